This is an optimization exercise on Yosys and OpenROAD, whose aim is small area, a short achievable clock period and few clock cycles, not a production implementation. RTL that was checked went through simulation tests only; none was proved equivalent to the original. Runs are listed by start time; runs that overlapped did not see each other's results, and the first one shown may already differ from the original design. The series may have gaps, and a smaller design here may also do less where the tests do not look. The RTL of runs 5 and 10 was laid out without a check of its function. Power is estimated from default activity; no workload was simulated.

## flow/run.sh

```bash
#!/bin/bash
# synth_recipe.tcl (not shown) runs the flow's synth.tcl, then flattens the netlist and writes it again
# the make line also repeats each setting of config.mk as NAME=value (left out here)
make -C /OpenROAD-flow-scripts/flow DESIGN_CONFIG=/design/flow/config.mk WORK_HOME=/design/flow/orfs CLKGATE_MAP_FILE= SYNTH_SCRIPT=/design/flow/synth_recipe.tcl finish
```

## flow/config.mk

```make
export PLATFORM = sky130hd
export DESIGN_NAME = processor_16b
export DESIGN_NICKNAME = processor_16b
export VERILOG_FILES = /design/flow/design.v
export SDC_FILE = /design/flow/constraint.sdc
export NUM_CORES = 4
export LEC_CHECK = 0
export CAP_MARGIN = 20
export CORE_MARGIN = 2
export CORE_UTILIZATION = 40
export SLEW_MARGIN = 20
```

## flow/constraint.sdc

```tcl
create_clock -name core_clock -period 50.0 [get_ports {clk}]
set_input_delay 10.0000 -clock core_clock [delete_from_list [all_inputs] [get_ports {clk}]]
set_output_delay 10.0000 -clock core_clock [all_outputs]
set_load 0.01 [all_outputs]
```

## flow/design.v

```verilog
`timescale 1ns / 1ps
module decoder_3x8(
input [2:0] in,
input en,
output reg [7:0] out
    );
    always@(en or in)
    begin
        out = 8'b0;
    if (en) begin
        case(in)
            3'b000: out = 8'b00000001;
            3'b001: out = 8'b00000010;
            3'b010: out = 8'b00000100;
            3'b011: out = 8'b00001000;
            3'b100: out = 8'b00010000;
            3'b101: out = 8'b00100000;
            3'b110: out = 8'b01000000;
            3'b111: out = 8'b10000000;
            default: out = 8'b00000000;
        endcase
        end
     end
endmodule
`timescale 1ns / 1ps
module reg_16b(
input clk, rst, load,
input [15:0] in,
output reg [15:0] dataout
    );
always@ (posedge clk)
begin
    if (rst)
        dataout <= 16'b0;
    else
        if(load)
            dataout <= in;
        else
            dataout <= dataout;
end
endmodule
`timescale 1ns / 1ps
module register(
input clk, rst, en, 
input [2:0] write_add, fir_add, sec_add,
input [15:0] write,
output [15:0] fir, sec
    );
wire [7:0] load;
wire [15:0] q [0:7];
decoder_3x8 write_dec(.in(write_add),.en(en),.out(load));
genvar k;
generate for (k = 0; k < 8; k = k + 1) begin : regs
    reg_16b r(.clk(clk), .rst(rst), .load(load[k]), .in(write), .dataout(q[k]));
end endgenerate
assign fir = q[fir_add];
assign sec = q[sec_add];
endmodule
`timescale 1ns / 1ps
module alu(
input [15:0] R, S,
input [3:0] opcode,
output reg [15:0] out,
output reg N, Z, C
    );
    wire [31:0] prod = R * S;
    always@(*) begin
    C = 1'b0;
    case(opcode)
        4'b0000: {C,out} = {1'b0, R} + {1'b0, S};  
        4'b0001: {C,out} = {1'b0, R} - {1'b0, S};  
        4'b0010: {C,out} = {prod[16], prod[15:0]};  
        4'b0011: out = (S == 16'b0) ? 16'hFFFF : R / S;  
        4'b0100: out = R + 16'd1;  
        4'b0101: out = R - 16'd1;  
        4'b0110: out = R & S;  
        4'b0111: out = R | S;  
        4'b1000: out = R ^ S;  
        4'b1001: out = ~R;  
        4'b1010: out = S;  
        4'b1011: out = S;  
        4'b1111: out = S;
        default: out = S;
    endcase
    N = out[15];
		if  (out == 16'b0)
		      Z = 1'b1;
		else
		      Z = 1'b0;
    end
endmodule
`timescale 1ns / 1ps
module idp(
input clk, rst, sel, en,
input [2:0] write_add, fir_add, sec_add,
input [3:0] opcode,
input [15:0] secin,
output [15:0] fir,
output [15:0] aluout,
output N, Z, C
    );
    wire [15:0] sec;
    wire [15:0] secmux;
    register regii(clk, rst, en, write_add, fir_add, sec_add, aluout, fir, sec);
    alu a1(fir, secmux, opcode, aluout, N, Z, C);
    assign secmux = sel ? secin : sec ;
endmodule
`timescale 1ns / 1ps
module instreg(
input clk, rst, load,
input [15:0] in,
output reg [15:0] dataout
    );
always@ (posedge clk)
begin
    if (rst)
        dataout <= 16'b0;
    else
        if(load)
            dataout <= in;
        else
            dataout <= dataout;
end
endmodule
`timescale 1ns / 1ps
module program_counter(
input clk, rst, load, inc,
input [15:0] in,
output reg [15:0] dataout
    );
    always@ (posedge clk)
    begin
        if(rst)
            dataout <= 16'b0;
        else
            if(load)
                dataout <= in;
            else if (inc)
                dataout <= dataout+1;
            else
                dataout <= dataout;
    end
endmodule
`timescale 1ns / 1ps
module executee(
input clk, rst, en, sel, pc_sel, pc_load, pc_inc, ir_load, add_sel, link,
input [15:0] din,
input [2:0] write_add, fir_add, sec_add,
input [3:0] opcode,
output C, N, Z,
output [15:0] dataout, irout, address
    );
wire [15:0] pc_out;
wire [15:0] pc_mux;
wire [15:0] sign_extn; 
wire [15:0] jadd; 
wire [15:0] fir;
wire [15:0] aluout;
instreg i0(clk, rst, ir_load, din, irout);
idp i1(clk, rst, sel, en, write_add, fir_add, sec_add, opcode, din, fir, aluout, N, Z, C);
program_counter p0(clk, rst, pc_load, pc_inc, pc_mux, pc_out);
assign address = (add_sel) ? fir : pc_out;
assign dataout = (link) ? pc_out : aluout;
assign sign_extn = {{8{irout[7]}}, irout[7:0]};
assign jadd = pc_out + sign_extn;
assign pc_mux = (pc_sel) ? aluout : jadd;
endmodule
`timescale 1ns / 1ps
module control_unit(
input clk, rst, N, Z, C,
input [15:0] IR,
output reg [2:0] write_add, fir_add, sec_add,
output reg add_sel, mux_sel, pc_id, pc_inc, pc_sel, ir_id, mem_wr, reg_wr, link,
output reg [3:0] opcode,
output reg [7:0] status
    );
reg [4:0] state;
reg [4:0] ns;
reg ps_N, ps_Z, ps_C; 				
reg ns_N, ns_Z, ns_C;
parameter RESET = 0, FETCH = 1, DECODE = 2, ADD=3, SUB = 4, MUL = 5, MOV = 6, DIV = 7, INC = 8, DEC = 9, AND = 10, OR = 11, XOR = 12, NOT = 13,  LD = 14, ST = 15, JMP = 16, BEQ = 17, BNE = 18, CALL = 19, RET = 20, ILLEGAL = 31;
always@ (posedge clk)
begin
    if(rst)
    state <= RESET;
    else
    state <= ns;
end
always@ (posedge clk)
begin
    if(rst)
    {ps_N, ps_Z, ps_C} <= 3'b0;
    else
    {ps_N, ps_Z, ps_C} <= {ns_N, ns_Z, ns_C};
end
always@ (*)
begin
    link = 1'b0;
    case(state)
        RESET: begin
            write_add = 3'b0; fir_add = 3'b0; sec_add = 3'b0;
            add_sel = 1'b0; mux_sel = 1'b0; pc_id = 1'b0; pc_inc = 1'b0; pc_sel = 1'b0; ir_id = 1'b0; mem_wr = 1'b0; reg_wr = 1'b0;
            opcode = 4'b1111;
            {ns_N, ns_Z, ns_C} = 3'b0;
            status = 8'hFF;
            ns = FETCH; 
        end   
        FETCH: begin
            write_add = 3'b0; fir_add = 3'b0; sec_add = 3'b0;
            add_sel = 1'b0; mux_sel = 1'b0; pc_id = 1'b0; pc_inc = 1'b1; pc_sel = 1'b0; ir_id = 1'b1; mem_wr = 1'b0; reg_wr = 1'b0;
            opcode = 4'b1111;
            {ns_N, ns_Z, ns_C} = {ps_N, ps_Z, ps_C};
            status = 8'h80;
            ns = DECODE; 
        end 
        DECODE: begin
            write_add = 3'b0; fir_add = 3'b0; sec_add = 3'b0;
            add_sel = 1'b0; mux_sel = 1'b0; pc_id = 1'b0; pc_inc = 1'b0; pc_sel = 1'b0; ir_id = 1'b0; mem_wr = 1'b0; reg_wr = 1'b0;
            opcode = 4'b1111;
            {ns_N, ns_Z, ns_C} = {ps_N, ps_Z, ps_C};
            status = 8'hC0;
            case( IR[15:7])
                   8'h80: ns = ADD;
                   8'h81: ns = SUB;
                   8'h82: ns = MUL;
                   8'h83: ns = MOV;
                   8'h84: ns = DIV;
                   8'h85: ns = INC;
                   8'h86: ns = DEC;
                   8'h87: ns = AND;
                   8'h88: ns = OR;
                   8'h89: ns = XOR;
                   8'h8A: ns = NOT;
                   8'h8B: ns = LD;
                   8'h8C: ns = ST;
                   8'h8D: ns = JMP;
                   8'h8E: ns = BEQ;
                   8'h8F: ns = BNE;
                   8'h90: ns = CALL;
                   8'h91: ns = RET;
                   default: ns = ILLEGAL;
            endcase
        end 
        ADD: begin
            write_add = IR[8:6]; fir_add = IR[5:3]; sec_add = IR[2:0];
            add_sel = 1'b0; mux_sel = 1'b0; pc_id = 1'b0; pc_inc = 1'b0; pc_sel = 1'b0; ir_id = 1'b0; mem_wr = 1'b0; reg_wr = 1'b1;
            opcode = 4'b0000;
            {ns_N, ns_Z, ns_C} = {N, Z, C}; 
            status =  {ps_N, ps_Z, ps_C, 5'b00000}; 
            ns = FETCH;
        end
        SUB: begin
            write_add = IR[8:6]; fir_add = IR[5:3]; sec_add = IR[2:0];
            add_sel = 1'b0; mux_sel = 1'b0; pc_id = 1'b0; pc_inc = 1'b0; pc_sel = 1'b0; ir_id = 1'b0; mem_wr = 1'b0; reg_wr = 1'b1;
            opcode = 4'b0001;
            {ns_N, ns_Z, ns_C} = {N, Z, C}; 
            status = 8'hC0;
            ns = FETCH;
        end
        MUL: begin
            write_add = IR[8:6]; fir_add = IR[5:3]; sec_add = IR[2:0];
            add_sel = 1'b0; mux_sel = 1'b0; pc_id = 1'b0; pc_inc = 1'b0; pc_sel = 1'b0; ir_id = 1'b0; mem_wr = 1'b0; reg_wr = 1'b1;
            opcode = 4'b0010;
            {ns_N, ns_Z, ns_C} = {N, Z, C}; 
            status = {ps_N, ps_Z, ps_C, 5'b00010};
            ns = FETCH;
        end
        MOV: begin
            write_add = IR[8:6]; fir_add = IR[5:3]; sec_add = IR[2:0];
            add_sel = 1'b0; mux_sel = 1'b0; pc_id = 1'b0; pc_inc = 1'b0; pc_sel = 1'b0; ir_id = 1'b0; mem_wr = 1'b0; reg_wr = 1'b1;
            opcode = 4'b1111;
            {ns_N, ns_Z, ns_C} = {ps_N, ps_Z, ps_C};
            status = {ps_N, ps_Z, ps_C, 5'b00011}; 
            ns = FETCH;
        end
        DIV: begin
            write_add = IR[8:6]; fir_add = IR[5:3]; sec_add = IR[2:0];
            add_sel = 1'b0; mux_sel = 1'b0; pc_id = 1'b0; pc_inc = 1'b0; pc_sel = 1'b0; ir_id = 1'b0; mem_wr = 1'b0; reg_wr = 1'b1;
            opcode = 4'b0011;
            {ns_N, ns_Z, ns_C} = {N, Z, C}; 
            status = {ps_N, ps_Z, ps_C, 5'b00100}; 
            ns = FETCH;
        end
        INC: begin
            write_add = IR[8:6]; fir_add = IR[5:3]; sec_add = IR[2:0];
            add_sel = 1'b0; mux_sel = 1'b0; pc_id = 1'b0; pc_inc = 1'b0; pc_sel = 1'b0; ir_id = 1'b0; mem_wr = 1'b0; reg_wr = 1'b1;
            opcode = 4'b0100;
            {ns_N, ns_Z, ns_C} = {ps_N, ps_Z, ps_C}; 
            status = {ps_N, ps_Z, ps_C, 5'b00110};
            ns = FETCH;
        end
        DEC: begin
            write_add = IR[8:6]; fir_add = IR[5:3]; sec_add = IR[2:0];
            add_sel = 1'b0; mux_sel = 1'b0; pc_id = 1'b0; pc_inc = 1'b0; pc_sel = 1'b0; ir_id = 1'b0; mem_wr = 1'b0; reg_wr = 1'b1;
            opcode = 4'b0101;
            {ns_N, ns_Z, ns_C} = {ps_N, ps_Z, ps_C}; 
            status = {ps_N, ps_Z, ps_C, 5'b01000};
            ns = FETCH;
        end
        AND: begin
            write_add = IR[8:6]; fir_add = IR[5:3]; sec_add = IR[2:0];
            add_sel = 1'b0; mux_sel = 1'b0; pc_id = 1'b0; pc_inc = 1'b0; pc_sel = 1'b0; ir_id = 1'b0; mem_wr = 1'b0; reg_wr = 1'b1;
            opcode = 4'b0110;
            {ns_N, ns_Z, ns_C} = {ps_N, ps_Z, ps_C}; 
            status = {ps_N, ps_Z, ps_C, 5'b01001};
            ns = FETCH;
        end
        OR: begin
            write_add = IR[8:6]; fir_add = IR[5:3]; sec_add = IR[2:0];
            add_sel = 1'b0; mux_sel = 1'b0; pc_id = 1'b0; pc_inc = 1'b0; pc_sel = 1'b0; ir_id = 1'b0; mem_wr = 1'b0; reg_wr = 1'b1;
            opcode = 4'b0111;
            {ns_N, ns_Z, ns_C} = {ps_N, ps_Z, ps_C};
            status = {ps_N, ps_Z, ps_C, 5'b01010};
            ns = FETCH;
        end
        XOR: begin
            write_add = IR[8:6]; fir_add = IR[5:3]; sec_add = IR[2:0];
            add_sel = 1'b0; mux_sel = 1'b0; pc_id = 1'b0; pc_inc = 1'b0; pc_sel = 1'b0; ir_id = 1'b0; mem_wr = 1'b0; reg_wr = 1'b1;
            opcode = 4'b1000;
            {ns_N, ns_Z, ns_C} = {ps_N, ps_Z, ps_C}; 
            status = {ps_N, ps_Z, ps_C, 5'b01011};
            ns = FETCH;
        end
        NOT: begin
            write_add = IR[8:6]; fir_add = IR[5:3]; sec_add = IR[2:0];
            add_sel = 1'b0; mux_sel = 1'b0; pc_id = 1'b0; pc_inc = 1'b0; pc_sel = 1'b0; ir_id = 1'b0; mem_wr = 1'b0; reg_wr = 1'b1;
            opcode = 4'b1001;
            {ns_N, ns_Z, ns_C} = {ps_N, ps_Z, ps_C};
            status = {ps_N, ps_Z, ps_C, 5'b01100};
            ns = FETCH;
        end
        LD: begin
            write_add = IR[8:6]; fir_add = IR[2:0]; sec_add = 4'b0;
            add_sel = 1'b1; mux_sel = 1'b1; pc_id = 1'b0; pc_inc = 1'b0; pc_sel = 1'b0; ir_id = 1'b0; mem_wr = 1'b0; reg_wr = 1'b1;
            opcode = 4'b1010;
            {ns_N, ns_Z, ns_C} = {ps_N, ps_Z, ps_C}; 
            status = {ps_N, ps_Z, ps_C, 5'b01101};
            ns = FETCH;
        end
        ST: begin
            write_add = 3'b000; fir_add = IR[5:3]; sec_add = IR[2:0];
            add_sel = 1'b1; mux_sel = 1'b0; pc_id = 1'b0; pc_inc = 1'b0; pc_sel = 1'b0; ir_id = 1'b0; mem_wr = 1'b1; reg_wr = 1'b0;
            opcode = 4'b1011;
            {ns_N, ns_Z, ns_C} = {ps_N, ps_Z, ps_C}; 
            status = {ps_N, ps_Z, ps_C, 5'b01110}; 
            ns = FETCH;
        end
        JMP: begin
            write_add = 3'b000; fir_add = 3'b000; sec_add = IR[2:0];
            add_sel = 1'b0; mux_sel = 1'b0; pc_id = 1'b1; pc_inc = 1'b0; pc_sel = 1'b1; ir_id = 1'b0; mem_wr = 1'b0; reg_wr = 1'b0;
            opcode = 4'b1111;
            {ns_N, ns_Z, ns_C} = {ps_N, ps_Z, ps_C}; 
            status = {ps_N, ps_Z, ps_C, 5'b01111};
            ns = FETCH; 
        end
        BEQ: begin
            write_add = 3'b000; fir_add = 3'b000; sec_add = IR[2:0];
            add_sel = 1'b0; mux_sel = 1'b0; pc_id = ps_Z; pc_inc = 1'b0; pc_sel = 1'b1; ir_id = 1'b0; mem_wr = 1'b0; reg_wr = 1'b0;
            opcode = 4'b1111;
            {ns_N, ns_Z, ns_C} = {ps_N, ps_Z, ps_C}; 
            status = {ps_N, ps_Z, ps_C, 5'b10000} ;
            ns = FETCH; 
        end
        BNE: begin
            write_add = 3'b000; fir_add = 3'b000; sec_add = IR[2:0];
            add_sel = 1'b0; mux_sel = 1'b0; pc_id = ~ps_Z; pc_inc = 1'b0; pc_sel = 1'b1; ir_id = 1'b0; mem_wr = 1'b0; reg_wr = 1'b0;
            opcode = 4'b1111;
            {ns_N, ns_Z, ns_C} = {ps_N, ps_Z, ps_C}; 
            status = {ps_N, ps_Z, ps_C, 5'b10001} ;
            ns = FETCH; 
        end
        CALL: begin
            write_add = 3'b000; fir_add = IR[5:3]; sec_add = IR[2:0];
            add_sel = 1'b1; mux_sel = 1'b0; pc_id = 1'b1; pc_inc = 1'b0; pc_sel = 1'b1; ir_id = 1'b0; mem_wr = 1'b1; reg_wr = 1'b0;
            link = 1'b1;
            opcode = 4'b1111;
            {ns_N, ns_Z, ns_C} = {ps_N, ps_Z, ps_C}; 
            status = {ps_N, ps_Z, ps_C, 5'b10010} ;
            ns = FETCH; 
        end
        RET: begin
            write_add = 3'b000; fir_add = IR[5:3]; sec_add = IR[2:0];
            add_sel = 1'b1; mux_sel = 1'b1; pc_id = 1'b1; pc_inc = 1'b0; pc_sel = 1'b1; ir_id = 1'b0; mem_wr = 1'b0; reg_wr = 1'b0;
            opcode = 4'b1111;
            {ns_N, ns_Z, ns_C} = {ps_N, ps_Z, ps_C}; 
            status = {ps_N, ps_Z, ps_C, 5'b10011} ;
            ns = FETCH; 
        end
        default: begin
            write_add = 3'b000; fir_add = 3'b000; sec_add = IR[2:0];
            add_sel = 1'b0; mux_sel = 1'b0; pc_id = 1'b0; pc_inc = 1'b0; pc_sel = 1'b0; ir_id = 1'b0; mem_wr = 1'b0; reg_wr = 1'b0;
            opcode = 4'b1111;
            {ns_N, ns_Z, ns_C} = 3'b000; 
            status = 8'hF0;
            ns = ILLEGAL; 
        end
    endcase
end
endmodule
`timescale 1ns / 1ps
module processor_16b(
input clk, rst, 
input [15:0] din,
output [15:0] dataout, address,
output [7:0] status,
output mem_wr
    );
    wire [15:0] irout;
    wire [2:0] write_add, fir_add, sec_add;
    wire [3:0] opcode;
    wire N, Z, C;
    wire add_sel, sel, pc_load, pc_inc, pc_sel, ir_load, reg_wr, link;
    control_unit u0(clk, rst, N, Z, C, irout ,write_add, fir_add, sec_add, add_sel, sel, pc_load, pc_inc, pc_sel, ir_load, mem_wr, reg_wr, link, opcode,status);
    executee eu0 (clk, rst, reg_wr, sel, pc_sel, pc_load, pc_inc, ir_load, add_sel, link, din,write_add, fir_add, sec_add,opcode,C, N, Z,dataout, irout, address);
endmodule
```

==> results of run 1 <==
[layer usage]
metal  GRT usage, %  part of all wire [%]  vias to the layer above
li1               -                     -                    11900
met1           40.5                    41                    12200
met2           49.4                    44                     1314
met3           5.07                   8.6                      309
met4           18.0                   6.3                        0
met5              0                     0                        -
[tightest hold or removal path, cell delays in order (launching register included)]
cell and delay [ns]:
dfxtp_1 0.31, nand2_1 0.05, a21oi_1 0.05
[state kept, by name, indices dropped and copies added (netlist names)]
signal and cells:
u0.ps_C 1, eu0.p0.dataout 16, eu0.i1.regii.regs.r.dataout 128, u0.state 5
eu0.i0.dataout 16, u0.ps_Z 1, u0.ps_N 1
[final cells by class]
cell class	count	area [um^2]	area share, %
Sequential cell	168	3360	12.2
Multi-Input combinational cell	2711	19700	71.5
Timing Repair Buffer	244	1980	7.21
Inverter	228	863	3.14
Tap cell	782	978	3.56
Clock inverter	15	211	0.769
Antenna cell	1	2.50	0.00910
Clock buffer	17	425	1.55
[worst min path at each step]
| stage | endpoint | slack (ns) | start | depth (start not counted) |
|---|---|---|---|---|
| floorplan | eu0.i0.dataout[12]$_SDFFE_PP0P_ | 0.43 | eu0.i0.dataout[12]$_SDFFE_PP0P_ | 2 |
| global placement | eu0.i0.dataout[13]$_SDFFE_PP0P_ | 0.44 | eu0.i0.dataout[13]$_SDFFE_PP0P_ | 2 |
| detailed placement | eu0.i0.dataout[13]$_SDFFE_PP0P_ | 0.45 | eu0.i0.dataout[13]$_SDFFE_PP0P_ | 2 |
| CTS | eu0.i0.dataout[13]$_SDFFE_PP0P_ | 0.46 | eu0.i0.dataout[13]$_SDFFE_PP0P_ | 2 |
| global route | eu0.i0.dataout[13]$_SDFFE_PP0P_ | 0.47 | eu0.i0.dataout[13]$_SDFFE_PP0P_ | 2 |
| finish | eu0.i0.dataout[15]$_SDFFE_PP0P_ | 0.46 | eu0.i0.dataout[15]$_SDFFE_PP0P_ | 2 |
[through the flow]
stage	worst slack, ns	TNS (ns)	instances	util [%]
floorplan	0.628	0	3301	-
global placement	-0.282	-0.282	4114	43.8
detailed placement	-0.752	-0.752	4114	43.8
CTS	0.0223	0	4148	44.9
global route	-0.263	-0.263	4165	45.6
finish	1.59	0	4166	45.6
[layout by cell type (no fill, tap or decap), types with 14 or more instances in the layout]
cell,instances
nand2_1,488
nor2_1,315
a21oi_1,255
ha_1,247
inv_1,215
buf_4,183
dfxtp_1,167
o21ai_0,118
fa_1,97
nor3_1,95
mux2_2,68
nand3_1,66
xnor2_1,64
clkdlybuf4s50_1,56
mux2i_1,53
o21a_1,51
xor2_1,47
a31oi_1,36
a21o_1,36
a211oi_1,35
and3_1,33
nor2b_1,32
o211ai_1,32
or3_1,26
nand2b_1,24
or2_2,24
a221oi_1,22
o31ai_1,21
nand3b_1,20
nand4_1,17
o22ai_1,17
clkbuf_16,17
a22oi_1,16
and2_1,15
nor4_1,15
o21bai_1,15
o21ai_1,14
[synthesized netlist by cell type (33+ instances only)]
cell        n  area [um^2]
a211oi_1   37          278
mux2_2     68          766
inv_1     215          807
nor2b_1    33          206
nand3_1    68          340
buf_2      37          185
mux2i_1    55          551
dfxtp_1   168         3360
nor2_1    320         1200
o21a_1     52          390
ha_1      249         3120
fa_1       97         1940
a31oi_1    38          238
clkbuf_1  129          484
nor3_1     98          490
xor2_1     47          412
nand2_1   491         1840
xnor2_1    64          561
a21oi_1   265         1330
o21ai_0   132          661
a21o_1     36          270
and3_1     35          219
[what timing repair did]
item	in CTS	in global routing
endpoints found under the setup margin	1	2
gates cloned	0	0
pin swaps	2	19
buffers inserted	2	17
gates resized for setup	9	69
[logic make-up after synthesis]
family | Yosys count | synth area share, %
AND/OR/NAND/NOR | 1235 | 23.3
AO/OA/AOI/OAI | 881 | 24.6
buffers and inverters | 422 | 7.15
adder cells (fa/ha/maj) | 348 | 20.8
flip-flops | 168 | 13.8
multiplexers | 132 | 6.10
XOR/XNOR | 115 | 4.35
==> summary.md, run 1 <==
| Metric | Value |
|---|---|
| Largest delay contributor family on the critical path | compound AO/OA/AOI/OAI gates |
| Outcome | finished clean |
| Achievable frequency | roughly 21 MHz |
| Setup crit start kind | input port |
| Setup violators final | 0 |
| Post-Syn Area | about 24000 um^2 |
| Worst relative slew slack | 22.6% |
| Slew @ Worst Pin | between 1 and 1.5 ns |
| Worst R2R Path Depth | 145 |
| Post-Syn Instances | 3301 |
| Average wire per standard cell | 24.2 um |
| Initial antenna violation count | 1 |
| YS warnings | 7 |
| Critical path depth | 143 |
| R2r startpoint | u0.state[1]$_SDFF_PP0_ |
| IO Count | 59 |
| Sink Count | 168 |
| H-tree depth | 4 |
| Critical Path Source | din[14] |
| DP HPWL | 73700 um |
| GR Util All Layers | 31.3% |
| Hold buffers post-CTS | 0 |
| Chip width | 251 um |
| Reg-to-reg endpoint | u0.ps_Z$_SDFFE_PP0N_ |
| Via density | approximately 6 |
| Antenna-violating nets left | 0 |
| Clock Root Buffer | clkbuf_16 |
| Critical path class | input port to primary output |
| Hold Crit Class | flop to flop |
| DRT Wirelength | between 100000 and 150000 um |
| Final Cycle Share | 96.8% |
| Length of the first detailed-routing pass in iterations | 8 |
| Crit path DAT | 38.41 ns |
| Nets@finish | 3734 |
| Hold WS | 0.457 ns |
| Synthesized flop and latch total | approximately 170 |
| Post-route cell area | 27500 um^2 |
| Core ar. | just over 60000 um^2 |
| Cell variety after synth | 122 |
| Clock Pin Slew Worst Setup and Hold Paths | approximately 0.08 ns |
| Iter 0 DRT Violations | 2434 |
| Worst EP required | 40.00 ns |
| Critical path endpoint | dataout[0] |
| Drt drc | 0 |
| Gr ovfl total | 0 |
| Max Root-Sink Buffers | 2 |
| CTS tree | built |
| Share of cells above drive strength 1 | 13.0% |
| Num CTS Buffers | 17 |
| IO Port Bufs | 58 |
| Max Slew Vio Count | 0 |
| Crit-path max FO | 18 |
| Final Hold Vio Count | 0 |
| Dominant synthesized flop cell | dfxtp_1 |
| Fillers | about 6100 |
| Crit path buf inv count | 15 |
| Post-route clock skew | around 0.014 ns |
| R2r setup slk | around 18 ns |
| CP peak stage delay | 0.48 ns |
| Placer's final routability congestion estimate | just under 1 |
| Via count | 25700 |
| Layout overhead on the synthesized area | 12.7% |
| Fin crit period | roughly 48 ns |
| Crit path capture type | primary output |
| Initial Util | 40.4% |
| Clock latency at the later pin of the worst-skew pair | 0.46 ns |
| Largest net degree at the start of global routing | 82 |
| Dpl cell area | 26400 um^2 |
| Die area | between 60000 and 70000 um^2 |
| Rows | 90 |
| First-pass GRT wire length | between 150000 and 200000 um |
| Max Cap Violations | 0 |
| Post-synth EDFFs | 0 |
| Sequential element share of the synthesized area | 13.8% |
| Die Y | 251 um |
| Mean post-synth cell area | 7.40 um^2 |
| Critical-path top delay cell | a2111oi_1 |
| FFs w/ async S/R, synth | 0% |
| Vias in the first global route | 24300 |
Testbench counts, summed over its fixed seeds: cycles 59,404.
Power of run 1 is left out: the tool's default activity adds up to more than one toggle a clock period on the data nets, which glitch-free logic cannot reach.
==> run 2, diff against run 1 <==
==> flow/design.v (replaced) <==
`timescale 1ns / 1ps
module processor_16b(
input clk, rst,
input [15:0] din,
output [15:0] dataout, address,
output [7:0] status,
output mem_wr
    );
    reg        exe;             
    reg        dv;              
    reg [15:0] pc;              
    reg [15:0] ir;
    reg        fN, fZ, fC;
    reg [15:0] rem, quo;        
    reg [3:0]  cnt;             
    wire [2:0] wa = ir[8:6];
    wire [2:0] fa = ir[5:3];
    wire [2:0] sa = ir[2:0];
    wire [4:0] k  = ir[11:7];
    wire legal = (ir[15:12] == 4'b0100) && (k <= 5'd17);
    wire op_add = legal && k == 5'd0;
    wire op_sub = legal && k == 5'd1;
    wire op_mul = legal && k == 5'd2;
    wire op_mov = legal && k == 5'd3;
    wire op_div = legal && k == 5'd4;
    wire op_inc = legal && k == 5'd5;
    wire op_dec = legal && k == 5'd6;
    wire op_and = legal && k == 5'd7;
    wire op_or  = legal && k == 5'd8;
    wire op_xor = legal && k == 5'd9;
    wire op_not = legal && k == 5'd10;
    wire op_ld  = legal && k == 5'd11;
    wire op_st  = legal && k == 5'd12;
    wire op_jmp = legal && k == 5'd13;
    wire op_beq = legal && k == 5'd14;
    wire op_bne = legal && k == 5'd15;
    wire op_cal = legal && k == 5'd16;
    wire op_ret = legal && k == 5'd17;
    wire [15:0] rf [0:7];
    wire [15:0] a = rf[fa];
    wire [15:0] b = rf[sa];
    wire [16:0] sum  = {1'b0, a} + {1'b0, b};
    wire [16:0] diff = {1'b0, a} - {1'b0, b};
    wire [16:0] prod = {1'b0, a} * {1'b0, b};
    function [4:0] blen;
        input [15:0] x;
        integer i;
        begin
            blen = 5'd0;
            for (i = 0; i < 16; i = i + 1)
                if (x[i]) blen = i + 1;
        end
    endfunction
    wire [4:0] la = blen(a);
    wire [4:0] lb = blen(b);
    wire [3:0] d0 = la[3:0] - lb[3:0];
    wire b_zero = (b == 16'd0);
    wire div_trivial = b_zero || diff[16];            
    wire [15:0] bs    = b << cnt;
    wire [16:0] rdiff = {1'b0, rem} - {1'b0, bs};
    wire        qbit  = ~rdiff[16];
    wire [15:0] qnext = {quo[14:0], qbit};
    reg [15:0] res;
    reg        setf;            
    reg        cres;
    always @(*) begin
        res = b; cres = 1'b0; setf = 1'b0;
        if (dv) begin
            res = qnext; setf = 1'b1;
        end else begin
            case (1'b1)
                op_add: begin res = sum[15:0];  cres = sum[16];  setf = 1'b1; end
                op_sub: begin res = diff[15:0]; cres = diff[16]; setf = 1'b1; end
                op_mul: begin res = prod[15:0]; cres = prod[16]; setf = 1'b1; end
                op_div: begin res = b_zero ? 16'hFFFF : 16'h0000; setf = 1'b1; end
                op_inc: res = a + 16'd1;
                op_dec: res = a - 16'd1;
                op_and: res = a & b;
                op_or:  res = a | b;
                op_xor: res = a ^ b;
                op_not: res = ~a;
                default: res = b;
            endcase
        end
    end
    wire halted  = exe && !legal;
    wire taken   = op_jmp || (op_beq && fZ) || (op_bne && !fZ);
    wire div_go  = op_div && !div_trivial;             
    wire div_end = dv && (cnt == 4'd0);
    wire seq = exe && !dv && (op_add || op_sub || op_mul || op_mov || (op_div && div_trivial) ||
               op_inc || op_dec || op_and || op_or || op_xor || op_not ||
               op_jmp || op_beq || op_bne);
    wire fetch = !exe || seq || div_end;
    wire wr_reg = exe && ((seq && !(op_jmp || op_beq || op_bne)) || div_end || op_ld) && !(dv && !div_end);
    wire use_a = exe && !dv && (op_st || op_cal || op_ret);
    wire use_b = exe && !dv && (op_ld || taken);
    assign address = use_a ? a : use_b ? b : pc;
    assign dataout = op_cal ? pc : b;
    assign mem_wr  = exe && !dv && (op_st || op_cal);
    assign status  = halted ? 8'hF0 : 8'h00;
    wire [15:0] wdata = (op_ld && !dv) ? din : res;
    genvar g;
    generate for (g = 0; g < 8; g = g + 1) begin : regs
        reg [15:0] r;
        always @(posedge clk) begin
            if (rst)
                r <= 16'd0;
            else if (wr_reg && wa == g)
                r <= wdata;
        end
        assign rf[g] = r;
    end endgenerate
    always @(posedge clk) begin
        if (rst) begin
            exe <= 1'b0;
            dv  <= 1'b0;
            pc  <= 16'd0;
            ir  <= 16'd0;
            {fN, fZ, fC} <= 3'b000;
            rem <= 16'd0;
            quo <= 16'd0;
            cnt <= 4'd0;
        end else begin
            if (exe && wr_reg && setf)
                {fN, fZ, fC} <= {res[15], res == 16'd0, cres};
            if (fetch) begin
                ir  <= din;
                pc  <= address + 16'd1;
                exe <= 1'b1;
            end else if (exe && !dv) begin
                if (op_ld || op_st || op_cal || op_ret)
                    exe <= 1'b0;
                if (op_cal)
                    pc <= b;
                if (op_ret)
                    pc <= din;
            end
            if (div_go && exe && !dv) begin
                dv  <= 1'b1;
                rem <= a;
                quo <= 16'd0;
                cnt <= d0;
            end else if (dv) begin
                if (qbit)
                    rem <= rdiff[15:0];
                quo <= qnext;
                cnt <= cnt - 4'd1;
                if (div_end)
                    dv <= 1'b0;
            end
        end
    end
endmodule
==> summary.md, run 2 <==
| Metric | Value |
|---|---|
| Sequential element share of the synthesized area | 19.4% (+5.6 points) |
| Leak | 8.87 nW |
| Setup bufs post-CTS | 0 (-2) |
| Crit-path max FO | 40 (+22) |
| Initial Util | 40.6% (+0.19 points) |
| Synthesized flop and latch total | 198 (+18%) |
| Cell variety after synth | 109 (-11%) |
| Max Cap Violations | 0 (unchanged) |
| Fin crit period | 14.70 ns (-33.71 ns) |
| Core ar. | 50400 um^2 (-17%) |
| Sink Count | 198 (+18%) |
| Drt drc | 0 (unchanged) |
| Max FFs per register | 128 (unchanged) |
| Worst EP required | 40.00 ns (about the same) |
| Setup violators final | 0 (unchanged) |
| Final Cycle Share | 29.4% (-67 points) |
| Power Total | 0.000695 W |
| Yosys top cell by area | dfxtp_1 |
| Most frequent cell after synthesis | nor2_1 |
| Final Worst Setup Slack | 35.30 ns (+33.71 ns) |
| Final Hold Vio Count | 0 (unchanged) |
| Layout overhead on the synthesized area | 8.17% |
| Reg with most FFs | regs.r |
| Via density | 6.35 (+2.9%) |
| DRT Wirelength | 96700 um (-4.1%) |
| R2r startpoint | ir[2]$_SDFFE_PP0N_ |
| Largest net degree at the start of global routing | 76 (-7.3%) |
| Clock Pin Slew Worst Setup and Hold Paths | 0.08 ns (about the same) |
| Clock Root Buffer | clkbuf_16 |
| Hold Path Origin | rem[0]$_SDFFE_PP0P_ |
| Num CTS Buffers | 17 (unchanged) |
| Gr ovfl total | 0 (unchanged) |
| Hold Crit Class | flop to flop |
| Cell area power density | 31.4 nW/um^2 |
| YS warnings | 1 (-6) |
| Post-synth EDFFs | 0 (unchanged) |
| Initial antenna violation count | 0 (-1) |
| CTS tree | built |
| Crit path DAT | 4.70 ns (-33.71 ns) |
| Setup TNS | 0 ns (unchanged) |
| Rows | 82 (-8.9%) |
| Commonest cells post-synth | nor2_1, nand2_1, dfxtp_1 |
| Post-route clock skew | 0.0288 ns (+0.0146 ns) |
| Commonest non-fill, non-tap cell in the layout | nor2_1 |
| GR Util All Layers | 36.0% (+4.7 points) |
| Sequential Area | 3970 um^2 (+18%) |
| Critical path class | flop to primary output |
| DP HPWL | 71500 um (-2.9%) |
| Antenna cells | 0 (-1) |
| Via count | 21100 (-18%) |
| Achievable frequency | 68.0 MHz (+230%) |
| Crit path capture type | primary output |
| H-tree depth | 4 (unchanged) |
| RSZ-0062 raised after global routing | false |
| Top cells by area, synth | dfxtp_1, fa_1, ha_1 |
| First-pass GRT wire length | 140000 um (-7.7%) |
| Worst vdd ir | 25.5 uV |
| Share of cells above drive strength 1 | 8.19% (-4.8 points) |
| Post-Syn Instances | 2683 (-19%) |
| Worst relative slew slack | 28.8% (+6.2 points) |
| Synth top area share | 19.4% (+5.6 points) |
| Vias in the first global route | 20500 (-16%) |
| Post-Syn Area | 20500 um^2 (-16%) |
| Clock latency at the later pin of the worst-skew pair | 0.51 ns (+0.05 ns) |
| Nets@finish | 2859 (-23%) |
| Cts repair resizes | 0 (-9) |
| Placer's final routability congestion estimate | 1.07 (+9.9%) |
| Multi-input gate area | 14900 um^2 (-24%) |
| Commonest cells after routing, fill and taps aside | nor2_1, nand2_1, dfxtp_1 |
| Max Root-Sink Buffers | 2 (unchanged) |
| Iter 0 DRT Violations | 2492 (+2.4%) |
| Antenna-violating nets left | 0 (unchanged) |
| Chip width | 230 um (-8.3%) |
| Die area | 53000 um^2 (-16%) |
| Slew @ Worst Pin | 1.06 ns (-0.0937 ns) |
| FFs w/ async S/R, synth | 0% (unchanged) |
| Length of the first detailed-routing pass in iterations | 5 (-3) |
| Setup crit start kind | flop |
| Hold buffers post-CTS | 0 (unchanged) |
| Critical Path Source | ir[2]$_SDFFE_PP0N_ |
| Dominant synthesized flop cell | dfxtp_1 |
| Die Y | 230 um (-8.3%) |
| IO Port Bufs | 54 (-6.9%) |
| Pre-CTS setup slack | 35.95 ns (+36.70 ns) |
| Outcome | finished clean |
| Max Slew Vio Count | 0 (unchanged) |
| Mean post-synth cell area | 7.63 um^2 (+3.2%) |
| IO Count | 59 (unchanged) |
| Average wire per standard cell | 29.1 um (+20%) |
| Fillers | 5155 (-16%) |
[run 2: cell types whose count changed after synthesis, sizes merged, moves of 30 or more]
cell / change
mux2i: +95
ha: -127
o21a: -40
mux2: -47
nor3: -58
a21oi: -78
inv: -36
dfxtp: +30
nand2: -191
[run 2: report_power, final]
part           internal, W  switching (W)
Sequential        0.000160     0.00000299
Clock            0.0000679      0.0000767
Combinational     0.000130       0.000257
Total             0.000358       0.000337
[run 2: logic make-up (layout without fill, tap and decap cells)]
| kind of cell | Yosys count | after routing | synth area share (%) |
|---|---|---|---|
| XOR/XNOR | 95 | 95 | 4.33 |
| flip-flops | 198 | 198 | 19.4 |
| other | 1 | 4 | 0.0183 |
| AO/OA/AOI/OAI | 695 | 695 | 22.9 |
| multiplexers | 179 | 179 | 9.24 |
| AND/OR/NAND/NOR | 918 | 918 | 20.3 |
| adder cells (fa/ha/maj) | 206 | 206 | 15.7 |
| buffers and inverters | 391 | 353 | 8.11 |
[run 2: worst paths after layout]
| path | endpoint | slack (ns) | cells past startpoint |
|---|---|---|---|
| min reg2reg | rem[0]$_SDFFE_PP0P_ | 0.46 | 2 |
| max reg2reg | regs[1].r[15]$_SDFFE_PP0P_ | 40.46 | 28 |
| max | address[0] | 35.30 | 10 |
| min | rem[0]$_SDFFE_PP0P_ | 0.46 | 2 |
[run 2: through the flow]
stage / hold WS [ns] / utilization (%) / cell area (um^2) / instances
after floorplan: 0.437 / - / 20500 / 2686
after global placement: 0.451 / 42.7 / 21500 / 3288
after detailed placement: 0.459 / 42.8 / 21500 / 3288
after CTS: 0.467 / 44.0 / 22100 / 3320
after global routing: 0.500 / 44.0 / 22100 / 3320
final: 0.463 / 44.0 / 22100 / 3320
[run 2: critical path, cell delays in order (launching register included)]
cell and delay, ns:
dfxtp_2 0.32, buf_4 0.42, clkinv_1 0.46, nand2_1 0.47
nor2_1 0.11, or2_1 0.25, buf_4 0.22, inv_1 0.59
mux2i_1 0.16, a21oi_1 0.51, clkdlybuf4s50_1 0.65
[run 2: metal layers]
| layer | wire (um) | vias to the layer above | part of all wire [%] | track usage [%] |
|---|---|---|---|---|
| met5 | 0 | - | 0 | 0 |
| met4 | 7510 | 0 | 7.8 | 24.9 |
| met3 | 8120 | 339 | 8.4 | 6.77 |
| met2 | 41500 | 1199 | 43 | 55.1 |
| met1 | 39600 | 10300 | 41 | 45.7 |
| li1 | - | 9304 | - | - |
[run 2: cell type report]
type / instances / area share (%)
clock inverter: 15 / 0.802
sequential: 198 / 17.9
clock buffer: 17 / 1.92
tap: 672 / 3.80
timing repair buffer: 126 / 4.87
multi-input combinational: 2097 / 67.4
inverter: 195 / 3.32
Testbench counts for the RTL of run 2, summed over its fixed seeds: cycles 28,483.
==> run 3, diff against run 2 <==
--- a/flow/design.v
+++ b/flow/design.v
@@ -39,8 +39,10 @@
     wire [15:0] rf [0:7];
     wire [15:0] a = rf[fa];
     wire [15:0] b = rf[sa];
-    wire [16:0] sum  = {1'b0, a} + {1'b0, b};
-    wire [16:0] diff = {1'b0, a} - {1'b0, b};
+    wire        subm = op_sub || op_div;
+    wire [15:0] yb   = op_inc ? 16'h0000 : op_dec ? 16'hFFFF : subm ? ~b : b;
+    wire [16:0] sum  = {1'b0, a} + {1'b0, yb} + {16'd0, subm || op_inc};
+    wire        cry  = sum[16] ^ subm;                
     wire [16:0] prod = {1'b0, a} * {1'b0, b};
     function [4:0] blen;
         input [15:0] x;
@@ -55,7 +57,8 @@
     wire [4:0] lb = blen(b);
     wire [3:0] d0 = la[3:0] - lb[3:0];
     wire b_zero = (b == 16'd0);
-    wire div_trivial = b_zero || diff[16];            
+    wire div_one = (la == lb);                        
+    wire div_trivial = b_zero || cry || div_one;       
     wire [15:0] bs    = b << cnt;
     wire [16:0] rdiff = {1'b0, rem} - {1'b0, bs};
     wire        qbit  = ~rdiff[16];
@@ -69,12 +72,12 @@
             res = qnext; setf = 1'b1;
         end else begin
             case (1'b1)
-                op_add: begin res = sum[15:0];  cres = sum[16];  setf = 1'b1; end
-                op_sub: begin res = diff[15:0]; cres = diff[16]; setf = 1'b1; end
+                op_add: begin res = sum[15:0];  cres = cry;  setf = 1'b1; end
+                op_sub: begin res = sum[15:0];  cres = cry;  setf = 1'b1; end
                 op_mul: begin res = prod[15:0]; cres = prod[16]; setf = 1'b1; end
-                op_div: begin res = b_zero ? 16'hFFFF : 16'h0000; setf = 1'b1; end
-                op_inc: res = a + 16'd1;
-                op_dec: res = a - 16'd1;
+                op_div: begin res = b_zero ? 16'hFFFF : cry ? 16'h0000 : 16'h0001; setf = 1'b1; end
+                op_inc: res = sum[15:0];
+                op_dec: res = sum[15:0];
                 op_and: res = a & b;
                 op_or:  res = a | b;
                 op_xor: res = a ^ b;
@@ -98,33 +101,42 @@
     assign dataout = op_cal ? pc : b;
     assign mem_wr  = exe && !dv && (op_st || op_cal);
     assign status  = halted ? 8'hF0 : 8'h00;
-    wire [15:0] wdata = (op_ld && !dv) ? din : res;
+    wire [15:0] wdata = rst ? 16'd0 : (op_ld && !dv) ? din : res;
     genvar g;
     generate for (g = 0; g < 8; g = g + 1) begin : regs
         reg [15:0] r;
-        always @(posedge clk) begin
-            if (rst)
-                r <= 16'd0;
-            else if (wr_reg && wa == g)
-                r <= wdata;
-        end
+        wire en = rst || (wr_reg && wa == g);
+        always @(posedge clk)
+            if (en) r <= wdata;
         assign rf[g] = r;
     end endgenerate
+    always @(posedge clk)
+        if (!rst && fetch)
+            ir <= din;
+    always @(posedge clk) begin
+        if (!rst) begin
+            if (div_go && exe && !dv) begin
+                rem <= a;
+                quo <= 16'd0;
+                cnt <= d0;
+            end else if (dv) begin
+                if (qbit)
+                    rem <= rdiff[15:0];
+                quo <= qnext;
+                cnt <= cnt - 4'd1;
+            end
+        end
+    end
     always @(posedge clk) begin
         if (rst) begin
             exe <= 1'b0;
             dv  <= 1'b0;
             pc  <= 16'd0;
-            ir  <= 16'd0;
             {fN, fZ, fC} <= 3'b000;
-            rem <= 16'd0;
-            quo <= 16'd0;
-            cnt <= 4'd0;
         end else begin
             if (exe && wr_reg && setf)
                 {fN, fZ, fC} <= {res[15], res == 16'd0, cres};
             if (fetch) begin
-                ir  <= din;
                 pc  <= address + 16'd1;
                 exe <= 1'b1;
             end else if (exe && !dv) begin
@@ -135,19 +147,10 @@
                 if (op_ret)
                     pc <= din;
             end
-            if (div_go && exe && !dv) begin
-                dv  <= 1'b1;
-                rem <= a;
-                quo <= 16'd0;
-                cnt <= d0;
-            end else if (dv) begin
-                if (qbit)
-                    rem <= rdiff[15:0];
-                quo <= qnext;
-                cnt <= cnt - 4'd1;
-                if (div_end)
-                    dv <= 1'b0;
-            end
+            if (div_go && exe && !dv)
+                dv <= 1'b1;
+            else if (div_end)
+                dv <= 1'b0;
         end
     end
 endmodule
==> summary.md, run 3 <==
| Metric | Value |
|---|---|
| Largest family of logic cells by synthesized area | compound AO/OA/AOI/OAI gates |
| Initial Util | 40.7% (+0.068 points) |
| Clock latency at the later pin of the worst-skew pair | 0.48 ns (-0.03 ns) |
| DP HPWL | 54300 um (-24%) |
| Die Y | 222 um (-3.5%) |
| Setup crit start kind | flop |
| Achievable frequency | 68.5 MHz (+0.68%) |
| Final Worst Setup Slack | 35.40 ns (+0.0999 ns) |
| Sink Count | 198 (unchanged) |
| Nets@finish | 2340 (-18%) |
| Antenna-violating nets left | 0 (unchanged) |
| Logic pwr share | 60.6% (+4.9 points) |
| Drt drc | 0 (unchanged) |
| Max Slew Vio Count | 0 (unchanged) |
| P_int | 0.000461 W (+29%) |
| Iter 0 DRT Violations | 2148 (-14%) |
| Most frequent cell after synthesis | nor2_1 |
| Setup TNS | 0 ns (unchanged) |
| Core ar. | 46800 um^2 (-7.2%) |
| Post-synth EDFFs | 179 (+179) |
| Setup bufs post-CTS | 0 (unchanged) |
| Gr ovfl total | 0 (unchanged) |
| Length of the first detailed-routing pass in iterations | 7 (+2) |
| Crit path DAT | 4.60 ns (-0.10 ns) |
| Post-Synth Simple-Gate Area | 16.6% (-3.8 points) |
| Worst EP required | 40.00 ns (about the same) |
| Post-Syn Instances | 2130 (-21%) |
| Xor/xnor share of the synthesized area | 4.64% (+0.31 points) |
| CTS tree | built |
| Post-Syn Area | 19000 um^2 (-7.0%) |
| Hold Crit Class | flop to flop |
| Layout overhead on the synthesized area | 8.78% |
| Placer's final routability congestion estimate | 1.01 (-5.4%) |
| Commonest cells after routing, fill and taps aside | nor2_1, nand2_1, inv_1 |
| Leak | 8.45 nW (-4.8%) |
| First-pass GRT wire length | 108000 um (-23%) |
| Slew @ Worst Pin | 1.15 ns (+0.0887 ns) |
| Initial antenna violation count | 2 (+2) |
| Cts repair resizes | 0 (unchanged) |
| YS warnings | 1 (unchanged) |
| Post-route clock skew | 0.0184 ns (-0.0104 ns) |
| Sequential element share of the synthesized area | 30.2% (+11 points) |
| Yosys top cell by area | edfxtp_1 |
| Clock Power Share | 16.3% (-4.5 points) |
| Net switching power figure | 0.000405 W (+20%) |
| Dominant synthesized flop cell | edfxtp_1 |
| Crit-path max FO | 44 (+10%) |
| Crit path buf inv count | 3 (-2) |
| DRT Wirelength | 73800 um (-24%) |
| Worst relative slew slack | 22.1% (-6.7 points) |
| Hold WS | 0.525 ns (+0.0614 ns) |
| Num CTS Buffers | 17 (unchanged) |
| Dpl cell area | 20100 um^2 (-6.6%) |
| Switching share of power | 46.8% (-1.7 points) |
| Mux contribution to synthesized area | 6.71% (-2.5 points) |
| IO Count | 59 (unchanged) |
| Clock Root Buffer | clkbuf_16 |
| Via count | 17200 (-19%) |
| Vias in the first global route | 16300 (-21%) |
| Reg with most FFs | regs.r |
| H-tree depth | 4 (unchanged) |
| Max FFs per register | 128 (unchanged) |
| Max Root-Sink Buffers | 2 (unchanged) |
| Die area | 49300 um^2 (-6.9%) |
| Sequential Power Share | 23.1% (-0.4 points) |
| Worst Hold Depth | 2 (unchanged) |
| Largest net degree at the start of global routing | 51 (-33%) |
| Crit path capture type | primary output |
| Pre-CTS setup slack | 36.02 ns (+0.0707 ns) |
| Outcome | finished clean |
| Final Hold Vio Count | 0 (unchanged) |
| Final Cycle Share | 29.2% (-0.20 points) |
| Synthesized flop and latch total | 198 (unchanged) |
| RSZ-0062 raised after global routing | false |
| Worst vdd ir | 47.1 uV (+84%) |
| Commonest non-fill, non-tap cell in the layout | nor2_1 |
| Via density | 6.26 (-1.5%) |
| Rows | 79 (-3.7%) |
| Adder-cell share of the synthesized area | 16.5% (+0.86 points) |
| Commonest cells post-synth | nor2_1, nand2_1, inv_1 |
| Critical-path top delay cell | a21boi_1 |
| Critical path, cell by cell | buf_4 -> or3_1 -> or2_2 -> a21boi_1 -> inv_1 -> mux2i_1 -> clkdlybuf4s50_1 |
| CP peak stage delay | 0.80 ns (+0.15 ns) |
| Cell area power density | 41.8 nW/um^2 (+33%) |
| Cell variety after synth | 104 (-4.6%) |
| Post-route cell area | 20700 um^2 (-6.5%) |
| Fin crit period | 14.60 ns (-0.0999 ns) |
| Average wire per standard cell | 26.9 um (-7.6%) |
| Chip width | 222 um (-3.5%) |
| Mean post-synth cell area | 8.93 um^2 (+17%) |
| Setup violators final | 0 (unchanged) |
| Max Cap Violations | 0 (unchanged) |
| Critical path depth | 7 (-3) |
| Top cells by area, synth | edfxtp_1, fa_1, ha_1 |
| Largest delay contributor family on the critical path | buffers and inverters |
| Worst R2R Path Depth | 27 (-3.6%) |
| FFs w/ async S/R, synth | 0% (unchanged) |
| Hold buffers post-CTS | 0 (unchanged) |
| IO Port Bufs | 54 (unchanged) |
| GR Util All Layers | 29.6% (-6.4 points) |
| Clock Pin Slew Worst Setup and Hold Paths | 0.08 ns (about the same) |
| Critical path class | flop to primary output |
| Post-synthesis compound-gate area fraction | 17.6% (-5.3 points) |
| Share of cells above drive strength 1 | 7.54% (-0.65 points) |
| Synth top area share | 28.2% (+8.9 points) |
==> run 3: cell count changes after synthesis, sizes merged, moves of 26 or more <==
cell,change
mux2i,-51
dfxtp,-179
edfxtp,+179
a21oi,-73
clkbuf,-35
o21ai,-45
nor2,-103
nand3,-26
nand2,-95
==> run 3: final timing paths <==
kind                            from                  to  slack [ns]
setup / recovery     ir[3]$_DFFE_PP_          address[2]       35.40
hold reg to reg   pc[2]$_SDFFE_PP0P_  pc[2]$_SDFFE_PP0P_        0.52
hold / removal    pc[2]$_SDFFE_PP0P_  pc[2]$_SDFFE_PP0P_        0.52
setup reg to reg     ir[3]$_DFFE_PP_     fZ$_SDFFE_PP0P_       40.26
==> run 3: metrics by stage <==
| step | util [%] | power [W] | cells |
|---|---|---|---|
| after floorplan | - | 0.000548 | 2133 |
| after global placement | 43.0 | 0.000713 | 2709 |
| after detailed placement | 43.0 | 0.000720 | 2709 |
| after CTS | 44.3 | 0.000863 | 2741 |
| after global routing | 44.3 | 0.000927 | 2741 |
| final | 44.3 | 0.000866 | 2742 |
==> run 3: cell type report <==
type / count / area [um^2]
Antenna cell: 1 / 2.50
Multi-Input combinational cell: 1593 / 11900
Sequential cell: 198 / 5760
Tap cell: 607 / 759
Clock buffer: 17 / 425
Timing Repair Buffer: 108 / 941
Clock inverter: 15 / 150
Fill cell: 4500 / 26100
Inverter: 203 / 762
==> run 3: kinds of logic after synthesis <==
| group | after synthesis |
|---|---|
| AND/OR/NAND/NOR | 687 |
| AO/OA/AOI/OAI | 492 |
| buffers and inverters | 342 |
| adder cells (fa/ha/maj) | 201 |
| flip-flops | 198 |
| multiplexers | 116 |
| XOR/XNOR | 93 |
| other | 1 |
==> run 3: worst min-delay path, stage by stage (launching register included) <==
cell	delay (ns)
dfxtp_1	0.32
nand3_1	0.07
a31oi_1	0.08
==> run 3: metal layers <==
layer  vias to the layer above  track usage, %  share of wire (%)
li1                       7493               -                  -
met1                      8352            41.0                 42
met2                      1104            43.6                 42
met3                       215            6.04                 11
met4                         2            15.1                5.5
met5                         -               0              0.011
==> run 3: power groups by stage <==
stage / registers, W / logic, W / clock network (W)
2_1_floorplan: 0.000200 / 0.000348 / 0
6_report: 0.000200 / 0.000525 / 0.000141
3_5_place_dp: 0.000203 / 0.000516 / 0
5_1_grt: 0.000201 / 0.000577 / 0.000149
3_3_place_gp: 0.000203 / 0.000509 / 0
4_1_cts: 0.000200 / 0.000520 / 0.000143
Testbench counts for the RTL of run 3, summed over its fixed seeds: cycles 28,282.
==> run 4, diff against run 3 <==
--- a/flow/design.v
+++ b/flow/design.v
@@ -8,20 +8,30 @@
     );
     reg        exe;             
     reg        dv;              
+    reg        rst_q;           
     reg [15:0] pc;              
     reg [15:0] ir;
     reg        fN, fZ, fC;
     reg [15:0] rem, quo;        
     reg [3:0]  cnt;             
+    reg        d_ua;            
+    reg        d_ld;            
+    reg        d_jmp, d_beq, d_bne;
+    reg        d_wr;            
+    reg        d_cal;           
+    reg        d_ill;           
+    function legal_f;
+        input [15:0] w;
+        legal_f = (w[15:12] == 4'b0100) && (w[11:7] <= 5'd17);
+    endfunction
     wire [2:0] wa = ir[8:6];
     wire [2:0] fa = ir[5:3];
     wire [2:0] sa = ir[2:0];
     wire [4:0] k  = ir[11:7];
-    wire legal = (ir[15:12] == 4'b0100) && (k <= 5'd17);
+    wire legal = legal_f(ir);
     wire op_add = legal && k == 5'd0;
     wire op_sub = legal && k == 5'd1;
     wire op_mul = legal && k == 5'd2;
-    wire op_mov = legal && k == 5'd3;
     wire op_div = legal && k == 5'd4;
     wire op_inc = legal && k == 5'd5;
     wire op_dec = legal && k == 5'd6;
@@ -31,11 +41,9 @@
     wire op_not = legal && k == 5'd10;
     wire op_ld  = legal && k == 5'd11;
     wire op_st  = legal && k == 5'd12;
-    wire op_jmp = legal && k == 5'd13;
-    wire op_beq = legal && k == 5'd14;
-    wire op_bne = legal && k == 5'd15;
     wire op_cal = legal && k == 5'd16;
     wire op_ret = legal && k == 5'd17;
+    wire op_br  = legal && (k == 5'd13 || k == 5'd14 || k == 5'd15);
     wire [15:0] rf [0:7];
     wire [15:0] a = rf[fa];
     wire [15:0] b = rf[sa];
@@ -86,62 +94,78 @@
             endcase
         end
     end
-    wire halted  = exe && !legal;
-    wire taken   = op_jmp || (op_beq && fZ) || (op_bne && !fZ);
+    wire taken   = d_jmp || (d_beq && fZ) || (d_bne && !fZ);
     wire div_go  = op_div && !div_trivial;             
     wire div_end = dv && (cnt == 4'd0);
-    wire seq = exe && !dv && (op_add || op_sub || op_mul || op_mov || (op_div && div_trivial) ||
-               op_inc || op_dec || op_and || op_or || op_xor || op_not ||
-               op_jmp || op_beq || op_bne);
+    wire seq = exe && !dv && legal && !(op_ld || op_st || op_cal || op_ret || div_go);
     wire fetch = !exe || seq || div_end;
-    wire wr_reg = exe && ((seq && !(op_jmp || op_beq || op_bne)) || div_end || op_ld) && !(dv && !div_end);
-    wire use_a = exe && !dv && (op_st || op_cal || op_ret);
-    wire use_b = exe && !dv && (op_ld || taken);
-    assign address = use_a ? a : use_b ? b : pc;
-    assign dataout = op_cal ? pc : b;
-    assign mem_wr  = exe && !dv && (op_st || op_cal);
-    assign status  = halted ? 8'hF0 : 8'h00;
-    wire [15:0] wdata = rst ? 16'd0 : (op_ld && !dv) ? din : res;
+    wire to_fetch = exe && (op_ld || op_st || op_cal || op_ret);
+    wire wr_reg = exe && !dv && legal && !(op_st || op_cal || op_ret || op_br || div_go) || div_end;
+    wire use_r = d_ua || d_ld || taken;
+    assign address = use_r ? (d_ua ? a : b) : pc;
+    assign dataout = d_cal ? pc : b;
+    assign mem_wr  = d_wr;
+    assign status  = d_ill ? 8'hF0 : 8'h00;
+    wire [15:0] wdata = rst_q ? 16'd0 : d_ld ? din : res;
     genvar g;
     generate for (g = 0; g < 8; g = g + 1) begin : regs
         reg [15:0] r;
-        wire en = rst || (wr_reg && wa == g);
+        wire en = rst_q || (wr_reg && wa == g);
         always @(posedge clk)
             if (en) r <= wdata;
         assign rf[g] = r;
     end endgenerate
     always @(posedge clk)
-        if (!rst && fetch)
+        rst_q <= rst;
+    always @(posedge clk)
+        if (fetch)
             ir <= din;
+    wire [4:0] nk = din[11:7];
+    wire       nl = legal_f(din);
     always @(posedge clk) begin
-        if (!rst) begin
-            if (div_go && exe && !dv) begin
-                rem <= a;
-                quo <= 16'd0;
-                cnt <= d0;
-            end else if (dv) begin
-                if (qbit)
-                    rem <= rdiff[15:0];
-                quo <= qnext;
-                cnt <= cnt - 4'd1;
-            end
+        if (rst || (!fetch && to_fetch)) begin
+            d_ua <= 1'b0; d_ld <= 1'b0; d_jmp <= 1'b0; d_beq <= 1'b0; d_bne <= 1'b0;
+            d_wr <= 1'b0; d_cal <= 1'b0; d_ill <= 1'b0;
+        end else if (fetch) begin
+            d_ua  <= nl && (nk == 5'd12 || nk == 5'd16 || nk == 5'd17);
+            d_ld  <= nl && nk == 5'd11;
+            d_jmp <= nl && nk == 5'd13;
+            d_beq <= nl && nk == 5'd14;
+            d_bne <= nl && nk == 5'd15;
+            d_wr  <= nl && (nk == 5'd12 || nk == 5'd16);
+            d_cal <= nl && nk == 5'd16;
+            d_ill <= !nl;
         end
+    end
+    always @(posedge clk) begin
+        if (div_go && exe && !dv) begin
+            rem <= a;
+            quo <= 16'd0;
+            cnt <= d0;
+        end else if (dv) begin
+            if (qbit)
+                rem <= rdiff[15:0];
+            quo <= qnext;
+            cnt <= cnt - 4'd1;
+        end
+    end
+    always @(posedge clk) begin
+        if (rst_q)
+            {fN, fZ, fC} <= 3'b000;
+        else if (wr_reg && setf)
+            {fN, fZ, fC} <= {res[15], res == 16'd0, cres};
     end
     always @(posedge clk) begin
         if (rst) begin
             exe <= 1'b0;
             dv  <= 1'b0;
             pc  <= 16'd0;
-            {fN, fZ, fC} <= 3'b000;
         end else begin
-            if (exe && wr_reg && setf)
-                {fN, fZ, fC} <= {res[15], res == 16'd0, cres};
             if (fetch) begin
                 pc  <= address + 16'd1;
                 exe <= 1'b1;
-            end else if (exe && !dv) begin
-                if (op_ld || op_st || op_cal || op_ret)
-                    exe <= 1'b0;
+            end else if (to_fetch) begin
+                exe <= 1'b0;
                 if (op_cal)
                     pc <= b;
                 if (op_ret)
==> summary.md, run 4 <==
| Metric | Value |
|---|---|
| IO Port Bufs | 54 (unchanged) |
| Post-Syn Area | 19800 um^2 (+3.9%) |
| Worst relative slew slack | 22.1% (about the same) |
| Reg with most FFs | regs.r |
| Placed cells | 2847 (+5.1%) |
| Commonest cells post-synth | nand2_1, nor2_1, inv_1 |
| Max FFs per register | 128 (unchanged) |
| Critical path class | flop to primary output |
| Setup TNS | 0 ns (unchanged) |
| Clock latency at the later pin of the worst-skew pair | 0.54 ns (+0.06 ns) |
| Worst hold endpoint | quo[8]$_SDFFE_PP0P_ |
| Chip width | 226 um (+1.9%) |
| Die area | 51200 um^2 (+3.8%) |
| Reg-to-reg endpoint | regs[3].r[15]$_DFFE_PP_ |
| CTS tree | built |
| Most frequent cell after synthesis | nand2_1 |
| Leak | 8.71 nW (+3.1%) |
| Worst vdd ir | 85.4 uV (+81%) |
| Die Y | 226 um (+1.9%) |
| DRT Wirelength | 75600 um (+2.4%) |
| Average wire per standard cell | 26.1 um (-2.9%) |
| Crit-path max FO | 48 (+9.1%) |
| Initial Util | 40.5% (-0.22 points) |
| Nets@finish | 2429 (+3.8%) |
| Switching share of power | 46.6% (-0.14 points) |
| Achievable frequency | 68.1 MHz (-0.61%) |
| Iter 0 DRT Violations | 2085 (-2.9%) |
| Logic pwr share | 64.0% (+3.4 points) |
| Worst R2R Path Depth | 26 (-3.7%) |
| Commonest non-fill, non-tap cell in the layout | nand2_1 |
| Crit path DAT | 4.69 ns (+0.09 ns) |
| P_int | 0.000599 W (+30%) |
| Dpl cell area | 20800 um^2 (+3.6%) |
| FFs w/ async S/R, synth | 0% (unchanged) |
| Antenna cells | 0 (-1) |
| Top cells by area, synth | edfxtp_1, fa_1, ha_1 |
| Hold Path Origin | quo[8]$_SDFFE_PP0P_ |
| Setup bufs post-CTS | 0 (unchanged) |
| Multi-input gate area | 12600 um^2 (+5.5%) |
| Hold WS | 0.447 ns (-0.0775 ns) |
| Max Root-Sink Buffers | 3 (+1) |
| Via density | 6.14 (-2.0%) |
| Outcome | finished clean |
| Cts repair resizes | 0 (unchanged) |
| Post-route cell area | 21700 um^2 (+4.9%) |
| Sequential element share of the synthesized area | 29.3% (-0.98 points) |
| Vias in the first global route | 17200 (+5.8%) |
| IO Count | 59 (unchanged) |
| Post-route clock skew | 0.0115 ns (-0.00685 ns) |
| Yosys top cell by area | edfxtp_1 |
| Fillers | 4815 (+7.0%) |
| RSZ-0062 raised after global routing | false |
| Synth top area share | 24.9% (-3.3 points) |
| Post-synth EDFFs | 164 (-8.4%) |
| Setup crit start kind | flop |
| Fin crit period | 14.69 ns (+0.0892 ns) |
| GR Util All Layers | 29.4% (-0.20 points) |
| Hold Crit Class | flop to flop |
| Cell area power density | 51.7 nW/um^2 (+24%) |
| Mean post-synth cell area | 8.94 um^2 (about the same) |
| Slew @ Worst Pin | 1.14 ns (-0.0143 ns) |
| Initial antenna violation count | 1 (-1) |
| Placer's final routability congestion estimate | 1.09 (+8.0%) |
| Max Slew Vio Count | 0 (unchanged) |
| R2r startpoint | ir[1]$_DFFE_PN_ |
| Non-Filler Instances | 2891 (+5.4%) |
| Post-layout util | 44.4% (+0.16 points) |
| Rows | 81 (+2.5%) |
| Layout overhead on the synthesized area | 9.78% |
| Commonest cells after routing, fill and taps aside | nand2_1, nor2_1, inv_1 |
| Length of the first detailed-routing pass in iterations | 6 (-1) |
| Worst Hold Depth | 2 (unchanged) |
| Sequential Power Share | 18.7% (-4.4 points) |
| Setup violators final | 0 (unchanged) |
| Max Cap Violations | 0 (unchanged) |
| Sequential Area | 5790 um^2 (+0.52%) |
| Gr ovfl total | 0 (unchanged) |
| DP HPWL | 54200 um (about the same) |
| Synthesized flop and latch total | 207 (+4.5%) |
| Drt drc | 0 (unchanged) |
| Hold buffers post-CTS | 0 (unchanged) |
| Share of cells above drive strength 1 | 9.70% (+2.2 points) |
| Via count | 17700 (+3.3%) |
| First-pass GRT wire length | 111000 um (+3.1%) |
| Final Hold Vio Count | 0 (unchanged) |
| Dominant synthesized flop cell | edfxtp_1 |
| Post-Syn Instances | 2211 (+3.8%) |
| Crit path capture type | primary output |
| Net switching power figure | 0.000523 W (+29%) |
| Antenna-violating nets left | 0 (unchanged) |
| Cell variety after synth | 125 (+20%) |
| Core ar. | 48800 um^2 (+4.5%) |
| Final Cycle Share | 29.4% (+0.18 points) |
| Num CTS Buffers | 24 (+7) |
| Sink Count | 207 (+4.5%) |
| Clock Root Buffer | clkbuf_16 |
| Clock Power Share | 17.3% (+1.0 points) |
| Worst EP required | 40.00 ns (about the same) |
| YS warnings | 1 (unchanged) |
| R2r setup slk | 40.42 ns (+0.16 ns) |
| Clock Pin Slew Worst Setup and Hold Paths | 0.06 ns (-0.02 ns) |
| Largest net degree at the start of global routing | 52 (+2.0%) |
| H-tree depth | 1 (-3) |
run 4: cell types whose count changed after synthesis, sizes merged, moves of 15 or more:
| cell | delta |
|---|---|
| nor2 | -18 |
| a211oi | +40 |
| edfxtp | -15 |
| nand2 | +46 |
| a21oi | +18 |
| dfxtp | +24 |
| mux2i | -31 |
run 4: area by class of cell:
type	instances	share of cell area [%]
Sequential cell	207	26.7
Inverter	197	3.44
Clock inverter	18	1.08
Multi-Input combinational cell	1674	57.8
Tap cell	664	3.83
Clock buffer	26	2.90
Timing Repair Buffer	105	4.25
run 4: power groups by stage:
stage	Combinational, W	Sequential (W)	Clock [W]
final	0.000718	0.000209	0.000195
after global placement	0.000691	0.000212	0
after CTS	0.000713	0.000209	0.000197
after detailed placement	0.000705	0.000212	0
after global routing	0.000794	0.000210	0.000202
after floorplan	0.000493	0.000209	0
run 4: worst max-delay path, cell delays in order, from the launching register on:
cell and delay (ns):
edfxtp_1 0.32, buf_4 0.50, or3_1 0.62, nor2_1 0.11
nor2_2 0.65, clkinv_1 0.71, a211oi_1 0.41, a21oi_1 0.14
inv_1 0.11, clkdlybuf4s50_1 0.54
run 4: kinds of logic after synthesis:
logic type | Yosys count | synth area share [%]
simple gates | 712 | 17.0
compound gates | 577 | 20.6
buf+inv | 333 | 7.59
flops | 207 | 29.3
fa+ha+maj | 202 | 16.0
mux | 97 | 5.63
xor+xnor | 82 | 3.95
other cells | 1 | 0.0190
run 4: stage by stage:
step / total power, W / setup WS, ns
2_1_floorplan: 0.000702 / 37.83
3_3_place_gp: 0.000903 / 36.04
3_5_place_dp: 0.000917 / 35.95
4_1_cts: 0.00112 / 35.33
5_1_grt: 0.00121 / 35.10
6_report: 0.00112 / 35.31
run 4: worst max-delay path by stage:
stage | from | to | slack [ns] | cells after the start
after floorplan | ir[1]$_DFFE_PN_ | address[12] | 37.83 | 9
after global placement | ir[0]$_DFFE_PN_ | address[10] | 36.04 | 9
after detailed placement | ir[0]$_DFFE_PN_ | address[10] | 35.95 | 9
after CTS | ir[0]$_DFFE_PN_ | address[10] | 35.33 | 9
after global routing | ir[0]$_DFFE_PN_ | address[10] | 35.10 | 9
final | ir[1]$_DFFE_PN_ | address[10] | 35.31 | 9
run 4: per-layer routing:
layer / routed length, um / up-vias / track usage [%]
met1: 31900 / 8741 / 40.2
met3: 7060 / 172 / 5.44
li1: - / 7880 / -
met4: 2890 / 0 / 9.66
met2: 33700 / 945 / 46.9
met5: 0 / - / 0
Testbench counts for the RTL of run 4, summed over its fixed seeds: cycles 28,282.
==> run 5, diff against run 4 <==
--- a/flow/design.v
+++ b/flow/design.v
@@ -8,11 +8,13 @@
     );
     reg        exe;             
     reg        dv;              
+    reg        mv;              
     reg        rst_q;           
     reg [15:0] pc;              
     reg [15:0] ir;
     reg        fN, fZ, fC;
-    reg [15:0] rem, quo;        
+    reg [16:0] acc;             
+    reg [15:0] quo;             
     reg [3:0]  cnt;             
     reg        d_ua;            
     reg        d_ld;            
@@ -51,7 +53,6 @@
     wire [15:0] yb   = op_inc ? 16'h0000 : op_dec ? 16'hFFFF : subm ? ~b : b;
     wire [16:0] sum  = {1'b0, a} + {1'b0, yb} + {16'd0, subm || op_inc};
     wire        cry  = sum[16] ^ subm;                
-    wire [16:0] prod = {1'b0, a} * {1'b0, b};
     function [4:0] blen;
         input [15:0] x;
         integer i;
@@ -67,8 +68,42 @@
     wire b_zero = (b == 16'd0);
     wire div_one = (la == lb);                        
     wire div_trivial = b_zero || cry || div_one;       
+    wire [15:0] rem   = acc[15:0];
     wire [15:0] bs    = b << cnt;
     wire [16:0] rdiff = {1'b0, rem} - {1'b0, bs};
+    function [2:0] topdig;                            
+        input [15:0] x;
+        begin
+            if (x[15])              topdig = 3'd5;
+            else if (|x[14:12])     topdig = 3'd4;
+            else if (|x[11:9])      topdig = 3'd3;
+            else if (|x[8:6])       topdig = 3'd2;
+            else if (|x[5:3])       topdig = 3'd1;
+            else                    topdig = 3'd0;
+        end
+    endfunction
+    wire [2:0]  ja  = topdig(a);
+    wire [2:0]  jb  = topdig(b);
+    wire        swp = (ja < jb);
+    wire [15:0] mx  = swp ? a : b;
+    wire [15:0] mm  = swp ? b : a;
+    wire [2:0]  mj0 = swp ? ja : jb;                  
+    wire [2:0]  mj  = mv ? cnt[2:0] : mj0;
+    reg  [2:0]  dg;
+    always @(*) begin
+        case (mj)
+            3'd0: dg = mx[2:0];
+            3'd1: dg = mx[5:3];
+            3'd2: dg = mx[8:6];
+            3'd3: dg = mx[11:9];
+            3'd4: dg = mx[14:12];
+            default: dg = {2'b00, mx[15]};
+        endcase
+    end
+    wire [16:0] mbase = mv ? {acc[13:0], 3'b000} : 17'd0;
+    wire [16:0] mres  = mbase + ({17{dg[0]}} & {1'b0, mm}) + ({17{dg[1]}} & {mm, 1'b0})
+                      + ({17{dg[2]}} & {mm[14:0], 2'b00});
+    wire        mlast = (mj == 3'd0);
     wire        qbit  = ~rdiff[16];
     wire [15:0] qnext = {quo[14:0], qbit};
     reg [15:0] res;
@@ -78,11 +113,13 @@
         res = b; cres = 1'b0; setf = 1'b0;
         if (dv) begin
             res = qnext; setf = 1'b1;
+        end else if (mv) begin
+            res = mres[15:0]; cres = mres[16]; setf = 1'b1;
         end else begin
             case (1'b1)
                 op_add: begin res = sum[15:0];  cres = cry;  setf = 1'b1; end
                 op_sub: begin res = sum[15:0];  cres = cry;  setf = 1'b1; end
-                op_mul: begin res = prod[15:0]; cres = prod[16]; setf = 1'b1; end
+                op_mul: begin res = mres[15:0]; cres = mres[16]; setf = 1'b1; end
                 op_div: begin res = b_zero ? 16'hFFFF : cry ? 16'h0000 : 16'h0001; setf = 1'b1; end
                 op_inc: res = sum[15:0];
                 op_dec: res = sum[15:0];
@@ -97,10 +134,13 @@
     wire taken   = d_jmp || (d_beq && fZ) || (d_bne && !fZ);
     wire div_go  = op_div && !div_trivial;             
     wire div_end = dv && (cnt == 4'd0);
-    wire seq = exe && !dv && legal && !(op_ld || op_st || op_cal || op_ret || div_go);
-    wire fetch = !exe || seq || div_end;
+    wire mul_go  = op_mul && !mlast;                   
+    wire mul_end = mv && mlast;
+    wire seq = exe && !dv && !mv && legal && !(op_ld || op_st || op_cal || op_ret || div_go || mul_go);
+    wire fetch = !exe || seq || div_end || mul_end;
     wire to_fetch = exe && (op_ld || op_st || op_cal || op_ret);
-    wire wr_reg = exe && !dv && legal && !(op_st || op_cal || op_ret || op_br || div_go) || div_end;
+    wire wr_reg = exe && !dv && !mv && legal && !(op_st || op_cal || op_ret || op_br || div_go || mul_go) ||
+                  div_end || mul_end;
     wire use_r = d_ua || d_ld || taken;
     assign address = use_r ? (d_ua ? a : b) : pc;
     assign dataout = d_cal ? pc : b;
@@ -138,14 +178,20 @@
         end
     end
     always @(posedge clk) begin
-        if (div_go && exe && !dv) begin
-            rem <= a;
+        if (div_go && exe && !dv && !mv) begin
+            acc <= {1'b0, a};
             quo <= 16'd0;
             cnt <= d0;
+        end else if (mul_go && exe && !dv && !mv) begin
+            acc <= mres;
+            cnt <= {1'b0, mj0 - 3'd1};
         end else if (dv) begin
             if (qbit)
-                rem <= rdiff[15:0];
+                acc[15:0] <= rdiff[15:0];
             quo <= qnext;
+            cnt <= cnt - 4'd1;
+        end else if (mv) begin
+            acc <= mres;
             cnt <= cnt - 4'd1;
         end
     end
@@ -159,6 +205,7 @@
         if (rst) begin
             exe <= 1'b0;
             dv  <= 1'b0;
+            mv  <= 1'b0;
             pc  <= 16'd0;
         end else begin
             if (fetch) begin
@@ -171,10 +218,14 @@
                 if (op_ret)
                     pc <= din;
             end
-            if (div_go && exe && !dv)
+            if (div_go && exe && !dv && !mv)
                 dv <= 1'b1;
             else if (div_end)
                 dv <= 1'b0;
+            if (mul_go && exe && !dv && !mv)
+                mv <= 1'b1;
+            else if (mul_end)
+                mv <= 1'b0;
         end
     end
 endmodule
==> flow/flow/run.sh (new file) <==
#!/bin/bash
# The standard layout, unchanged except that repair_timing is asked to
# leave a setup margin, so that the paths that set the achieved period (bus
# outputs, din inputs, ALU) are sized and buffered for a short period rather
# than only for the 50 ns clock. The SDC, clock period and every other step
# are the standard ones.
set -euo pipefail
bash standard.sh SETUP_SLACK_MARGIN=37 finish > standard.log 2>&1
==> flow/standard.sh (new file) <==
#!/bin/bash
# synth_recipe.tcl (not shown) runs the flow's synth.tcl, then flattens the netlist and writes it again
# the make line also repeats each setting of config.mk as NAME=value (left out here)
make -C /OpenROAD-flow-scripts/flow DESIGN_CONFIG=/design/flow/config.mk WORK_HOME=/design/flow/orfs CLKGATE_MAP_FILE= SYNTH_SCRIPT=/design/flow/synth_recipe.tcl "${@:-finish}"
removed: flow/run.sh
==> summary.md, run 5 <==
| Metric | Value |
|---|---|
| RSZ-0062 raised after global routing | true |
| Reg with most FFs | regs.r |
| Rows | 77 (-4.9%) |
| Post-Syn Instances | 2085 (-5.7%) |
| Post-layout util | 47.1% (+2.6 points) |
| Critical path class | flop to primary output |
| H-tree depth | 1 (unchanged) |
| Max Cap Violations | 0 (unchanged) |
| Worst relative slew slack | 28.8% (+6.7 points) |
| Chip width | 216 um (-4.8%) |
| Via density | 6.29 (+2.5%) |
| Share of cells above drive strength 1 | 14.5% (+4.8 points) |
| Initial Util | 40.5% (about the same) |
| FFs w/ async S/R, synth | 0% (unchanged) |
| Dominant synthesized flop cell | edfxtp_1 |
| Synth top area share | 27.5% (+2.6 points) |
| Hold Crit Class | flop to flop |
| Slew @ Worst Pin | 1.07 ns (-0.0727 ns) |
| Leak | 8.27 nW (-5.0%) |
| Nets@finish | 2280 (-6.1%) |
| First-pass GRT wire length | 106000 um (-5.2%) |
| Max Root-Sink Buffers | 3 (unchanged) |
| Most frequent cell after synthesis | nor2_1 |
| Vias in the first global route | 16200 (-5.7%) |
| IO Port Bufs | 54 (unchanged) |
| Core ar. | 44200 um^2 (-9.5%) |
| Post-route clock skew | 0.0351 ns (+0.0236 ns) |
| Num CTS Buffers | 24 (unchanged) |
| Drt drc | 0 (unchanged) |
| Clock latency at the later pin of the worst-skew pair | 0.59 ns (+0.05 ns) |
| Worst vdd ir | 29.6 uV (-65%) |
| Post-Syn Area | 17900 um^2 (-9.5%) |
| DRT Wirelength | 73100 um (-3.3%) |
| Synthesized flop and latch total | 208 (+0.48%) |
| Hold WS | 0.461 ns (+0.0136 ns) |
| Setup violators final | 0 (unchanged) |
| Iter 0 DRT Violations | 2517 (+21%) |
| Outcome | finished clean |
| Initial antenna violation count | 2 (+1) |
| Fin crit period | 13.05 ns (-1.64 ns) |
| Pre-CTS setup slack | 36.23 ns (+0.288 ns) |
| Commonest cells post-synth | nor2_1, a21oi_1, nand2_1 |
| Sequential element share of the synthesized area | 32.4% (+3.2 points) |
| Mean post-synth cell area | 8.59 um^2 (-4.0%) |
| Final Worst Setup Slack | 36.95 ns (+1.64 ns) |
| Clock Root Buffer | clkbuf_16 |
| Critical path, cell by cell | bufbuf_16 -> nand2b_1 -> o22ai_1 -> o32ai_4 -> mux2_2 -> a21oi_4 -> clkbuf_2 |
| GR Util All Layers | 30.2% (+0.78 points) |
| Antenna cells | 0 (unchanged) |
| Cell area power density | 39.1 nW/um^2 (-24%) |
| Commonest cells after routing, fill and taps aside | nor2_1, a21oi_1, nand2_1 |
| Worst EP required | 40.00 ns (about the same) |
| Crit path DAT | 3.05 ns (-1.64 ns) |
| Die Y | 216 um (-4.8%) |
| Via count | 17300 (-2.3%) |
| Setup crit start kind | flop |
| CTS tree | built |
| Length of the first detailed-routing pass in iterations | 6 (unchanged) |
| Crit-path max FO | 12 (-75%) |
| Crit path capture type | primary output |
| Antenna-violating nets left | 0 (unchanged) |
| Layout overhead on the synthesized area | 16.3% |
| Yosys top cell by area | edfxtp_1 |
| YS warnings | 1 (unchanged) |
| Largest net degree at the start of global routing | 56 (+7.7%) |
| DP HPWL | 51000 um (-6.0%) |
| Top cells by area, synth | edfxtp_1, ha_1, a21oi_1 |
| Sink Count | 208 (+0.48%) |
| Clock Pin Slew Worst Setup and Hold Paths | 0.06 ns (about the same) |
| Gr ovfl total | 0 (unchanged) |
| CP peak stage delay | 0.51 ns (-0.20 ns) |
| Final Cycle Share | 26.1% (-3.3 points) |
| Max Slew Vio Count | 0 (unchanged) |
| Max FFs per register | 128 (unchanged) |
| Average wire per standard cell | 26.5 um (+1.5%) |
| Commonest non-fill, non-tap cell in the layout | nor2_1 |
| Critical-path top delay cell | o22ai_1 |
| Placer's final routability congestion estimate | 1.01 (-7.9%) |
| Post-synth EDFFs | 164 (unchanged) |
| Final Hold Vio Count | 0 (unchanged) |
| IO Count | 59 (unchanged) |
| Achievable frequency | 76.6 MHz (+13%) |
| Setup TNS | 0 ns (unchanged) |
| Cell variety after synth | 109 (-13%) |
| Die area | 46500 um^2 (-9.3%) |
-- run 5: cell types whose count changed after synthesis, sizes merged, moves of 11 or more --
cell | previous run | this run
ha | 118 | 86
xnor2 | 56 | 44
or3 | 18 | 5
a221oi | 25 | 13
fa | 84 | 30
clkbuf | 70 | 87
mux2i | 68 | 90
buf | 66 | 55
nand2 | 254 | 185
nor2 | 231 | 257
a21oi | 134 | 209
inv | 186 | 116
-- run 5: worst max-delay path, delay by kind of cell, from the launching register on --
kind                   cells  cell delay, ns
AOI/OAI and AO/OA          3            0.97
buffers and inverters      2            0.52
DFF                        1            0.50
muxes                      1            0.34
and+or+nand+nor            1            0.14
-- run 5: where the power goes --
part | switching, W | leakage, nW | internal (W)
combinational | 0.000274 | 5.89 | 0.000146
clock | 0.0000790 | 0.375 | 0.0000971
sequential | 0.00000926 | 2.01 | 0.000209
total | 0.000362 | 8.27 | 0.000452
-- run 5: worst paths after layout --
path                       startpoint                      end  cells after the start  slack (ns)
setup / recovery      ir[3]$_DFFE_PN_               address[3]                      7       36.95
hold / removal    quo[8]$_SDFFE_PP0P_      quo[8]$_SDFFE_PP0P_                      2        0.46
setup reg to reg      ir[3]$_DFFE_PN_  regs[5].r[15]$_DFFE_PP_                     39       39.45
hold reg to reg   quo[8]$_SDFFE_PP0P_      quo[8]$_SDFFE_PP0P_                      2        0.46
-- run 5: through the flow --
step                      area [um^2]  power [W]  instances
after floorplan                 17900   0.000477       2088
after global placement          18800   0.000605       2630
after detailed placement        18800   0.000605       2630
after CTS                       20500   0.000797       2727
after global routing            20800   0.000853       2755
final                           20800   0.000814       2755
-- run 5: kinds of logic after synthesis --
kind of cell,after synthesis,share of synthesized area (%)
AOI/OAI and AO/OA,625,23.1
xor gates and xnor gates,74,3.66
adders and majority gates,116,9.37
buffers and inverters,265,6.58
DFF,208,32.4
muxes,108,6.70
other,1,0.0209
and+or+nand+nor,688,18.2
-- run 5: what timing repair did --
item,4_1_cts,5_1_grt
gates cloned,6,2
hold buffers,0,0
pin swaps,16,11
hold endpoints to repair,0,0
resized for setup,128,48
buffers inserted,48,26
setup endpoints to repair,32,22
-- run 5: final cells by class --
type	count	area, um^2
repair buffers	173	1680
well taps	592	741
clock inverters	12	113
multi-input cells	1616	11300
inverters	123	490
clock buffers	31	647
flip-flops and latches	208	5810
fillers	4250	23400
-- run 5: layer usage --
layer | GRT usage, % | vias to the layer above | share of wire (%)
li1 | - | 7643 | -
met1 | 42.1 | 8435 | 42
met2 | 46.1 | 1078 | 43
met3 | 6.33 | 170 | 11
met4 | 10.9 | 2 | 4.0
met5 | 0 | - | 0.018
==> run 6, diff against run 5 <==
--- a/flow/design.v
+++ b/flow/design.v
@@ -46,9 +46,18 @@
     wire op_cal = legal && k == 5'd16;
     wire op_ret = legal && k == 5'd17;
     wire op_br  = legal && (k == 5'd13 || k == 5'd14 || k == 5'd15);
+    reg  [7:0]  fa_oh, sa_oh;
     wire [15:0] rf [0:7];
-    wire [15:0] a = rf[fa];
-    wire [15:0] b = rf[sa];
+    reg  [15:0] a, b;
+    integer ri;
+    always @(*) begin
+        a = 16'd0;
+        b = 16'd0;
+        for (ri = 0; ri < 8; ri = ri + 1) begin
+            a = a | ({16{fa_oh[ri]}} & rf[ri]);
+            b = b | ({16{sa_oh[ri]}} & rf[ri]);
+        end
+    end
     wire        subm = op_sub || op_div;
     wire [15:0] yb   = op_inc ? 16'h0000 : op_dec ? 16'hFFFF : subm ? ~b : b;
     wire [16:0] sum  = {1'b0, a} + {1'b0, yb} + {16'd0, subm || op_inc};
@@ -141,8 +150,8 @@
     wire to_fetch = exe && (op_ld || op_st || op_cal || op_ret);
     wire wr_reg = exe && !dv && !mv && legal && !(op_st || op_cal || op_ret || op_br || div_go || mul_go) ||
                   div_end || mul_end;
-    wire use_r = d_ua || d_ld || taken;
-    assign address = use_r ? (d_ua ? a : b) : pc;
+    wire use_b = d_ld || taken;
+    assign address = ({16{d_ua}} & a) | ({16{use_b}} & b) | ({16{!(d_ua || use_b)}} & pc);
     assign dataout = d_cal ? pc : b;
     assign mem_wr  = d_wr;
     assign status  = d_ill ? 8'hF0 : 8'h00;
@@ -158,8 +167,11 @@
     always @(posedge clk)
         rst_q <= rst;
     always @(posedge clk)
-        if (fetch)
-            ir <= din;
+        if (fetch) begin
+            ir    <= din;
+            fa_oh <= 8'd1 << din[5:3];
+            sa_oh <= 8'd1 << din[2:0];
+        end
     wire [4:0] nk = din[11:7];
     wire       nl = legal_f(din);
     always @(posedge clk) begin
--- a/flow/flow/run.sh
+++ b/flow/flow/run.sh
@@ -5,4 +5,4 @@
 # than only for the 50 ns clock. The SDC, clock period and every other step
 # are the standard ones.
 set -euo pipefail
-bash standard.sh SETUP_SLACK_MARGIN=37 finish > standard.log 2>&1
+bash standard.sh SETUP_SLACK_MARGIN=38 finish > standard.log 2>&1
==> summary.md, run 6 <==
| Metric | Value |
|---|---|
| Hold Crit Class | flop to flop |
| Slew @ Worst Pin | 1.09 ns (+0.0274 ns) |
| Post-synth EDFFs | 174 (+6.1%) |
| Largest net degree at the start of global routing | 61 (+8.9%) |
| Final Cycle Share | 24.9% (-1.2 points) |
| Rows | 77 (unchanged) |
| Die area | 46100 um^2 (-0.74%) |
| H-tree depth | 1 (unchanged) |
| GR Util All Layers | 31.6% (+1.5 points) |
| Achievable frequency | 80.4 MHz (+4.9%) |
| Average wire per standard cell | 28.0 um (+5.4%) |
| Clock latency at the later pin of the worst-skew pair | 0.60 ns (about the same) |
| Via count | 17700 (+2.4%) |
| Die Y | 215 um (-0.37%) |
| Vias in the first global route | 16600 (+2.4%) |
| R2r startpoint | sa_oh[1]$_SDFFCE_PP0N_ |
| Worst relative slew slack | 27.1% (-1.7 points) |
| CTS tree | built |
| Initial Util | 40.4% (-0.13 points) |
| Antenna cells | 0 (unchanged) |
| R2r setup slk | 39.15 ns (-0.30 ns) |
| Top Registers | regs.r: 128 flops, acc: 16 flops, pc: 16 flops |
| Hold buffers post-CTS | 0 (unchanged) |
| YS warnings | 1 (unchanged) |
| Synth top area share | 29.4% (+1.9 points) |
| Layout overhead on the synthesized area | 22.4% |
| Max Root-Sink Buffers | 3 (unchanged) |
| Share of cells above drive strength 1 | 23.0% (+8.4 points) |
| Critical Path Source | fa_oh[1]$_SDFFCE_PP0N_ |
| CP dominant cell by count | buf_4 |
| Critical path class | flop to primary output |
| Cell area power density | 56.1 nW/um^2 (+43%) |
| Worst R2R Path Depth | 39 (unchanged) |
| Post-Syn Area | 17800 um^2 (-0.75%) |
| Post-route clock skew | 0.0344 ns (-0.000713 ns) |
| Post-Syn Instances | 1962 (-5.9%) |
| Outcome | finished clean |
| Final Hold Vio Count | 0 (unchanged) |
| IO Count | 59 (unchanged) |
| Critical path, cell by cell | buf_12 -> buf_4 -> a22oi_1 -> nand4_1 -> buf_4 -> a22oi_2 -> o21ai_2 -> buf_2 |
| Leak | 8.53 nW (+3.0%) |
| Initial antenna violation count | 1 (-1) |
| Mean post-synth cell area | 9.05 um^2 (+5.5%) |
| Synthesized flop and latch total | 218 (+4.8%) |
| Top cells by area, synth | edfxtp_1, ha_1, a22oi_1 |
| Core ar. | 44000 um^2 (-0.44%) |
| Nets@finish | 2250 (-1.3%) |
| Antenna-violating nets left | 0 (unchanged) |
| Post-layout util | 49.4% (+2.3 points) |
| Gr ovfl total | 0 (unchanged) |
| Sequential element share of the synthesized area | 34.4% (+1.9 points) |
| Clock Pin Slew Worst Setup and Hold Paths | 0.06 ns (about the same) |
| Chip width | 215 um (-0.37%) |
| Critical path endpoint | address[4] |
| CP peak stage delay | 0.47 ns (-0.04 ns) |
| DRT Wirelength | 76200 um (+4.3%) |
| RSZ-0062 raised after global routing | true |
| Fin crit period | 12.44 ns (-0.609 ns) |
| Setup violators final | 0 (unchanged) |
| Iter 0 DRT Violations | 2678 (+6.4%) |
| Length of the first detailed-routing pass in iterations | 6 (unchanged) |
| Via density | 6.51 (+3.5%) |
| Cell variety after synth | 98 (-10%) |
| Yosys top cell by area | edfxtp_1 |
| DP HPWL | 48900 um (-4.0%) |
| Critical path depth | 8 (+1) |
| Max Cap Violations | 0 (unchanged) |
| Max Slew Vio Count | 0 (unchanged) |
| Setup crit start kind | flop |
| Crit path DAT | 2.44 ns (-0.61 ns) |
| Placer's final routability congestion estimate | 1.06 (+5.3%) |
| IO Port Bufs | 54 (unchanged) |
| Crit path buf inv count | 4 (+2) |
| Commonest cells after routing, fill and taps aside | nor2_1, edfxtp_1, nand2_1 |
| Reg-to-reg endpoint | fZ$_SDFFE_PP0P_ |
| Sink Count | 218 (+4.8%) |
| Most frequent cell after synthesis | nor2_1 |
| Num CTS Buffers | 25 (+4.2%) |
| First-pass GRT wire length | 109000 um (+3.4%) |
| Worst EP required | 40.00 ns (about the same) |
| Clock Root Buffer | clkbuf_16 |
| Max FFs per register | 128 (unchanged) |
| Worst vdd ir | 107 uV (+260%) |
| Dominant synthesized flop cell | edfxtp_1 |
| Largest delay contributor family on the critical path | buffers and inverters |
| Critical-path top delay cell | edfxtp_1 |
| FFs w/ async S/R, synth | 0% (unchanged) |
| Commonest non-fill, non-tap cell in the layout | nor2_1 |
| Setup TNS | 0 ns (unchanged) |
| Crit path capture type | primary output |
| Crit-path max FO | 13 (+1) |
| Commonest cells post-synth | nor2_1, edfxtp_1, nand2_1 |
| Reg with most FFs | regs.r |
| Drt drc | 0 (unchanged) |
-- run 6: cell count changes after synthesis, sizes merged, moves of 13 or more --
cell,before,now
nand3b,17,1
a21oi,209,160
a22oi,6,142
inv,116,102
o21ai,126,112
mux2i,90,54
o211ai,26,39
nand4,4,31
nand2b,41,11
a211oi,57,24
o22ai,27,9
nor2,257,187
or3,5,28
-- run 6: worst min-delay path by stage --
stage / from / end / cells past startpoint
floorplan: d_bne$_SDFFE_PP0N_ / d_bne$_SDFFE_PP0N_ / 2
CTS: d_wr$_SDFFE_PP0N_ / d_wr$_SDFFE_PP0N_ / 2
global route: quo[5]$_SDFFE_PP0P_ / quo[5]$_SDFFE_PP0P_ / 2
global placement: d_wr$_SDFFE_PP0N_ / d_wr$_SDFFE_PP0N_ / 2
finish: d_wr$_SDFFE_PP0N_ / d_wr$_SDFFE_PP0N_ / 2
detailed placement: d_wr$_SDFFE_PP0N_ / d_wr$_SDFFE_PP0N_ / 2
-- run 6: worst min-delay path, delay by kind of cell, from the launching register on --
family	cells	cell delay, ns
flip-flops	1	0.31
AO/OA/AOI/OAI	1	0.05
AND/OR/NAND/NOR	1	0.06
-- run 6: metrics by stage --
step | setup slack, ns | hold slack [ns] | std cells | instance area (um^2) | power (W)
floorplan | 38.19 | 0.431 | 1965 | 17800 | 0.000725
global placement | 37.13 | 0.444 | 2501 | 18500 | 0.000950
detailed placement | 37.07 | 0.453 | 2501 | 18500 | 0.000959
CTS | 37.64 | 0.466 | 2703 | 21400 | 0.00120
global route | 37.52 | 0.488 | 2726 | 21700 | 0.00129
finish | 37.56 | 0.464 | 2726 | 21700 | 0.00122
-- run 6: final cells by class --
| type | instances | area [um^2] |
|---|---|---|
| sequential | 218 | 6120 |
| tap | 592 | 741 |
| clock inverter | 13 | 168 |
| fill | 4076 | 22300 |
| timing repair buffer | 271 | 2550 |
| multi-input combinational | 1490 | 11000 |
| inverter | 110 | 480 |
| clock buffer | 32 | 694 |
-- run 6: what timing repair did --
action / in CTS / in global routing
pin swaps: 51 / 27
resized for setup: 349 / 41
setup buffers: 156 / 22
setup endpoints to repair: 32 / 32
gates cloned: 1 / 0
-- run 6: kinds of logic after synthesis --
| logic type | count (synthesis) | synth area share [%] |
|---|---|---|
| compound gates | 630 | 24.1 |
| simple gates | 591 | 16.8 |
| buf+inv | 258 | 7.14 |
| flops | 218 | 34.4 |
| fa+ha+maj | 117 | 9.49 |
| mux | 75 | 4.50 |
| xor+xnor | 72 | 3.55 |
| other cells | 1 | 0.0211 |
-- run 6: power breakdown --
part	switching [W]	internal, W
registers	0.0000133	0.000238
logic	0.000490	0.000283
clock network	0.0000820	0.000115
-- run 6: per-layer routing --
metal	vias up	wire [um]	share of wire, %	track usage, %
li1	7579	-	-	-
met1	8535	29500	39	41.2
met2	1305	31600	42	47.2
met3	327	9220	12	8.46
met4	2	5800	7.6	18.4
met5	-	11	0.014	0
Testbench counts for the RTL of run 6, summed over its fixed seeds: cycles 29,935.
==> run 7, diff against run 6 <==
--- a/flow/flow/run.sh
+++ b/flow/flow/run.sh
@@ -5,4 +5,4 @@
 # than only for the 50 ns clock. The SDC, clock period and every other step
 # are the standard ones.
 set -euo pipefail
-bash standard.sh SETUP_SLACK_MARGIN=38 finish > standard.log 2>&1
+bash standard.sh SETUP_SLACK_MARGIN=39 finish > standard.log 2>&1
==> summary.md, run 7 <==
| Metric | Value |
|---|---|
| Layout overhead on the synthesized area | 23.4% |
| Iter 0 DRT Violations | 2464 (-8.0%) |
| Sequential Power Share | 20.8% (+0.2 points) |
| Power Total | 0.00122 W (about the same) |
| RSZ-0062 raised after global routing | true |
| Gr ovfl total | 0 (unchanged) |
| Logic pwr share | 63.9% (+0.6 points) |
| R2r startpoint | sa_oh[5]$_SDFFCE_PN0N_ |
| Worst relative slew slack | 19.0% (-8.1 points) |
| DP HPWL | 50000 um (+2.1%) |
| CP dominant cell by count | buf_6 |
| Hold WS | 0.470 ns (+0.00511 ns) |
| IO Count | 59 (unchanged) |
| Outcome | finished clean |
| Max Slew Vio Count | 0 (unchanged) |
| Placer's final routability congestion estimate | 1.01 (-4.5%) |
| Post-layout util | 49.8% (+0.41 points) |
| P_int | 0.000629 W (-1.1%) |
| Crit path capture type | primary output |
| Die area | 46100 um^2 (unchanged) |
| Non-Filler Instances | 2749 (+0.84%) |
| Share of cells above drive strength 1 | 25.2% (+2.2 points) |
| Worst Hold Depth | 2 (unchanged) |
| Reg-to-reg endpoint | fZ$_SDFFE_PP0P_ |
| H-tree depth | 1 (unchanged) |
| Post-Syn Area | 17800 um^2 (unchanged) |
| Hold buffers post-CTS | 0 (unchanged) |
| Antenna cells | 0 (unchanged) |
| Via count | 17600 (-0.91%) |
| Clock Root Buffer | clkbuf_16 |
| Initial antenna violation count | 1 (unchanged) |
| Sink Count | 218 (unchanged) |
| Clock Pin Slew Worst Setup and Hold Paths | 0.07 ns (about the same) |
| Vias in the first global route | 16600 (-0.078%) |
| Post-synth EDFFs | 174 (unchanged) |
| Reg with most FFs | regs.r |
| Slew @ Worst Pin | 1.20 ns (+0.109 ns) |
| R2r setup slk | 39.33 ns (+0.18 ns) |
| Largest net degree at the start of global routing | 61 (unchanged) |
| Leak | 8.68 nW (+1.8%) |
| Critical path class | flop to primary output |
| DRT Wirelength | 76000 um (-0.24%) |
| Sequential element share of the synthesized area | 34.4% (unchanged) |
| Num CTS Buffers | 25 (unchanged) |
| Max Cap Violations | 0 (unchanged) |
| Crit path DAT | 2.43 ns (about the same) |
| Final Hold Vio Count | 0 (unchanged) |
| Synth top area share | 29.4% (unchanged) |
| Antenna-violating nets left | 0 (unchanged) |
| Cell area power density | 55.6 nW/um^2 (-0.85%) |
| IO Port Bufs | 54 (unchanged) |
| Mean post-synth cell area | 9.05 um^2 (unchanged) |
| Nets@finish | 2272 (+0.98%) |
| Final Cycle Share | 24.9% (about the same) |
| Clock Power Share | 15.4% (-0.7 points) |
| Worst vdd ir | 101 uV (-5.0%) |
| Via density | 6.40 (-1.7%) |
| Clock latency at the later pin of the worst-skew pair | 0.59 ns (about the same) |
| Placed cells | 2507 (+0.24%) |
| Setup violators final | 0 (unchanged) |
| Fin crit period | 12.43 ns (-0.0106 ns) |
| Max FFs per register | 128 (unchanged) |
| Commonest non-fill, non-tap cell in the layout | nor2_1 |
| Hold Crit Class | flop to flop |
| Cell variety after synth | 98 (unchanged) |
| Core ar. | 44000 um^2 (unchanged) |
| Worst R2R Path Depth | 39 (unchanged) |
| Synthesized flop and latch total | 218 (unchanged) |
| FFs w/ async S/R, synth | 0% (unchanged) |
| Rows | 77 (unchanged) |
| CTS tree | built |
| Setup crit start kind | flop |
| Initial Util | 40.4% (unchanged) |
| Achievable frequency | 80.5 MHz (about the same) |
| Top Registers | regs.r: 128 flops, acc: 16 flops, pc: 16 flops |
| Yosys top cell by area | edfxtp_1 |
| Net switching power figure | 0.000591 W (+1.1%) |
| CP peak stage delay | 0.54 ns (+0.07 ns) |
| Post-route clock skew | 0.0267 ns (-0.00773 ns) |
| Worst EP required | 40.00 ns (about the same) |
| First-pass GRT wire length | 110000 um (+0.78%) |
| Drt drc | 0 (unchanged) |
| Dominant synthesized flop cell | edfxtp_1 |
| Max Root-Sink Buffers | 3 (unchanged) |
| Hold Path Origin | quo[5]$_SDFFE_PP0P_ |
| Average wire per standard cell | 27.7 um (-1.1%) |
| Most frequent cell after synthesis | nor2_1 |
| Chip width | 215 um (unchanged) |
| Commonest cells post-synth | nor2_1, edfxtp_1, nand2_1 |
| Switching share of power | 48.5% (+0.55 points) |
| Die Y | 215 um (unchanged) |
| Critical-path top delay cell | edfxtp_1 |
| YS warnings | 1 (unchanged) |
| GR Util All Layers | 31.9% (+0.29 points) |
| Setup TNS | 0 ns (unchanged) |
| Critical path, cell by cell | buf_6 -> buf_6 -> a22oi_2 -> nand4_4 -> buf_6 -> mux2_4 -> buf_6 |
| Commonest cells after routing, fill and taps aside | nor2_1, edfxtp_1, nand2_1 |
| Post-Syn Instances | 1962 (unchanged) |
| Worst hold endpoint | quo[5]$_SDFFE_PP0P_ |
| Top cells by area, synth | edfxtp_1, ha_1, a22oi_1 |
| Length of the first detailed-routing pass in iterations | 6 (unchanged) |
| Crit-path max FO | 5 (-8) |
[run 7: cell counts after synthesis]
Identical to the previous run, type by type.
[run 7: per-layer routing]
| layer | track usage, % | up-vias | wire, um |
|---|---|---|---|
| met4 | 18.9 | 0 | 5850 |
| li1 | - | 7645 | - |
| met1 | 42.2 | 8354 | 29300 |
| met5 | 0 | - | 0 |
| met3 | 8.29 | 340 | 9570 |
| met2 | 47.1 | 1247 | 31300 |
[run 7: through the flow]
step | cell area [um^2] | setup WS [ns]
after floorplan | 18300 | 38.36
after global placement | 18900 | 37.39
after detailed placement | 18900 | 37.25
after CTS | 21600 | 37.60
after global routing | 21900 | 37.56
final | 21900 | 37.57
[run 7: cells by family (layout without fill, tap and decap cells)]
kind of cell | after synthesis | count (layout) | share of synthesized area, %
AOI/OAI and AO/OA | 630 | 630 | 24.1
and+or+nand+nor | 591 | 592 | 16.8
buffers and inverters | 258 | 449 | 7.14
DFF | 218 | 218 | 34.4
adders and majority gates | 117 | 117 | 9.49
muxes | 75 | 75 | 4.50
xor gates and xnor gates | 72 | 72 | 3.55
other | 1 | 4 | 0.0211
[run 7: critical path, delay by kind of cell (launching register included)]
family                 cells  cell delay (ns)
and+or+nand+nor            1             0.23
AOI/OAI and AO/OA          1             0.20
buffers and inverters      4             0.60
muxes                      1             0.27
DFF                        1             0.54
[run 7: worst max-delay path by stage]
stage / startpoint / endpoint / depth (start not counted)
after floorplan: sa_oh[0]$_SDFFCE_PP0N_ / address[15] / 8
after global placement: fa_oh[0]$_SDFFCE_PP0N_ / address[6] / 5
after detailed placement: fa_oh[3]$_SDFFCE_PP0N_ / address[15] / 6
after CTS: sa_oh[5]$_SDFFCE_PN0N_ / dataout[11] / 7
after global routing: sa_oh[5]$_SDFFCE_PN0N_ / address[11] / 8
final: sa_oh[5]$_SDFFCE_PN0N_ / dataout[11] / 7
[run 7: area by class of cell]
class,count,area [um^2]
Inverter,110,489
Clock inverter,18,160
Clock buffer,28,658
Sequential cell,218,6110
Multi-Input combinational cell,1490,11100
Timing Repair Buffer,293,2660
Tap cell,592,741
Fill cell,4037,22100
[run 7: power groups by stage]
| stage | clock network, W | logic (W) | registers (W) |
|---|---|---|---|
| 2_1_floorplan | 0 | 0.000486 | 0.000248 |
| 3_5_place_dp | 0 | 0.000709 | 0.000259 |
| 4_1_cts | 0.000190 | 0.000752 | 0.000251 |
| 5_1_grt | 0.000196 | 0.000840 | 0.000254 |
| 3_3_place_gp | 0 | 0.000701 | 0.000259 |
| 6_report | 0.000188 | 0.000779 | 0.000253 |
[run 7: timing repair]
item,4_1_cts,5_1_grt
resized for setup,317,54
setup buffers,179,14
endpoints found under the setup margin,101,75
cloned,1,1
pin swaps,56,32
==> run 8, diff against run 7 <==
--- a/flow/design.v
+++ b/flow/design.v
@@ -9,16 +9,15 @@
     reg        exe;             
     reg        dv;              
     reg        mv;              
-    reg        rst_q;           
     reg [15:0] pc;              
     reg [15:0] ir;
+    reg [15:0] opa, opb;        
     reg        fN, fZ, fC;
     reg [16:0] acc;             
     reg [15:0] quo;             
     reg [3:0]  cnt;             
     reg        d_ua;            
-    reg        d_ld;            
-    reg        d_jmp, d_beq, d_bne;
+    reg        d_ub;            
     reg        d_wr;            
     reg        d_cal;           
     reg        d_ill;           
@@ -27,8 +26,6 @@
         legal_f = (w[15:12] == 4'b0100) && (w[11:7] <= 5'd17);
     endfunction
     wire [2:0] wa = ir[8:6];
-    wire [2:0] fa = ir[5:3];
-    wire [2:0] sa = ir[2:0];
     wire [4:0] k  = ir[11:7];
     wire legal = legal_f(ir);
     wire op_add = legal && k == 5'd0;
@@ -46,18 +43,8 @@
     wire op_cal = legal && k == 5'd16;
     wire op_ret = legal && k == 5'd17;
     wire op_br  = legal && (k == 5'd13 || k == 5'd14 || k == 5'd15);
-    reg  [7:0]  fa_oh, sa_oh;
-    wire [15:0] rf [0:7];
-    reg  [15:0] a, b;
-    integer ri;
-    always @(*) begin
-        a = 16'd0;
-        b = 16'd0;
-        for (ri = 0; ri < 8; ri = ri + 1) begin
-            a = a | ({16{fa_oh[ri]}} & rf[ri]);
-            b = b | ({16{sa_oh[ri]}} & rf[ri]);
-        end
-    end
+    wire [15:0] a = opa;
+    wire [15:0] b = opb;
     wire        subm = op_sub || op_div;
     wire [15:0] yb   = op_inc ? 16'h0000 : op_dec ? 16'hFFFF : subm ? ~b : b;
     wire [16:0] sum  = {1'b0, a} + {1'b0, yb} + {16'd0, subm || op_inc};
@@ -80,6 +67,8 @@
     wire [15:0] rem   = acc[15:0];
     wire [15:0] bs    = b << cnt;
     wire [16:0] rdiff = {1'b0, rem} - {1'b0, bs};
+    wire        qbit  = ~rdiff[16];
+    wire [15:0] qnext = {quo[14:0], qbit};
     function [2:0] topdig;                            
         input [15:0] x;
         begin
@@ -113,8 +102,6 @@
     wire [16:0] mres  = mbase + ({17{dg[0]}} & {1'b0, mm}) + ({17{dg[1]}} & {mm, 1'b0})
                       + ({17{dg[2]}} & {mm[14:0], 2'b00});
     wire        mlast = (mj == 3'd0);
-    wire        qbit  = ~rdiff[16];
-    wire [15:0] qnext = {quo[14:0], qbit};
     reg [15:0] res;
     reg        setf;            
     reg        cres;
@@ -140,7 +127,6 @@
             endcase
         end
     end
-    wire taken   = d_jmp || (d_beq && fZ) || (d_bne && !fZ);
     wire div_go  = op_div && !div_trivial;             
     wire div_end = dv && (cnt == 4'd0);
     wire mul_go  = op_mul && !mlast;                   
@@ -150,40 +136,40 @@
     wire to_fetch = exe && (op_ld || op_st || op_cal || op_ret);
     wire wr_reg = exe && !dv && !mv && legal && !(op_st || op_cal || op_ret || op_br || div_go || mul_go) ||
                   div_end || mul_end;
-    wire use_b = d_ld || taken;
-    assign address = ({16{d_ua}} & a) | ({16{use_b}} & b) | ({16{!(d_ua || use_b)}} & pc);
+    wire wr_fwd = wr_reg && !op_ld;
+    assign address = d_ua ? a : d_ub ? b : pc;
     assign dataout = d_cal ? pc : b;
     assign mem_wr  = d_wr;
     assign status  = d_ill ? 8'hF0 : 8'h00;
-    wire [15:0] wdata = rst_q ? 16'd0 : d_ld ? din : res;
+    wire [15:0] wdata = rst ? 16'd0 : op_ld ? din : res;
+    wire [15:0] rf [0:7];
     genvar g;
     generate for (g = 0; g < 8; g = g + 1) begin : regs
         reg [15:0] r;
-        wire en = rst_q || (wr_reg && wa == g);
+        wire en = rst || (wr_reg && wa == g);
         always @(posedge clk)
             if (en) r <= wdata;
         assign rf[g] = r;
     end endgenerate
-    always @(posedge clk)
-        rst_q <= rst;
+    wire [2:0]  nfa = din[5:3];
+    wire [2:0]  nsa = din[2:0];
+    wire [15:0] na  = (wr_fwd && wa == nfa) ? res : rf[nfa];
+    wire [15:0] nb  = (wr_fwd && wa == nsa) ? res : rf[nsa];
+    wire        nz  = (wr_fwd && setf) ? (res == 16'd0) : fZ;
+    wire [4:0]  nk  = din[11:7];
+    wire        nl  = legal_f(din);
     always @(posedge clk)
         if (fetch) begin
-            ir    <= din;
-            fa_oh <= 8'd1 << din[5:3];
-            sa_oh <= 8'd1 << din[2:0];
-        end
-    wire [4:0] nk = din[11:7];
-    wire       nl = legal_f(din);
+            ir  <= din;
+            opa <= na;
+            opb <= nb;
+        end
     always @(posedge clk) begin
         if (rst || (!fetch && to_fetch)) begin
-            d_ua <= 1'b0; d_ld <= 1'b0; d_jmp <= 1'b0; d_beq <= 1'b0; d_bne <= 1'b0;
-            d_wr <= 1'b0; d_cal <= 1'b0; d_ill <= 1'b0;
+            d_ua <= 1'b0; d_ub <= 1'b0; d_wr <= 1'b0; d_cal <= 1'b0; d_ill <= 1'b0;
         end else if (fetch) begin
             d_ua  <= nl && (nk == 5'd12 || nk == 5'd16 || nk == 5'd17);
-            d_ld  <= nl && nk == 5'd11;
-            d_jmp <= nl && nk == 5'd13;
-            d_beq <= nl && nk == 5'd14;
-            d_bne <= nl && nk == 5'd15;
+            d_ub  <= nl && (nk == 5'd11 || nk == 5'd13 || (nk == 5'd14 && nz) || (nk == 5'd15 && !nz));
             d_wr  <= nl && (nk == 5'd12 || nk == 5'd16);
             d_cal <= nl && nk == 5'd16;
             d_ill <= !nl;
@@ -208,7 +194,7 @@
         end
     end
     always @(posedge clk) begin
-        if (rst_q)
+        if (rst)
             {fN, fZ, fC} <= 3'b000;
         else if (wr_reg && setf)
             {fN, fZ, fC} <= {res[15], res == 16'd0, cres};
--- a/flow/flow/run.sh
+++ b/flow/flow/run.sh
@@ -5,4 +5,4 @@
 # than only for the 50 ns clock. The SDC, clock period and every other step
 # are the standard ones.
 set -euo pipefail
-bash standard.sh SETUP_SLACK_MARGIN=39 finish > standard.log 2>&1
+bash standard.sh SETUP_SLACK_MARGIN=38.5 finish > standard.log 2>&1
==> summary.md, run 8 <==
| Metric | Value |
|---|---|
| Outcome | finished clean |
| Max Root-Sink Buffers | 3 (unchanged) |
| Max Slew Vio Count | 0 (unchanged) |
| Crit-path max FO | 8 (+3) |
| Hold WS | 0.458 ns (-0.0120 ns) |
| Largest delay contributor family on the critical path | flip-flops |
| Initial Util | 40.5% (+0.12 points) |
| Rows | 80 (+3.9%) |
| Mean post-synth cell area | 8.57 um^2 (-5.3%) |
| Average wire per standard cell | 26.2 um (-5.1%) |
| Die area | 50000 um^2 (+8.4%) |
| Commonest cells post-synth | nand2_1, nor2_1, edfxtp_1 |
| YS warnings | 1 (unchanged) |
| Commonest non-fill, non-tap cell in the layout | nand2_1 |
| Critical-path top delay cell | dfxtp_4 |
| Crit path capture type | primary output |
| CTS tree | built |
| Setup TNS | 0 ns (unchanged) |
| FFs w/ async S/R, synth | 0% (unchanged) |
| Max FFs per register | 128 (unchanged) |
| Die Y | 224 um (+4.1%) |
| Cell area power density | 33.8 nW/um^2 (-39%) |
| Clock Pin Slew Worst Setup and Hold Paths | 0.06 ns (about the same) |
| Via density | 6.33 (-1.1%) |
| Fillers | 4609 (+14%) |
| Reg with most FFs | regs.r |
| Nets@finish | 2464 (+8.5%) |
| Length of the first detailed-routing pass in iterations | 6 (unchanged) |
| Cell variety after synth | 101 (+3.1%) |
| Slew @ Worst Pin | 1.08 ns (-0.120 ns) |
| Critical path class | flop to primary output |
| Dpl cell area | 20200 um^2 (+6.8%) |
| Antenna cells | 0 (unchanged) |
| Final Cycle Share | 23.5% (-1.3 points) |
| IO Port Bufs | 54 (unchanged) |
| Synthesized flop and latch total | 230 (+5.5%) |
| Setup violators final | 0 (unchanged) |
| Max Cap Violations | 0 (unchanged) |
| Num CTS Buffers | 27 (+8.0%) |
| Largest net degree at the start of global routing | 54 (-11%) |
| Post-route cell area | 22500 um^2 (+2.6%) |
| Commonest cells after routing, fill and taps aside | nand2_1, nor2_1, edfxtp_1 |
| Crit path buf inv count | 3 (-1) |
| Power Total | 0.000759 W (-38%) |
| Sink Count | 230 (+5.5%) |
| IO Count | 59 (unchanged) |
| Worst vdd ir | 28.5 uV (-72%) |
| DRT Wirelength | 77800 um (+2.3%) |
| CP peak stage delay | 0.37 ns (-0.17 ns) |
| Final Worst Setup Slack | 38.24 ns (+0.669 ns) |
| Worst EP required | 40.00 ns (about the same) |
| Initial antenna violation count | 2 (+1) |
| Sequential element share of the synthesized area | 33.7% (-0.63 points) |
| Yosys top cell by area | edfxtp_1 |
| Post-Syn Instances | 2250 (+15%) |
| Worst relative slew slack | 27.3% (+8.3 points) |
| Layout overhead on the synthesized area | 16.6% |
| RSZ-0062 raised after global routing | true |
| Crit path DAT | 1.76 ns (-0.67 ns) |
| Clock latency at the later pin of the worst-skew pair | 0.60 ns (about the same) |
| Post-route clock skew | 0.0319 ns (+0.00521 ns) |
| Dominant synthesized flop cell | edfxtp_1 |
| Top cells by area, synth | edfxtp_1, ha_1, nand2_1 |
| Most frequent cell after synthesis | nand2_1 |
| Antenna-violating nets left | 0 (unchanged) |
| Fin crit period | 11.76 ns (-0.669 ns) |
| GR Util All Layers | 30.5% (-1.4 points) |
| Vias in the first global route | 17700 (+6.8%) |
| Final Hold Vio Count | 0 (unchanged) |
| Via count | 18700 (+6.6%) |
| Placer's final routability congestion estimate | 0.976 (-3.6%) |
| Iter 0 DRT Violations | 2270 (-7.9%) |
| Leak | 8.83 nW (+1.8%) |
| Post-synth EDFFs | 190 (+9.2%) |
| Clock Root Buffer | clkbuf_16 |
| Chip width | 224 um (+4.1%) |
| Critical path, cell by cell | buf_12 -> mux2i_1 -> nor2_1 -> a21oi_2 -> inv_1 -> buf_2 |
| Setup crit start kind | flop |
| Hold Crit Class | flop to flop |
| Core ar. | 47600 um^2 (+8.2%) |
| Share of cells above drive strength 1 | 17.4% (-7.8 points) |
| H-tree depth | 1 (unchanged) |
| Synth top area share | 29.6% (+0.17 points) |
| First-pass GRT wire length | 115000 um (+4.2%) |
| Achievable frequency | 85.0 MHz (+5.7%) |
| Gr ovfl total | 0 (unchanged) |
| Post-Syn Area | 19300 um^2 (+8.5%) |
| Drt drc | 0 (unchanged) |
| Pre-CTS setup slack | 37.45 ns (+0.199 ns) |
| DP HPWL | 52200 um (+4.5%) |
[run 8: area by class of cell]
class | instances | area [um^2] | area share, %
Clock buffer | 30 | 687 | 3.05
Clock inverter | 17 | 231 | 1.03
Inverter | 135 | 586 | 2.60
Multi-Input combinational cell | 1718 | 11700 | 52.1
Sequential cell | 230 | 6520 | 29.0
Tap cell | 615 | 769 | 3.42
Timing Repair Buffer | 218 | 1980 | 8.79
[run 8: worst paths after layout]
path                           from           endpoint  slack, ns  depth (start not counted)
hold / removal      fZ$_SDFFE_PP0P_    fZ$_SDFFE_PP0P_       0.46                          2
hold reg to reg     fZ$_SDFFE_PP0P_    fZ$_SDFFE_PP0P_       0.46                          2
setup / recovery  d_ub$_SDFFE_PP0N_        address[14]      38.24                          6
setup reg to reg  opb[12]$_DFFE_PN_  d_ub$_SDFFE_PP0N_      39.55                         32
[run 8: what timing repair did]
action,in CTS,in global routing
pin swaps,22,15
hold endpoints to repair,0,0
hold buffers,0,0
endpoints found under the setup margin,57,54
buffers inserted,89,23
gates resized for setup,273,35
[run 8: layer usage]
metal	track usage, %	share of wire [%]	vias up
li1	-	-	8326
met3	7.37	10	271
met1	39.3	39	9047
met4	17.3	6.7	4
met5	0	0.035	-
met2	47.0	44	1099
[run 8: kinds of logic after synthesis]
group                    synth area share, %
adder cells (fa/ha/maj)                 8.69
multiplexers                            8.36
buffers and inverters                   6.64
other                                 0.0194
AO/OA/AOI/OAI                           22.0
XOR/XNOR                                2.84
AND/OR/NAND/NOR                         17.7
flip-flops                              33.7
[run 8: power breakdown]
group / total [W] / switching, W / internal (W)
sequential: 0.000238 / 0.00000958 / 0.000228
clock: 0.000212 / 0.0000876 / 0.000125
combinational: 0.000309 / 0.000194 / 0.000115
total: 0.000759 / 0.000291 / 0.000468
[run 8: tightest hold or removal path: stages (launching register included)]
cell and delay [ns]:
dfxtp_1 0.31, nand2_1 0.05, a21oi_1 0.05
[run 8: through the flow]
stage | std cells | util [%]
2_1_floorplan | 2253 | -
3_3_place_gp | 2803 | 42.4
3_5_place_dp | 2803 | 42.4
4_1_cts | 2939 | 46.5
5_1_grt | 2963 | 47.2
6_report | 2963 | 47.2
Testbench counts for the RTL of run 8, summed over its fixed seeds: cycles 29,935.
==> run 9, diff against run 8 <==
--- a/flow/flow/run.sh
+++ b/flow/flow/run.sh
@@ -5,4 +5,4 @@
 # than only for the 50 ns clock. The SDC, clock period and every other step
 # are the standard ones.
 set -euo pipefail
-bash standard.sh SETUP_SLACK_MARGIN=38.5 finish > standard.log 2>&1
+bash standard.sh SETUP_SLACK_MARGIN=38 finish > standard.log 2>&1
==> summary.md, run 9 <==
| Metric | Value |
|---|---|
| Outcome | finished clean |
| Antenna-violating nets left | 0 (unchanged) |
| Cell variety after synth | 101 (unchanged) |
| Top cells by area, synth | edfxtp_1, ha_1, nand2_1 |
| Drt drc | 0 (unchanged) |
| Post-synth EDFFs | 190 (unchanged) |
| Antenna cells | 0 (unchanged) |
| Largest delay contributor family on the critical path | buffers and inverters |
| GR Util All Layers | 29.6% (-0.93 points) |
| Share of cells above drive strength 1 | 11.8% (-5.5 points) |
| Max Root-Sink Buffers | 3 (unchanged) |
| Gr ovfl total | 0 (unchanged) |
| Synth top area share | 29.6% (unchanged) |
| Critical path depth | 6 (unchanged) |
| Worst R2R Path Depth | 30 (-6.3%) |
| Leak | 8.44 nW (-4.4%) |
| Layout overhead on the synthesized area | 12.3% |
| Vias in the first global route | 17300 (-2.1%) |
| Fin crit period | 12.00 ns (+0.244 ns) |
| Slew @ Worst Pin | 1.10 ns (+0.0133 ns) |
| Chip width | 224 um (unchanged) |
| CP peak stage delay | 0.52 ns (+0.15 ns) |
| Cell area power density | 33.3 nW/um^2 (-1.2%) |
| Num CTS Buffers | 26 (-3.7%) |
| Crit-path max FO | 3 (-5) |
| Worst Hold Depth | 2 (unchanged) |
| Commonest cells post-synth | nand2_1, nor2_1, edfxtp_1 |
| Max FFs per register | 128 (unchanged) |
| Clock Pin Slew Worst Setup and Hold Paths | 0.06 ns (about the same) |
| FFs w/ async S/R, synth | 0% (unchanged) |
| Reg with most FFs | regs.r |
| Dominant synthesized flop cell | edfxtp_1 |
| Placed cells | 2804 (+0.036%) |
| YS warnings | 1 (unchanged) |
| DRT Wirelength | 74400 um (-4.3%) |
| Hold Crit Class | flop to flop |
| Most frequent cell after synthesis | nand2_1 |
| Rows | 80 (unchanged) |
| Clock Root Buffer | clkbuf_16 |
| Setup violators final | 0 (unchanged) |
| Sink Count | 230 (unchanged) |
| Critical-path top delay cell | edfxtp_1 |
| Critical path class | flop to primary output |
| Post-layout util | 45.5% (-1.7 points) |
| Die area | 50000 um^2 (unchanged) |
| Post-route clock skew | 0.0323 ns (+0.000460 ns) |
| Placer's final routability congestion estimate | 0.995 (+1.9%) |
| Post-Syn Area | 19300 um^2 (unchanged) |
| Sequential element share of the synthesized area | 33.7% (unchanged) |
| Setup TNS | 0 ns (unchanged) |
| Length of the first detailed-routing pass in iterations | 6 (unchanged) |
| Core ar. | 47600 um^2 (unchanged) |
| Via count | 18100 (-3.3%) |
| H-tree depth | 1 (unchanged) |
| Final Cycle Share | 24.0% (+0.49 points) |
| IO Count | 59 (unchanged) |
| Average wire per standard cell | 25.7 um (-2.0%) |
| Initial Util | 40.5% (unchanged) |
| Worst vdd ir | 28.9 uV (+1.7%) |
| IO Port Bufs | 54 (unchanged) |
| Nets@finish | 2393 (-2.9%) |
| RSZ-0062 raised after global routing | true |
| Achievable frequency | 83.3 MHz (-2.0%) |
| Die Y | 224 um (unchanged) |
| Via density | 6.27 (-0.96%) |
| Crit path buf inv count | 3 (unchanged) |
| Crit path DAT | 2.00 ns (+0.24 ns) |
| Crit path capture type | primary output |
| Commonest non-fill, non-tap cell in the layout | nand2_1 |
| Max Cap Violations | 0 (unchanged) |
| DP HPWL | 51700 um (-0.95%) |
| Mean post-synth cell area | 8.57 um^2 (unchanged) |
| Post-Syn Instances | 2250 (unchanged) |
| Initial antenna violation count | 0 (-2) |
| Clock latency at the later pin of the worst-skew pair | 0.59 ns (about the same) |
| Final Hold Vio Count | 0 (unchanged) |
| Yosys top cell by area | edfxtp_1 |
| Iter 0 DRT Violations | 2241 (-1.3%) |
| Max Slew Vio Count | 0 (unchanged) |
| Critical path, cell by cell | buf_4 -> mux2i_1 -> nor2_1 -> a21oi_2 -> inv_1 -> dlygate4sd2_1 |
| Worst EP required | 40.00 ns (about the same) |
| Non-Filler Instances | 2894 (-2.3%) |
| Commonest cells after routing, fill and taps aside | nand2_1, nor2_1, edfxtp_1 |
| Setup crit start kind | flop |
| Final Worst Setup Slack | 38.00 ns (-0.244 ns) |
| Synthesized flop and latch total | 230 (unchanged) |
| Hold buffers post-CTS | 0 (unchanged) |
| Power Total | 0.000722 W (-4.9%) |
| Largest net degree at the start of global routing | 54 (unchanged) |
| CTS tree | built |
| First-pass GRT wire length | 111000 um (-2.8%) |
| Pre-CTS setup slack | 37.25 ns (-0.196 ns) |
| Worst relative slew slack | 26.5% (-0.77 points) |
run 9: worst min-delay path, stage by stage (launching register included):
cell and delay [ns]:
dfxtp_1 0.31, nand2_1 0.05, a21oi_1 0.05
run 9: per-layer routing:
metal	track usage, %	routed length [um]
met1	39.8	30600
met2	46.1	32900
met3	5.25	6700
met4	14.2	4240
met5	0	0
run 9: where the power goes:
part           internal (W)  total [W]  switching [W]
clock              0.000107   0.000191      0.0000839
combinational      0.000106   0.000294       0.000188
sequential         0.000228   0.000237     0.00000886
run 9: cells by family (layout without fill, tap and decap cells):
family | count (synthesis) | after routing | share of synthesized area [%]
XOR/XNOR | 61 | 61 | 2.84
adder cells (fa/ha/maj) | 116 | 116 | 8.69
AND/OR/NAND/NOR | 737 | 737 | 17.7
flip-flops | 230 | 230 | 33.7
AO/OA/AOI/OAI | 662 | 662 | 22.0
multiplexers | 138 | 138 | 8.36
other | 1 | 4 | 0.0194
buffers and inverters | 305 | 331 | 6.64
run 9: layout make-up:
class / count / area (um^2)
Fill cell: 4597 / 26000
Multi-Input combinational cell: 1718 / 11600
Sequential cell: 230 / 6520
Timing Repair Buffer: 148 / 1380
Tap cell: 615 / 769
Clock buffer: 33 / 677
Inverter: 135 / 552
Clock inverter: 15 / 153
run 9: timing repair:
action                                  CTS  global route
gates resized for setup                 112            10
endpoints found under the setup margin   37            13
endpoints found under the hold margin     0             0
cloned                                    0             0
pin swaps                                 0             1
setup buffers                            33             8
run 9: stage by stage:
stage	hold WS (ns)	area [um^2]
2_1_floorplan	0.432	19300
3_3_place_gp	0.442	20200
3_5_place_dp	0.449	20200
4_1_cts	0.457	21500
5_1_grt	0.492	21700
6_report	0.458	21700
run 9: path summary, 6_finish.rpt:
| kind | slack, ns | endpoint | startpoint |
|---|---|---|---|
| worst max-delay path | 38.00 | address[12] | opb[12]$_DFFE_PN_ |
| worst min-delay path | 0.46 | fZ$_SDFFE_PP0P_ | fZ$_SDFFE_PP0P_ |
| worst max register to register | 39.51 | d_ub$_SDFFE_PP0N_ | opb[14]$_DFFE_PN_ |
| worst min register to register | 0.46 | fZ$_SDFFE_PP0P_ | fZ$_SDFFE_PP0P_ |
==> run 10, diff against run 9 <==
--- a/flow/design.v
+++ b/flow/design.v
@@ -14,7 +14,6 @@
     reg [15:0] opa, opb;        
     reg        fN, fZ, fC;
     reg [16:0] acc;             
-    reg [15:0] quo;             
     reg [3:0]  cnt;             
     reg        d_ua;            
     reg        d_ub;            
@@ -47,7 +46,93 @@
     wire [15:0] b = opb;
     wire        subm = op_sub || op_div;
     wire [15:0] yb   = op_inc ? 16'h0000 : op_dec ? 16'hFFFF : subm ? ~b : b;
-    wire [16:0] sum  = {1'b0, a} + {1'b0, yb} + {16'd0, subm || op_inc};
+    function [16:0] radd;
+        input [15:0] x, y;
+        input        ci;
+        integer i;
+        reg c;
+        begin
+            c = ci;
+            for (i = 0; i < 16; i = i + 1) begin
+                radd[i] = x[i] ^ y[i] ^ c;
+                c = (x[i] & y[i]) | (c & (x[i] ^ y[i]));
+            end
+            radd[16] = c;
+        end
+    endfunction
+    function [8:0] radd8;
+        input [7:0] x, y;
+        input       ci;
+        integer i;
+        reg c;
+        begin
+            c = ci;
+            for (i = 0; i < 8; i = i + 1) begin
+                radd8[i] = x[i] ^ y[i] ^ c;
+                c = (x[i] & y[i]) | (c & (x[i] ^ y[i]));
+            end
+            radd8[8] = c;
+        end
+    endfunction
+    function [16:0] csadd;
+        input [15:0] x, y;
+        input        ci;
+        reg [8:0] lo, h0, h1;
+        begin
+            lo = radd8(x[7:0], y[7:0], ci);
+            h0 = radd8(x[15:8], y[15:8], 1'b0);
+            h1 = radd8(x[15:8], y[15:8], 1'b1);
+            csadd = {lo[8] ? h1 : h0, lo[7:0]};
+        end
+    endfunction
+    function [4:0] radd4;
+        input [3:0] x, y;
+        input       ci;
+        integer i;
+        reg c;
+        begin
+            c = ci;
+            for (i = 0; i < 4; i = i + 1) begin
+                radd4[i] = x[i] ^ y[i] ^ c;
+                c = (x[i] & y[i]) | (c & (x[i] ^ y[i]));
+            end
+            radd4[4] = c;
+        end
+    endfunction
+    function [16:0] csadd4;
+        input [16:0] x, y;
+        reg [4:0] b0, b10, b11, b20, b21, b30, b31;
+        reg c1, c2, c3;
+        reg [3:0] s1, s2, s3;
+        begin
+            b0  = radd4(x[3:0], y[3:0], 1'b0);
+            b10 = radd4(x[7:4], y[7:4], 1'b0);
+            b11 = radd4(x[7:4], y[7:4], 1'b1);
+            b20 = radd4(x[11:8], y[11:8], 1'b0);
+            b21 = radd4(x[11:8], y[11:8], 1'b1);
+            b30 = radd4(x[15:12], y[15:12], 1'b0);
+            b31 = radd4(x[15:12], y[15:12], 1'b1);
+            c1 = b0[4];
+            s1 = c1 ? b11[3:0] : b10[3:0];
+            c2 = c1 ? b11[4] : b10[4];
+            s2 = c2 ? b21[3:0] : b20[3:0];
+            c3 = c2 ? b21[4] : b20[4];
+            s3 = c3 ? b31[3:0] : b30[3:0];
+            csadd4 = {x[16] ^ y[16] ^ (c3 ? b31[4] : b30[4]), s3, s2, s1, b0[3:0]};
+        end
+    endfunction
+    function gtf;
+        input [15:0] x, y;                            
+        integer i;
+        reg c;
+        begin
+            c = 1'b0;
+            for (i = 0; i < 16; i = i + 1)
+                c = (y[i] & ~x[i]) | (c & ~(x[i] ^ y[i]));
+            gtf = c;
+        end
+    endfunction
+    wire [16:0] sum  = csadd(a, yb, subm || op_inc);
     wire        cry  = sum[16] ^ subm;                
     function [4:0] blen;
         input [15:0] x;
@@ -63,12 +148,14 @@
     wire [3:0] d0 = la[3:0] - lb[3:0];
     wire b_zero = (b == 16'd0);
     wire div_one = (la == lb);                        
-    wire div_trivial = b_zero || cry || div_one;       
-    wire [15:0] rem   = acc[15:0];
+    wire b_gt_a = gtf(a, b);
+    wire div_trivial = b_zero || b_gt_a || div_one;    
+    wire [15:0] rem   = opa;
     wire [15:0] bs    = b << cnt;
-    wire [16:0] rdiff = {1'b0, rem} - {1'b0, bs};
+    wire [16:0] rsum  = csadd(rem, ~bs, 1'b1);
+    wire [16:0] rdiff = {~rsum[16], rsum[15:0]};      
     wire        qbit  = ~rdiff[16];
-    wire [15:0] qnext = {quo[14:0], qbit};
+    wire [15:0] qnext = {acc[14:0], qbit};
     function [2:0] topdig;                            
         input [15:0] x;
         begin
@@ -99,34 +186,42 @@
         endcase
     end
     wire [16:0] mbase = mv ? {acc[13:0], 3'b000} : 17'd0;
-    wire [16:0] mres  = mbase + ({17{dg[0]}} & {1'b0, mm}) + ({17{dg[1]}} & {mm, 1'b0})
-                      + ({17{dg[2]}} & {mm[14:0], 2'b00});
+    wire [16:0] mp0 = {17{dg[0]}} & {1'b0, mm};
+    wire [16:0] mp1 = {17{dg[1]}} & {mm, 1'b0};
+    wire [16:0] mp2 = {17{dg[2]}} & {mm[14:0], 2'b00};
+    wire [16:0] ms1 = mbase ^ mp0 ^ mp1;
+    wire [16:0] mc1 = {(mbase[15:0] & mp0[15:0]) | (mbase[15:0] & mp1[15:0]) | (mp0[15:0] & mp1[15:0]), 1'b0};
+    wire [16:0] ms2 = ms1 ^ mc1 ^ mp2;
+    wire [16:0] mc2 = {(ms1[15:0] & mc1[15:0]) | (ms1[15:0] & mp2[15:0]) | (mc1[15:0] & mp2[15:0]), 1'b0};
+    wire [16:0] mres = csadd4(ms2, mc2);
     wire        mlast = (mj == 3'd0);
-    reg [15:0] res;
-    reg        setf;            
-    reg        cres;
-    always @(*) begin
-        res = b; cres = 1'b0; setf = 1'b0;
-        if (dv) begin
-            res = qnext; setf = 1'b1;
-        end else if (mv) begin
-            res = mres[15:0]; cres = mres[16]; setf = 1'b1;
-        end else begin
-            case (1'b1)
-                op_add: begin res = sum[15:0];  cres = cry;  setf = 1'b1; end
-                op_sub: begin res = sum[15:0];  cres = cry;  setf = 1'b1; end
-                op_mul: begin res = mres[15:0]; cres = mres[16]; setf = 1'b1; end
-                op_div: begin res = b_zero ? 16'hFFFF : cry ? 16'h0000 : 16'h0001; setf = 1'b1; end
-                op_inc: res = sum[15:0];
-                op_dec: res = sum[15:0];
-                op_and: res = a & b;
-                op_or:  res = a | b;
-                op_xor: res = a ^ b;
-                op_not: res = ~a;
-                default: res = b;
-            endcase
-        end
-    end
+    wire s_q   = dv;
+    wire s_m   = mv || op_mul;
+    wire s_sum = !dv && !mv && (op_add || op_sub || op_inc || op_dec);
+    wire s_dv  = !dv && !mv && op_div;
+    wire s_and = !dv && !mv && op_and;
+    wire s_or  = !dv && !mv && op_or;
+    wire s_xor = !dv && !mv && op_xor;
+    wire s_not = !dv && !mv && op_not;
+    wire s_b   = !(s_q || s_m || s_sum || s_dv || s_and || s_or || s_xor || s_not);
+    wire [15:0] resz = ({16{s_q}} & qnext) | ({16{s_sum}} & sum[15:0])
+                    | ({16{s_dv && b_zero}}) | {15'd0, s_dv && !b_gt_a}
+                    | ({16{s_and}} & (a & b)) | ({16{s_or}} & (a | b)) | ({16{s_xor}} & (a ^ b))
+                    | ({16{s_not}} & ~a) | ({16{s_b}} & b);
+    wire [15:0] res = resz | ({16{s_m}} & mres[15:0]);
+    function [4:0] tzc;                               
+        input [15:0] x;
+        integer i;
+        begin
+            tzc = 5'd16;
+            for (i = 15; i >= 0; i = i - 1)
+                if (x[i]) tzc = i;
+        end
+    endfunction
+    wire [5:0] tzs  = {1'b0, tzc(a)} + {1'b0, tzc(b)};
+    wire       zres = s_m ? (tzs >= 6'd16) : (resz == 16'd0);
+    wire setf = dv || mv || op_add || op_sub || op_mul || op_div;
+    wire cres = (s_m && mres[16]) || (!dv && !mv && (op_add || op_sub) && cry);
     wire div_go  = op_div && !div_trivial;             
     wire div_end = dv && (cnt == 4'd0);
     wire mul_go  = op_mul && !mlast;                   
@@ -138,6 +233,16 @@
                   div_end || mul_end;
     wire wr_fwd = wr_reg && !op_ld;
     assign address = d_ua ? a : d_ub ? b : pc;
+    reg [15:0] pinc;
+    integer pi;
+    reg pcy;
+    always @(*) begin
+        pcy = 1'b1;
+        for (pi = 0; pi < 16; pi = pi + 1) begin
+            pinc[pi] = address[pi] ^ pcy;
+            pcy = pcy & address[pi];
+        end
+    end
     assign dataout = d_cal ? pc : b;
     assign mem_wr  = d_wr;
     assign status  = d_ill ? 8'hF0 : 8'h00;
@@ -153,9 +258,19 @@
     end endgenerate
     wire [2:0]  nfa = din[5:3];
     wire [2:0]  nsa = din[2:0];
-    wire [15:0] na  = (wr_fwd && wa == nfa) ? res : rf[nfa];
-    wire [15:0] nb  = (wr_fwd && wa == nsa) ? res : rf[nsa];
-    wire        nz  = (wr_fwd && setf) ? (res == 16'd0) : fZ;
+    wire        fwa = wr_fwd && wa == nfa;
+    wire        fwb = wr_fwd && wa == nsa;
+    reg  [15:0] na, nb;
+    integer ri;
+    always @(*) begin
+        na = {16{fwa}} & res;
+        nb = {16{fwb}} & res;
+        for (ri = 0; ri < 8; ri = ri + 1) begin
+            na = na | ({16{nfa == ri && !(wr_fwd && wa == ri)}} & rf[ri]);
+            nb = nb | ({16{nsa == ri && !(wr_fwd && wa == ri)}} & rf[ri]);
+        end
+    end
+    wire        nz  = (wr_fwd && setf) ? zres : fZ;
     wire [4:0]  nk  = din[11:7];
     wire        nl  = legal_f(din);
     always @(posedge clk)
@@ -163,7 +278,8 @@
             ir  <= din;
             opa <= na;
             opb <= nb;
-        end
+        end else if (dv && qbit)
+            opa <= rdiff[15:0];
     always @(posedge clk) begin
         if (rst || (!fetch && to_fetch)) begin
             d_ua <= 1'b0; d_ub <= 1'b0; d_wr <= 1'b0; d_cal <= 1'b0; d_ill <= 1'b0;
@@ -177,16 +293,13 @@
     end
     always @(posedge clk) begin
         if (div_go && exe && !dv && !mv) begin
-            acc <= {1'b0, a};
-            quo <= 16'd0;
+            acc <= 17'd0;
             cnt <= d0;
         end else if (mul_go && exe && !dv && !mv) begin
             acc <= mres;
             cnt <= {1'b0, mj0 - 3'd1};
         end else if (dv) begin
-            if (qbit)
-                acc[15:0] <= rdiff[15:0];
-            quo <= qnext;
+            acc[15:0] <= qnext;
             cnt <= cnt - 4'd1;
         end else if (mv) begin
             acc <= mres;
@@ -197,7 +310,7 @@
         if (rst)
             {fN, fZ, fC} <= 3'b000;
         else if (wr_reg && setf)
-            {fN, fZ, fC} <= {res[15], res == 16'd0, cres};
+            {fN, fZ, fC} <= {res[15], zres, cres};
     end
     always @(posedge clk) begin
         if (rst) begin
@@ -207,7 +320,7 @@
             pc  <= 16'd0;
         end else begin
             if (fetch) begin
-                pc  <= address + 16'd1;
+                pc  <= pinc;
                 exe <= 1'b1;
             end else if (to_fetch) begin
                 exe <= 1'b0;
--- a/flow/config.mk
+++ b/flow/config.mk
@@ -7,5 +7,9 @@
 export LEC_CHECK = 0
 export CAP_MARGIN = 20
 export CORE_MARGIN = 2
-export CORE_UTILIZATION = 40
+export CORE_UTILIZATION = 55
+export CTS_BUF_LIST = sky130_fd_sc_hd__clkbuf_16
+export CTS_CLUSTER_DIAMETER = 80
+export CTS_CLUSTER_SIZE = 25
+export PLACE_DENSITY = 0.7
 export SLEW_MARGIN = 20
==> summary.md, run 10 <==
| Metric | Value |
|---|---|
| Outcome | finished clean |
| Commonest non-fill, non-tap cell in the layout | nand2_1 |
| Worst Hold Depth | 2 (unchanged) |
| Critical-path top delay cell | clkdlybuf4s50_1 |
| Mean post-synth cell area | 9.18 um^2 (+7.1%) |
| DRT Wirelength | 69600 um (-6.5%) |
| Cell variety after synth | 92 (-8.9%) |
| Post-synth EDFFs | 174 (-8.4%) |
| Hold Path Origin | acc[13]$_SDFFE_PP0P_ |
| YS warnings | 1 (unchanged) |
| Crit path capture type | primary output |
| Iter 0 DRT Violations | 2491 (+11%) |
| Via density | 7.18 (+15%) |
| Switching share of power | 41.1% (+2.2 points) |
| Clock latency at the later pin of the worst-skew pair | 0.53 ns (-0.06 ns) |
| Commonest cells post-synth | nand2_1, nor2_1, edfxtp_1 |
| Max Root-Sink Buffers | 3 (unchanged) |
| Top cells by area, synth | edfxtp_1, fa_1, ha_1 |
| Rows | 64 (-20%) |
| Chip width | 181 um (-19%) |
| Die area | 32600 um^2 (-35%) |
| Sequential Area | 6040 um^2 (-7.4%) |
| Post-Syn Instances | 1870 (-17%) |
| Synthesized flop and latch total | 214 (-7.0%) |
| Dominant synthesized flop cell | edfxtp_1 |
| Layout overhead on the synthesized area | 12.9% |
| R2r setup slk | 38.45 ns (-1.06 ns) |
| Nets@finish | 2077 (-13%) |
| Power Total | 0.000651 W (-9.9%) |
| First-pass GRT wire length | 103000 um (-7.8%) |
| Sequential element share of the synthesized area | 35.1% (+1.4 points) |
| IO Port Bufs | 54 (unchanged) |
| Placer's final routability congestion estimate | 1.06 (+6.8%) |
| Max Cap Violations | 0 (unchanged) |
| RSZ-0062 raised after global routing | true |
| Final Cycle Share | 24.0% (about the same) |
| Clock Power Share | 21.8% (-4.6 points) |
| Reg-to-reg endpoint | regs[0].r[15]$_DFFE_PP_ |
| Achievable frequency | 83.3 MHz (about the same) |
| Fillers | 2547 (-45%) |
| Worst vdd ir | 28.6 uV (-1.2%) |
| Worst relative slew slack | 21.9% (-4.6 points) |
| Post-route clock skew | 0.0257 ns (-0.00664 ns) |
| Average wire per standard cell | 30.1 um (+17%) |
| Initial antenna violation count | 1 (+1) |
| Critical path class | flop to primary output |
| CP peak stage delay | 0.58 ns (+0.06 ns) |
| Crit-path max FO | 16 (+13) |
| Initial Util | 56.0% (+15 points) |
| Worst R2R Path Depth | 36 (+20%) |
| Core ar. | 30700 um^2 (-36%) |
| Clock Pin Slew Worst Setup and Hold Paths | 0.09 ns (+0.03 ns) |
| CTS tree | built |
| R2r startpoint | opb[13]$_DFFE_PN_ |
| Sequential Power Share | 35.2% (+2.3 points) |
| Yosys top cell by area | edfxtp_1 |
| Cell area power density | 33.6 nW/um^2 (+0.73%) |
| P_int | 0.000384 W (-13%) |
| H-tree depth | 1 (unchanged) |
| IO Count | 59 (unchanged) |
| Multi-input gate area | 10400 um^2 (-10%) |
| Length of the first detailed-routing pass in iterations | 9 (+3) |
| Sink Count | 214 (-7.0%) |
| Net switching power figure | 0.000267 W (-4.7%) |
| Vias in the first global route | 16200 (-6.7%) |
| Post-Syn Area | 17200 um^2 (-11%) |
| Gr ovfl total | 0 (unchanged) |
| Drt drc | 0 (unchanged) |
| Via count | 16600 (-8.5%) |
| Worst hold endpoint | acc[14]$_SDFFE_PP0P_ |
| Reg with most FFs | regs.r |
| Fin crit period | 12.01 ns (+0.00180 ns) |
| Slew @ Worst Pin | 1.16 ns (+0.0651 ns) |
| Logic pwr share | 43.0% (+2.3 points) |
| Synth top area share | 30.4% (+0.86 points) |
| Worst EP required | 40.00 ns (about the same) |
| GR Util All Layers | 41.9% (+12 points) |
| Setup violators final | 0 (unchanged) |
| Critical path, cell by cell | buf_12 -> clkinvlp_4 -> o21ai_0 -> clkdlybuf4s50_1 |
| Num CTS Buffers | 16 (-38%) |
| DP HPWL | 47800 um (-7.6%) |
| Die Y | 181 um (-19%) |
| Final Hold Vio Count | 0 (unchanged) |
| Share of cells above drive strength 1 | 12.0% (+0.11 points) |
| Most frequent cell after synthesis | nand2_1 |
| Crit path DAT | 2.01 ns (about the same) |
| Leak | 7.56 nW (-10%) |
| Setup crit start kind | flop |
| Antenna-violating nets left | 0 (unchanged) |
| Max Slew Vio Count | 0 (unchanged) |
| Clock Root Buffer | clkbuf_16 |
| Max FFs per register | 128 (unchanged) |
| Largest net degree at the start of global routing | 64 (+19%) |
| Hold Crit Class | flop to flop |
| FFs w/ async S/R, synth | 0% (unchanged) |
| Commonest cells after routing, fill and taps aside | nand2_1, nor2_1, edfxtp_1 |
| Setup TNS | 0 ns (unchanged) |
## run 10: cell types whose count changed after synthesis, moves of 21 or more
cell	change
fa_1	+32
inv_1	-45
nand2_1	-74
nor2_1	-56
mux2i_1	-39
a21oi_1	-48
xnor2_1	-30
a222oi_1	+21
o21ai_0	-107
a22o_1	+27
## run 10: kinds of logic (layout without fill, tap and decap cells)
family / count (synthesis) / in the layout / share of synthesized area [%]
compound gates: 589 / 589 / 24.5
simple gates: 584 / 584 / 15.8
buf+inv: 237 / 279 / 5.57
flops: 214 / 214 / 35.1
fa+ha+maj: 151 / 151 / 13.7
mux: 70 / 70 / 4.13
xor+xnor: 24 / 24 / 1.22
other cells: 1 / 5 / 0.0219
## run 10: layer usage
metal  global-route usage (%)  vias to the layer above  wire length [um]
li1                         -                     7079                 -
met3                     12.8                      349              9350
met1                     52.4                     7850             24900
met4                     25.9                        0              5290
met5                        0                        -                 0
met2                     63.3                     1317             30000
## run 10: worst max-delay path by stage
| stage | start | end | slack (ns) | cells after the start |
|---|---|---|---|---|
| after global placement | din[3] | opa[15]$_DFFE_PP_ | 37.27 | 8 |
| after global routing | opb[9]$_DFFE_PN_ | dataout[9] | 37.98 | 4 |
| after detailed placement | din[3] | opa[15]$_DFFE_PP_ | 37.21 | 8 |
| final | opb[9]$_DFFE_PN_ | dataout[9] | 37.99 | 4 |
| after CTS | opb[0]$_DFFE_PN_ | address[0] | 37.97 | 4 |
| after floorplan | din[0] | opb[2]$_DFFE_PN_ | 38.27 | 7 |
## run 10: final cells by class
type | instances | share of cell area (%)
repair buffers | 162 | 7.70
diodes | 1 | 0.0129
clock buffers | 17 | 2.20
multi-input cells | 1422 | 53.7
clock inverters | 8 | 0.659
well taps | 396 | 2.56
inverters | 92 | 2.03
flip-flops and latches | 214 | 31.2
## run 10: power by group through the flow
stage | registers [W] | clock network, W | logic, W
2_1_floorplan | 0.000227 | 0 | 0.000169
3_3_place_gp | 0.000236 | 0 | 0.000249
3_5_place_dp | 0.000236 | 0 | 0.000255
4_1_cts | 0.000228 | 0.000143 | 0.000269
5_1_grt | 0.000230 | 0.000149 | 0.000300
6_report | 0.000229 | 0.000142 | 0.000280
## run 10: what timing repair did
action,CTS,global route
pin swaps,0,2
hold buffers,0,0
gates resized for setup,82,33
setup buffers,35,9
setup endpoints to repair,59,46
## run 10: critical path: cells and delay by family, from the launching register on
family / cells / cell delay, ns
AOI/OAI and AO/OA: 1 / 0.20
buffers and inverters: 3 / 0.89
DFF: 1 / 0.39
## run 10: stage by stage
stage               instance area (um^2)  instances  hold slack [ns]  setup WS (ns)  util [%]
floorplan                          17200       1873            0.448          38.27         -
global placement                   18200       2241            0.485          37.27      59.2
detailed placement                 18200       2242            0.498          37.21      59.3
CTS                                19200       2302            0.508          37.97      62.5
global route                       19400       2311            0.527          37.98      63.2
finish                             19400       2312            0.508          37.99      63.2
==> run 11, diff against run 10 <==
--- a/flow/design.v
+++ b/flow/design.v
@@ -14,6 +14,7 @@
     reg [15:0] opa, opb;        
     reg        fN, fZ, fC;
     reg [16:0] acc;             
+    reg [15:0] quo;             
     reg [3:0]  cnt;             
     reg        d_ua;            
     reg        d_ub;            
@@ -85,42 +86,6 @@
             csadd = {lo[8] ? h1 : h0, lo[7:0]};
         end
     endfunction
-    function [4:0] radd4;
-        input [3:0] x, y;
-        input       ci;
-        integer i;
-        reg c;
-        begin
-            c = ci;
-            for (i = 0; i < 4; i = i + 1) begin
-                radd4[i] = x[i] ^ y[i] ^ c;
-                c = (x[i] & y[i]) | (c & (x[i] ^ y[i]));
-            end
-            radd4[4] = c;
-        end
-    endfunction
-    function [16:0] csadd4;
-        input [16:0] x, y;
-        reg [4:0] b0, b10, b11, b20, b21, b30, b31;
-        reg c1, c2, c3;
-        reg [3:0] s1, s2, s3;
-        begin
-            b0  = radd4(x[3:0], y[3:0], 1'b0);
-            b10 = radd4(x[7:4], y[7:4], 1'b0);
-            b11 = radd4(x[7:4], y[7:4], 1'b1);
-            b20 = radd4(x[11:8], y[11:8], 1'b0);
-            b21 = radd4(x[11:8], y[11:8], 1'b1);
-            b30 = radd4(x[15:12], y[15:12], 1'b0);
-            b31 = radd4(x[15:12], y[15:12], 1'b1);
-            c1 = b0[4];
-            s1 = c1 ? b11[3:0] : b10[3:0];
-            c2 = c1 ? b11[4] : b10[4];
-            s2 = c2 ? b21[3:0] : b20[3:0];
-            c3 = c2 ? b21[4] : b20[4];
-            s3 = c3 ? b31[3:0] : b30[3:0];
-            csadd4 = {x[16] ^ y[16] ^ (c3 ? b31[4] : b30[4]), s3, s2, s1, b0[3:0]};
-        end
-    endfunction
     function gtf;
         input [15:0] x, y;                            
         integer i;
@@ -150,12 +115,12 @@
     wire div_one = (la == lb);                        
     wire b_gt_a = gtf(a, b);
     wire div_trivial = b_zero || b_gt_a || div_one;    
-    wire [15:0] rem   = opa;
+    wire [15:0] rem   = acc[15:0];
     wire [15:0] bs    = b << cnt;
     wire [16:0] rsum  = csadd(rem, ~bs, 1'b1);
     wire [16:0] rdiff = {~rsum[16], rsum[15:0]};      
     wire        qbit  = ~rdiff[16];
-    wire [15:0] qnext = {acc[14:0], qbit};
+    wire [15:0] qnext = {quo[14:0], qbit};
     function [2:0] topdig;                            
         input [15:0] x;
         begin
@@ -186,14 +151,8 @@
         endcase
     end
     wire [16:0] mbase = mv ? {acc[13:0], 3'b000} : 17'd0;
-    wire [16:0] mp0 = {17{dg[0]}} & {1'b0, mm};
-    wire [16:0] mp1 = {17{dg[1]}} & {mm, 1'b0};
-    wire [16:0] mp2 = {17{dg[2]}} & {mm[14:0], 2'b00};
-    wire [16:0] ms1 = mbase ^ mp0 ^ mp1;
-    wire [16:0] mc1 = {(mbase[15:0] & mp0[15:0]) | (mbase[15:0] & mp1[15:0]) | (mp0[15:0] & mp1[15:0]), 1'b0};
-    wire [16:0] ms2 = ms1 ^ mc1 ^ mp2;
-    wire [16:0] mc2 = {(ms1[15:0] & mc1[15:0]) | (ms1[15:0] & mp2[15:0]) | (mc1[15:0] & mp2[15:0]), 1'b0};
-    wire [16:0] mres = csadd4(ms2, mc2);
+    wire [16:0] mres  = mbase + ({17{dg[0]}} & {1'b0, mm}) + ({17{dg[1]}} & {mm, 1'b0})
+                      + ({17{dg[2]}} & {mm[14:0], 2'b00});
     wire        mlast = (mj == 3'd0);
     wire s_q   = dv;
     wire s_m   = mv || op_mul;
@@ -204,22 +163,10 @@
     wire s_xor = !dv && !mv && op_xor;
     wire s_not = !dv && !mv && op_not;
     wire s_b   = !(s_q || s_m || s_sum || s_dv || s_and || s_or || s_xor || s_not);
-    wire [15:0] resz = ({16{s_q}} & qnext) | ({16{s_sum}} & sum[15:0])
+    wire [15:0] res = ({16{s_q}} & qnext) | ({16{s_m}} & mres[15:0]) | ({16{s_sum}} & sum[15:0])
                     | ({16{s_dv && b_zero}}) | {15'd0, s_dv && !b_gt_a}
                     | ({16{s_and}} & (a & b)) | ({16{s_or}} & (a | b)) | ({16{s_xor}} & (a ^ b))
                     | ({16{s_not}} & ~a) | ({16{s_b}} & b);
-    wire [15:0] res = resz | ({16{s_m}} & mres[15:0]);
-    function [4:0] tzc;                               
-        input [15:0] x;
-        integer i;
-        begin
-            tzc = 5'd16;
-            for (i = 15; i >= 0; i = i - 1)
-                if (x[i]) tzc = i;
-        end
-    endfunction
-    wire [5:0] tzs  = {1'b0, tzc(a)} + {1'b0, tzc(b)};
-    wire       zres = s_m ? (tzs >= 6'd16) : (resz == 16'd0);
     wire setf = dv || mv || op_add || op_sub || op_mul || op_div;
     wire cres = (s_m && mres[16]) || (!dv && !mv && (op_add || op_sub) && cry);
     wire div_go  = op_div && !div_trivial;             
@@ -270,7 +217,7 @@
             nb = nb | ({16{nsa == ri && !(wr_fwd && wa == ri)}} & rf[ri]);
         end
     end
-    wire        nz  = (wr_fwd && setf) ? zres : fZ;
+    wire        nz  = (wr_fwd && setf) ? (res == 16'd0) : fZ;
     wire [4:0]  nk  = din[11:7];
     wire        nl  = legal_f(din);
     always @(posedge clk)
@@ -278,8 +225,7 @@
             ir  <= din;
             opa <= na;
             opb <= nb;
-        end else if (dv && qbit)
-            opa <= rdiff[15:0];
+        end
     always @(posedge clk) begin
         if (rst || (!fetch && to_fetch)) begin
             d_ua <= 1'b0; d_ub <= 1'b0; d_wr <= 1'b0; d_cal <= 1'b0; d_ill <= 1'b0;
@@ -293,13 +239,16 @@
     end
     always @(posedge clk) begin
         if (div_go && exe && !dv && !mv) begin
-            acc <= 17'd0;
+            acc <= {1'b0, a};
+            quo <= 16'd0;
             cnt <= d0;
         end else if (mul_go && exe && !dv && !mv) begin
             acc <= mres;
             cnt <= {1'b0, mj0 - 3'd1};
         end else if (dv) begin
-            acc[15:0] <= qnext;
+            if (qbit)
+                acc[15:0] <= rdiff[15:0];
+            quo <= qnext;
             cnt <= cnt - 4'd1;
         end else if (mv) begin
             acc <= mres;
@@ -310,7 +259,7 @@
         if (rst)
             {fN, fZ, fC} <= 3'b000;
         else if (wr_reg && setf)
-            {fN, fZ, fC} <= {res[15], zres, cres};
+            {fN, fZ, fC} <= {res[15], res == 16'd0, cres};
     end
     always @(posedge clk) begin
         if (rst) begin
==> summary.md, run 11 <==
| Metric | Value |
|---|---|
| Outcome | finished clean |
| Sequential Area | 6520 um^2 (+8.0%) |
| Worst relative slew slack | 23.2% (+1.3 points) |
| Via density | 6.89 (-4.0%) |
| Antenna-violating nets left | 0 (unchanged) |
| Post-Syn Instances | 1855 (-0.80%) |
| Critical path class | flop to primary output |
| Largest net degree at the start of global routing | 57 (-11%) |
| Sink Count | 230 (+7.5%) |
| Initial antenna violation count | 1 (unchanged) |
| Setup TNS | 0 ns (unchanged) |
| Worst vdd ir | 28.2 uV (-1.4%) |
| DP HPWL | 42600 um (-11%) |
| Final Cycle Share | 24.0% (-0.034 points) |
| Crit path DAT | 1.99 ns (-0.02 ns) |
| GR Util All Layers | 37.0% (-4.8 points) |
| Gr ovfl total | 0 (unchanged) |
| First-pass GRT wire length | 92500 um (-10%) |
| Worst EP required | 40.00 ns (about the same) |
| YS warnings | 1 (unchanged) |
| Dominant synthesized flop cell | edfxtp_1 |
| Fin crit period | 11.99 ns (-0.0169 ns) |
| Max Root-Sink Buffers | 3 (unchanged) |
| Share of cells above drive strength 1 | 9.20% (-2.8 points) |
| Die area | 33200 um^2 (+1.7%) |
| Multi-input gate area | 10000 um^2 (-3.7%) |
| Most frequent cell after synthesis | edfxtp_1 |
| Max Slew Vio Count | 0 (unchanged) |
| Setup violators final | 0 (unchanged) |
| Max Cap Violations | 0 (unchanged) |
| Drt drc | 0 (unchanged) |
| Rows | 65 (+1.6%) |
| Chip width | 182 um (+0.83%) |
| Layout overhead on the synthesized area | 10.6% |
| Post-synth EDFFs | 190 (+9.2%) |
| RSZ-0062 raised after global routing | true |
| Placed cells | 2230 (-0.54%) |
| Hold Crit Class | flop to flop |
| Commonest cells post-synth | edfxtp_1, nor2_1, nand2_1 |
| Vias in the first global route | 15100 (-6.9%) |
| Final Hold Vio Count | 0 (unchanged) |
| Core ar. | 31400 um^2 (+2.4%) |
| DRT Wirelength | 62600 um (-10%) |
| Synth top area share | 32.7% (+2.2 points) |
| Reg-to-reg endpoint | regs[1].r[15]$_DFFE_PP_ |
| Setup crit start kind | flop |
| Post-layout util | 61.5% (-1.7 points) |
| Sequential element share of the synthesized area | 37.3% (+2.2 points) |
| Post-route clock skew | 0.0432 ns (+0.0175 ns) |
| Crit path buf inv count | 1 (-2) |
| Mean post-synth cell area | 9.41 um^2 (+2.5%) |
| Critical-path top delay cell | edfxtp_1 |
| IO Port Bufs | 54 (unchanged) |
| Die Y | 182 um (+0.83%) |
| Hold buffers post-CTS | 0 (unchanged) |
| Yosys top cell by area | edfxtp_1 |
| Leak | 7.64 nW (+1.1%) |
| Fillers | 2640 (+3.7%) |
| Num CTS Buffers | 16 (unchanged) |
| IO Count | 59 (unchanged) |
| Initial Util | 55.6% (-0.36 points) |
| Iter 0 DRT Violations | 2360 (-5.3%) |
| Cell variety after synth | 83 (-9.8%) |
| Commonest non-fill, non-tap cell in the layout | edfxtp_1 |
| Via count | 15700 (-5.2%) |
| Slew @ Worst Pin | 1.15 ns (-0.00973 ns) |
| Nets@finish | 2038 (-1.9%) |
| Average wire per standard cell | 27.4 um (-8.9%) |
| Post-Syn Area | 17500 um^2 (+1.7%) |
| Top cells by area, synth | edfxtp_1, ha_1, fa_1 |
| Reg with most FFs | regs.r |
| Length of the first detailed-routing pass in iterations | 7 (-2) |
| Clock Root Buffer | clkbuf_16 |
| Worst Hold Depth | 2 (unchanged) |
| Crit path capture type | primary output |
| Critical path, cell by cell | nand2_1 -> o21ai_2 -> clkdlybuf4s50_1 |
| CTS tree | built |
| Crit-path max FO | 6 (-10) |
| R2r startpoint | ir[13]$_DFFE_PN_ |
| Max FFs per register | 128 (unchanged) |
| R2r setup slk | 39.60 ns (+1.15 ns) |
| H-tree depth | 1 (unchanged) |
| Cell area power density | 32.9 nW/um^2 (-2.1%) |
| FFs w/ async S/R, synth | 0% (unchanged) |
| Worst R2R Path Depth | 28 (-22%) |
| Placer's final routability congestion estimate | 0.984 (-7.4%) |
| Achievable frequency | 83.4 MHz (+0.14%) |
| Non-Filler Instances | 2285 (-1.2%) |
| Hold Path Origin | fZ$_SDFFE_PP0P_ |
| Largest delay contributor family on the critical path | flip-flops |
| Clock Pin Slew Worst Setup and Hold Paths | 0.10 ns (about the same) |
| Synthesized flop and latch total | 230 (+7.5%) |
| CP peak stage delay | 0.65 ns (+0.07 ns) |
| Commonest cells after routing, fill and taps aside | edfxtp_1, nor2_1, nand2_1 |
| Clock latency at the later pin of the worst-skew pair | 0.53 ns (about the same) |
| Worst hold endpoint | fZ$_SDFFE_PP0P_ |
==> run 11: worst reg2reg max path: cells and delay by family, from the launching register on <==
| kind | cells | cell delay [ns] |
|---|---|---|
| compound gates | 5 | 1.54 |
| fa+ha+maj | 14 | 5.87 |
| buf+inv | 3 | 0.37 |
| simple gates | 4 | 1.62 |
| flops | 1 | 0.39 |
| xor+xnor | 2 | 0.29 |
==> run 11: metal layers <==
layer  vias to the layer above  wire length, um  track usage (%)
met4                         0             4200             22.1
li1                       6871                -                -
met3                       312             7680             7.74
met2                      1143            28200             58.4
met5                         -                0             1.04
met1                      7413            22600             47.2
==> run 11: logic make-up after synthesis <==
group / count (synthesis) / synth area share (%)
other: 1 / 0.0215
muxes: 96 / 5.72
xor gates and xnor gates: 32 / 1.77
adders and majority gates: 145 / 12.8
DFF: 230 / 37.3
AOI/OAI and AO/OA: 521 / 21.2
buffers and inverters: 250 / 5.76
and+or+nand+nor: 580 / 15.5
==> run 11: area by class of cell <==
cell class / instances / area share (%)
multi-input combinational: 1378 / 51.9
sequential: 230 / 33.8
timing repair buffer: 136 / 6.84
tap: 402 / 2.61
inverter: 113 / 2.35
clock buffer: 16 / 2.07
clock inverter: 8 / 0.415
antenna: 2 / 0.0259
==> run 11: stage by stage <==
stage	total power (W)	instance area, um^2	setup slack [ns]	hold slack, ns
2_1_floorplan	0.000408	17500	38.23	0.432
3_3_place_gp	0.000484	18400	37.49	0.441
3_5_place_dp	0.000490	18400	37.42	0.449
4_1_cts	0.000627	19200	38.00	0.463
5_1_grt	0.000665	19300	37.92	0.487
6_report	0.000635	19300	38.01	0.468
==> run 11: power breakdown <==
| part | switching (W) | leakage, nW | internal, W | total, W |
|---|---|---|---|---|
| sequential | 0.0000108 | 2.24 | 0.000228 | 0.000238 |
| clock | 0.0000725 | 0.235 | 0.0000608 | 0.000133 |
| combinational | 0.000165 | 5.17 | 0.0000983 | 0.000263 |
| total | 0.000248 | 7.64 | 0.000387 | 0.000635 |
==> run 11: worst max-delay path by stage <==
| stage | from | cells after the start | endpoint | slack, ns |
|---|---|---|---|---|
| 6_report | opa[1]$_DFFE_PN_ | 3 | address[1] | 38.01 |
| 5_1_grt | opb[12]$_DFFE_PN_ | 4 | address[12] | 37.92 |
| 4_1_cts | din[13] | 6 | d_ub$_SDFFE_PP0N_ | 38.00 |
| 3_5_place_dp | din[2] | 8 | opb[8]$_DFFE_PN_ | 37.42 |
| 3_3_place_gp | din[13] | 6 | d_ub$_SDFFE_PP0N_ | 37.49 |
| 2_1_floorplan | din[1] | 7 | opb[10]$_DFFE_PN_ | 38.23 |
==> run 11: what timing repair did <==
item                                    CTS  global route
endpoints found under the setup margin   37            33
setup buffers                            24             5
resized for setup                        72            24
pin swaps                                 0             1
gates cloned                              0             0
Testbench counts for the RTL of run 11, summed over its fixed seeds: cycles 29,935.
==> run 12, diff against run 11 <==
==> flow/flow/run.sh (replaced) <==
#!/bin/bash
# The standard layout, with two changes in how it is made:
#  - repair_timing is asked to leave a setup margin, so that the paths that
#    set the achieved period (bus outputs, din inputs, ALU) are sized and
#    buffered for a short period rather than only for the 50 ns clock;
#  - every port still gets its buffer, but a plain buf_2 is asked for rather
#    than the delay cells the port buffering otherwise picks.
# The SDC, clock period, synthesis and every other step are the standard ones.
set -euo pipefail
bash standard.sh SETUP_SLACK_MARGIN=38 "BUFFER_PORTS_ARGS=-buffer_cell sky130_fd_sc_hd__buf_2" finish > standard.log 2>&1
==> summary.md, run 12 <==
| Metric | Value |
|---|---|
| Post-synth EDFFs | 190 (unchanged) |
| Core ar. | 31400 um^2 (unchanged) |
| Via count | 15600 (-0.65%) |
| Iter 0 DRT Violations | 2208 (-6.4%) |
| Setup violators final | 0 (unchanged) |
| Gr ovfl total | 0 (unchanged) |
| Synthesized flop and latch total | 230 (unchanged) |
| Multi-input gate area | 10000 um^2 (-0.25%) |
| YS warnings | 1 (unchanged) |
| Max FFs per register | 128 (unchanged) |
| Leak | 7.32 nW (-4.2%) |
| Commonest non-fill, non-tap cell in the layout | edfxtp_1 |
| Initial Util | 55.6% (unchanged) |
| Num CTS Buffers | 16 (unchanged) |
| Synth top area share | 32.7% (unchanged) |
| First-pass GRT wire length | 91800 um (-0.66%) |
| Post-Synth Simple-Gate Area | 15.5% (unchanged) |
| Via density | 6.92 (+0.45%) |
| Max Cap Violations | 0 (unchanged) |
| Most frequent cell after synthesis | edfxtp_1 |
| Commonest cells post-synth | edfxtp_1, nor2_1, nand2_1 |
| Clock Pin Slew Worst Setup and Hold Paths | 0.10 ns (about the same) |
| Chip width | 182 um (unchanged) |
| Pre-CTS setup slack | 37.83 ns (+0.414 ns) |
| Hold buffers post-CTS | 0 (unchanged) |
| Cell variety after synth | 83 (unchanged) |
| Clock Root Buffer | clkbuf_16 |
| Placer's final routability congestion estimate | 0.961 (-2.4%) |
| Final Hold Vio Count | 0 (unchanged) |
| IO Port Bufs | 54 (unchanged) |
| Rows | 65 (unchanged) |
| CTS tree | built |
| Hold Crit Class | flop to flop |
| Power Total | 0.000633 W (-0.34%) |
| Dominant synthesized flop cell | edfxtp_1 |
| Achievable frequency | 83.8 MHz (+0.44%) |
| Max Root-Sink Buffers | 3 (unchanged) |
| Outcome | finished clean |
| DP HPWL | 42700 um (+0.10%) |
| Sequential element share of the synthesized area | 37.3% (unchanged) |
| Antenna cells | 0 (-2) |
| RSZ-0062 raised after global routing | false |
| Largest family of logic cells by synthesized area | compound AO/OA/AOI/OAI gates |
| GR Util All Layers | 36.7% (-0.33 points) |
| Sink Count | 230 (unchanged) |
| Mean post-synth cell area | 9.41 um^2 (unchanged) |
| Crit-path max FO | 14 (+8) |
| Final Worst Setup Slack | 38.06 ns (+0.0522 ns) |
| Post-Syn Area | 17500 um^2 (unchanged) |
| Yosys top cell by area | edfxtp_1 |
| Worst EP required | 40.00 ns (about the same) |
| H-tree depth | 1 (unchanged) |
| Die area | 33200 um^2 (unchanged) |
| Critical path class | flop to primary output |
| Sequential Area | 6510 um^2 (about the same) |
| FFs w/ async S/R, synth | 0% (unchanged) |
| Length of the first detailed-routing pass in iterations | 10 (+3) |
| Post-Syn Instances | 1855 (unchanged) |
| Crit path DAT | 1.94 ns (-0.05 ns) |
| Setup crit start kind | flop |
| Reg with most FFs | regs.r |
| Clock latency at the later pin of the worst-skew pair | 0.53 ns (about the same) |
| Top cells by area, synth | edfxtp_1, ha_1, fa_1 |
| Share of cells above drive strength 1 | 10.1% (+0.87 points) |
| Max Slew Vio Count | 0 (unchanged) |
| Die Y | 182 um (unchanged) |
| Initial antenna violation count | 0 (-1) |
| Fillers | 2724 (+3.2%) |
| Crit path capture type | primary output |
| Non-Filler Instances | 2260 (-1.1%) |
| Post-route clock skew | 0.0311 ns (-0.0121 ns) |
| DRT Wirelength | 61600 um (-1.6%) |
| Adder-cell share of the synthesized area | 12.8% (unchanged) |
| Final Cycle Share | 23.9% (-0.10 points) |
| Slew @ Worst Pin | 1.14 ns (-0.0123 ns) |
| Worst relative slew slack | 24.1% (+0.82 points) |
| Antenna-violating nets left | 0 (unchanged) |
| Setup TNS | 0 ns (unchanged) |
| Vias in the first global route | 15100 (-0.086%) |
| Drt drc | 0 (unchanged) |
| Placed cells | 2231 (+0.045%) |
| Fin crit period | 11.94 ns (-0.0522 ns) |
| IO Count | 59 (unchanged) |
| Xor/xnor share of the synthesized area | 1.77% (unchanged) |
| Layout overhead on the synthesized area | 7.03% |
| Largest net degree at the start of global routing | 60 (+5.3%) |
| Cell area power density | 33.9 nW/um^2 (+3.0%) |
| Worst vdd ir | 32.8 uV (+16%) |
| Commonest cells after routing, fill and taps aside | edfxtp_1, nor2_1, nand2_1 |
| Mux contribution to synthesized area | 5.72% (unchanged) |
| Average wire per standard cell | 27.3 um (-0.49%) |
| Post-synthesis compound-gate area fraction | 21.2% (unchanged) |
| Nets@finish | 2015 (-1.1%) |
==> run 12: critical path: stages, from the launching register on <==
cell and delay (ns):
edfxtp_1 0.35, buf_4 0.30, inv_1 0.26, o21ai_0 0.31, buf_2 0.19
==> run 12: path summary, 6_finish.rpt <==
check / from / to / slack [ns] / cells past startpoint
setup / recovery: opb[4]$_DFFE_PN_ / dataout[4] / 38.06 / 4
hold / removal: fZ$_SDFFE_PP0P_ / fZ$_SDFFE_PP0P_ / 0.47 / 2
setup reg to reg: ir[13]$_DFFE_PN_ / d_ub$_SDFFE_PP0N_ / 39.34 / 30
hold reg to reg: fZ$_SDFFE_PP0P_ / fZ$_SDFFE_PP0P_ / 0.47 / 2
==> run 12: through the flow <==
| stage | utilization, % | instance area, um^2 | hold slack (ns) |
|---|---|---|---|
| final | 59.5 | 18700 | 0.466 |
| after global routing | 59.5 | 18700 | 0.495 |
| after CTS | 59.5 | 18700 | 0.468 |
| after detailed placement | 57.7 | 18100 | 0.454 |
| after floorplan | - | 17500 | 0.432 |
| after global placement | 57.7 | 18100 | 0.440 |
==> run 12: cell type report <==
type | count | area share [%]
clock inverters | 8 | 0.630
inverters | 113 | 2.29
flip-flops and latches | 230 | 34.9
multi-input cells | 1378 | 53.5
well taps | 402 | 2.69
clock buffers | 16 | 2.14
repair buffers | 113 | 3.86
==> run 12: what timing repair did <==
| item | in CTS | in global routing |
|---|---|---|
| setup endpoints to repair | 20 | 3 |
| buffers inserted | 4 | 0 |
| resized for setup | 4 | 1 |
| pin swaps | 0 | 0 |
==> run 12: layer usage <==
| layer | global-route usage (%) | vias to the layer above | routed length, um |
|---|---|---|---|
| met3 | 6.61 | 290 | 6360 |
| met4 | 21.3 | 0 | 4370 |
| li1 | - | 6820 | - |
| met2 | 58.2 | 1064 | 27700 |
| met1 | 47.6 | 7463 | 23200 |
| met5 | 0 | - | 0 |
==> run 12: cells by family (layout without fill, tap and decap cells) <==
group / Yosys count / count (layout)
simple gates: 580 / 580
compound gates: 521 / 521
buf+inv: 250 / 250
flops: 230 / 230
fa+ha+maj: 145 / 145
mux: 96 / 96
xor+xnor: 32 / 32
other cells: 1 / 4
==> run 12: where the power goes <==
| group | total, W | switching, W | internal (W) |
|---|---|---|---|
| clock network | 0.000137 | 0.0000744 | 0.0000628 |
| registers | 0.000240 | 0.0000127 | 0.000228 |
| logic | 0.000255 | 0.000162 | 0.0000932 |
| total | 0.000633 | 0.000249 | 0.000384 |
==> run 13, diff against run 12 <==
--- a/flow/flow/run.sh
+++ b/flow/flow/run.sh
@@ -7,4 +7,4 @@
 #    than the delay cells the port buffering otherwise picks.
 # The SDC, clock period, synthesis and every other step are the standard ones.
 set -euo pipefail
-bash standard.sh SETUP_SLACK_MARGIN=38 "BUFFER_PORTS_ARGS=-buffer_cell sky130_fd_sc_hd__buf_2" finish > standard.log 2>&1
+bash standard.sh SETUP_SLACK_MARGIN=38.4 "BUFFER_PORTS_ARGS=-buffer_cell sky130_fd_sc_hd__buf_2" finish > standard.log 2>&1
==> summary.md, run 13 <==
| Metric | Value |
|---|---|
| Fin crit period | 11.60 ns (-0.334 ns) |
| Final Cycle Share | 23.2% (-0.67 points) |
| Setup violators final | 0 (unchanged) |
| RSZ-0062 raised after global routing | true |
| Clock latency at the later pin of the worst-skew pair | 0.53 ns (about the same) |
| Largest net degree at the start of global routing | 60 (unchanged) |
| Chip width | 182 um (unchanged) |
| Via density | 6.95 (+0.38%) |
| Worst relative slew slack | 19.9% (-4.1 points) |
| Final Hold Vio Count | 0 (unchanged) |
| DP HPWL | 43400 um (+1.8%) |
| Crit-path max FO | 9 (-5) |
| CP peak stage delay | 0.48 ns (+0.13 ns) |
| Commonest non-fill, non-tap cell in the layout | edfxtp_1 |
| Length of the first detailed-routing pass in iterations | 9 (-1) |
| Die Y | 182 um (unchanged) |
| GR Util All Layers | 37.8% (+1.0 points) |
| Dominant synthesized flop cell | edfxtp_1 |
| Sink Count | 230 (unchanged) |
| Mean post-synth cell area | 9.41 um^2 (unchanged) |
| Initial Util | 55.6% (unchanged) |
| Max Slew Vio Count | 0 (unchanged) |
| Critical path class | flop to primary output |
| Crit path capture type | primary output |
| Slew @ Worst Pin | 1.19 ns (+0.0530 ns) |
| Clock Pin Slew Worst Setup and Hold Paths | 0.10 ns (about the same) |
| Synthesized flop and latch total | 230 (unchanged) |
| IO Port Bufs | 54 (unchanged) |
| Synth top area share | 32.7% (unchanged) |
| Initial antenna violation count | 2 (+2) |
| Max Root-Sink Buffers | 3 (unchanged) |
| Post-route clock skew | 0.0312 ns (+0.000143 ns) |
| Hold Crit Class | flop to flop |
| Cell area power density | 33.4 nW/um^2 (-1.5%) |
| Worst EP required | 40.00 ns (about the same) |
| Post-route cell area | 19300 um^2 (+3.2%) |
| Gr ovfl total | 0 (unchanged) |
| Top cells by area, synth | edfxtp_1, ha_1, fa_1 |
| Critical path, cell by cell | buf_12 -> mux2i_1 -> o21ai_1 -> buf_2 |
| Non-Filler Instances | 2311 (+2.3%) |
| Dpl cell area | 18100 um^2 (about the same) |
| Crit path DAT | 1.60 ns (-0.34 ns) |
| FFs w/ async S/R, synth | 0% (unchanged) |
| Rows | 65 (unchanged) |
| DRT Wirelength | 63400 um (+2.9%) |
| Post-Syn Area | 17500 um^2 (unchanged) |
| Drt drc | 0 (unchanged) |
| First-pass GRT wire length | 94400 um (+2.8%) |
| Core ar. | 31400 um^2 (unchanged) |
| Max FFs per register | 128 (unchanged) |
| IO Count | 59 (unchanged) |
| Die area | 33200 um^2 (unchanged) |
| Setup crit start kind | flop |
| Outcome | finished clean |
| Worst vdd ir | 26.9 uV (-18%) |
| Setup TNS | 0 ns (unchanged) |
| Placed cells | 2231 (unchanged) |
| Vias in the first global route | 15300 (+1.6%) |
| Num CTS Buffers | 16 (unchanged) |
| Most frequent cell after synthesis | edfxtp_1 |
| Iter 0 DRT Violations | 2483 (+12%) |
| Sequential element share of the synthesized area | 37.3% (unchanged) |
| Average wire per standard cell | 27.4 um (+0.58%) |
| YS warnings | 1 (unchanged) |
| CTS tree | built |
| Antenna-violating nets left | 0 (unchanged) |
| Cell variety after synth | 83 (unchanged) |
| Commonest cells post-synth | edfxtp_1, nor2_1, nand2_1 |
| Layout overhead on the synthesized area | 10.4% |
| Critical-path top delay cell | edfxtp_1 |
| Clock Root Buffer | clkbuf_16 |
| Via count | 16100 (+2.6%) |
| Reg with most FFs | regs.r |
| H-tree depth | 1 (unchanged) |
| Share of cells above drive strength 1 | 13.2% (+3.1 points) |
| Commonest cells after routing, fill and taps aside | edfxtp_1, nor2_1, nand2_1 |
| Achievable frequency | 86.2 MHz (+2.9%) |
| Post-synth EDFFs | 190 (unchanged) |
| Leak | 7.58 nW (+3.6%) |
| Post-Syn Instances | 1855 (unchanged) |
| Max Cap Violations | 0 (unchanged) |
| Nets@finish | 2064 (+2.4%) |
| Yosys top cell by area | edfxtp_1 |
| Placer's final routability congestion estimate | 0.985 (+2.6%) |
[run 13: final timing paths]
path | startpoint | endpoint | slack [ns] | cells past startpoint
worst min register to register | fZ$_SDFFE_PP0P_ | fZ$_SDFFE_PP0P_ | 0.47 | 2
worst max register to register | ir[13]$_DFFE_PN_ | d_ub$_SDFFE_PP0N_ | 39.32 | 30
worst max-delay path | opb[5]$_DFFE_PN_ | address[5] | 38.40 | 4
worst min-delay path | fZ$_SDFFE_PP0P_ | fZ$_SDFFE_PP0P_ | 0.47 | 2
[run 13: layout make-up]
cell class	count	area, um^2
repair buffers	162	1260
multi-input cells	1378	10000
fillers	2665	12100
flip-flops and latches	230	6520
well taps	402	503
inverters	113	462
clock buffers	16	400
diodes	1	2.50
clock inverters	9	101
[run 13: logic make-up (layout without fill, tap and decap cells)]
kind of cell	after synthesis	in the layout	synth area share [%]
fa+ha+maj	145	145	12.8
xor+xnor	32	32	1.77
compound gates	521	521	21.2
buf+inv	250	300	5.76
simple gates	580	580	15.5
mux	96	96	5.72
other cells	1	5	0.0215
flops	230	230	37.3
[run 13: repair_timing]
item                                    4_1_cts  5_1_grt
buffers inserted                             18       36
pin swaps                                     0        6
hold buffers                                  0        0
endpoints found under the setup margin       32       29
resized for setup                            64       23
hold endpoints to repair                      0        0
[run 13: per-stage QoR]
step	setup WS, ns	total power (W)	utilization, %	hold slack [ns]
after floorplan	38.41	0.000408	-	0.432
after global placement	37.77	0.000483	57.7	0.441
after detailed placement	37.96	0.000488	57.7	0.457
after CTS	38.37	0.000631	60.2	0.469
after global routing	38.34	0.000672	61.4	0.486
final	38.40	0.000643	61.4	0.470
[run 13: metal layers]
layer | GRT usage, % | vias to the layer above | share of wire (%)
li1 | - | 6927 | -
met1 | 47.6 | 7729 | 37
met2 | 59.6 | 1115 | 45
met3 | 9.12 | 277 | 11
met4 | 21.7 | 2 | 6.7
met5 | 0 | - | 0.028
[run 13: critical path, delay by kind of cell, from the launching register on]
| kind | cells | cell delay [ns] |
|---|---|---|
| buffers and inverters | 2 | 0.35 |
| muxes | 1 | 0.13 |
| AOI/OAI and AO/OA | 1 | 0.11 |
| DFF | 1 | 0.48 |
[run 13: where the power goes]
part           internal [W]  total, W  leakage (nW)  switching [W]
clock             0.0000655  0.000138         0.237      0.0000727
sequential         0.000228  0.000239          2.24      0.0000108
combinational      0.000100  0.000266          5.11       0.000166
total              0.000393  0.000643          7.58       0.000250
==> run 14, diff against run 13 <==
--- a/flow/design.v
+++ b/flow/design.v
@@ -14,7 +14,6 @@
     reg [15:0] opa, opb;        
     reg        fN, fZ, fC;
     reg [16:0] acc;             
-    reg [15:0] quo;             
     reg [3:0]  cnt;             
     reg        d_ua;            
     reg        d_ub;            
@@ -115,12 +114,12 @@
     wire div_one = (la == lb);                        
     wire b_gt_a = gtf(a, b);
     wire div_trivial = b_zero || b_gt_a || div_one;    
-    wire [15:0] rem   = acc[15:0];
+    wire [15:0] rem   = opa;
     wire [15:0] bs    = b << cnt;
     wire [16:0] rsum  = csadd(rem, ~bs, 1'b1);
     wire [16:0] rdiff = {~rsum[16], rsum[15:0]};      
     wire        qbit  = ~rdiff[16];
-    wire [15:0] qnext = {quo[14:0], qbit};
+    wire [15:0] qnext = {acc[14:0], qbit};
     function [2:0] topdig;                            
         input [15:0] x;
         begin
@@ -225,7 +224,8 @@
             ir  <= din;
             opa <= na;
             opb <= nb;
-        end
+        end else if (dv && qbit)
+            opa <= rdiff[15:0];
     always @(posedge clk) begin
         if (rst || (!fetch && to_fetch)) begin
             d_ua <= 1'b0; d_ub <= 1'b0; d_wr <= 1'b0; d_cal <= 1'b0; d_ill <= 1'b0;
@@ -239,16 +239,13 @@
     end
     always @(posedge clk) begin
         if (div_go && exe && !dv && !mv) begin
-            acc <= {1'b0, a};
-            quo <= 16'd0;
+            acc <= 17'd0;
             cnt <= d0;
         end else if (mul_go && exe && !dv && !mv) begin
             acc <= mres;
             cnt <= {1'b0, mj0 - 3'd1};
         end else if (dv) begin
-            if (qbit)
-                acc[15:0] <= rdiff[15:0];
-            quo <= qnext;
+            acc[15:0] <= qnext;
             cnt <= cnt - 4'd1;
         end else if (mv) begin
             acc <= mres;
--- a/flow/flow/run.sh
+++ b/flow/flow/run.sh
@@ -7,4 +7,4 @@
 #    than the delay cells the port buffering otherwise picks.
 # The SDC, clock period, synthesis and every other step are the standard ones.
 set -euo pipefail
-bash standard.sh SETUP_SLACK_MARGIN=38.4 "BUFFER_PORTS_ARGS=-buffer_cell sky130_fd_sc_hd__buf_2" finish > standard.log 2>&1
+bash standard.sh SETUP_SLACK_MARGIN=38 "BUFFER_PORTS_ARGS=-buffer_cell sky130_fd_sc_hd__buf_2" finish > standard.log 2>&1
==> summary.md, run 14 <==
| Metric | Value |
|---|---|
| Outcome | finished clean |
| Placer's final routability congestion estimate | 1.01 (+3.0%) |
| Hold WS | 0.454 ns (-0.0166 ns) |
| Die Y | 178 um (-2.2%) |
| Largest net degree at the start of global routing | 58 (-3.3%) |
| Worst relative slew slack | 25.9% (+6.0 points) |
| CTS tree | built |
| Length of the first detailed-routing pass in iterations | 11 (+2) |
| Post-route clock skew | 0.0495 ns (+0.0183 ns) |
| Vias in the first global route | 14900 (-2.8%) |
| Post-Syn Instances | 1792 (-3.4%) |
| IO Count | 59 (unchanged) |
| Clock Root Buffer | clkbuf_16 |
| Commonest non-fill, non-tap cell in the layout | nand2_1 |
| Crit path DAT | 1.98 ns (+0.38 ns) |
| Commonest cells after routing, fill and taps aside | nand2_1, edfxtp_1, nor2_1 |
| Antenna-violating nets left | 0 (unchanged) |
| Worst EP required | 40.00 ns (about the same) |
| Post-synthesis compound-gate area fraction | 25.3% (+4.1 points) |
| Max Cap Violations | 0 (unchanged) |
| Iter 0 DRT Violations | 2702 (+8.8%) |
| Cell area power density | 34.8 nW/um^2 (+4.1%) |
| Sequential Power Share | 37.0% (about the same) |
| Worst Hold Depth | 2 (unchanged) |
| Gr ovfl total | 0 (unchanged) |
| Achievable frequency | 83.5 MHz (-3.2%) |
| IO Port Bufs | 54 (unchanged) |
| Logic pwr share | 42.5% (+1.1 points) |
| Post-Syn Area | 16700 um^2 (-4.4%) |
| Dominant synthesized flop cell | edfxtp_1 |
| Most frequent cell after synthesis | nand2_1 |
| YS warnings | 1 (unchanged) |
| Crit path capture type | primary output |
| Final Cycle Share | 24.0% (+0.75 points) |
| Crit-path max FO | 11 (+2) |
| Via density | 7.15 (+2.9%) |
| H-tree depth | 1 (unchanged) |
| Chip width | 178 um (-2.2%) |
| Layout overhead on the synthesized area | 7.50% |
| Clock Power Share | 20.5% (-1.0 points) |
| Yosys top cell by area | edfxtp_1 |
| Worst vdd ir | 41.8 uV (+55%) |
| Xor/xnor share of the synthesized area | 1.81% (+0.043 points) |
| Nets@finish | 1962 (-4.9%) |
| Sink Count | 214 (-7.0%) |
| Fin crit period | 11.98 ns (+0.377 ns) |
| Commonest cells post-synth | nand2_1, edfxtp_1, nor2_1 |
| Final Hold Vio Count | 0 (unchanged) |
| Num CTS Buffers | 16 (unchanged) |
| Largest family of logic cells by synthesized area | compound AO/OA/AOI/OAI gates |
| Via count | 15700 (-2.3%) |
| Clock latency at the later pin of the worst-skew pair | 0.53 ns (about the same) |
| Initial Util | 56.0% (+0.43 points) |
| Average wire per standard cell | 29.4 um (+7.3%) |
| DRT Wirelength | 64600 um (+1.9%) |
| P_int | 0.000366 W (-7.0%) |
| Slew @ Worst Pin | 1.10 ns (-0.0874 ns) |
| Leak | 7.12 nW (-6.1%) |
| Sequential Area | 6030 um^2 (-7.5%) |
| Max Slew Vio Count | 0 (unchanged) |
| Reg-to-reg endpoint | regs[5].r[15]$_DFFE_PP_ |
| Setup violators final | 0 (unchanged) |
| Mux contribution to synthesized area | 2.99% (-2.7 points) |
| Worst R2R Path Depth | 29 (-3.3%) |
| Clock Pin Slew Worst Setup and Hold Paths | 0.09 ns (about the same) |
| Post-Synth Simple-Gate Area | 14.9% (-0.60 points) |
| Hold buffers post-CTS | 0 (unchanged) |
| Multi-input gate area | 9830 um^2 (-1.9%) |
| Setup crit start kind | flop |
| Critical path class | flop to primary output |
| Mean post-synth cell area | 9.32 um^2 (-0.99%) |
| Max FFs per register | 128 (unchanged) |
| Synthesized flop and latch total | 214 (-7.0%) |
| Adder-cell share of the synthesized area | 13.4% (+0.64 points) |
| Cell variety after synth | 94 (+13%) |
| Drt drc | 0 (unchanged) |
| Post-synth EDFFs | 174 (-8.4%) |
| Setup TNS | 0 ns (unchanged) |
| DP HPWL | 44600 um (+2.8%) |
| Max Root-Sink Buffers | 3 (unchanged) |
| Initial antenna violation count | 2 (unchanged) |
| Sequential element share of the synthesized area | 36.1% (-1.2 points) |
| GR Util All Layers | 41.0% (+3.2 points) |
| Synth top area share | 31.3% (-1.4 points) |
| FFs w/ async S/R, synth | 0% (unchanged) |
| Reg with most FFs | regs.r |
| Hold Crit Class | flop to flop |
| R2r setup slk | 39.50 ns (+0.18 ns) |
| RSZ-0062 raised after global routing | false |
| Core ar. | 29800 um^2 (-5.1%) |
| Switching share of power | 41.3% (+2.5 points) |
| Critical path endpoint | dataout[12] |
| Power Total | 0.000624 W (-3.0%) |
| Top cells by area, synth | edfxtp_1, ha_1, fa_1 |
| Net switching power figure | 0.000258 W (+3.2%) |
| Die area | 31800 um^2 (-4.3%) |
| Fillers | 2582 (-3.1%) |
| R2r startpoint | ir[13]$_DFFE_PN_ |
| Critical Path Source | opb[12]$_DFFE_PN_ |
| Rows | 63 (-3.1%) |
| First-pass GRT wire length | 95700 um (+1.4%) |
| Share of cells above drive strength 1 | 11.6% (-1.6 points) |
[run 14: power groups by stage]
stage          sequential, W  combinational [W]  clock [W]
6_report            0.000231           0.000265   0.000128
3_3_place_gp        0.000235           0.000248          0
2_1_floorplan       0.000227           0.000173          0
3_5_place_dp        0.000235           0.000251          0
4_1_cts             0.000230           0.000256   0.000128
5_1_grt             0.000232           0.000286   0.000135
[run 14: cell type report]
type                       instances  share of cell area, %
antenna                            1                 0.0139
clock buffer                      16                   2.23
clock inverter                     7                  0.460
inverter                          93                   1.95
multi-input combinational       1354                   54.8
sequential                       214                   33.6
tap                              390                   2.72
timing repair buffer             120                   4.27
[run 14: stage by stage]
step / instance area, um^2 / util, % / worst slack (ns) / cells
after global placement: 17400 / 58.3 / 38.02 / 2161
final: 17900 / 60.2 / 38.02 / 2195
after floorplan: 16700 / - / 38.14 / 1795
after global routing: 17900 / 60.2 / 38.02 / 2194
after detailed placement: 17400 / 58.3 / 37.99 / 2161
after CTS: 17900 / 60.2 / 37.98 / 2194
[run 14: cells by family (layout without fill, tap and decap cells)]
logic type	after synthesis	in the layout
AOI/OAI and AO/OA	591	591
xor gates and xnor gates	33	33
muxes	46	46
other	1	5
and+or+nand+nor	534	534
buffers and inverters	227	236
adders and majority gates	146	146
DFF	214	214
[run 14: how the worst min path moves through the flow]
stage	slack (ns)	to	startpoint
finish	0.45	fZ$_SDFFE_PP0P_	fZ$_SDFFE_PP0P_
global route	0.48	fZ$_SDFFE_PP0P_	fZ$_SDFFE_PP0P_
CTS	0.46	fZ$_SDFFE_PP0P_	fZ$_SDFFE_PP0P_
detailed placement	0.45	fZ$_SDFFE_PP0P_	fZ$_SDFFE_PP0P_
global placement	0.44	fZ$_SDFFE_PP0P_	fZ$_SDFFE_PP0P_
floorplan	0.43	fZ$_SDFFE_PP0P_	fZ$_SDFFE_PP0P_
[run 14: per-layer routing]
layer	share of wire [%]	global-route usage (%)
met1	38	54.4
met4	7.5	26.5
met5	0.019	0
met3	12	8.97
met2	43	60.6
[run 14: repair_timing]
item                                    CTS  global route
gates resized for setup                   3             1
endpoints found under the hold margin     0             0
setup buffers                            10             0
cloned                                    0             0
endpoints found under the setup margin   23             1
pin swaps                                 0             0
[run 14: critical path, stage by stage (launching register included)]
cell and delay [ns]:
edfxtp_1 0.77, inv_2 0.28, o21ai_0 0.23, buf_2 0.16
Testbench counts for the RTL of run 14, summed over its fixed seeds: cycles 29,935.
==> run 15, diff against run 14 <==
--- a/flow/design.v
+++ b/flow/design.v
@@ -112,7 +112,7 @@
     wire [3:0] d0 = la[3:0] - lb[3:0];
     wire b_zero = (b == 16'd0);
     wire div_one = (la == lb);                        
-    wire b_gt_a = gtf(a, b);
+    wire b_gt_a = cry;                                
     wire div_trivial = b_zero || b_gt_a || div_one;    
     wire [15:0] rem   = opa;
     wire [15:0] bs    = b << cnt;
==> summary.md, run 15 <==
| Metric | Value |
|---|---|
| Crit path DAT | 1.98 ns (about the same) |
| Max Cap Violations | 0 (unchanged) |
| Chip width | 177 um (-0.51%) |
| Clock latency at the later pin of the worst-skew pair | 0.53 ns (about the same) |
| Final Hold Vio Count | 0 (unchanged) |
| Worst R2R Path Depth | 31 (+6.9%) |
| Clock Root Buffer | clkbuf_16 |
| R2r setup slk | 38.39 ns (-1.11 ns) |
| DP HPWL | 44300 um (-0.86%) |
| Max Root-Sink Buffers | 3 (unchanged) |
| CTS tree | built |
| First-pass GRT wire length | 93700 um (-2.0%) |
| Setup TNS | 0 ns (unchanged) |
| Placer's final routability congestion estimate | 0.997 (-1.7%) |
| Dominant synthesized flop cell | edfxtp_1 |
| Num CTS Buffers | 15 (-1) |
| Reg with most FFs | regs.r |
| Setup crit start kind | flop |
| Synth top area share | 31.6% (+0.33 points) |
| H-tree depth | 1 (unchanged) |
| Reg-to-reg endpoint | opb[5]$_DFFE_PN_ |
| Sequential element share of the synthesized area | 36.5% (+0.38 points) |
| Top cells by area, synth | edfxtp_1, fa_1, ha_1 |
| Cell area power density | 35.5 nW/um^2 (+2.1%) |
| Cell variety after synth | 92 (-2.1%) |
| Crit-path max FO | 12 (+1) |
| Hold buffers post-CTS | 0 (unchanged) |
| Post-synth EDFFs | 174 (unchanged) |
| Layout overhead on the synthesized area | 8.08% |
| Crit path capture type | primary output |
| Critical path endpoint | dataout[9] |
| Post-Syn Instances | 1725 (-3.7%) |
| Critical path class | flop to primary output |
| Mean post-synth cell area | 9.58 um^2 (+2.8%) |
| Initial antenna violation count | 2 (unchanged) |
| Worst EP required | 40.00 ns (about the same) |
| Antenna-violating nets left | 0 (unchanged) |
| Die Y | 177 um (-0.51%) |
| DRT Wirelength | 63900 um (-1.0%) |
| Die area | 31400 um^2 (-1.0%) |
| Yosys top cell by area | edfxtp_1 |
| Outcome | finished clean |
| Hold Crit Class | flop to flop |
| Final Cycle Share | 24.0% (about the same) |
| Length of the first detailed-routing pass in iterations | 9 (-2) |
| R2r startpoint | ir[13]$_DFFE_PN_ |
| Vias in the first global route | 14600 (-1.7%) |
| Share of cells above drive strength 1 | 13.2% (+1.6 points) |
| Iter 0 DRT Violations | 2543 (-5.9%) |
| Via density | 7.21 (+0.91%) |
| Post-Syn Area | 16500 um^2 (-1.0%) |
| Initial Util | 55.7% (-0.28 points) |
| IO Count | 59 (unchanged) |
| Worst vdd ir | 42.1 uV (+0.65%) |
| Commonest non-fill, non-tap cell in the layout | edfxtp_1 |
| Commonest cells post-synth | edfxtp_1, nand2_1, nor2_1 |
| Post-layout util | 60.2% (about the same) |
| IO Port Bufs | 54 (unchanged) |
| Slew @ Worst Pin | 1.14 ns (+0.0314 ns) |
| Core ar. | 29600 um^2 (-0.53%) |
| Hold WS | 0.472 ns (+0.0177 ns) |
| Largest net degree at the start of global routing | 53 (-8.6%) |
| Most frequent cell after synthesis | edfxtp_1 |
| Average wire per standard cell | 30.0 um (+2.0%) |
| Max Slew Vio Count | 0 (unchanged) |
| Rows | 63 (unchanged) |
| FFs w/ async S/R, synth | 0% (unchanged) |
| Setup violators final | 0 (unchanged) |
| Sink Count | 214 (unchanged) |
| YS warnings | 1 (unchanged) |
| Achievable frequency | 83.5 MHz (about the same) |
| Synthesized flop and latch total | 214 (unchanged) |
| Leak | 7.00 nW (-1.7%) |
| Via count | 15400 (-2.1%) |
| Critical Path Source | opb[9]$_DFFE_PN_ |
| Gr ovfl total | 0 (unchanged) |
| Max FFs per register | 128 (unchanged) |
| Drt drc | 0 (unchanged) |
| RSZ-0062 raised after global routing | false |
| Fin crit period | 11.98 ns (-0.00420 ns) |
| Nets@finish | 1882 (-4.1%) |
| Clock Pin Slew Worst Setup and Hold Paths | 0.10 ns (about the same) |
| Commonest cells after routing, fill and taps aside | edfxtp_1, nand2_1, nor2_1 |
| GR Util All Layers | 40.6% (-0.42 points) |
| Worst relative slew slack | 23.8% (-2.1 points) |
| Post-route clock skew | 0.0418 ns (-0.00771 ns) |
| Worst Hold Depth | 2 (unchanged) |
## run 15: changes by cell type after synthesis, moves of 10 or more
cell      change
o211ai_1     -10
inv_1        -15
nand2_1      -12
buf_2        +14
a21oi_1      -55
mux2i_1      +27
nor2_1       -14
ha_1         -16
and3_1       -12
## run 15: worst min-delay path by stage
stage	startpoint	endpoint	slack (ns)
after global routing	acc[5]$_SDFFE_PP0P_	acc[5]$_SDFFE_PP0P_	0.49
after floorplan	fZ$_SDFFE_PP0P_	fZ$_SDFFE_PP0P_	0.43
after global placement	fZ$_SDFFE_PP0P_	fZ$_SDFFE_PP0P_	0.44
after CTS	fZ$_SDFFE_PP0P_	fZ$_SDFFE_PP0P_	0.47
final	fZ$_SDFFE_PP0P_	fZ$_SDFFE_PP0P_	0.47
after detailed placement	fZ$_SDFFE_PP0P_	fZ$_SDFFE_PP0P_	0.46
## run 15: kinds of logic after synthesis
family,count (synthesis),synth area share (%)
compound gates,533,23.8
xor+xnor,33,1.83
fa+ha+maj,130,12.4
buf+inv,227,5.65
flops,214,36.5
mux,76,5.07
other cells,1,0.0227
simple gates,511,14.8
## run 15: routing by layer
layer / global-route usage [%] / wire length, um
met3: 10.5 / 7980
met1: 52.0 / 23500
met5: 0 / 9
met4: 23.1 / 4420
met2: 62.4 / 28000
## run 15: repair_timing
item / in CTS / in global routing
setup buffers: 15 / 7
setup endpoints to repair: 25 / 35
resized for setup: 4 / 5
pin swaps: 0 / 4
## run 15: critical path, stage by stage (launching register included)
cell	delay [ns]
edfxtp_1	0.34
buf_4	0.23
clkinv_1	0.38
o21ai_0	0.32
buf_2	0.19
## run 15: power breakdown
part           switching, W  leakage, nW  internal, W
registers         0.0000189         2.09     0.000214
clock network     0.0000640        0.225    0.0000602
logic              0.000175         4.68     0.000101
## run 15: area by class of cell
cell class	instances	area [um^2]
clock inverters	7	62.6
fillers	2552	11800
diodes	1	2.50
well taps	390	488
flip-flops and latches	214	6030
repair buffers	133	895
multi-input cells	1287	9680
clock buffers	15	375
inverters	83	318
## run 15: metrics by stage
stage                     instances  worst slack [ns]  instance area (um^2)  power [W]
after floorplan                1728             38.28                 16500   0.000411
after global placement         2084             37.92                 17200   0.000493
after detailed placement       2084             37.86                 17200   0.000498
after CTS                      2121             38.01                 17700   0.000624
after global routing           2129             38.01                 17900   0.000664
final                          2130             38.02                 17900   0.000633
Testbench counts for the RTL of run 15, summed over its fixed seeds: cycles 29,935.
==> run 16, diff against run 15 <==
--- a/flow/config.mk
+++ b/flow/config.mk
@@ -7,9 +7,9 @@
 export LEC_CHECK = 0
 export CAP_MARGIN = 20
 export CORE_MARGIN = 2
-export CORE_UTILIZATION = 55
+export CORE_UTILIZATION = 65
 export CTS_BUF_LIST = sky130_fd_sc_hd__clkbuf_16
-export CTS_CLUSTER_DIAMETER = 80
-export CTS_CLUSTER_SIZE = 25
-export PLACE_DENSITY = 0.7
+export CTS_CLUSTER_DIAMETER = 100
+export CTS_CLUSTER_SIZE = 30
+export PLACE_DENSITY = 0.8
 export SLEW_MARGIN = 20
==> summary.md, run 16 <==
| Metric | Value |
|---|---|
| Chip width | 163 um (-7.8%) |
| Sink Count | 214 (unchanged) |
| Share of cells above drive strength 1 | 12.7% (-0.44 points) |
| Crit path capture type | primary output |
| Sequential element share of the synthesized area | 36.5% (unchanged) |
| Final Hold Vio Count | 0 (unchanged) |
| Initial Util | 66.0% (+10 points) |
| Worst relative slew slack | 20.2% (-3.7 points) |
| Rows | 58 (-7.9%) |
| Pre-CTS setup slack | 37.90 ns (+0.0384 ns) |
| Most frequent cell after synthesis | edfxtp_1 |
| DRT Wirelength | 62900 um (-1.6%) |
| Synth top area share | 31.6% (unchanged) |
| Average wire per standard cell | 30.6 um (+2.0%) |
| H-tree depth | 1 (unchanged) |
| Setup crit start kind | flop |
| Placer's final routability congestion estimate | 1.06 (+5.9%) |
| Max Cap Violations | 0 (unchanged) |
| Dominant synthesized flop cell | edfxtp_1 |
| Crit-path max FO | 10 (-2) |
| R2r setup slk | 38.32 ns (-0.07 ns) |
| Worst R2R Path Depth | 29 (-6.5%) |
| Post-route clock skew | 0.0332 ns (-0.00860 ns) |
| Commonest cells post-synth | edfxtp_1, nand2_1, nor2_1 |
| Core ar. | 25000 um^2 (-16%) |
| Via density | 7.64 (+5.9%) |
| IO Count | 59 (unchanged) |
| Final Worst Setup Slack | 37.96 ns (-0.0669 ns) |
| Num CTS Buffers | 12 (-3) |
| Initial antenna violation count | 2 (unchanged) |
| YS warnings | 1 (unchanged) |
| Reg-to-reg endpoint | opa[15]$_DFFE_PP_ |
| Sequential Power Share | 38.3% (+1.5 points) |
| Commonest cells after routing, fill and taps aside | edfxtp_1, nand2_1, nor2_1 |
| CTS tree | built |
| Gr ovfl total | 0 (unchanged) |
| Length of the first detailed-routing pass in iterations | 10 (+1) |
| Logic pwr share | 44.3% (+0.7 points) |
| Clock Root Buffer | clkbuf_16 |
| IO Port Bufs | 54 (unchanged) |
| Via count | 15700 (+2.1%) |
| R2r startpoint | ir[13]$_DFFE_PN_ |
| Drt drc | 0 (unchanged) |
| Slew @ Worst Pin | 1.18 ns (+0.0487 ns) |
| Layout overhead on the synthesized area | 6.29% |
| Antenna-violating nets left | 0 (unchanged) |
| Yosys top cell by area | edfxtp_1 |
| Fin crit period | 12.04 ns (+0.0669 ns) |
| Iter 0 DRT Violations | 2691 (+5.8%) |
| Die area | 26700 um^2 (-15%) |
| Post-synth EDFFs | 174 (unchanged) |
| Leak | 6.88 nW (-1.7%) |
| Die Y | 163 um (-7.8%) |
| Cell variety after synth | 92 (unchanged) |
| Max Slew Vio Count | 0 (unchanged) |
| Clock latency at the later pin of the worst-skew pair | 0.51 ns (-0.02 ns) |
| GR Util All Layers | 47.6% (+7.0 points) |
| Reg with most FFs | regs.r |
| DP HPWL | 43300 um (-2.3%) |
| Critical path endpoint | dataout[12] |
| FFs w/ async S/R, synth | 0% (unchanged) |
| Switching share of power | 41.3% (+0.62 points) |
| Clock Power Share | 17.4% (-2.2 points) |
| Hold Crit Class | flop to flop |
| Worst EP required | 40.00 ns (about the same) |
| Setup TNS | 0 ns (unchanged) |
| Post-Syn Instances | 1725 (unchanged) |
| Synthesized flop and latch total | 214 (unchanged) |
| Power Total | 0.000613 W (-3.2%) |
| Max Root-Sink Buffers | 3 (unchanged) |
| Crit path DAT | 2.04 ns (+0.06 ns) |
| Outcome | finished clean |
| Net switching power figure | 0.000253 W (-1.7%) |
| Critical path class | flop to primary output |
| Top cells by area, synth | edfxtp_1, fa_1, ha_1 |
| Post-Syn Area | 16500 um^2 (unchanged) |
| P_int | 0.000360 W (-4.2%) |
| Mean post-synth cell area | 9.58 um^2 (unchanged) |
| Cell area power density | 34.9 nW/um^2 (-1.6%) |
| Commonest non-fill, non-tap cell in the layout | edfxtp_1 |
| Vias in the first global route | 15000 (+2.7%) |
| Final Cycle Share | 24.1% (+0.13 points) |
| Max FFs per register | 128 (unchanged) |
| Worst vdd ir | 47.4 uV (+13%) |
| Nets@finish | 1867 (-0.80%) |
| First-pass GRT wire length | 93400 um (-0.40%) |
| Achievable frequency | 83.0 MHz (-0.56%) |
| Critical Path Source | opb[12]$_DFFE_PN_ |
| Setup violators final | 0 (unchanged) |
| Largest net degree at the start of global routing | 53 (unchanged) |
| Clock Pin Slew Worst Setup and Hold Paths | 0.10 ns (about the same) |
| Hold buffers post-CTS | 0 (unchanged) |
| RSZ-0062 raised after global routing | false |
-- run 16: cell counts after synthesis --
No cell type changed its count.
-- run 16: worst max-delay path, stage by stage (launching register included) --
cell and delay [ns]:
edfxtp_1 0.74, clkinv_2 0.40, o21ai_0 0.25, buf_2 0.16
-- run 16: cell families (layout without fill, tap and decap cells) --
| family | Yosys count | count (layout) | share of synthesized area (%) |
|---|---|---|---|
| AOI/OAI and AO/OA | 533 | 533 | 23.8 |
| xor gates and xnor gates | 33 | 33 | 1.83 |
| other | 1 | 7 | 0.0227 |
| and+or+nand+nor | 511 | 511 | 14.8 |
| buffers and inverters | 227 | 220 | 5.65 |
| DFF | 214 | 214 | 36.5 |
| muxes | 76 | 76 | 5.07 |
| adders and majority gates | 130 | 130 | 12.4 |
-- run 16: worst min path at each step --
stage,slack (ns),cells after the start,start,end
2_1_floorplan,0.43,2,fZ$_SDFFE_PP0P_,fZ$_SDFFE_PP0P_
6_report,0.48,2,acc[5]$_SDFFE_PP0P_,acc[5]$_SDFFE_PP0P_
3_5_place_dp,0.46,2,fZ$_SDFFE_PP0P_,fZ$_SDFFE_PP0P_
4_1_cts,0.47,2,fZ$_SDFFE_PP0P_,fZ$_SDFFE_PP0P_
5_1_grt,0.50,2,fZ$_SDFFE_PP0P_,fZ$_SDFFE_PP0P_
3_3_place_gp,0.44,2,fZ$_SDFFE_PP0P_,fZ$_SDFFE_PP0P_
-- run 16: repair_timing --
item / CTS / global route
endpoints found under the setup margin: 24 / 37
gates resized for setup: 5 / 9
hold endpoints to repair: 0 / 0
buffers inserted: 10 / 2
-- run 16: metrics by stage --
step                util [%]  hold slack [ns]  area, um^2  instances
floorplan                  -            0.432       16500       1728
global placement        68.1            0.442       17100       2022
detailed placement      68.1            0.460       17100       2023
CTS                     69.9            0.473       17500       2049
global route            70.1            0.500       17600       2052
finish                  70.1            0.479       17600       2054
-- run 16: final cells by class --
cell class / count / area [um^2]
Clock buffer: 12 / 300
Inverter: 83 / 323
Multi-Input combinational cell: 1287 / 9660
Timing Repair Buffer: 121 / 777
Clock inverter: 4 / 50.0
Tap cell: 330 / 413
Fill cell: 1960 / 7480
Sequential cell: 214 / 6030
Antenna cell: 3 / 7.51
-- run 16: metal layers --
metal | track usage [%] | part of all wire [%]
met1 | 58.8 | 34
met2 | 70.1 | 42
met3 | 16.9 | 16
met4 | 32.0 | 8.9
met5 | 0 | 0
-- run 16: power groups by stage --
stage	clock network, W	registers, W	logic, W
after floorplan	0	0.000228	0.000183
after global placement	0	0.000238	0.000249
after detailed placement	0	0.000238	0.000255
after CTS	0.000106	0.000232	0.000262
after global routing	0.000111	0.000235	0.000292
final	0.000107	0.000235	0.000272
==> run 17, diff against run 16 <==
--- a/flow/flow/run.sh
+++ b/flow/flow/run.sh
@@ -7,4 +7,4 @@
 #    than the delay cells the port buffering otherwise picks.
 # The SDC, clock period, synthesis and every other step are the standard ones.
 set -euo pipefail
-bash standard.sh SETUP_SLACK_MARGIN=38 "BUFFER_PORTS_ARGS=-buffer_cell sky130_fd_sc_hd__buf_2" finish > standard.log 2>&1
+bash standard.sh SETUP_SLACK_MARGIN=37.8 "BUFFER_PORTS_ARGS=-buffer_cell sky130_fd_sc_hd__buf_2" finish > standard.log 2>&1
--- a/flow/config.mk
+++ b/flow/config.mk
@@ -7,9 +7,9 @@
 export LEC_CHECK = 0
 export CAP_MARGIN = 20
 export CORE_MARGIN = 2
-export CORE_UTILIZATION = 65
+export CORE_UTILIZATION = 55
 export CTS_BUF_LIST = sky130_fd_sc_hd__clkbuf_16
-export CTS_CLUSTER_DIAMETER = 100
-export CTS_CLUSTER_SIZE = 30
-export PLACE_DENSITY = 0.8
+export CTS_CLUSTER_DIAMETER = 80
+export CTS_CLUSTER_SIZE = 25
+export PLACE_DENSITY = 0.7
 export SLEW_MARGIN = 20
==> summary.md, run 17 <==
| Metric | Value |
|---|---|
| Nets@finish | 1880 (+0.70%) |
| Sequential element share of the synthesized area | 36.5% (unchanged) |
| Max FFs per register | 128 (unchanged) |
| Hold WS | 0.471 ns (-0.00835 ns) |
| Die Y | 177 um (+8.5%) |
| Rows | 63 (+8.6%) |
| Post-route clock skew | 0.0393 ns (+0.00610 ns) |
| DP HPWL | 44300 um (+2.3%) |
| H-tree depth | 1 (unchanged) |
| Critical path class | flop to primary output |
| Max Slew Vio Count | 0 (unchanged) |
| Post-Syn Instances | 1725 (unchanged) |
| Gr ovfl total | 0 (unchanged) |
| Iter 0 DRT Violations | 2561 (-4.8%) |
| Antenna-violating nets left | 0 (unchanged) |
| YS warnings | 1 (unchanged) |
| First-pass GRT wire length | 93700 um (+0.35%) |
| Share of cells above drive strength 1 | 12.9% (+0.17 points) |
| Achievable frequency | 81.9 MHz (-1.4%) |
| Crit-path max FO | 11 (+1) |
| Largest net degree at the start of global routing | 53 (unchanged) |
| Average wire per standard cell | 30.2 um (-1.4%) |
| Chip width | 177 um (+8.5%) |
| Drt drc | 0 (unchanged) |
| Leak | 6.97 nW (+1.4%) |
| Via density | 7.24 (-5.2%) |
| Fin crit period | 12.22 ns (+0.173 ns) |
| Hold Crit Class | flop to flop |
| Worst relative slew slack | 20.7% (+0.57 points) |
| Placer's final routability congestion estimate | 0.997 (-5.6%) |
| Top cells by area, synth | edfxtp_1, fa_1, ha_1 |
| IO Port Bufs | 54 (unchanged) |
| Setup TNS | 0 ns (unchanged) |
| Max Cap Violations | 0 (unchanged) |
| Synthesized flop and latch total | 214 (unchanged) |
| CTS tree | built |
| Sink Count | 214 (unchanged) |
| Initial antenna violation count | 1 (-1) |
| Clock Root Buffer | clkbuf_16 |
| Length of the first detailed-routing pass in iterations | 9 (-1) |
| Hold buffers post-CTS | 0 (unchanged) |
| Dominant synthesized flop cell | edfxtp_1 |
| Commonest cells after routing, fill and taps aside | edfxtp_1, nand2_1, nor2_1 |
| Num CTS Buffers | 15 (+3) |
| Die area | 31400 um^2 (+18%) |
| FFs w/ async S/R, synth | 0% (unchanged) |
| Clock Pin Slew Worst Setup and Hold Paths | 0.10 ns (about the same) |
| Setup crit start kind | flop |
| DRT Wirelength | 64200 um (+2.1%) |
| Worst vdd ir | 42.4 uV (-11%) |
| Outcome | finished clean |
| Final Cycle Share | 24.4% (+0.35 points) |
| Clock latency at the later pin of the worst-skew pair | 0.52 ns (about the same) |
| Post-Syn Area | 16500 um^2 (unchanged) |
| Fillers | 2562 (+31%) |
| Commonest cells post-synth | edfxtp_1, nand2_1, nor2_1 |
| Crit path DAT | 2.22 ns (+0.18 ns) |
| Cell area power density | 35.6 nW/um^2 (+1.9%) |
| Max Root-Sink Buffers | 3 (unchanged) |
| Crit path capture type | primary output |
| Final Hold Vio Count | 0 (unchanged) |
| Vias in the first global route | 14600 (-3.1%) |
| Commonest non-fill, non-tap cell in the layout | edfxtp_1 |
| Core ar. | 29600 um^2 (+18%) |
| Layout overhead on the synthesized area | 7.71% |
| Cell variety after synth | 92 (unchanged) |
| Reg with most FFs | regs.r |
| RSZ-0062 raised after global routing | false |
| Initial Util | 55.7% (-10 points) |
| Slew @ Worst Pin | 1.19 ns (+0.00436 ns) |
| Synth top area share | 31.6% (unchanged) |
| Most frequent cell after synthesis | edfxtp_1 |
| Yosys top cell by area | edfxtp_1 |
| Via count | 15400 (-1.8%) |
| Worst EP required | 40.00 ns (about the same) |
| Post-synth EDFFs | 174 (unchanged) |
| IO Count | 59 (unchanged) |
| Setup violators final | 0 (unchanged) |
| GR Util All Layers | 40.6% (-7.0 points) |
| Mean post-synth cell area | 9.58 um^2 (unchanged) |
==> run 17: cell types whose count changed in the layout (fill, tap and decap cells not counted), sizes merged <==
cell / change
buf: +10
clkbuf: +3
diode: -2
inv: +2
bufinv: +1
clkinv: +1
clkinvlp: -1
==> run 17: area by class of cell <==
type | count | area [um^2] | area share (%)
clock inverter | 7 | 62.6 | 0.352
sequential | 214 | 6030 | 33.9
multi-input combinational | 1287 | 9670 | 54.3
inverter | 83 | 317 | 1.78
clock buffer | 15 | 375 | 2.11
tap | 390 | 488 | 2.74
timing repair buffer | 131 | 852 | 4.79
antenna | 1 | 2.50 | 0.0141
==> run 17: layer usage <==
metal	track usage, %	vias to the layer above	share of wire (%)
li1	-	6499	-
met1	52.7	7402	37
met2	61.9	1208	43
met3	9.79	304	12
met4	23.6	0	7.1
met5	0	-	0
==> run 17: worst paths after layout <==
check	from	end	slack (ns)	cells after the start
max	opb[14]$_DFFE_PN_	dataout[14]	37.78	3
min	fZ$_SDFFE_PP0P_	fZ$_SDFFE_PP0P_	0.47	2
max reg2reg	ir[13]$_DFFE_PN_	opa[10]$_DFFE_PP_	38.21	31
min reg2reg	fZ$_SDFFE_PP0P_	fZ$_SDFFE_PP0P_	0.47	2
==> run 17: per-stage QoR <==
stage	cells	power [W]	utilization [%]	setup slack, ns	area (um^2)
4_1_cts	2110	0.000622	59.5	37.84	17600
3_3_place_gp	2084	0.000493	58.0	37.92	17200
2_1_floorplan	1728	0.000411	-	38.28	16500
6_report	2128	0.000633	60.0	37.78	17800
3_5_place_dp	2084	0.000498	58.0	37.86	17200
5_1_grt	2127	0.000664	60.0	37.81	17800
==> run 17: report_power, final <==
part,internal (W),switching [W],leakage (nW)
logic,0.000101,0.000175,4.66
clock network,0.0000602,0.0000636,0.225
registers,0.000214,0.0000189,2.09
==> run 17: what timing repair did <==
item	4_1_cts	5_1_grt
buffers inserted	4	16
setup endpoints to repair	17	13
pin swaps	0	0
gates resized for setup	2	2
endpoints found under the hold margin	0	0
==> run 17: cells by family after synthesis <==
group | count (synthesis) | share of synthesized area, %
flops | 214 | 36.5
compound gates | 533 | 23.8
xor+xnor | 33 | 1.83
fa+ha+maj | 130 | 12.4
buf+inv | 227 | 5.65
simple gates | 511 | 14.8
other cells | 1 | 0.0227
mux | 76 | 5.07
==> run 17: critical path, cell delays in order, from the launching register on <==
cell and delay, ns:
edfxtp_1 0.84, inv_1 0.37, o21ai_0 0.28, buf_2 0.19
==> run 18, diff against run 17 <==
--- a/flow/flow/run.sh
+++ b/flow/flow/run.sh
@@ -7,4 +7,4 @@
 #    than the delay cells the port buffering otherwise picks.
 # The SDC, clock period, synthesis and every other step are the standard ones.
 set -euo pipefail
-bash standard.sh SETUP_SLACK_MARGIN=37.8 "BUFFER_PORTS_ARGS=-buffer_cell sky130_fd_sc_hd__buf_2" finish > standard.log 2>&1
+bash standard.sh SETUP_SLACK_MARGIN=38.2 "BUFFER_PORTS_ARGS=-buffer_cell sky130_fd_sc_hd__buf_2" finish > standard.log 2>&1
--- a/flow/config.mk
+++ b/flow/config.mk
@@ -7,9 +7,9 @@
 export LEC_CHECK = 0
 export CAP_MARGIN = 20
 export CORE_MARGIN = 2
-export CORE_UTILIZATION = 55
+export CORE_UTILIZATION = 65
 export CTS_BUF_LIST = sky130_fd_sc_hd__clkbuf_16
-export CTS_CLUSTER_DIAMETER = 80
-export CTS_CLUSTER_SIZE = 25
-export PLACE_DENSITY = 0.7
+export CTS_CLUSTER_DIAMETER = 100
+export CTS_CLUSTER_SIZE = 30
+export PLACE_DENSITY = 0.8
 export SLEW_MARGIN = 20
==> summary.md, run 18 <==
| Metric | Value |
|---|---|
| Max Slew Vio Count | 0 (unchanged) |
| Placed cells | 2023 (-2.9%) |
| Sink Count | 214 (unchanged) |
| Largest family of logic cells by synthesized area | compound AO/OA/AOI/OAI gates |
| Hold Crit Class | flop to flop |
| Length of the first detailed-routing pass in iterations | 10 (+1) |
| Drt drc | 0 (unchanged) |
| Largest delay contributor family on the critical path | buffers and inverters |
| Commonest cells post-synth | edfxtp_1, nand2_1, nor2_1 |
| Share of cells above drive strength 1 | 13.5% (+0.63 points) |
| DRT Wirelength | 63200 um (-1.6%) |
| Clock latency at the later pin of the worst-skew pair | 0.51 ns (about the same) |
| Dominant synthesized flop cell | edfxtp_1 |
| Largest net degree at the start of global routing | 53 (unchanged) |
| Outcome | finished clean |
| Final Cycle Share | 23.7% (-0.74 points) |
| Hold Path Origin | acc[5]$_SDFFE_PP0P_ |
| Via density | 7.65 (+5.6%) |
| Initial antenna violation count | 1 (unchanged) |
| Setup violators final | 0 (unchanged) |
| Critical path, cell by cell | inv_1 -> o21ai_0 -> buf_2 |
| Cell area power density | 34.9 nW/um^2 (-1.9%) |
| Crit path buf inv count | 2 (unchanged) |
| GR Util All Layers | 47.6% (+7.0 points) |
| Via count | 15800 (+2.3%) |
| Crit-path max FO | 6 (-5) |
| CTS tree | built |
| YS warnings | 1 (unchanged) |
| Num CTS Buffers | 12 (-3) |
| Setup TNS | 0 ns (unchanged) |
| Crit path DAT | 1.85 ns (-0.37 ns) |
| Worst relative slew slack | 20.9% (+0.13 points) |
| Synth top area share | 31.6% (unchanged) |
| Most frequent cell after synthesis | edfxtp_1 |
| IO Port Bufs | 54 (unchanged) |
| Layout overhead on the synthesized area | 6.78% |
| Worst EP required | 40.00 ns (about the same) |
| Reg with most FFs | regs.r |
| Post-route clock skew | 0.0288 ns (-0.0104 ns) |
| Antenna cells | 0 (-1) |
| Setup crit start kind | flop |
| DP HPWL | 43300 um (-2.3%) |
| Critical Path Source | opb[2]$_DFFE_PN_ |
| Synthesized flop and latch total | 214 (unchanged) |
| Mux contribution to synthesized area | 5.07% (unchanged) |
| Average wire per standard cell | 30.7 um (+1.6%) |
| Post-Synth Simple-Gate Area | 14.8% (unchanged) |
| Iter 0 DRT Violations | 2733 (+6.7%) |
| Yosys top cell by area | edfxtp_1 |
| Worst vdd ir | 48.3 uV (+14%) |
| FFs w/ async S/R, synth | 0% (unchanged) |
| Rows | 58 (-7.9%) |
| Mean post-synth cell area | 9.58 um^2 (unchanged) |
| Max Cap Violations | 0 (unchanged) |
| Clock Root Buffer | clkbuf_16 |
| Nets@finish | 1876 (-0.21%) |
| Placer's final routability congestion estimate | 1.06 (+5.9%) |
| R2r startpoint | ir[13]$_DFFE_PN_ |
| Commonest non-fill, non-tap cell in the layout | edfxtp_1 |
| Initial Util | 66.0% (+10 points) |
| Final Worst Setup Slack | 38.15 ns (+0.370 ns) |
| Vias in the first global route | 15000 (+3.3%) |
| Gr ovfl total | 0 (unchanged) |
| Post-Syn Area | 16500 um^2 (unchanged) |
| H-tree depth | 1 (unchanged) |
| CP peak stage delay | 0.53 ns (-0.31 ns) |
| Top cells by area, synth | edfxtp_1, fa_1, ha_1 |
| Core ar. | 25000 um^2 (-16%) |
| Die Y | 163 um (-7.8%) |
| Critical-path top delay cell | edfxtp_1 |
| First-pass GRT wire length | 93500 um (-0.24%) |
| Non-Filler Instances | 2060 (-3.2%) |
| Achievable frequency | 84.4 MHz (+3.1%) |
| Post-Syn Instances | 1725 (unchanged) |
| Adder-cell share of the synthesized area | 12.4% (unchanged) |
| Cell variety after synth | 92 (unchanged) |
| Max FFs per register | 128 (unchanged) |
| Fin crit period | 11.85 ns (-0.370 ns) |
| Die area | 26700 um^2 (-15%) |
| Chip width | 163 um (-7.8%) |
| Clock Pin Slew Worst Setup and Hold Paths | 0.11 ns (about the same) |
| Critical path class | flop to primary output |
| Crit path capture type | primary output |
| Post-synthesis compound-gate area fraction | 23.8% (unchanged) |
| Max Root-Sink Buffers | 3 (unchanged) |
| Xor/xnor share of the synthesized area | 1.83% (unchanged) |
| RSZ-0062 raised after global routing | true |
| Antenna-violating nets left | 0 (unchanged) |
| Final Hold Vio Count | 0 (unchanged) |
| Pre-CTS setup slack | 37.90 ns (+0.0384 ns) |
| IO Count | 59 (unchanged) |
| Slew @ Worst Pin | 1.17 ns (-0.0148 ns) |
| Sequential element share of the synthesized area | 36.5% (unchanged) |
| Leak | 6.92 nW (-0.79%) |
| Commonest cells after routing, fill and taps aside | edfxtp_1, nand2_1, nor2_1 |
| Post-synth EDFFs | 174 (unchanged) |
[run 18: changes by cell type in the layout (fill, tap and decap cells not counted), moves of 2 or more]
cell and delta:
clkinvlp_4 +2, inv_4 +4, inv_1 -6, o21ai_1 +3, clkbuf_16 -3, o21ai_0 -3
clkinv_1 -4
[run 18: cells by family after synthesis]
kind of cell / Yosys count
AO/OA/AOI/OAI: 533
buffers and inverters: 227
adder cells (fa/ha/maj): 130
AND/OR/NAND/NOR: 511
other: 1
multiplexers: 76
flip-flops: 214
XOR/XNOR: 33
[run 18: area by class of cell]
cell class | instances | area [um^2]
multi-input combinational | 1287 | 9670
fill | 1946 | 7400
sequential | 214 | 6030
timing repair buffer | 130 | 845
tap | 330 | 413
inverter | 83 | 334
clock buffer | 12 | 300
clock inverter | 4 | 50.0
[run 18: through the flow]
step	instance area (um^2)	util [%]	hold slack (ns)	total power (W)
after global placement	17100	68.1	0.442	0.000486
after floorplan	16500	-	0.432	0.000411
after detailed placement	17100	68.1	0.460	0.000493
after CTS	17500	69.9	0.473	0.000600
after global routing	17600	70.5	0.500	0.000639
final	17600	70.5	0.479	0.000616
[run 18: final timing paths]
path	endpoint	slack (ns)	cells after the start
worst max-delay path	dataout[2]	38.15	3
worst min-delay path	acc[5]$_SDFFE_PP0P_	0.48	2
worst max register to register	opa[15]$_DFFE_PP_	38.75	31
worst min register to register	acc[5]$_SDFFE_PP0P_	0.48	2
[run 18: worst min-delay path, delay by kind of cell, from the launching register on]
kind	cells	cell delay (ns)
compound gates	1	0.05
flops	1	0.33
simple gates	1	0.06
[run 18: routing by layer]
layer | share of wire [%] | vias to the layer above | GRT usage (%)
li1 | - | 6496 | -
met1 | 33 | 7301 | 59.4
met2 | 42 | 1574 | 69.9
met3 | 16 | 387 | 15.9
met4 | 8.9 | 4 | 32.5
met5 | 0.084 | - | 1.14
[run 18: what timing repair did]
action                                 4_1_cts  5_1_grt
hold buffers                                 0        0
setup buffers                               12        9
setup endpoints to repair                   31       45
endpoints found under the hold margin        0        0
resized for setup                            9       17
pin swaps                                    0        0
[run 18: where the power goes]
part	switching (W)	total (W)	internal [W]
Clock	0.0000617	0.000108	0.0000459
Combinational	0.000174	0.000275	0.000101
Sequential	0.0000192	0.000233	0.000214
Total	0.000255	0.000616	0.000361
==> run 19, diff against run 18 <==
--- a/flow/flow/run.sh
+++ b/flow/flow/run.sh
@@ -7,4 +7,4 @@
 #    than the delay cells the port buffering otherwise picks.
 # The SDC, clock period, synthesis and every other step are the standard ones.
 set -euo pipefail
-bash standard.sh SETUP_SLACK_MARGIN=38.2 "BUFFER_PORTS_ARGS=-buffer_cell sky130_fd_sc_hd__buf_2" finish > standard.log 2>&1
+bash standard.sh SETUP_SLACK_MARGIN=38.4 "BUFFER_PORTS_ARGS=-buffer_cell sky130_fd_sc_hd__buf_2" finish > standard.log 2>&1
==> summary.md, run 19 <==
| Metric | Value |
|---|---|
| Post-synth EDFFs | 174 (unchanged) |
| Worst relative slew slack | 27.8% (+6.9 points) |
| Hold Crit Class | flop to flop |
| Commonest cells post-synth | edfxtp_1, nand2_1, nor2_1 |
| Synthesized flop and latch total | 214 (unchanged) |
| Rows | 58 (unchanged) |
| Share of cells above drive strength 1 | 15.3% (+1.8 points) |
| Dpl cell area | 17100 um^2 (+0.13%) |
| Dominant synthesized flop cell | edfxtp_1 |
| Hold WS | 0.486 ns (+0.00709 ns) |
| Post-route clock skew | 0.0304 ns (+0.00157 ns) |
| Synth top area share | 31.6% (unchanged) |
| Met1 usage | 58.8% (-0.65 points) |
| Top cells by area, synth | edfxtp_1, fa_1, ha_1 |
| Reg with most FFs | regs.r |
| Final Cycle Share | 23.3% (-0.39 points) |
| Max Root-Sink Buffers | 3 (unchanged) |
| Final Hold Vio Count | 0 (unchanged) |
| Layout overhead on the synthesized area | 9.14% |
| Sequential element share of the synthesized area | 36.5% (unchanged) |
| Num CTS Buffers | 13 (+1) |
| Worst vdd ir | 47.9 uV (-0.89%) |
| Fin crit period | 11.65 ns (-0.195 ns) |
| Outcome | finished clean |
| Initial Util | 66.0% (unchanged) |
| Max FFs per register | 128 (unchanged) |
| Via density | 7.55 (-1.3%) |
| Drt drc | 0 (unchanged) |
| Setup TNS | 0 ns (unchanged) |
| Sequential Power Share | 36.4% (-1.5 points) |
| Met3 Track Usage GR | 15.0% (-0.91 points) |
| H-tree depth | 1 (unchanged) |
| First-pass GRT wire length | 92900 um (-0.58%) |
| Iter 0 DRT Violations | 2902 (+6.2%) |
| Leak | 7.06 nW (+2.0%) |
| IO Count | 59 (unchanged) |
| Max Slew Vio Count | 0 (unchanged) |
| Logic pwr share | 44.5% (about the same) |
| Post-Syn Area | 16500 um^2 (unchanged) |
| DRT Wirelength | 62800 um (-0.66%) |
| CTS tree | built |
| Average wire per standard cell | 30.2 um (-1.5%) |
| Fillers | 1907 (-2.0%) |
| Met2 Track Usage GR | 70.4% (+0.56 points) |
| Gr ovfl total | 0 (unchanged) |
| Worst EP required | 40.00 ns (about the same) |
| Sink Count | 214 (unchanged) |
| Clock Pin Slew Worst Setup and Hold Paths | 0.10 ns (about the same) |
| Achievable frequency | 85.8 MHz (+1.7%) |
| Cell area power density | 35.1 nW/um^2 (+0.47%) |
| Placer's final routability congestion estimate | 1.10 (+3.7%) |
| Commonest non-fill, non-tap cell in the layout | edfxtp_1 |
| Crit path capture type | primary output |
| Slew @ Worst Pin | 1.08 ns (-0.0971 ns) |
| Largest net degree at the start of global routing | 50 (-5.7%) |
| Setup violators final | 0 (unchanged) |
| Setup crit start kind | flop |
| Crit-path max FO | 3 (-3) |
| Via count | 15700 (-0.51%) |
| Die Y | 163 um (unchanged) |
| Length of the first detailed-routing pass in iterations | 10 (unchanged) |
| Clock Power Share | 19.1% (+1.6 points) |
| Antenna-violating nets left | 0 (unchanged) |
| Initial antenna violation count | 1 (unchanged) |
| IO Port Bufs | 54 (unchanged) |
| DP HPWL | 43300 um (about the same) |
| RSZ-0062 raised after global routing | true |
| Max Cap Violations | 0 (unchanged) |
| Clock latency at the later pin of the worst-skew pair | 0.52 ns (about the same) |
| FFs w/ async S/R, synth | 0% (unchanged) |
| Mean post-synth cell area | 9.58 um^2 (unchanged) |
| Busiest grt layer | met2 |
| Core ar. | 25000 um^2 (unchanged) |
| Post-Syn Instances | 1725 (unchanged) |
| Net switching power figure | 0.000262 W (+2.9%) |
| Post-route cell area | 18000 um^2 (+2.2%) |
| Hold buffers post-CTS | 0 (unchanged) |
| Most frequent cell after synthesis | edfxtp_1 |
| Crit path DAT | 1.65 ns (-0.20 ns) |
| Antenna cells | 0 (unchanged) |
| R2r setup slk | 38.56 ns (-0.19 ns) |
| Cell variety after synth | 92 (unchanged) |
| Chip width | 163 um (unchanged) |
| Yosys top cell by area | edfxtp_1 |
| YS warnings | 1 (unchanged) |
| GR Util All Layers | 47.1% (-0.51 points) |
| Nets@finish | 1890 (+0.75%) |
| Commonest cells after routing, fill and taps aside | edfxtp_1, nand2_1, nor2_1 |
| P_int | 0.000370 W (+2.5%) |
| Vias in the first global route | 14900 (-0.89%) |
| Critical path class | flop to primary output |
| Clock Root Buffer | clkbuf_16 |
| Die area | 26700 um^2 (unchanged) |
| Switching share of power | 41.4% (+0.10 points) |
[run 19: cell types whose count changed in the layout (fill, tap and decap cells not counted), sizes merged]
cell	previous run	this run
clkbuf	12	13
clkinvlp	3	9
buf	130	143
clkinv	4	7
inv	80	74
[run 19: timing repair]
item / CTS / global route
setup endpoints to repair: 64 / 63
pin swaps: 0 / 1
buffers inserted: 20 / 14
gates resized for setup: 53 / 36
[run 19: cells by family after synthesis]
| family | count (synthesis) | synth area share [%] |
|---|---|---|
| adder cells (fa/ha/maj) | 130 | 12.4 |
| multiplexers | 76 | 5.07 |
| AO/OA/AOI/OAI | 533 | 23.8 |
| flip-flops | 214 | 36.5 |
| XOR/XNOR | 33 | 1.83 |
| other | 1 | 0.0227 |
| buffers and inverters | 227 | 5.65 |
| AND/OR/NAND/NOR | 511 | 14.8 |
[run 19: worst paths after layout]
path	from	endpoint	depth (start not counted)
min reg2reg	acc[5]$_SDFFE_PP0P_	acc[5]$_SDFFE_PP0P_	2
max	opb[2]$_DFFE_PN_	address[2]	4
min	acc[5]$_SDFFE_PP0P_	acc[5]$_SDFFE_PP0P_	2
max reg2reg	ir[13]$_DFFE_PN_	d_ub$_SDFFE_PP0N_	34
[run 19: per-stage QoR]
step	total power, W	util [%]	std cells	setup WS, ns
finish	0.000632	72.0	2077	38.35
global route	0.000659	72.0	2077	38.28
CTS	0.000617	71.0	2063	38.34
global placement	0.000487	68.1	2021	37.86
floorplan	0.000411	-	1728	38.41
detailed placement	0.000492	68.2	2023	37.86
[run 19: power by group through the flow]
stage          logic (W)  clock network [W]  registers (W)
2_1_floorplan   0.000183                  0       0.000228
3_3_place_gp    0.000250                  0       0.000236
3_5_place_dp    0.000256                  0       0.000237
4_1_cts         0.000266           0.000120       0.000230
5_1_grt         0.000303           0.000125       0.000231
6_report        0.000282           0.000121       0.000230
[run 19: final cells by class]
class | count | area (um^2) | share of cell area (%)
clock buffers | 13 | 325 | 1.80
clock inverters | 7 | 106 | 0.590
inverters | 83 | 389 | 2.16
multi-input cells | 1287 | 9720 | 53.9
flip-flops and latches | 214 | 6040 | 33.5
well taps | 330 | 413 | 2.29
repair buffers | 143 | 1040 | 5.79
[run 19: layer usage]
metal	wire length, um	up-vias
li1	-	6526
met1	21400	7393
met2	26700	1376
met3	9100	384
met4	5550	2
met5	16	-
[run 19: worst max-delay path: stages (launching register included)]
cell and delay (ns):
edfxtp_1 0.58, buf_6 0.20, mux2i_4 0.14, o21ai_2 0.08, buf_2 0.14

separate check: timing with driven ports:
The flow's constraints put no driver on any port. The routed layouts listed below were extracted and timed again, unchanged, in two steps. Step 1 assumes that a clkbuf_16 drives the clock port and a buf_2 every other input. Step 2, shift: input delay + t, output delay - t, t = (earliest + latest rising clock arrival at the registers) / 2. This alone moves slack from input paths to output paths. Slacks: ideal ports / drivers / drivers and shift; pairs: ideal ports / drivers.
run | t, ns | setup WS [ns] | worst register clock-pin slew, ns | worst slew at a driven data input, ns | cell pins on the clock port's net
run 1 | 0.504 | 1.593 / 1.571 / 1.571 | 0.08 / 0.08 | 0.04 | 1
run 2 | 0.556 | 35.299 / 35.236 / 35.792 | 0.10 / 0.10 | 0.03 | 1
run 3 | 0.522 | 35.399 / 35.346 / 35.869 | 0.09 / 0.09 | 0.05 | 1
run 4 | 0.591 | 35.310 / 35.252 / 35.843 | 0.07 / 0.07 | 0.07 | 1
run 5 | 0.625 | 36.952 / 36.899 / 37.523 | 0.07 / 0.07 | 0.03 | 1
run 6 | 0.640 | 37.560 / 37.504 / 37.508 | 0.06 / 0.06 | 0.04 | 1
run 7 | 0.635 | 37.571 / 37.512 / 38.147 | 0.07 / 0.07 | 0.03 | 1
run 8 | 0.645 | 38.240 / 38.183 / 38.000 | 0.07 / 0.07 | 0.04 | 1
run 9 | 0.627 | 37.996 / 37.943 / 37.452 | 0.07 / 0.07 | 0.04 | 1
run 10 | 0.581 | 37.994 / 37.935 / 37.504 | 0.10 / 0.10 | 0.05 | 1
run 11 | 0.561 | 38.011 / 37.960 / 37.583 | 0.10 / 0.10 | 0.04 | 1
run 12 | 0.562 | 38.063 / 38.015 / 37.943 | 0.11 / 0.11 | 0.04 | 1
run 13 | 0.564 | 38.397 / 38.346 / 37.954 | 0.10 / 0.10 | 0.03 | 1
run 14 | 0.562 | 38.019 / 37.966 / 37.933 | 0.10 / 0.10 | 0.04 | 1
run 15 | 0.560 | 38.024 / 37.971 / 37.931 | 0.10 / 0.10 | 0.03 | 1
run 16 | 0.544 | 37.957 / 37.908 / 37.892 | 0.11 / 0.11 | 0.03 | 1
run 17 | 0.558 | 37.784 / 37.730 / 37.844 | 0.10 / 0.10 | 0.03 | 1
run 18 | 0.546 | 38.154 / 38.105 / 37.886 | 0.11 / 0.11 | 0.03 | 1
run 19 | 0.561 | 38.349 / 38.294 / 37.951 | 0.11 / 0.11 | 0.03 | 1
After both steps setup and hold are still met in every run listed. The setup slack of run 9, which loses most, moves by -0.053 ns with the drivers and by -0.544 ns with both steps.
